This design comes from an exercise in tuning for small area, a short achievable clock period and few clock cycles on the open sky130 flow, not from production work.
At most, simulation tests tie the RTL to the original design; equivalence was not proved.
The runs stand in the order in which they began. Some may have run side by side, so a run need not build on the results above it, and the first need not be the original design.
Not every run is shown, and edits may drop behaviour that the tests do not exercise.
The RTL of run 3 was laid out without a check of its function.
The clock port is modelled as an ideal driver; clocking choices that lean on that would not hold on a real chip.
Power and IR drop assume default switching activity.

**flow/design.v**
```verilog
module Mips_machine (
	input clk,     
	input rst,     
	output [31:0] imem_addr,    
	input  [31:0] imem_rdata,   
	output [31:0] dmem_addr,    
	output [31:0] dmem_wdata,   
	output        dmem_we,      
	input  [31:0] dmem_rdata    
);
wire [31:0] PC_In,PC_Out,InstMem_Out,Reg1;  
wire RegDst,MemToReg,MemWrite,ALUSrcA,RegWrite,IRWrite,PCWrite,BeQ,BnE;
wire[1:0] ALUop,PCSrc,ALUSrcB;
wire [4:0] mux1_out;
wire [31 : 0]Read_Data_1,Read_Data_2,A,B,mux2_out;
wire [31:0] sign_out;
wire [3:0]ALUci;
wire [31:0] mux3_out,ALU_out,ALU_Result,mux4_out;
wire zero;
  wire [31:0] Ram_Out,Reg2;
PC pc(PC_In,PC_Out,rst,clk,(BeQ&&zero)|(BnE&&~zero)|PCWrite);
assign imem_addr = PC_Out;
assign InstMem_Out = imem_rdata;
RegWe reg1(InstMem_Out,Reg1,rst,clk,IRWrite);
assign dmem_addr = ALU_out;
assign dmem_wdata = B;
assign dmem_we = MemWrite;
assign Ram_Out = dmem_rdata;
SimpleReg reg2(Ram_Out,clk,rst,Reg2);
mux2_1 mux2(mux2_out,MemToReg,Reg2,ALU_out);
mux5b_2to1 mux1(mux1_out,RegDst,Reg1[15:11],Reg1[20:16]);
RegFile RegMem(clk,RegWrite,mux1_out,mux2_out,Reg1[25:21],Read_Data_1,Reg1[20:16],Read_Data_2);
DoubleReg reg3(Read_Data_1,Read_Data_2,clk,rst,A,B);
SignExt sgnext(Reg1[15:0],sign_out);
mux_4to1 mux3(mux3_out,ALUSrcB,B,sign_out,32'b1,sign_out);
mux2_1 mux4(mux4_out,ALUSrcA,A,PC_Out);
ALU ALU1(ALUci,mux4_out,mux3_out,zero,ALU_Result);
SimpleReg reg4(ALU_Result,clk,rst,ALU_out);
mux_4to1 mux5(PC_In,PCSrc,ALU_Result,{PC_Out[31:26],Reg1[25:0]},ALU_out,32'b0);
ALU_control ALUCtrl(Reg1[5:0],ALUop,ALUci);
Control C1(Reg1[31:26],rst,clk,MemWrite,IRWrite,RegDst,MemToReg,RegWrite,ALUSrcA,ALUSrcB,ALUop,BeQ,BnE,PCWrite,PCSrc);
endmodule
module Control(
  input [5:0]op,   
  input rst,  
  input clk,
 output reg MemWrite,IRWrite,RegDst,MemToReg,RegWrite,ALUSrcA,
 output reg [1:0] ALUSrcB,ALUop,
 output reg  BeQ,BnE,PCWrite,
 output reg [1:0] PCSrc
);
reg [3:0] state;
reg [3:0] nextState;
parameter s0= 4'd0;
parameter s1= 4'd1;
parameter s2= 4'd2;
parameter s3= 4'd3;
parameter s4= 4'd4;
parameter s5= 4'd5;
parameter s6= 4'd6;
parameter s7= 4'd7;
parameter s8= 4'd8;
parameter s9= 4'd9;
parameter s10= 4'd10;
parameter s11= 4'd11;
parameter s12= 4'd12;    
always @(posedge clk) begin 
  if(~rst)
    state <= s0;
  else
    state <= nextState;
end
always @(*) begin 
  case (state)
      s0:nextState=s1;
      s1:begin
        if(op==6'b101011 || op==6'b100011)
          nextState=s2;   
        else if(op==6'b000000)
          nextState=s5;   
        else if(op==6'b000101)
          nextState=s7;   
        else if(op==6'b000100)
          nextState=s8;   
        else if(op==6'b001000)
          nextState=s9;   
        else if(op==6'b000010)
          nextState=s11;   
        else
          nextState=s1;   
      end
      s2:begin
        if (op==6'b100011)
          nextState=s12;  
        else
          nextState=s4;  
      end
      s12:nextState=s3;
      s3:nextState=s0;
      s4:nextState=s0;
      s5:nextState=s6;
      s6:nextState=s0;
      s7:nextState=s0;
      s8:nextState=s0;
      s9:nextState=s10;
      s10:nextState=s0;
      s11:nextState=s0;
    default :  nextState=s0; 
  endcase
end
always @(*) begin 
  MemWrite=1'b0;
  IRWrite=1'b0;
  RegDst=1'b0;
  MemToReg=1'b0;
  RegWrite=1'b0;
  ALUSrcA =1'b0;     
  ALUSrcB=2'b00;
  ALUop=2'b00;
  BeQ=1'b0;
  BnE=1'b0;
  PCWrite=1'b0;
  PCSrc=2'b00;
  case (state)
    s0:begin
      IRWrite=1'b1;
      ALUSrcA =1'b0;     
      ALUSrcB=2'b01;
      ALUop=2'b00;
      PCSrc=2'b00;
      PCWrite=1'b1;
    end
    s1:begin
      ALUSrcA =1'b0;     
      ALUSrcB=2'b11;
      ALUop=2'b00;
    end
    s2,s12:begin
      ALUSrcA =1'b1;     
      ALUSrcB=2'b10;
      ALUop=2'b00;
    end
    s3:begin
      ALUSrcA =1'b1;     
      ALUSrcB=2'b10;
      RegDst=1'b0;
      MemToReg=1'b1;
      RegWrite=1'b1;
    end
    s4:begin
      ALUSrcA =1'b1;     
      ALUSrcB=2'b10;
      MemWrite=1'b1;
    end
    s5:begin
      ALUSrcA =1'b1;     
      ALUSrcB=2'b00;
      ALUop=2'b10;
    end
    s6:begin
      ALUSrcA =1'b1;     
      ALUSrcB=2'b00;
      ALUop=2'b10;
      RegDst=1'b1;
      MemToReg=1'b0;
      RegWrite=1'b1;
    end
    s7:begin
      ALUSrcA =1'b1;     
      ALUSrcB=2'b00;
      ALUop=2'b01;
      PCSrc=2'b01;
      BnE=1'b1;
    end
    s8:begin
      ALUSrcA =1'b1;     
      ALUSrcB=2'b00;
      ALUop=2'b01;
      PCSrc=2'b01;
      BeQ=1'b1;
    end
    s9:begin
      ALUSrcA =1'b1;     
      ALUSrcB=2'b10;
      ALUop=2'b00;
    end
    s10:begin
      ALUSrcA =1'b1;     
      ALUSrcB=2'b10;
      ALUop=2'b00;
      RegDst=1'b0;
      MemToReg=1'b0;
      RegWrite=1'b1;
    end
    s11:begin
      PCSrc=2'b10;
      PCWrite=1'b1;
    end
    default : begin
      IRWrite=1'b1;
      ALUSrcA =1'b0;     
      ALUSrcB=2'b01;
      ALUop=2'b00;
      PCSrc=2'b00;
      PCWrite=1'b1;
    end
  endcase
end
endmodule  
module ALU
  (
    input [3:0]ALUOp,
    input [31:0]inA,inB,
    output reg Zero, 
    output reg [31:0]Result
  );
  always @ (ALUOp,inA,inB) begin
	case (ALUOp)
      	4'b0000: Result = inA&inB;
      	4'b0001: Result = inA|inB;
        4'b0010: Result = inA+inB;
      	4'b0110: 
      			 Result = inA-inB;
      	4'b0111: begin
          		if(inA<inB)
                  Result = 32'b1;
          		else
                  Result = 32'b0;	
                end
      	default: Result = 32'b0;
    endcase
    if(Result==0)
        Zero=1;
     else
       Zero=0;
  end
endmodule
module ALU_control(input [5:0]funct,
                   input [1:0]ALUOp,
                   output [3:0]ALUci);
  assign ALUci[3]=1'b0;
  assign ALUci[2]=~ALUOp[1]&ALUOp[0] | ALUOp[1]&~ALUOp[0]&funct[5]&~funct[4]&~funct[3]&~funct[2]&funct[1]&~funct[0] | ALUOp[1]&~ALUOp[0]&funct[5]&~funct[4]&funct[3]&~funct[2]&funct[1]&~funct[0];
  assign ALUci[1]=~ALUOp[1]&~ALUOp[0] | ~ALUOp[1]&ALUOp[0] | ALUOp[1]&~ALUOp[0]&funct[5]&~funct[4]&~funct[3]&~funct[2]&~funct[1]&~funct[0] | ALUOp[1]&~ALUOp[0]&funct[5]&~funct[4]&~funct[3]&~funct[2]&funct[1]&~funct[0] | ALUOp[1]&~ALUOp[0]&funct[5]&~funct[4]&funct[3]&~funct[2]&funct[1]&~funct[0];
  assign ALUci[0]=ALUOp[1]&~ALUOp[0]&funct[5]&~funct[4]&~funct[3]&funct[2]&~funct[1]&funct[0] | ALUOp[1]&~ALUOp[0]&funct[5]&~funct[4]&funct[3]&~funct[2]&funct[1]&~funct[0];
endmodule
module RegFile(  
      input                    clk,                                       
      input                    FR_WE,                   
      input          [4:0]     FR_Waddr,                
  	  input          [31:0]     FR_Wdata,                
      input          [4:0]     FR_RAddr_1,              
  	  output         [31:0]     FR_Rdata_1,             
      input          [4:0]     FR_RAddr_2,  
  	  output         [31:0]     FR_Rdata_2  
 );  
  	  reg     [31:0] reg_File [31:0];           
      always @ (posedge clk ) begin   
                if(FR_WE) begin                         
                     reg_File[FR_Waddr] <= FR_Wdata;    
                end   
      end  
  assign FR_Rdata_1 = reg_File[FR_RAddr_1];
  assign FR_Rdata_2 = reg_File[FR_RAddr_2];
 endmodule
module DoubleReg (     
  input [31:0] DataIn1,DataIn2,
  input clk,reset,     
  output reg [31:0] DataOut1,DataOut2
);
  always @ (posedge clk) begin 
    if(reset == 1'b0) begin
      DataOut1 <= 32'b0;
        DataOut2 <= 32'b0;
    end
    else begin
              DataOut1<=DataIn1;
            DataOut2<=DataIn2;
        end
      end 
endmodule
module SimpleReg (     
	input [31:0] DataIn, 
	input clk,reset,     
	output reg [31:0] DataOut
);
  always @ (posedge clk) begin   
        	if(reset == 1'b0) 
			DataOut <= 32'b0;
		else 
			DataOut<=DataIn;
      end 
endmodule
module RegWe (PCNext, PCResult, reset, clk,PCWrite);
    input               reset;                   
    input               clk;                     
    input               PCWrite;                 
    input       [31:0]  PCNext;                  
    output reg  [31:0]  PCResult;                
    always @(posedge clk)
    begin
      if (!reset)PCResult <= 32'h00000000;            
      else if (PCWrite)PCResult <= PCNext;              
    end
endmodule
module PC (PCNext, PCResult, reset, clk,PCEn);
    input               reset;                   
    input               clk;                     
    input               PCEn;                 
    input       [31:0]  PCNext;                  
    output reg  [31:0]  PCResult;                
    always @(posedge clk)
    begin
      if (!reset)PCResult <= 32'h00000000;            
      else if (PCEn)PCResult <= PCNext;              
    end
endmodule
module SignExt(
  input wire [15:0] DataIn,
  output reg [31:0] DataOut);
  always @*
    begin
      if (DataIn[15]==0)
        DataOut[31:16] = 16'b0000000000000000;
      else
        DataOut[31:16] = 16'b1111111111111111;
		DataOut[15:0] = DataIn;
    end
endmodule
module mux_4to1 (Z,Sel,V,W,X,Y);
  parameter WID = 32;
  input wire [WID-1:0] V,W,X,Y;
  input wire [1:0] Sel;
  output wire [WID-1:0] Z;
  assign Z= Sel[0]? (Sel[1]? Y:X) : (Sel[1]? W:V);
endmodule
module mux2_1 (Z,Sel,X,Y);
  parameter WID = 32;
  input wire [WID-1:0] X, Y;
  input wire Sel;
  output wire [WID-1:0] Z;
  assign Z= Sel ? X:Y;
endmodule
module mux5b_2to1 (Z,Sel,X,Y);    
  parameter WID = 5;
  input wire [WID-1:0] X, Y;
  input wire Sel;
  output wire [WID-1:0] Z;
  assign Z= Sel ? X:Y;
endmodule
```
**flow/run.sh**
```bash
#!/bin/bash
# synth_recipe.tcl (not shown) runs the flow's synth.tcl, then flattens the netlist and writes it again
# the make line also repeats each setting of config.mk as NAME=value (left out here)
make -C /OpenROAD-flow-scripts/flow DESIGN_CONFIG=/design/flow/config.mk WORK_HOME=/design/flow/orfs CLKGATE_MAP_FILE= SYNTH_SCRIPT=/design/flow/synth_recipe.tcl finish
```
**flow/config.mk**
```make
export PLATFORM = sky130hd
export DESIGN_NAME = Mips_machine
export DESIGN_NICKNAME = Mips_machine
export VERILOG_FILES = /design/flow/design.v
export SDC_FILE = /design/flow/constraint.sdc
export NUM_CORES = 4
export LEC_CHECK = 0
export CAP_MARGIN = 20
export CORE_MARGIN = 2
export CORE_UTILIZATION = 40
export SLEW_MARGIN = 20
```
**flow/constraint.sdc**
```tcl
create_clock -name core_clock -period 8.0 [get_ports {clk}]
set_input_delay 1.6000 -clock core_clock [delete_from_list [all_inputs] [get_ports {clk}]]
set_output_delay 1.6000 -clock core_clock [all_outputs]
set_load 0.01 [all_outputs]
```
==> insert_results.sql, run 1 <==
INSERT INTO impl_metrics (metric_group, metric, value, unit) VALUES
('run', 'cap_violations', '0', ''),
('critical_path', 'longest_individual_stage_delay_on_the_worst_path', '780', 'ps'),
('route', 'detail_route.wirelength', '191000', 'um'),
('timing', 'max_clock_freq', '0.140', 'GHz'),
('critical_path', 'r2r_path_start', 'mux3.Sel[1]$_DFF_P_', ''),
('placed_design', 'place.port_buffers', '162', ''),
('timing', 'slew-limit-headroom', '21.9', '%'),
('route', 'routed_via_density', '6.16', ''),
('layout', 'finish.net_count', '3972', ''),
('hold_path', 'min-delay-path-class', 'register to register', ''),
('power', 'p_total', '23000', 'uW'),
('synth', 'ys_types', '101', ''),
('power', 'ir_worst_vdd', '0.189', 'mV'),
('layout', 'fin_util', '45.7', '%'),
('synth', 'avgSynthCellArea', '16.6', 'um^2'),
('clock_tree', 'cts_tree', 'yes', ''),
('clock_tree', 'clock_tree.root_cell', 'clkbuf_16', ''),
('synth', 'number_of_synthesized_flops_with_an_enable_pin', '1024', ''),
('clock_tree', 'cts_htree_levels', '3', ''),
('synth', 'synthTopCellsByArea', 'edfxtp_1, mux4_2, dfxtp_1', ''),
('synth', 'synth_seq_area_share', '57.4', '%'),
('timing', 'grt_setup_unrepaired', 'false', ''),
('clock_tree', 'cts_num_sinks', '1234', ''),
('layout', 'drive_above_1_share', '27.0', '%'),
('route', 'drtPass1Iterations', '6', ''),
('clock_tree', 'clk-insertion-delay-late', '760', 'ps'),
('clock_tree', 'cts_inserted_buffers', '121', ''),
('layout', 'layoutNonFillerInstCount', '5929', ''),
('synth', 'synth-main-ff-cell', 'edfxtp_1', ''),
('critical_path', 'cp_slowest_cell', 'nor2_4', ''),
('critical_path', 'timing.rr.end', 'pc.PCResult[28]$_SDFFE_PN0P_', ''),
('critical_path', 'setup.worst_path.end_class', 'register', ''),
('critical_path', 'timing.critical_path.mode_cell', 'or4b_1', ''),
('placed_design', 'hpwlAfterDp', '119000', 'um'),
('timing', 'final.period_utilization', '89.1', '%'),
('grt', 'initial_antenna_violation_count', '7', ''),
('clock_tree', 'cts.repair_timing.setup_buffer_count', '0', ''),
('critical_path', 'worst_setup_path_start_kind', 'register', ''),
('critical_path', 'r2r.worst_path.cells', '16', ''),
('placed_design', 'place.detailed.instances', '5697', ''),
('clock_tree', 'post_cts_resize_count', '0', ''),
('power', 'reported_leakage_power', '0.0225', 'uW'),
('layout', 'multi_input_area', '0.0248', 'mm^2'),
('timing', 'min_clock_period_post_route', '7130', 'ps'),
('placed_design', 'routabilityCongestion', '0.981', ''),
('timing', 'timing.clock.skew', '33.7', 'ps'),
('route', 'detailroute.via_count', '36544', ''),
('grt', 'grt_max_degree', '113', ''),
('floorplan', 'floorplan.io_pins', '163', ''),
('critical_path', 'setup.worst_path.class', 'register to register', ''),
('synth', 'synth_area_leader', 'edfxtp_1', ''),
('grt', 'grt.overflow.total', '0', ''),
('run_status', 'run_status', 'complete, no violations', ''),
('layout', 'area.sequential', '0.0350', 'mm^2'),
('hold_path', 'hold_depth', '2', ''),
('synth', 'post_synthesis_net_count', '3862', ''),
('timing', 'report.final.slew_viol_count', '0', ''),
('clock_tree', 'cts.reportedPaths.clkPinSlew', '60', 'ps'),
('synth', 'synth.top_cell.area_share', '50.5', '%'),
('synth', 'postSynthCellCount', '3680', ''),
('floorplan', 'floorplan.die_area', '0.155', 'mm^2'),
('route', 'drt-wirelength-per-cell', '32.2', 'um'),
('grt', 'first_global_vias', '36616', ''),
('critical_path', 'timing.critical_path.required', '8640', 'ps'),
('power', 'power.density', '332', 'mW/mm^2'),
('floorplan', 'effective_utilization_at_floorplan', '40.2', '%'),
('route', 'postRouteAntennaNets', '0', ''),
('layout', 'area_growth_syn_to_layout', '13.8', '%'),
('critical_path', 'cp_cell_sequence', 'nor2_4 > a22oi_1 > ha_1 > nor2b_1 > or4_1 > or4b_1 > o21ai_2 > xnor2_1 > o221ai_2 > or3_1 > nor4_1 > nand4_1 > or4b_1 > o31a_1 > or2_2 > o32ai_1', ''),
('floorplan', 'coreArea', '0.152', 'mm^2'),
('critical_path', 'worst-r2r-setup-slack', '870', 'ps');
==> cell usage in the layout (no fill, tap or decap), types with 121 or more instances in the layout <==
cell type,instances
mux4_2,640
inv_1,121
nor2b_1,134
nand2_1,152
mux2i_1,146
dfxtp_1,196
edfxtp_1,1024
clkdlybuf4s50_1,161
clkbuf_16,123
==> state kept, by name, summed over array words and instances (netlist names), 2 cells and up <==
register and flops:
reg4.DataOut 32, pc.PCResult 32, reg1.PCResult 32, reg2.DataOut 32, reg3.DataOut1 32, mux5.Sel 2
RegMem.reg_File 1024, C1.state 4, reg3.DataOut2 32, mux3.Sel 2
==> metal layers <==
metal / share of wire (%) / vias to the layer above / track usage (%)
met4: 3.6 / 0 / 8.50
met5: 0 / - / 0
met2: 50 / 1648 / 41.0
li1: - / 15153 / -
met3: 7.4 / 330 / 3.44
met1: 39 / 19413 / 32.4
==> worst max path at each step <==
stage,slack (ps),depth (start not counted),to,startpoint
after floorplan,2600,19,pc.PCResult[27]$_SDFFE_PN0P_,mux4.Sel$_DFF_P_
after global placement,1060,16,pc.PCResult[30]$_SDFFE_PN0P_,mux3.Sel[1]$_DFF_P_
after detailed placement,970,16,pc.PCResult[28]$_SDFFE_PN0P_,mux3.Sel[1]$_DFF_P_
after CTS,950,16,pc.PCResult[28]$_SDFFE_PN0P_,mux3.Sel[1]$_DFF_P_
after global routing,620,16,pc.PCResult[27]$_SDFFE_PN0P_,mux3.Sel[1]$_DFF_P_
final,870,16,pc.PCResult[28]$_SDFFE_PN0P_,mux3.Sel[1]$_DFF_P_
==> kinds of logic (layout without fill, tap and decap cells) <==
kind of cell,after synthesis,after routing,share of synthesized area [%]
xor gates and xnor gates,29,29,0.429
AOI/OAI and AO/OA,444,444,4.94
adders and majority gates,116,116,2.41
other,0,4,0
DFF,1234,1234,57.4
buffers and inverters,377,592,2.38
and+or+nand+nor,647,647,5.52
muxes,833,833,26.9
==> through the flow <==
stage | setup WS [ps] | hold slack [ps] | instance area, um^2
after floorplan | 2600 | 478 | 60900
final | 870 | 488 | 69300
after global routing | 624 | 505 | 69300
after detailed placement | 968 | 477 | 65100
after global placement | 1060 | 482 | 65100
after CTS | 947 | 488 | 69300
==> synth_stat cells (all sizes together), types with 12 or more instances <==
cell / instances
a21o: 13
a21oi: 118
a22oi: 16
a31oi: 13
and2: 67
buf: 80
clkbuf: 175
dfxtp: 210
edfxtp: 1024
ha: 114
inv: 122
mux2: 46
mux2i: 147
mux4: 640
nand2: 152
nand2b: 19
nand3: 22
nor2: 130
nor2b: 134
nor3: 33
nor4: 16
o211ai: 12
o21a: 17
o21ai: 99
o21bai: 17
o221ai: 14
o31ai: 24
or2: 12
xnor2: 23
==> final cells by class <==
| class | count | area share [%] |
|---|---|---|
| Antenna cell | 4 | 0.0144 |
| Clock buffer | 155 | 4.70 |
| Tap cell | 2030 | 3.66 |
| Clock inverter | 73 | 1.34 |
| Timing Repair Buffer | 242 | 3.37 |
| Multi-Input combinational cell | 2069 | 35.8 |
| Sequential cell | 1234 | 50.5 |
| Inverter | 122 | 0.661 |
==> where the power goes <==
| group | switching (uW) | leakage [uW] | internal [uW] |
|---|---|---|---|
| clock network | 2530 | 0.00204 | 3520 |
| logic | 4910 | 0.00929 | 3360 |
| registers | 708 | 0.0112 | 7940 |
==> critical path: cells and delay by family, from the launching register on <==
| kind | cells | cell delay [ps] |
|---|---|---|
| simple gates | 9 | 4400 |
| compound gates | 5 | 1750 |
| fa+ha+maj | 1 | 350 |
| flops | 1 | 340 |
| xor+xnor | 1 | 180 |
Testbench counts, summed over its fixed seeds: cycles 214,821.
==> run 2: changes to the inputs <==
==> flow/design.v (replaced) <==
module Mips_machine (
	input clk,     
	input rst,     
	output [31:0] imem_addr,    
	input  [31:0] imem_rdata,   
	output [31:0] dmem_addr,    
	output [31:0] dmem_wdata,   
	output        dmem_we,      
	input  [31:0] dmem_rdata    
);
reg [31:0] pc;
reg [31:0] rf [0:31];
reg        e_wen;     
reg        e_lw;
reg        e_sw;
reg        e_imm;     
reg  [2:0] e_fn;      
reg  [4:0] e_rd;
reg [31:0] e_a;
reg [31:0] e_b;       
reg [15:0] e_i;
wire [31:0] opb = e_imm ? {{16{e_i[15]}}, e_i} : e_b;
wire [32:0] diff = {1'b0, e_a} - {1'b0, opb};
reg  [31:0] alu;
always @(*) begin
  case (e_fn)
    3'd1:    alu = diff[31:0];
    3'd2:    alu = e_a & opb;
    3'd3:    alu = e_a | opb;
    3'd4:    alu = {31'd0, diff[32]};
    default: alu = e_a + opb;
  endcase
end
wire [31:0] wb = e_lw ? dmem_rdata : alu;
assign dmem_addr  = alu;
assign dmem_wdata = e_b;
assign dmem_we    = e_sw;
always @(posedge clk)
  if (e_wen) rf[e_rd] <= wb;
wire [31:0] ins = imem_rdata;
wire  [5:0] op  = ins[31:26];
wire  [4:0] rs  = ins[25:21];
wire  [4:0] rt  = ins[20:16];
wire  [4:0] rd  = ins[15:11];
wire  [5:0] fn  = ins[5:0];
wire is_r    = op == 6'h00;
wire is_addi = op == 6'h08;
wire is_lw   = op == 6'h23;
wire is_sw   = op == 6'h2B;
wire is_beq  = op == 6'h04;
wire is_bne  = op == 6'h05;
wire is_j    = op == 6'h02;
wire [31:0] va = (e_wen && e_rd == rs) ? wb : rf[rs];
wire [31:0] vb = (e_wen && e_rd == rt) ? wb : rf[rt];
wire eq    = va == vb;
wire taken = (is_beq & eq) | (is_bne & ~eq);
wire [31:0] pc1  = pc + 32'd1;
wire [31:0] btgt = pc1 + {{16{ins[15]}}, ins[15:0]};
wire [31:0] jtgt = {pc1[31:26], ins[25:0]};
assign imem_addr = pc;
reg [2:0] fsel;
always @(*) begin
  fsel = 3'd0;
  if (is_r) begin
    if (fn[1]) fsel = fn[3] ? 3'd4 : 3'd1;
    else if (fn[2]) fsel = fn[0] ? 3'd3 : 3'd2;
  end
end
always @(posedge clk) begin
  if (!rst) begin
    pc    <= 32'd0;
    e_wen <= 1'b0;
    e_lw  <= 1'b0;
    e_sw  <= 1'b0;
  end else begin
    pc    <= taken ? btgt : is_j ? jtgt : pc1;
    e_wen <= is_r | is_addi | is_lw;
    e_lw  <= is_lw;
    e_sw  <= is_sw;
  end
  e_imm <= ~is_r;
  e_fn  <= fsel;
  e_rd  <= is_r ? rd : rt;
  e_a   <= va;
  e_b   <= vb;
  e_i   <= ins[15:0];
end
endmodule
==> run 2 against run 1 <==
  * Non-clock buffer count increased by 79
  * First-iteration DRC count increased by 39%
  * Sequential cell count decreased by 86
  * Area after synthesis increased by 1.8%
  * Worst setup slack got worse by 520 ps
  * Sequential power decreased by 17%
  * Cell count increased by 11%
  * Clock skew increased by 5.0 ps
  * Total power decreased by 31%
  * Sequential share of layout area decreased by 3.4 points
==> insert_results.sql, run 2 <==
INSERT INTO impl_metrics (metric_group, metric, value, unit) VALUES
('floorplan', 'effective_utilization_at_floorplan', '40.3', '%'),
('floorplan', 'die_x', '398', 'um'),
('power', 'combinationalPowerShare', '18.6', '%'),
('power', 'reported_leakage_power', '0.0242', 'uW'),
('clock_tree', 'clock_tree.root_cell', 'clkbuf_16', ''),
('floorplan', 'number_of_placement_rows', '144', ''),
('placed_design', 'hpwlAfterDp', '137000', 'um'),
('layout', 'finish.net_count', '4629', ''),
('synth', 'number_of_synthesized_flops_with_an_enable_pin', '1024', ''),
('critical_path', 'cp_slowest_cell', 'a2111oi_4', ''),
('grt', 'grt_max_degree', '97', ''),
('layout', 'fillers', '13458', ''),
('critical_path', 'timing.critical_path.mode_cell', 'buf_4', ''),
('floorplan', 'floorplan.die_area', '0.158', 'mm^2'),
('clock_tree', 'cts_num_sinks', '1148', ''),
('floorplan', 'floorplan.io_pins', '163', ''),
('floorplan', 'die_height', '398', 'um'),
('layout', 'mostFrequentLayoutCell', 'edfxtp_1', ''),
('power', 'power.density', '224', 'mW/mm^2'),
('timing', 'final.period_utilization', '95.7', '%'),
('timing', 'setup_viol', '0', ''),
('critical_path', 'critical-path-top-delay-family', 'compound AO/OA/AOI/OAI gates', ''),
('hold_path', 'min-delay-path-class', 'register to register', ''),
('clock_tree', 'cts.repair_timing.setup_buffer_count', '0', ''),
('grt', 'grt_first_pass_wirelength', '302000', 'um'),
('route', 'drt-wirelength-per-cell', '32.6', 'um'),
('synth', 'synthTopCellsByArea', 'edfxtp_1, mux4_2, dfxtp_1', ''),
('timing', 'slew-limit-headroom', '19.9', '%'),
('layout', 'area.sequential', '0.0332', 'mm^2'),
('timing', 'worstMarginPinSlew', '1190', 'ps'),
('power', 'power_frac_clock', '36.1', '%'),
('run', 'cap_violations', '0', ''),
('timing', 'max_clock_freq', '0.131', 'GHz'),
('synth', 'synth_seq_area_share', '53.6', '%'),
('layout', 'area_growth_syn_to_layout', '13.8', '%'),
('synth', 'yosysWarnings', '1', ''),
('synth', 'synth_area_leader', 'edfxtp_1', ''),
('route', 'detail_route.wirelength', '214000', 'um'),
('grt', 'first_global_vias', '40976', ''),
('power', 'switching_share', '28.5', '%'),
('power', 'power_frac_seq', '45.3', '%'),
('clock_tree', 'cts.reportedPaths.clkPinSlew', '70', 'ps'),
('synth', 'syn_area', '0.0620', 'mm^2'),
('critical_path', 'worst_setup_path_start_kind', 'register', ''),
('synth', 'synth-main-ff-cell', 'edfxtp_1', ''),
('clock_tree', 'cts_tree', 'yes', ''),
('clock_tree', 'clk-insertion-delay-late', '760', 'ps'),
('critical_path', 'worstPathBufferInverterCount', '4', ''),
('timing', 'report.final.slew_viol_count', '0', ''),
('route', 'post-route-drc-count', '0', ''),
('synth', 'postSynthCellCount', '4244', ''),
('run_status', 'run_status', 'complete, no violations', ''),
('synth', 'post-synth-top-count-cell', 'edfxtp_1', ''),
('synth', 'fraction_of_synthesis_flops_using_an_asynchronous_set_or_reset_pin', '0', '%'),
('clock_tree', 'cts_htree_levels', '3', ''),
('clock_tree', 'cts_inserted_buffers', '119', ''),
('timing', 'timing.clock.skew', '38.7', 'ps'),
('critical_path', 'critical_path_peak_fanout', '12', ''),
('layout', 'max_ffs_per_register', '1024', ''),
('timing', 'final-hold-violation-count', '0', ''),
('critical_path', 'timing.critical_path.arrival', '6050', 'ps'),
('timing', 'finalSetupTns', '0', 'ps'),
('floorplan', 'coreArea', '0.154', 'mm^2'),
('critical_path', 'timing.critical_path.required', '6400', 'ps'),
('synth', 'post_synthesis_net_count', '4460', ''),
('placed_design', 'place.port_buffers', '162', ''),
('power', 'internal_power', '11300', 'uW'),
('layout', 'drive_above_1_share', '22.6', '%'),
('critical_path', 'setup.worst_path.end_class', 'primary output', ''),
('layout', 'largest_register', 'rf', ''),
('route', 'dr.first_iter.drc_count', '5248', ''),
('synth', 'post_synth_most_frequent_cells', 'edfxtp_1, mux4_2, mux2i_1, nor2_1, nand2_1', ''),
('timing', 'grt_setup_unrepaired', 'false', ''),
('layout', 'multi_input_area', '0.0272', 'mm^2'),
('grt', 'initial_antenna_violation_count', '7', ''),
('power', 'netSwitchingPower', '4500', 'uW'),
('synth', 'avgSynthCellArea', '14.6', 'um^2'),
('grt', 'grt.overflow.total', '0', ''),
('route', 'drtPass1Iterations', '9', ''),
('critical_path', 'longest_individual_stage_delay_on_the_worst_path', '710', 'ps'),
('route', 'routed_via_density', '6.40', ''),
('synth', 'synth.top_cell.area_share', '49.6', '%'),
('timing', 'fin_worst_hold_slack', '660', 'ps'),
('synth', 'ys_types', '101', ''),
('critical_path', 'cp_cell_sequence', 'buf_4 > buf_4 > mux2i_1 > ha_1 > nor2_1 > nand2_1 > a2111oi_4 > o31ai_1 > a21oi_1 > a31oi_1 > xor2_1 > o21ai_0 > o21a_1 > inv_1 > clkdlybuf4s50_1', ''),
('route', 'postRouteAntennaNets', '0', ''),
('placed_design', 'routabilityCongestion', '0.981', ''),
('route', 'detailroute.via_count', '41999', ''),
('grt', 'globalRouteTotalUtil', '26.6', '%'),
('layout', 'most-common-layout-cells', 'edfxtp_1, mux4_2, mux2i_1', ''),
('critical_path', 'setup.worst_path.class', 'register to primary output', ''),
('timing', 'min_clock_period_post_route', '7650', 'ps'),
('clock_tree', 'ctsLongestPathBuffers', '3', ''),
('power', 'ir_worst_vdd', '0.202', 'mV'),
('synth', 'postSynthRegisterBits', '1148', '');
==> run 2: cell types whose count changed after synthesis, sizes merged, moves of 51 or more <==
cell / previous run / this run
a21oi: 118 / 183
a22oi: 16 / 80
buf: 80 / 160
clkbuf: 175 / 113
dfxtp: 210 / 124
mux2i: 147 / 237
mux4: 640 / 521
nand3: 22 / 73
nor2: 130 / 212
nor2b: 134 / 63
==> run 2: layout make-up <==
cell class,count,share of cell area (%)
Multi-Input combinational cell,2669,38.5
Sequential cell,1148,47.1
Timing Repair Buffer,321,4.30
Clock inverter,92,1.32
Inverter,154,0.824
Antenna cell,2,0.00709
Clock buffer,136,4.34
Tap cell,2044,3.62
==> run 2: power groups by stage <==
| stage | sequential (uW) | combinational [uW] | clock (uW) |
|---|---|---|---|
| 6_report | 7170 | 2940 | 5710 |
| 5_1_grt | 7170 | 3130 | 6000 |
| 3_3_place_gp | 7300 | 2840 | 0 |
| 2_1_floorplan | 7280 | 1670 | 0 |
| 4_1_cts | 7170 | 2880 | 5780 |
| 3_5_place_dp | 7300 | 2870 | 0 |
==> run 2: routing by layer <==
metal,global-route usage [%],vias up,wire length [um]
li1,-,17434,-
met1,35.6,21786,82900
met2,43.2,2383,102000
met3,5.01,392,21100
met4,9.66,4,8240
met5,0,-,27
==> run 2: path summary, 6_finish.rpt <==
path / startpoint / end / slack [ps] / depth (start not counted)
worst max-delay path: e_imm$_DFF_P_ / dmem_addr[29] / 350 / 15
worst min-delay path: pc[30]$_SDFF_PN0_ / pc[30]$_SDFF_PN0_ / 660 / 3
worst max register to register: e_imm$_DFF_P_ / pc[29]$_SDFF_PN0_ / 930 / 21
worst min register to register: pc[30]$_SDFF_PN0_ / pc[30]$_SDFF_PN0_ / 660 / 3
==> run 2: kinds of logic after synthesis <==
family / after synthesis / share of synthesized area [%]
multiplexers: 786 / 23.3
XOR/XNOR: 108 / 1.53
AO/OA/AOI/OAI: 765 / 8.35
AND/OR/NAND/NOR: 860 / 7.02
flip-flops: 1148 / 53.6
adder cells (fa/ha/maj): 150 / 3.06
buffers and inverters: 427 / 3.18
==> run 2: metrics by stage <==
step | power [uW] | utilization, % | setup slack [ps] | instance area [um^2] | instances
3_3_place_gp | 10100 | 43.2 | 823 | 66500 | 6332
5_1_grt | 16300 | 45.8 | 152 | 70600 | 6566
4_1_cts | 15800 | 45.8 | 269 | 70500 | 6562
2_1_floorplan | 8950 | - | 1540 | 62000 | 4244
3_5_place_dp | 10200 | 43.2 | 752 | 66500 | 6334
6_report | 15800 | 45.8 | 346 | 70600 | 6566
==> run 2: worst reg2reg max path: stages (launching register included) <==
cell	delay, ps
dfxtp_1	310
buf_4	170
buf_4	280
mux2i_1	510
ha_1	480
nor2_1	260
nand2_1	160
a2111oi_4	710
o31ai_1	290
a21oi_1	400
a31oi_1	200
a311oi_1	350
o32ai_2	130
buf_4	220
xnor2_1	130
o21ai_0	480
o31ai_1	160
buf_4	190
nor4_4	630
mux2i_4	460
buf_12	230
mux2i_1	240
==> run 2: what timing repair did <==
item | in CTS | in global routing
endpoints found under the setup margin | 1 | 1
resized for setup | 1 | 1
hold buffers | 0 | 0
Testbench counts for the RTL of run 2, summed over its fixed seeds: cycles 55,603.
==> run 3: changes to the inputs <==
--- a/flow/design.v
+++ b/flow/design.v
@@ -15,23 +15,8 @@
 reg        e_sw;
-reg        e_imm;     
-reg  [2:0] e_fn;      
 reg  [4:0] e_rd;
-reg [31:0] e_a;
-reg [31:0] e_b;       
-reg [15:0] e_i;
-wire [31:0] opb = e_imm ? {{16{e_i[15]}}, e_i} : e_b;
-wire [32:0] diff = {1'b0, e_a} - {1'b0, opb};
-reg  [31:0] alu;
-always @(*) begin
-  case (e_fn)
-    3'd1:    alu = diff[31:0];
-    3'd2:    alu = e_a & opb;
-    3'd3:    alu = e_a | opb;
-    3'd4:    alu = {31'd0, diff[32]};
-    default: alu = e_a + opb;
-  endcase
-end
-wire [31:0] wb = e_lw ? dmem_rdata : alu;
-assign dmem_addr  = alu;
-assign dmem_wdata = e_b;
+reg [31:0] e_res;     
+reg [31:0] e_sd;      
+wire [31:0] wb = e_lw ? dmem_rdata : e_res;
+assign dmem_addr  = e_res;
+assign dmem_wdata = e_sd;
 assign dmem_we    = e_sw;
@@ -54,2 +39,15 @@
 wire [31:0] vb = (e_wen && e_rd == rt) ? wb : rf[rt];
+wire f_sub = is_r & fn[1];
+wire f_and = is_r & ~fn[1] & fn[2] & ~fn[0];
+wire f_or  = is_r & ~fn[1] & fn[2] & fn[0];
+wire f_slt = is_r & fn[1] & fn[3];
+wire [31:0] opb = is_r ? vb : {{16{ins[15]}}, ins[15:0]};
+wire [32:0] sum = {1'b0, va} + {1'b0, f_sub ? ~opb : opb} + {32'd0, f_sub};
+reg  [31:0] res;
+always @(*) begin
+  if (f_and)      res = va & vb;
+  else if (f_or)  res = va | vb;
+  else if (f_slt) res = {31'd0, ~sum[32]};
+  else            res = sum[31:0];
+end
 wire eq    = va == vb;
@@ -60,10 +58,2 @@
 assign imem_addr = pc;
-reg [2:0] fsel;
-always @(*) begin
-  fsel = 3'd0;
-  if (is_r) begin
-    if (fn[1]) fsel = fn[3] ? 3'd4 : 3'd1;
-    else if (fn[2]) fsel = fn[0] ? 3'd3 : 3'd2;
-  end
-end
 always @(posedge clk) begin
@@ -80,8 +70,5 @@
   end
-  e_imm <= ~is_r;
-  e_fn  <= fsel;
   e_rd  <= is_r ? rd : rt;
-  e_a   <= va;
-  e_b   <= vb;
-  e_i   <= ins[15:0];
+  e_res <= res;
+  e_sd  <= vb;
 end
--- a/flow/config.mk
+++ b/flow/config.mk
@@ -7,2 +7,3 @@
 export LEC_CHECK = 0
+export ABC_CLOCK_PERIOD_IN_PS = 3500
 export CAP_MARGIN = 20
@@ -10,2 +11,3 @@
 export CORE_UTILIZATION = 40
+export SETUP_SLACK_MARGIN = 4.5
 export SLEW_MARGIN = 20
==> run 3 against run 2 <==
  * Count of clock-buffer cells in the layout increased by 2
  * Die area is 8.1% lower
  * Fmax is 34% higher
  * Still clean on timing, DRC and antenna
  * First-iteration DRC count decreased by 12%
  * Worst setup slack better by 2000 ps
  * Clock skew up 1.1 ps
  * Combinational power is 4% lower
  * Sequential share of layout area grew 0.19 points
  * Sequential cell count down 20
  * Critical endpoint is now e_res[0]$_DFF_P_
==> insert_results.sql, run 3 <==
INSERT INTO impl_metrics (metric_group, metric, value, unit) VALUES
('route', 'post-route-drc-count', '0', ''),
('clock_tree', 'cts_htree_levels', '3', ''),
('layout', 'drive_above_1_share', '37.7', '%'),
('critical_path', 'worst-r2r-setup-slack', '2800', 'ps'),
('route', 'dr.first_iter.drc_count', '4636', ''),
('power', 'p_total', '15500', 'uW'),
('clock_tree', 'cts_tree', 'yes', ''),
('placed_design', 'place.port_buffers', '162', ''),
('hold_path', 'min-delay-start', 'pc[30]$_SDFF_PN0_', ''),
('power', 'netSwitchingPower', '4160', 'uW'),
('synth', 'synth.top_cell.area_share', '54.0', '%'),
('timing', 'worstMarginPinSlew', '1170', 'ps'),
('placed_design', 'routabilityCongestion', '0.901', ''),
('layout', 'mostFrequentLayoutCell', 'edfxtp_1', ''),
('timing', 'max_clock_freq', '0.175', 'GHz'),
('timing', 'final-hold-violation-count', '0', ''),
('grt', 'grt_max_degree', '69', ''),
('critical_path', 'r2r_path_start', 'e_lw$_SDFF_PN0_', ''),
('critical_path', 'worstSetupStartpoint', 'imem_rdata[16]', ''),
('floorplan', 'floorplan.die_area', '0.145', 'mm^2'),
('route', 'detail_route.wirelength', '185000', 'um'),
('timing', 'slew-limit-headroom', '21.8', '%'),
('critical_path', 'setup.worst_path.class', 'input pin to register', ''),
('timing', 'final.period_utilization', '71.2', '%'),
('power', 'power_frac_clock', '35.5', '%'),
('run', 'cap_violations', '0', ''),
('floorplan', 'number_of_placement_rows', '138', ''),
('synth', 'fraction_of_synthesis_flops_using_an_asynchronous_set_or_reset_pin', '0', '%'),
('layout', 'finish.net_count', '3856', ''),
('synth', 'synth-main-ff-cell', 'edfxtp_1', ''),
('timing', 'min_clock_period_post_route', '5700', 'ps'),
('layout', 'fillers', '11534', ''),
('synth', 'avgSynthCellArea', '17.3', 'um^2'),
('clock_tree', 'number_of_buffers_inserted_by_hold_repair_at_cts', '0', ''),
('clock_tree', 'cts.reportedPaths.clkPinSlew', '60', 'ps'),
('floorplan', 'die_x', '381', 'um'),
('power', 'reported_leakage_power', '0.0235', 'uW'),
('run_status', 'run_status', 'complete, no violations', ''),
('synth', 'post_synthesis_net_count', '3483', ''),
('grt', 'first_global_vias', '34980', ''),
('synth', 'synth_seq_area_share', '57.7', '%'),
('placed_design', 'place.detailed.instances', '5232', ''),
('synth', 'post-synth-top-count-cell', 'edfxtp_1', ''),
('critical_path', 'critical_path_peak_fanout', '13', ''),
('floorplan', 'effective_utilization_at_floorplan', '40.2', '%'),
('power', 'internal_power', '11400', 'uW'),
('synth', 'yosysWarnings', '1', ''),
('critical_path', 'timing.critical_path.required', '8620', 'ps'),
('critical_path', 'worst_setup_path_start_kind', 'input pin', ''),
('synth', 'postSynthRegisterBits', '1128', ''),
('clock_tree', 'cts_num_sinks', '1128', ''),
('power', 'power.density', '224', 'mW/mm^2'),
('floorplan', 'floorplan.io_pins', '163', ''),
('layout', 'largest_register', 'rf', ''),
('critical_path', 'setup.worst_path.end_class', 'register', ''),
('clock_tree', 'ctsLongestPathBuffers', '3', ''),
('route', 'drtPass1Iterations', '6', ''),
('route', 'detailroute.via_count', '35217', ''),
('power', 'combinationalPowerShare', '18.1', '%'),
('critical_path', 'timing.critical_path.arrival', '6320', 'ps'),
('power', 'power_frac_seq', '46.4', '%'),
('layout', 'area_growth_syn_to_layout', '22.0', '%'),
('synth', 'number_of_synthesized_flops_with_an_enable_pin', '1024', ''),
('synth', 'synthTopCellsByArea', 'edfxtp_1, mux4_2, dfxtp_1', ''),
('clock_tree', 'clock_tree.root_cell', 'clkbuf_16', ''),
('route', 'routed_via_density', '6.25', ''),
('hold_path', 'min-delay-path-class', 'register to register', ''),
('floorplan', 'coreArea', '0.141', 'mm^2'),
('clock_tree', 'clk-insertion-delay-late', '750', 'ps'),
('synth', 'postSynthCellCount', '3280', ''),
('layout', 'layoutNonFillerInstCount', '5638', ''),
('power', 'switching_share', '26.7', '%'),
('timing', 'timing.clock.skew', '39.9', 'ps'),
('layout', 'max_ffs_per_register', '1024', ''),
('clock_tree', 'cts_inserted_buffers', '112', ''),
('placed_design', 'hpwlAfterDp', '108000', 'um'),
('power', 'ir_worst_vdd', '0.202', 'mV'),
('route', 'postRouteAntennaNets', '0', ''),
('layout', 'most-common-layout-cells', 'edfxtp_1, mux4_2, buf_4', ''),
('timing', 'report.final.slew_viol_count', '0', ''),
('grt', 'grt.overflow.total', '0', ''),
('synth', 'synth_area_leader', 'edfxtp_1', ''),
('route', 'drt-wirelength-per-cell', '32.9', 'um'),
('grt', 'globalRouteTotalUtil', '25.3', '%'),
('floorplan', 'die_height', '381', 'um'),
('synth', 'syn_area', '0.0569', 'mm^2'),
('timing', 'finalSetupTns', '0', 'ps'),
('synth', 'ys_types', '71', ''),
('synth', 'post_synth_most_frequent_cells', 'edfxtp_1, mux4_2, nand2_1, clkbuf_1, ha_1', ''),
('timing', 'setup_viol', '0', ''),
('grt', 'grt_first_pass_wirelength', '261000', 'um'),
('grt', 'initial_antenna_violation_count', '3', ''),
('timing', 'grt_setup_unrepaired', 'true', '');
==> run 3: cell types whose count changed after synthesis, sizes merged, moves of 56 or more <==
| cell | delta |
|---|---|
| mux2i | -151 |
| mux4 | +114 |
| nor2 | -88 |
| buf | -81 |
| a22oi | -80 |
| inv | -58 |
| a21oi | -56 |
==> run 3: metrics by stage <==
stage	hold WS [ps]	instance area [um^2]	utilization [%]	worst slack, ps
6_report	700	69400	49.1	2300
5_1_grt	732	69400	49.1	2160
4_1_cts	683	68700	48.6	2460
3_5_place_dp	671	61600	43.6	761
3_3_place_gp	666	61600	43.5	759
2_1_floorplan	698	57300	-	1810
==> run 3: path summary, 6_finish.rpt <==
| check | cells past startpoint | endpoint |
|---|---|---|
| min reg2reg | 3 | pc[30]$_SDFF_PN0_ |
| min | 3 | pc[30]$_SDFF_PN0_ |
| max reg2reg | 19 | e_res[0]$_DFF_P_ |
| max | 20 | e_res[0]$_DFF_P_ |
==> run 3: power by group through the flow <==
stage | combinational, uW | clock (uW) | sequential (uW)
finish | 2810 | 5520 | 7220
global route | 2980 | 5790 | 7220
CTS | 2710 | 5580 | 7220
detailed placement | 2380 | 0 | 7340
global placement | 2350 | 0 | 7340
floorplan | 1400 | 0 | 7300
==> run 3: kinds of logic (layout without fill, tap and decap cells) <==
group           count (synthesis)  in the layout  synth area share, %
simple gates                  441            443                 3.57
flops                        1128           1128                 57.7
compound gates                374            374                 4.17
mux                           767            767                 27.6
fa+ha+maj                     137            137                 3.04
xor+xnor                      120            120                 1.85
other cells                     0              1                    0
buf+inv                       313            778                 2.12
==> run 3: timing repair <==
action,in CTS,in global routing
buffers inserted,124,32
gates resized for setup,293,92
setup endpoints to repair,82,64
pin swaps,97,73
gates cloned,36,5
==> run 3: area by class of cell <==
type,count,area [um^2],area share [%]
Clock buffer,138,3050,4.39
Antenna cell,1,2.50,0.00360
Multi-Input combinational cell,1841,24200,34.9
Tap cell,1890,2360,3.41
Timing Repair Buffer,476,5800,8.36
Sequential cell,1128,32800,47.3
Clock inverter,70,779,1.12
Inverter,94,358,0.515
==> run 3: routing by layer <==
layer | track usage, % | share of wire, % | routed length, um
met5 | 0 | 0.0054 | 10
met4 | 9.16 | 3.6 | 6740
met3 | 4.01 | 9.1 | 16800
met2 | 41.3 | 49 | 89900
met1 | 34.4 | 39 | 71800
==> run 3: worst max-delay path, stage by stage <==
cell	delay, ps
buf_16	130
buf_4	160
buf_16	170
mux4_2	520
mux4_2	530
mux2i_2	300
o21ai_2	180
xnor2_1	160
a21oi_1	280
ha_1	370
a21oi_1	220
nand2_1	70
o31a_1	310
a41oi_2	270
o31ai_2	100
a221o_1	320
buf_4	150
nand4_1	80
nand3_1	120
o41ai_2	270
==> run 4: changes to the inputs <==
==> flow/design.v (replaced) <==
module Mips_machine (
	input clk,     
	input rst,     
	output [31:0] imem_addr,    
	input  [31:0] imem_rdata,   
	output [31:0] dmem_addr,    
	output [31:0] dmem_wdata,   
	output        dmem_we,      
	input  [31:0] dmem_rdata    
);
reg [31:0] rf [0:31];
reg [31:0] pc;
reg        r_valid;
reg [31:0] ir;
reg        r_pred;    
reg [31:0] r_alt;     
reg        x_wen;     
reg        x_lw;
reg        x_sw;
reg        x_br;      
reg        x_bne;
reg        x_pred;
reg [31:0] x_alt;
reg        x_imm;     
reg        x_add;
reg        x_sub;
reg        x_and;
reg        x_or;
reg        x_slt;
reg        x_fa;      
reg        x_fb;      
reg  [4:0] x_rd;
reg [31:0] x_a;
reg [31:0] x_b;
reg [15:0] x_i;
reg        m_wen;
reg        m_lw;
reg        m_sw;
reg        m_slt;     
reg        m_lt;
reg  [4:0] m_rd;
reg [31:0] m_res;     
reg [31:0] m_sd;      
wire [31:0] alu = m_slt ? {31'd0, m_lt} : m_res;
wire [31:0] wb  = m_lw ? dmem_rdata : alu;
assign dmem_addr  = m_res;
assign dmem_wdata = m_sd;
assign dmem_we    = m_sw;
always @(posedge clk)
  if (m_wen) rf[m_rd] <= wb;
wire [31:0] a = x_fa ? alu : x_a;
wire [31:0] b = x_fb ? alu : x_b;
wire [31:0] s_imm = a + {{16{x_i[15]}}, x_i};
wire [31:0] s_add = a + b;
wire [32:0] s_sub = {1'b0, a} - {1'b0, b};
wire [31:0] res = ({32{x_imm}} & s_imm)
                | ({32{x_add}} & s_add)
                | ({32{x_sub}} & s_sub[31:0])
                | ({32{x_and}} & (a & b))
                | ({32{x_or}}  & (a | b));
wire eq      = a == b;
wire mispred = x_br & ((x_bne ^ eq) != x_pred);
wire  [5:0] op  = ir[31:26];
wire  [4:0] rs  = ir[25:21];
wire  [4:0] rt  = ir[20:16];
wire  [4:0] rd  = ir[15:11];
wire  [5:0] fn  = ir[5:0];
wire is_r    = op == 6'h00;
wire is_addi = op == 6'h08;
wire is_lw   = op == 6'h23;
wire is_sw   = op == 6'h2B;
wire is_br   = op[5:1] == 5'b00010;
wire uses_rt = is_r | is_sw | is_br;
wire [31:0] hs = 32'd1 << rs;
wire [31:0] ht = 32'd1 << rt;
reg  [31:0] ra, rb;
integer k;
always @(*) begin
  ra = 32'd0;
  rb = 32'd0;
  for (k = 0; k < 32; k = k + 1) begin
    ra = ra | ({32{hs[k]}} & rf[k]);
    rb = rb | ({32{ht[k]}} & rf[k]);
  end
end
wire [31:0] va = (m_wen && m_rd == rs) ? wb : ra;
wire [31:0] vb = (m_wen && m_rd == rt) ? wb : rb;
wire stall = r_valid & x_lw & ((x_rd == rs) | (uses_rt & (x_rd == rt)));
wire r_go  = r_valid & ~stall & ~mispred;
wire [4:0] r_rd = is_r ? rd : rt;
wire [31:0] ins  = imem_rdata;
wire  [5:0] fop  = ins[31:26];
wire f_j    = fop == 6'h02;
wire f_br   = fop[5:1] == 5'b00010;               
wire f_pred = f_br & (fop[0] ^ (ins[25:21] == ins[20:16]));
wire [31:0] pc1  = pc + 32'd1;
wire [31:0] btgt = pc1 + {{16{ins[15]}}, ins[15:0]};
wire [31:0] jtgt = {pc1[31:26], ins[25:0]};
assign imem_addr = pc;
always @(posedge clk) begin
  if (!rst) begin
    pc      <= 32'd0;
    r_valid <= 1'b0;
    x_wen   <= 1'b0;
    x_lw    <= 1'b0;
    x_sw    <= 1'b0;
    x_br    <= 1'b0;
    m_wen   <= 1'b0;
    m_lw    <= 1'b0;
    m_sw    <= 1'b0;
  end else begin
    pc      <= mispred ? x_alt : stall ? pc : f_pred ? btgt : f_j ? jtgt : pc1;
    r_valid <= mispred ? 1'b0 : stall ? r_valid : 1'b1;
    x_wen   <= r_go & (is_r | is_addi | is_lw);
    x_lw    <= r_go & is_lw;
    x_sw    <= r_go & is_sw;
    x_br    <= r_go & is_br;
    m_wen   <= x_wen;
    m_lw    <= x_lw;
    m_sw    <= x_sw;
  end
  if (!stall) begin
    ir     <= ins;
    r_pred <= f_pred;
    r_alt  <= f_pred ? pc1 : btgt;
  end
  x_bne  <= op[0];
  x_pred <= r_pred;
  x_alt  <= r_alt;
  x_imm  <= ~is_r;
  x_add  <= is_r & ~fn[1] & ~fn[2];
  x_sub  <= is_r & fn[1];
  x_and  <= is_r & ~fn[1] & fn[2] & ~fn[0];
  x_or   <= is_r & ~fn[1] & fn[2] & fn[0];
  x_slt  <= is_r & fn[1] & fn[3];
  x_fa   <= x_wen & (x_rd == rs);
  x_fb   <= x_wen & (x_rd == rt);
  x_rd   <= r_rd;
  x_a    <= va;
  x_b    <= vb;
  x_i    <= ir[15:0];
  m_slt  <= x_slt;
  m_lt   <= s_sub[32];
  m_rd   <= x_rd;
  m_res  <= res;
  m_sd   <= b;
end
endmodule
==> run 4 against run 3 <==
  * First-iteration DRC count rose to 2.6 times the previous value
  * Critical path depth fell by 7
  * Count of clock-buffer cells in the layout rose by 46
  * Die area rose by 8.5%
  * Sequential cell count rose by 199
  * Via count rose by 54%
  * Sequential share of layout area rose by 2.1 points
  * Synthesized cell count rose by 47%
  * Hold slack got worse by 370 ps
  * Non-clock buffer count rose by 63
  * Largest cell class unchanged
==> insert_results.sql, run 4 <==
INSERT INTO impl_metrics (metric_group, metric, value, unit) VALUES
('run_status', 'run_status', 'complete, no violations', ''),
('layout', 'area_growth_syn_to_layout', '22.9', '%'),
('timing', 'slew-limit-headroom', '16.6', '%'),
('grt', 'grt.overflow.total', '0', ''),
('route', 'postRouteAntennaNets', '0', ''),
('grt', 'gr_met1_demand_resource', '46.1', '%'),
('floorplan', 'floorplan.die_area', '0.158', 'mm^2'),
('synth', 'postSynthCellCount', '4828', ''),
('timing', 'timing.clock.skew', '39.3', 'ps'),
('synth', 'synthMuxAreaShare', '2.08', '%'),
('grt', 'grt_max_degree', '72', ''),
('route', 'post-route-drc-count', '0', ''),
('grt', 'grt_most_used_layer', 'met2', ''),
('timing', 'final-hold-violation-count', '0', ''),
('grt', 'initial_antenna_violation_count', '6', ''),
('route', 'routed_via_density', '7.38', ''),
('synth', 'synth.top_cell.area_share', '52.9', '%'),
('timing', 'grt_setup_unrepaired', 'true', ''),
('synth', 'post-synth-top-count-cell', 'edfxtp_1', ''),
('synth', 'synth_xor_area_share', '1.63', '%'),
('power', 'power_frac_clock', '33.5', '%'),
('power', 'reported_leakage_power', '0.0262', 'uW'),
('synth', 'post_synth_fa_ha_maj_area_fraction', '3.35', '%'),
('critical_path', 'cp_slowest_cell', 'nand4_1', ''),
('synth', 'avgSynthCellArea', '12.8', 'um^2'),
('placed_design', 'hpwlAfterDp', '159000', 'um'),
('critical_path', 'r2r.worst_path.cells', '13', ''),
('synth', 'synth_seq_area_share', '60.6', '%'),
('clock_tree', 'cts_num_sinks', '1327', ''),
('clock_tree', 'clk-insertion-delay-late', '820', 'ps'),
('critical_path', 'timing.critical_path.arrival', '4650', 'ps'),
('grt', 'globalRouteTotalUtil', '36.3', '%'),
('run', 'cap_violations', '0', ''),
('layout', 'finish.net_count', '5419', ''),
('power', 'p_total', '18800', 'uW'),
('floorplan', 'die_height', '397', 'um'),
('route', 'detail_route.wirelength', '298000', 'um'),
('synth', 'number_of_synthesized_flops_with_an_enable_pin', '1089', ''),
('critical_path', 'cp_cell_sequence', 'buf_12 > buf_12 > mux2i_4 > ha_4 > nand4b_1 > nor4_4 > nand4_1 > xnor2_2 > and2_4 > nor2_4 > o21ai_1 > o21ba_4 > nor4_4', ''),
('synth', 'postSynthRegisterBits', '1327', ''),
('synth', 'synth-main-ff-cell', 'edfxtp_1', ''),
('synth', 'post_synth_and_or_nand_nor_area_fraction', '7.38', '%'),
('power', 'netSwitchingPower', '5590', 'uW'),
('layout', 'area.sequential', '0.0375', 'mm^2'),
('power', 'power.density', '248', 'mW/mm^2'),
('synth', 'post_synthesis_net_count', '5057', ''),
('synth', 'fraction_of_synthesis_flops_using_an_asynchronous_set_or_reset_pin', '0', '%'),
('clock_tree', 'cts_htree_levels', '4', ''),
('power', 'power_frac_seq', '45.8', '%'),
('clock_tree', 'clock_tree.root_cell', 'clkbuf_16', ''),
('critical_path', 'setup.worst_path.class', 'register to register', ''),
('synth', 'synth_top_family_by_area', 'compound AO/OA/AOI/OAI gates', ''),
('power', 'combinationalPowerShare', '20.7', '%'),
('placed_design', 'place.port_buffers', '162', ''),
('synth', 'yosysWarnings', '1', ''),
('clock_tree', 'cts_inserted_buffers', '138', ''),
('power', 'switching_share', '29.7', '%'),
('critical_path', 'critical_path_peak_fanout', '9', ''),
('layout', 'mostFrequentLayoutCell', 'edfxtp_1', ''),
('clock_tree', 'ctsLongestPathBuffers', '3', ''),
('timing', 'report.final.slew_viol_count', '0', ''),
('critical_path', 'longest_individual_stage_delay_on_the_worst_path', '530', 'ps'),
('power', 'ir_worst_vdd', '0.253', 'mV'),
('grt', 'met2_usage', '49.6', '%'),
('floorplan', 'die_x', '397', 'um'),
('layout', 'drive_above_1_share', '21.3', '%'),
('hold_path', 'min-delay-path-class', 'register to register', ''),
('timing', 'worstMarginPinSlew', '1220', 'ps'),
('timing', 'min_clock_period_post_route', '3950', 'ps'),
('route', 'drt-wirelength-per-cell', '40.5', 'um'),
('synth', 'synthTopCellsByArea', 'edfxtp_1, dfxtp_1, a221oi_1', ''),
('floorplan', 'effective_utilization_at_floorplan', '40.2', '%'),
('grt', 'grt_use_met3', '16.5', '%'),
('hold_path', 'hold_depth', '0', ''),
('timing', 'finalSetupTns', '0', 'ps'),
('critical_path', 'path_depth', '13', ''),
('critical_path', 'setup.worst_path.end_class', 'register', ''),
('clock_tree', 'cts_tree', 'yes', ''),
('floorplan', 'floorplan.io_pins', '163', ''),
('power', 'internal_power', '13200', 'uW'),
('grt', 'first_global_vias', '51174', ''),
('synth', 'syn_area', '0.0618', 'mm^2'),
('route', 'dr.first_iter.drc_count', '11832', ''),
('synth', 'post_synth_most_frequent_cells', 'edfxtp_1, a221oi_1, a22o_1, clkbuf_1, nor2_1', ''),
('critical_path', 'worstPathBufferInverterCount', '2', ''),
('critical_path', 'timing.critical_path.required', '8700', 'ps'),
('timing', 'setup_viol', '0', ''),
('critical_path', 'worst_setup_path_start_kind', 'register', ''),
('floorplan', 'number_of_placement_rows', '144', ''),
('synth', 'ys_types', '99', ''),
('synth', 'synth_area_leader', 'edfxtp_1', ''),
('timing', 'max_clock_freq', '0.253', 'GHz'),
('grt', 'grt_first_pass_wirelength', '401000', 'um'),
('layout', 'fillers', '13188', ''),
('route', 'detailroute.via_count', '54242', ''),
('layout', 'max_ffs_per_register', '1024', ''),
('timing', 'final.period_utilization', '49.4', '%'),
('layout', 'largest_register', 'rf', ''),
('placed_design', 'routabilityCongestion', '0.940', ''),
('clock_tree', 'number_of_buffers_inserted_by_hold_repair_at_cts', '0', ''),
('synth', 'synth-compound-area-share', '21.8', '%'),
('floorplan', 'coreArea', '0.154', 'mm^2'),
('clock_tree', 'cts.reportedPaths.clkPinSlew', '60', 'ps'),
('route', 'drtPass1Iterations', '7', ''),
('layout', 'multi_input_area', '0.0258', 'mm^2'),
('layout', 'most-common-layout-cells', 'edfxtp_1, a221oi_1, a22o_1', ''),
('critical_path', 'critical-path-top-delay-family', 'simple AND/OR/NAND/NOR gates', '');
[run 4: cell count changes after synthesis, moves of 34 or more]
cell	before	now
o21ai_0	78	147
nor2_1	124	251
inv_1	92	166
o211ai_1	4	38
dfxtp_1	104	238
a21oi_1	126	207
a221oi_1	2	522
clkbuf_1	140	265
nor3_1	15	103
edfxtp_1	1024	1089
buf_1	69	23
a22o_1	0	514
mux4_2	634	0
nand4_1	19	140
[run 4: cell families (layout without fill, tap and decap cells)]
kind of cell,count (synthesis),in the layout
AOI/OAI and AO/OA,1702,1702
DFF,1327,1327
and+or+nand+nor,913,913
buffers and inverters,485,954
adders and majority gates,163,163
muxes,123,123
xor gates and xnor gates,115,115
other,0,11
[run 4: worst paths after layout]
path	from	endpoint	slack, ps
setup / recovery	x_fb$_DFF_P_	pc[22]$_SDFFE_PN0P_	4050
hold / removal	x_slt$_DFF_P_	m_slt$_DFF_P_	330
setup reg to reg	x_fb$_DFF_P_	pc[22]$_SDFFE_PN0P_	4050
hold reg to reg	x_slt$_DFF_P_	m_slt$_DFF_P_	330
[run 4: repair_timing]
action	in CTS	in global routing
endpoints found under the setup margin	137	108
pin swaps	94	138
resized for setup	402	219
setup buffers	122	98
cloned	9	1
[run 4: power groups by stage]
stage | clock network (uW) | logic (uW) | registers (uW)
3_3_place_gp | 0 | 3080 | 8740
2_1_floorplan | 0 | 1830 | 8660
3_5_place_dp | 0 | 3110 | 8740
4_1_cts | 6270 | 3510 | 8610
6_report | 6300 | 3900 | 8620
5_1_grt | 6530 | 4070 | 8620
[run 4: area by class of cell]
class                      count  area share (%)
antenna                       11          0.0362
clock buffer                 184            5.08
clock inverter                63           0.553
inverter                     168           0.850
multi-input combinational   3016            33.9
sequential                  1327            49.4
tap                         2044            3.37
timing repair buffer         539            6.78
[run 4: through the flow]
stage / setup slack (ps) / hold slack, ps / util [%] / instance area, um^2 / cells
2_1_floorplan: 4070 / 310 / - / 62100 / 4828
3_3_place_gp: 2180 / 314 / 43.4 / 66700 / 6858
3_5_place_dp: 2350 / 327 / 43.4 / 66700 / 6858
4_1_cts: 4200 / 338 / 48.2 / 74000 / 7236
5_1_grt: 3960 / 342 / 49.4 / 75900 / 7343
6_report: 4050 / 334 / 49.4 / 76000 / 7352
[run 4: worst register-to-register path, cell delays in order, from the launching register on]
cell and delay [ps]:
dfxtp_4 470, buf_12 190, buf_12 120, mux2i_4 300
ha_4 230, nand4b_1 190, nor4_4 520, nand4_1 540
xnor2_2 370, and2_4 360, nor2_4 70, o21ai_1 100
o21ba_4 180, nor4_4 230
[run 4: layer usage]
layer / vias to the layer above / part of all wire [%] / wire length [um]
li1: 20449 / - / -
met1: 26557 / 35 / 105000
met2: 5762 / 40 / 119000
met3: 1466 / 17 / 49200
met4: 8 / 8.3 / 24600
met5: - / 0.058 / 172
Testbench counts for the RTL of run 4, summed over its fixed seeds: cycles 58,559.
==> run 5: changes to the inputs <==
--- a/flow/design.v
+++ b/flow/design.v
@@ -15,3 +15,2 @@
 reg        r_pred;    
-reg [31:0] r_alt;     
 reg        x_wen;     
@@ -29,4 +28,2 @@
 reg        x_slt;
-reg        x_fa;      
-reg        x_fb;      
 reg  [4:0] x_rd;
@@ -34,2 +31,4 @@
 reg [31:0] x_b;
+reg [31:0] x_fa;
+reg [31:0] x_fb;
 reg [15:0] x_i;
@@ -38,4 +37,2 @@
 reg        m_sw;
-reg        m_slt;     
-reg        m_lt;
 reg  [4:0] m_rd;
@@ -43,3 +40,3 @@
 reg [31:0] m_sd;      
-wire [31:0] alu = m_slt ? {31'd0, m_lt} : m_res;
+wire [31:0] alu = m_res;
 wire [31:0] wb  = m_lw ? dmem_rdata : alu;
@@ -50,4 +47,4 @@
   if (m_wen) rf[m_rd] <= wb;
-wire [31:0] a = x_fa ? alu : x_a;
-wire [31:0] b = x_fb ? alu : x_b;
+wire [31:0] a = x_a | x_fa;
+wire [31:0] b = x_b | x_fb;
 wire [31:0] s_imm = a + {{16{x_i[15]}}, x_i};
@@ -59,3 +56,4 @@
                 | ({32{x_and}} & (a & b))
-                | ({32{x_or}}  & (a | b));
+                | ({32{x_or}}  & (a | b))
+                | {31'd0, x_slt & s_sub[32]};
 wire eq      = a == b;
@@ -90,2 +88,6 @@
 wire [4:0] r_rd = is_r ? rd : rt;
+wire r_fa = x_wen & (x_rd == rs);
+wire r_fb = x_wen & (x_rd == rt);
+wire [15:0] boff = r_pred ? ~ir[15:0] : ir[15:0];
+wire [32:0] asum = {pc, 1'b1} + {{16{boff[15]}}, boff, r_pred};
 wire [31:0] ins  = imem_rdata;
@@ -96,3 +98,4 @@
 wire [31:0] pc1  = pc + 32'd1;
-wire [31:0] btgt = pc1 + {{16{ins[15]}}, ins[15:0]};
+wire [32:0] bsum = {pc, 1'b1} + {{16{ins[15]}}, ins[15:0], 1'b1};
+wire [31:0] btgt = bsum[32:1];
 wire [31:0] jtgt = {pc1[31:26], ins[25:0]};
@@ -124,3 +127,2 @@
     r_pred <= f_pred;
-    r_alt  <= f_pred ? pc1 : btgt;
   end
@@ -128,6 +130,6 @@
   x_pred <= r_pred;
-  x_alt  <= r_alt;
+  x_alt  <= asum[32:1];
   x_imm  <= ~is_r;
   x_add  <= is_r & ~fn[1] & ~fn[2];
-  x_sub  <= is_r & fn[1];
+  x_sub  <= is_r & fn[1] & ~fn[3];
   x_and  <= is_r & ~fn[1] & fn[2] & ~fn[0];
@@ -135,10 +137,8 @@
   x_slt  <= is_r & fn[1] & fn[3];
-  x_fa   <= x_wen & (x_rd == rs);
-  x_fb   <= x_wen & (x_rd == rt);
+  x_fa   <= {32{r_fa}} & res;
+  x_fb   <= {32{r_fb}} & res;
   x_rd   <= r_rd;
-  x_a    <= va;
-  x_b    <= vb;
+  x_a    <= {32{~r_fa}} & va;
+  x_b    <= {32{~r_fb}} & vb;
   x_i    <= ir[15:0];
-  m_slt  <= x_slt;
-  m_lt   <= s_sub[32];
   m_rd   <= x_rd;
--- a/flow/config.mk
+++ b/flow/config.mk
@@ -7,6 +7,6 @@
 export LEC_CHECK = 0
-export ABC_CLOCK_PERIOD_IN_PS = 3500
 export CAP_MARGIN = 20
 export CORE_MARGIN = 2
-export CORE_UTILIZATION = 40
+export CORE_UTILIZATION = 35
+export PLACE_DENSITY = 0.5
 export SETUP_SLACK_MARGIN = 4.5
==> run 5 against run 4 <==
  * Still clean
  * First-iteration DRC count fell by 5.2%
  * Non-clock buffer count fell by 83
  * Global-route usage fell by 3.7 points
  * Count of clock-buffer cells in the layout fell by 2
  * Die area rose by 17%
  * Combinational power fell by 4%
  * Hold slack improved by 66 ps
  * Sequential share of layout area rose by 0.064 points
  * Synthesized cell count rose by 7.3%
==> insert_results.sql, run 5 <==
INSERT INTO impl_metrics (metric_group, metric, value, unit) VALUES
('clock_tree', 'cts.reportedPaths.clkPinSlew', '60', 'ps'),
('critical_path', 'timing.rr.end', 'x_a[9]$_DFF_P_', ''),
('timing', 'timing.clock.skew', '36.5', 'ps'),
('layout', 'largest_register', 'rf', ''),
('clock_tree', 'cts_inserted_buffers', '148', ''),
('synth', 'syn_area', '0.0631', 'mm^2'),
('power', 'internal_power', '13700', 'uW'),
('clock_tree', 'number_of_buffers_inserted_by_hold_repair_at_cts', '0', ''),
('route', 'postRouteAntennaNets', '0', ''),
('layout', 'design_area', '0.0763', 'mm^2'),
('critical_path', 'setup.worst_path.end_class', 'register', ''),
('power', 'p_total', '19400', 'uW'),
('timing', 'final-hold-violation-count', '0', ''),
('clock_tree', 'ctsLongestPathBuffers', '3', ''),
('route', 'detail_route.wirelength', '313000', 'um'),
('timing', 'grt_setup_unrepaired', 'true', ''),
('timing', 'report.final.slew_viol_count', '0', ''),
('power', 'ir_worst_vdd', '0.204', 'mV'),
('placed_design', 'place.port_buffers', '162', ''),
('hold_path', 'hold_depth', '0', ''),
('layout', 'mostFrequentLayoutCell', 'edfxtp_1', ''),
('power', 'reported_leakage_power', '0.0259', 'uW'),
('critical_path', 'timing.critical_path.arrival', '4250', 'ps'),
('critical_path', 'worst-r2r-setup-slack', '4410', 'ps'),
('clock_tree', 'cts_htree_levels', '4', ''),
('run_status', 'run_status', 'complete, no violations', ''),
('clock_tree', 'clk-insertion-delay-late', '850', 'ps'),
('timing', 'min_clock_period_post_route', '3590', 'ps'),
('grt', 'grt.overflow.total', '0', ''),
('synth', 'yosysWarnings', '1', ''),
('critical_path', 'worst_setup_path_start_kind', 'register', ''),
('route', 'drtPass1Iterations', '10', ''),
('power', 'combinationalPowerShare', '19.4', '%'),
('synth', 'synth-main-ff-cell', 'edfxtp_1', ''),
('power', 'switching_share', '29.6', '%'),
('synth', 'synth_area_leader', 'edfxtp_1', ''),
('grt', 'grt_max_degree', '65', ''),
('placed_design', 'hpwlAfterDp', '180000', 'um'),
('layout', 'fillers', '16604', ''),
('floorplan', 'coreArea', '0.179', 'mm^2'),
('route', 'detailroute.via_count', '54429', ''),
('grt', 'grt_first_pass_wirelength', '419000', 'um'),
('synth', 'postSynthRegisterBits', '1355', ''),
('layout', 'max_ffs_per_register', '1024', ''),
('timing', 'finalSetupTns', '0', 'ps'),
('critical_path', 'setup.worst_path.class', 'register to register', ''),
('grt', 'globalRouteTotalUtil', '32.6', '%'),
('hold_path', 'min_to', 'm_rd[0]$_DFF_P_', ''),
('layout', 'most-common-layout-cells', 'edfxtp_1, a22oi_1, nor2_1', ''),
('run', 'cap_violations', '0', ''),
('timing', 'max_clock_freq', '0.278', 'GHz'),
('synth', 'post_synthesis_net_count', '5441', ''),
('synth', 'synth.top_cell.area_share', '50.3', '%'),
('clock_tree', 'cts_tree', 'yes', ''),
('hold_path', 'min-delay-start', 'x_rd[0]$_DFF_P_', ''),
('timing', 'setup_viol', '0', ''),
('layout', 'area.sequential', '0.0378', 'mm^2'),
('timing', 'worstMarginPinSlew', '1200', 'ps'),
('route', 'dr.first_iter.drc_count', '11222', ''),
('power', 'power.density', '254', 'mW/mm^2'),
('floorplan', 'floorplan.io_pins', '163', ''),
('timing', 'final.period_utilization', '44.9', '%'),
('clock_tree', 'cts_num_sinks', '1355', ''),
('synth', 'synthTopCellsByArea', 'edfxtp_1, dfxtp_1, a22oi_1', ''),
('layout', 'finish.net_count', '5728', ''),
('critical_path', 'r2r_path_start', 'ir[21]$_DFFE_PN_', ''),
('floorplan', 'floorplan.die_area', '0.184', 'mm^2'),
('synth', 'postSynthCellCount', '5181', ''),
('layout', 'area_growth_syn_to_layout', '20.9', '%'),
('synth', 'post-synth-top-count-cell', 'edfxtp_1', ''),
('synth', 'post_synth_most_frequent_cells', 'edfxtp_1, a22oi_1, nor2_1, dfxtp_1, clkbuf_1', ''),
('floorplan', 'number_of_placement_rows', '155', ''),
('synth', 'synth_seq_area_share', '59.8', '%'),
('critical_path', 'critical_path_peak_fanout', '16', ''),
('grt', 'initial_antenna_violation_count', '11', ''),
('power', 'netSwitchingPower', '5740', 'uW'),
('power', 'power_frac_clock', '36.4', '%'),
('critical_path', 'r2r.worst_path.cells', '8', ''),
('synth', 'number_of_synthesized_flops_with_an_enable_pin', '1057', ''),
('layout', 'drive_above_1_share', '17.6', '%'),
('route', 'drt-wirelength-per-cell', '39.4', 'um'),
('route', 'routed_via_density', '6.85', ''),
('grt', 'first_global_vias', '51304', ''),
('layout', 'multi_input_area', '0.0258', 'mm^2'),
('floorplan', 'die_x', '429', 'um'),
('hold_path', 'min-delay-path-class', 'register to register', ''),
('floorplan', 'die_height', '429', 'um'),
('synth', 'fraction_of_synthesis_flops_using_an_asynchronous_set_or_reset_pin', '0', '%'),
('critical_path', 'timing.critical_path.required', '8660', 'ps'),
('power', 'power_frac_seq', '44.2', '%'),
('synth', 'avgSynthCellArea', '12.2', 'um^2'),
('placed_design', 'routabilityCongestion', '0.938', ''),
('timing', 'slew-limit-headroom', '20.3', '%'),
('layout', 'fin_util', '42.7', '%'),
('placed_design', 'detailed_place.area', '0.0688', 'mm^2'),
('synth', 'ys_types', '86', ''),
('clock_tree', 'clock_tree.root_cell', 'clkbuf_16', ''),
('floorplan', 'effective_utilization_at_floorplan', '35.3', '%'),
('route', 'post-route-drc-count', '0', '');
## run 5: area by class of cell
class | count | area share, %
Clock inverter | 85 | 1.23
Sequential cell | 1355 | 49.5
Tap cell | 2355 | 3.86
Antenna cell | 4 | 0.0131
Multi-Input combinational cell | 3355 | 33.9
Timing Repair Buffer | 456 | 5.53
Clock buffer | 182 | 5.21
Inverter | 152 | 0.789
## run 5: what timing repair did
item,in CTS,in global routing
buffers inserted,57,49
resized for setup,203,172
pin swaps,50,60
cloned,3,2
setup endpoints to repair,188,120
## run 5: per-layer routing
metal	part of all wire, %	up-vias	track usage [%]	wire [um]
met2	41	4841	46.8	130000
met1	38	26982	43.0	118000
li1	-	21369	-	-
met5	0.056	-	0.703	174
met3	14	1217	10.5	43400
met4	7.1	20	18.8	22300
## run 5: worst max path at each step
| stage | slack [ps] | startpoint | to | cells past startpoint |
|---|---|---|---|---|
| after floorplan | 4130 | imem_rdata[0] | pc[30]$_SDFFE_PN0P_ | 13 |
| after global placement | 3070 | imem_rdata[0] | pc[30]$_SDFFE_PN0P_ | 14 |
| after detailed placement | 3050 | imem_rdata[0] | pc[30]$_SDFFE_PN0P_ | 14 |
| after CTS | 4500 | ir[24]$_DFFE_PN_ | x_a[21]$_DFF_P_ | 9 |
| after global routing | 4420 | x_fa[28]$_DFF_P_ | pc[28]$_SDFFE_PN0P_ | 13 |
| final | 4410 | ir[21]$_DFFE_PN_ | x_a[9]$_DFF_P_ | 8 |
## run 5: per-stage QoR
stage          cells  setup slack, ps  hold WS, ps
2_1_floorplan   5181             4130          364
3_3_place_gp    7560             3070          389
3_5_place_dp    7562             3050          389
4_1_cts         7889             4500          400
5_1_grt         7941             4420          403
6_report        7944             4410          400
## run 5: cell families after synthesis
group,share of synthesized area (%)
compound gates,20.8
xor+xnor,2.43
fa+ha+maj,3.89
buf+inv,2.86
flops,59.8
mux,0.783
simple gates,9.47
## run 5: power by group through the flow
stage               registers [uW]  logic [uW]  clock network (uW)
floorplan                     8690        1860                   0
global placement              8730        3310                   0
detailed placement            8730        3320                   0
CTS                           8580        3480                7100
global route                  8590        3930                7370
finish                        8580        3760                7070
## run 5: worst max-delay path, cell delays in order (launching register included)
cell and delay (ps):
edfxtp_1 650, nand2b_2 510, nor2_4 90, buf_4 280
a22o_1 290, a221oi_1 300, nand4_1 160, nor3_1 940
a211oi_1 180
Testbench counts for the RTL of run 5, summed over its fixed seeds: cycles 58,559.
==> run 6: changes to the inputs <==
--- a/flow/config.mk
+++ b/flow/config.mk
@@ -10,2 +10,4 @@
 export CORE_UTILIZATION = 35
+export CTS_CLUSTER_DIAMETER = 80
+export CTS_CLUSTER_SIZE = 30
 export PLACE_DENSITY = 0.5
==> run 6 against run 5 <==
  * Register-to-register slack got worse by 60 ps
  * Via count fell by 0.51%
  * Sequential cell count stayed put
  * Non-clock buffer count is 3 higher
  * Design area is 2.5% lower
  * First-iteration DRC count shrank 1.1%
  * Hold slack gained 6.6 ps
==> insert_results.sql, run 6 <==
INSERT INTO impl_metrics (metric_group, metric, value, unit) VALUES
('run_status', 'run_status', 'complete, no violations', ''),
('floorplan', 'die_x', '429', 'um'),
('synth', 'fraction_of_synthesis_flops_using_an_asynchronous_set_or_reset_pin', '0', '%'),
('timing', 'grt_setup_unrepaired', 'true', ''),
('grt', 'grt.overflow.total', '0', ''),
('layout', 'layoutNonFillerInstCount', '7832', ''),
('critical_path', 'cp_cell_sequence', 'nand2b_2 > nor2_4 > buf_4 > a22o_1 > a221oi_1 > nand4_1 > nor3_1 > a211oi_1', ''),
('timing', 'worstMarginPinSlew', '1210', 'ps'),
('layout', 'largest_register', 'rf', ''),
('floorplan', 'effective_utilization_at_floorplan', '35.3', '%'),
('clock_tree', 'cts_inserted_buffers', '81', ''),
('floorplan', 'coreArea', '0.179', 'mm^2'),
('synth', 'synth_area_leader', 'edfxtp_1', ''),
('clock_tree', 'cts_tree', 'yes', ''),
('timing', 'timing.clock.skew', '62.5', 'ps'),
('critical_path', 'setup.worst_path.end_class', 'register', ''),
('layout', 'max_ffs_per_register', '1024', ''),
('synth', 'post_synthesis_net_count', '5441', ''),
('timing', 'min_clock_period_post_route', '3650', 'ps'),
('clock_tree', 'cts_num_sinks', '1355', ''),
('critical_path', 'worstPathBufferInverterCount', '1', ''),
('floorplan', 'floorplan.io_pins', '163', ''),
('hold_path', 'min-delay-path-class', 'register to register', ''),
('critical_path', 'setup.worst_path.class', 'register to register', ''),
('layout', 'design_area', '0.0744', 'mm^2'),
('critical_path', 'cp_slowest_cell', 'nor2_4', ''),
('critical_path', 'timing.critical_path.arrival', '4240', 'ps'),
('placed_design', 'place.detailed.instances', '7562', ''),
('layout', 'area_growth_syn_to_layout', '17.9', '%'),
('layout', 'most-common-layout-cells', 'edfxtp_1, a22oi_1, nor2_1', ''),
('grt', 'first_global_vias', '50541', ''),
('timing', 'finalSetupTns', '0', 'ps'),
('placed_design', 'hpwlAfterDp', '180000', 'um'),
('synth', 'avgSynthCellArea', '12.2', 'um^2'),
('timing', 'final.period_utilization', '45.7', '%'),
('timing', 'report.final.slew_viol_count', '0', ''),
('clock_tree', 'cts.reportedPaths.clkPinSlew', '90', 'ps'),
('floorplan', 'floorplan.die_area', '0.184', 'mm^2'),
('route', 'detailroute.via_count', '54151', ''),
('placed_design', 'place.port_buffers', '162', ''),
('critical_path', 'critical_path_peak_fanout', '13', ''),
('route', 'drt-wirelength-per-cell', '39.8', 'um'),
('route', 'drtPass1Iterations', '8', ''),
('synth', 'post-synth-top-count-cell', 'edfxtp_1', ''),
('placed_design', 'detailed_place.area', '0.0688', 'mm^2'),
('layout', 'mostFrequentLayoutCell', 'edfxtp_1', ''),
('synth', 'synth-main-ff-cell', 'edfxtp_1', ''),
('synth', 'number_of_synthesized_flops_with_an_enable_pin', '1057', ''),
('clock_tree', 'clock_tree.root_cell', 'clkbuf_16', ''),
('grt', 'initial_antenna_violation_count', '8', ''),
('timing', 'fin_worst_hold_slack', '407', 'ps'),
('floorplan', 'number_of_placement_rows', '155', ''),
('critical_path', 'critical-path-top-delay-family', 'simple AND/OR/NAND/NOR gates', ''),
('layout', 'fillers', '16721', ''),
('synth', 'synth.top_cell.area_share', '50.3', '%'),
('placed_design', 'place_ws', '3050', 'ps'),
('route', 'dr.first_iter.drc_count', '11103', ''),
('run', 'cap_violations', '0', ''),
('route', 'postRouteAntennaNets', '0', ''),
('layout', 'finish.net_count', '5664', ''),
('critical_path', 'timing.critical_path.required', '8580', 'ps'),
('synth', 'syn_area', '0.0631', 'mm^2'),
('layout', 'area.sequential', '0.0377', 'mm^2'),
('grt', 'grt_max_degree', '65', ''),
('timing', 'slew-limit-headroom', '19.3', '%'),
('grt', 'globalRouteTotalUtil', '32.4', '%'),
('layout', 'drive_above_1_share', '16.7', '%'),
('synth', 'postSynthCellCount', '5181', ''),
('timing', 'setup_viol', '0', ''),
('route', 'post-route-drc-count', '0', ''),
('timing', 'postLayoutSetupSlackWorst', '4350', 'ps'),
('clock_tree', 'number_of_buffers_inserted_by_hold_repair_at_cts', '0', ''),
('critical_path', 'longest_individual_stage_delay_on_the_worst_path', '670', 'ps'),
('power', 'reported_leakage_power', '0.0250', 'uW'),
('route', 'detail_route.wirelength', '311000', 'um'),
('synth', 'synth_seq_area_share', '59.8', '%'),
('layout', 'multi_input_area', '0.0259', 'mm^2'),
('route', 'routed_via_density', '6.91', ''),
('power', 'ir_worst_vdd', '0.226', 'mV'),
('clock_tree', 'cts_htree_levels', '3', ''),
('critical_path', 'worst_setup_path_start_kind', 'register', ''),
('synth', 'post_synth_most_frequent_cells', 'edfxtp_1, a22oi_1, nor2_1, dfxtp_1, clkbuf_1', ''),
('placed_design', 'routabilityCongestion', '0.938', ''),
('clock_tree', 'clk-insertion-delay-late', '780', 'ps'),
('grt', 'grt_first_pass_wirelength', '417000', 'um'),
('floorplan', 'die_height', '429', 'um'),
('synth', 'yosysWarnings', '1', ''),
('synth', 'ys_types', '86', ''),
('synth', 'synthTopCellsByArea', 'edfxtp_1, dfxtp_1, a22oi_1', ''),
('timing', 'final-hold-violation-count', '0', ''),
('power', 'power.density', '233', 'mW/mm^2'),
('timing', 'max_clock_freq', '0.274', 'GHz'),
('synth', 'postSynthRegisterBits', '1355', ''),
('clock_tree', 'ctsLongestPathBuffers', '3', '');
## run 6: cell count changes in the layout (fill, tap and decap cells not counted), sizes merged, moves of 3 or more
cell	previous run	this run
bufinv	13	2
clkbuf	187	94
clkinv	51	27
clkinvlp	14	4
diode	4	7
inv	159	181
## run 6: cell families (layout without fill, tap and decap cells)
family,after synthesis,count (layout),share of synthesized area [%]
AOI/OAI and AO/OA,1739,1740,20.8
xor gates and xnor gates,175,175,2.43
adders and majority gates,194,194,3.89
buffers and inverters,472,760,2.86
DFF,1355,1355,59.8
muxes,45,45,0.783
other,0,7,0
and+or+nand+nor,1201,1201,9.47
## run 6: power breakdown
| part | total (uW) | internal, uW | switching [uW] |
|---|---|---|---|
| registers | 8570 | 8440 | 131 |
| clock network | 5040 | 2160 | 2880 |
| logic | 3760 | 1220 | 2540 |
## run 6: layout make-up
type	count	area share [%]
Antenna cell	7	0.0235
Clock buffer	87	2.78
Clock inverter	62	1.21
Inverter	152	0.805
Multi-Input combinational cell	3355	34.8
Sequential cell	1355	50.7
Tap cell	2355	3.96
Timing Repair Buffer	459	5.67
## run 6: final timing paths
check | from | end | slack [ps] | cells after the start
worst max register to register | ir[21]$_DFFE_PN_ | x_a[18]$_DFF_P_ | 4350 | 8
worst min register to register | x_rd[0]$_DFF_P_ | m_rd[0]$_DFF_P_ | 410 | 0
worst max-delay path | ir[21]$_DFFE_PN_ | x_a[18]$_DFF_P_ | 4350 | 8
worst min-delay path | x_rd[0]$_DFF_P_ | m_rd[0]$_DFF_P_ | 410 | 0
## run 6: layer usage
metal	track usage (%)	vias up	share of wire, %
met1	43.3	27045	38
met4	17.6	6	6.8
li1	-	21177	-
met5	0	-	0.015
met3	9.62	1091	13
met2	47.2	4832	42
## run 6: what timing repair did
action                                  in CTS  in global routing
cloned                                       4                  2
endpoints found under the setup margin     184                111
pin swaps                                   55                 75
setup buffers                               59                 49
gates resized for setup                    213                176
## run 6: through the flow
| stage | util (%) | total power (uW) |
|---|---|---|
| 6_report | 41.6 | 17400 |
| 5_1_grt | 41.6 | 17800 |
| 4_1_cts | 40.9 | 17100 |
| 3_5_place_dp | 38.4 | 12000 |
| 3_3_place_gp | 38.4 | 12000 |
| 2_1_floorplan | - | 10600 |
==> run 7: changes to the inputs <==
--- a/flow/design.v
+++ b/flow/design.v
@@ -15,2 +15,4 @@
 reg        r_pred;    
+reg [31:0] r_hs;      
+reg [31:0] r_ht;      
 reg        x_wen;     
@@ -71,4 +73,4 @@
 wire uses_rt = is_r | is_sw | is_br;
-wire [31:0] hs = 32'd1 << rs;
-wire [31:0] ht = 32'd1 << rt;
+wire [31:0] hs = r_hs;
+wire [31:0] ht = r_ht;
 reg  [31:0] ra, rb;
@@ -124,2 +126,4 @@
   end
+  r_hs   <= 32'd1 << (stall ? rs : ins[25:21]);
+  r_ht   <= 32'd1 << (stall ? rt : ins[20:16]);
   if (!stall) begin
--- a/flow/config.mk
+++ b/flow/config.mk
@@ -10,4 +10,2 @@
 export CORE_UTILIZATION = 35
-export CTS_CLUSTER_DIAMETER = 80
-export CTS_CLUSTER_SIZE = 30
 export PLACE_DENSITY = 0.5
==> run 7 against run 6 <==
  * Utilization rose by 0.11 points
  * Non-clock buffer count fell by 110
  * Register-to-register slack improved by 240 ps
  * Hold slack got worse by 11 ps
  * Die area rose by 1.9%
  * Area after synthesis rose by 1.9%
  * Clock power rose by 46%
  * Sequential power rose by 4.2%
  * Clock skew fell by 5.0 ps
  * Fmax rose by 6.0%
  * Sequential share of layout area rose by 0.56 points
  * Count of clock-buffer cells in the layout rose by 99
  * Critical path type is now register to primary output
  * Critical endpoint is now imem_addr[13]
  * Largest power group unchanged
  * Highest routed layer unchanged
==> insert_results.sql, run 7 <==
INSERT INTO impl_metrics (metric_group, metric, value, unit) VALUES
('synth', 'post_synth_most_frequent_cells', 'edfxtp_1, a22oi_1, nor2_1, dfxtp_1, clkbuf_1', ''),
('synth', 'synthTopCellsByArea', 'edfxtp_1, dfxtp_1, a22oi_1', ''),
('timing', 'worstMarginPinSlew', '1340', 'ps'),
('critical_path', 'setup.worst_path.class', 'register to primary output', ''),
('clock_tree', 'ctsLongestPathBuffers', '3', ''),
('synth', 'yosysWarnings', '1', ''),
('layout', 'mostFrequentLayoutCell', 'edfxtp_1', ''),
('placed_design', 'place.port_buffers', '162', ''),
('floorplan', 'die_height', '433', 'um'),
('route', 'routed_via_density', '6.63', ''),
('layout', 'multi_input_area', '0.0252', 'mm^2'),
('hold_path', 'min_to', 'm_rd[3]$_DFF_P_', ''),
('timing', 'setup_viol', '0', ''),
('layout', 'finish.net_count', '5703', ''),
('route', 'detailroute.via_count', '53261', ''),
('placed_design', 'place_ws', '2690', 'ps'),
('timing', 'postLayoutSetupSlackWorst', '4550', 'ps'),
('synth', 'post-synth-top-count-cell', 'edfxtp_1', ''),
('grt', 'grt.overflow.total', '0', ''),
('synth', 'synth_top_family_by_area', 'compound AO/OA/AOI/OAI gates', ''),
('timing', 'max_clock_freq', '0.290', 'GHz'),
('critical_path', 'cp_cell_sequence', 'clkdlybuf4s50_1', ''),
('timing', 'slew-limit-headroom', '10.0', '%'),
('clock_tree', 'clock_tree.root_cell', 'clkbuf_16', ''),
('power', 'ir_worst_vdd', '0.249', 'mV'),
('route', 'dr.first_iter.drc_count', '11009', ''),
('placed_design', 'detailed_place.area', '0.0695', 'mm^2'),
('grt', 'grt_first_pass_wirelength', '414000', 'um'),
('layout', 'drive_above_1_share', '16.0', '%'),
('floorplan', 'number_of_placement_rows', '157', ''),
('critical_path', 'r2r_path_start', 'm_wen$_SDFF_PN0_', ''),
('clock_tree', 'cts_num_sinks', '1419', ''),
('critical_path', 'timing.critical_path.arrival', '1850', 'ps'),
('critical_path', 'worst_setup_path_start_kind', 'register', ''),
('route', 'detail_route.wirelength', '309000', 'um'),
('timing', 'timing.clock.skew', '57.5', 'ps'),
('hold_path', 'min-delay-start', 'x_rd[3]$_DFF_P_', ''),
('synth', 'postSynthRegisterBits', '1419', ''),
('layout', 'max_ffs_per_register', '1024', ''),
('layout', 'area_growth_syn_to_layout', '18.6', '%'),
('timing', 'report.final.slew_viol_count', '0', ''),
('layout', 'most-common-layout-cells', 'edfxtp_1, a22oi_1, nor2_1', ''),
('synth', 'post_synth_and_or_nand_nor_area_fraction', '9.36', '%'),
('route', 'drtPass1Iterations', '14', ''),
('timing', 'grt_setup_unrepaired', 'true', ''),
('placed_design', 'routabilityCongestion', '0.956', ''),
('layout', 'layoutNonFillerInstCount', '8039', ''),
('route', 'drt-wirelength-per-cell', '38.4', 'um'),
('synth', 'synth.top_cell.area_share', '49.3', '%'),
('floorplan', 'floorplan.io_pins', '163', ''),
('clock_tree', 'cts_tree', 'yes', ''),
('critical_path', 'worst-r2r-setup-slack', '4590', 'ps'),
('timing', 'min_clock_period_post_route', '3450', 'ps'),
('synth', 'number_of_synthesized_flops_with_an_enable_pin', '1057', ''),
('synth', 'post_synthesis_net_count', '5501', ''),
('synth', 'ys_types', '95', ''),
('critical_path', 'longest_individual_stage_delay_on_the_worst_path', '580', 'ps'),
('run_status', 'run_status', 'complete, no violations', ''),
('critical_path', 'setup.worst_path.end_class', 'primary output', ''),
('clock_tree', 'cts_inserted_buffers', '155', ''),
('power', 'reported_leakage_power', '0.0261', 'uW'),
('critical_path', 'worstPathBufferInverterCount', '1', ''),
('synth', 'synth-main-ff-cell', 'edfxtp_1', ''),
('clock_tree', 'clk-insertion-delay-late', '850', 'ps'),
('critical_path', 'cp_slowest_cell', 'clkdlybuf4s50_1', ''),
('synth', 'synthMuxAreaShare', '0.834', '%'),
('clock_tree', 'cts.reportedPaths.clkPinSlew', '60', 'ps'),
('placed_design', 'hpwlAfterDp', '176000', 'um'),
('hold_path', 'hold_depth', '0', ''),
('placed_design', 'place.detailed.instances', '7703', ''),
('timing', 'final-hold-violation-count', '0', ''),
('critical_path', 'r2r.worst_path.cells', '3', ''),
('layout', 'fillers', '17102', ''),
('clock_tree', 'number_of_buffers_inserted_by_hold_repair_at_cts', '0', ''),
('synth', 'avgSynthCellArea', '12.3', 'um^2'),
('grt', 'initial_antenna_violation_count', '9', ''),
('synth', 'synth_xor_area_share', '2.52', '%'),
('grt', 'first_global_vias', '51112', ''),
('floorplan', 'floorplan.die_area', '0.187', 'mm^2'),
('timing', 'finalSetupTns', '0', 'ps'),
('grt', 'globalRouteTotalUtil', '32.0', '%'),
('route', 'post-route-drc-count', '0', ''),
('timing', 'final.period_utilization', '43.1', '%'),
('synth', 'synth-compound-area-share', '20.1', '%'),
('synth', 'fraction_of_synthesis_flops_using_an_asynchronous_set_or_reset_pin', '0', '%'),
('floorplan', 'effective_utilization_at_floorplan', '35.2', '%'),
('synth', 'postSynthCellCount', '5241', ''),
('grt', 'grt_max_degree', '78', ''),
('layout', 'area.sequential', '0.0391', 'mm^2'),
('hold_path', 'min-delay-path-class', 'register to register', ''),
('synth', 'syn_area', '0.0643', 'mm^2'),
('critical_path', 'timing.critical_path.required', '6400', 'ps'),
('clock_tree', 'cts_htree_levels', '4', ''),
('critical_path', 'critical-path-top-delay-family', 'buffers and inverters', ''),
('synth', 'synth_seq_area_share', '60.6', '%'),
('critical_path', 'timing.rr.end', 'rf[11][0]$_DFFE_PP_', ''),
('run', 'cap_violations', '0', ''),
('floorplan', 'coreArea', '0.183', 'mm^2'),
('power', 'power.density', '261', 'mW/mm^2'),
('floorplan', 'die_x', '433', 'um'),
('layout', 'largest_register', 'rf', ''),
('synth', 'post_synth_fa_ha_maj_area_fraction', '3.82', '%'),
('route', 'postRouteAntennaNets', '0', ''),
('synth', 'synth_area_leader', 'edfxtp_1', ''),
('critical_path', 'critical_path_peak_fanout', '8', ''),
('layout', 'design_area', '0.0763', 'mm^2');
-- run 7: cells by family after synthesis --
| family | after synthesis |
|---|---|
| buffers and inverters | 465 |
| XOR/XNOR | 185 |
| AO/OA/AOI/OAI | 1728 |
| AND/OR/NAND/NOR | 1201 |
| multiplexers | 49 |
| flip-flops | 1419 |
| adder cells (fa/ha/maj) | 194 |
-- run 7: worst register-to-register path: cells and delay by family (launching register included) --
kind	cells	cell delay (ps)
AND/OR/NAND/NOR	2	1740
buffers and inverters	1	720
flip-flops	1	550
-- run 7: metrics by stage --
step	power, uW	utilization (%)	hold slack, ps
5_1_grt	20500	41.7	410
6_report	20000	41.7	396
3_3_place_gp	12400	38.0	397
2_1_floorplan	10900	-	367
4_1_cts	19700	41.2	404
3_5_place_dp	12400	38.0	396
-- run 7: where the power goes --
| group | leakage, uW | switching, uW | internal [uW] |
|---|---|---|---|
| Combinational | 0.0110 | 2460 | 1200 |
| Sequential | 0.0126 | 164 | 8770 |
| Clock | 0.00250 | 3230 | 4130 |
| Total | 0.0261 | 5850 | 14100 |
-- run 7: timing repair --
item,CTS,global route
buffers inserted,18,24
gates cloned,0,3
resized for setup,153,150
pin swaps,31,48
endpoints found under the setup margin,133,121
-- run 7: layer usage --
| layer | vias up | share of wire, % | global-route usage, % |
|---|---|---|---|
| met3 | 1090 | 14 | 10.6 |
| met1 | 26362 | 37 | 40.9 |
| li1 | 21265 | - | - |
| met5 | - | 0.024 | 0 |
| met2 | 4534 | 43 | 47.3 |
| met4 | 10 | 6.7 | 17.9 |
-- run 7: worst max path at each step --
stage	startpoint	end	slack (ps)	cells past startpoint
final	pc[13]$_SDFFE_PN0P_	imem_addr[13]	4550	1
after global routing	r_pred$_DFFE_PN_	x_alt[30]$_DFF_P_	4440	13
after CTS	x_fb[1]$_DFF_P_	x_fb[23]$_DFF_P_	4450	13
after detailed placement	imem_rdata[15]	pc[31]$_SDFFE_PN0P_	2690	12
after global placement	imem_rdata[15]	pc[31]$_SDFFE_PN0P_	2650	12
after floorplan	imem_rdata[15]	pc[31]$_SDFFE_PN0P_	4250	11
-- run 7: cell type report --
type	instances	share of cell area (%)
flip-flops and latches	1419	51.3
well taps	2464	4.04
clock inverters	96	1.28
repair buffers	349	4.05
clock buffers	186	5.45
inverters	160	0.838
repair inverters	1	0.0115
multi-input cells	3357	33.0
diodes	7	0.0230
Testbench counts for the RTL of run 7, summed over its fixed seeds: cycles 58,559.
==> run 8: changes to the inputs <==
==> flow/flow/run.sh (new file) <==
#!/bin/bash
# The standard layout, with every input and output port buffered by a
# sky130_fd_sc_hd__buf_2 instead of the buffer the resizer picks by default.
set -euo pipefail
export BUFFER_PORTS_ARGS="-buffer_cell sky130_fd_sc_hd__buf_2"
bash standard.sh finish > standard.log 2>&1
==> flow/standard.sh (new file) <==
#!/bin/bash
# synth_recipe.tcl (not shown) runs the flow's synth.tcl, then flattens the netlist and writes it again
# the make line also repeats each setting of config.mk as NAME=value (left out here)
make -C /OpenROAD-flow-scripts/flow DESIGN_CONFIG=/design/flow/config.mk WORK_HOME=/design/flow/orfs CLKGATE_MAP_FILE= SYNTH_SCRIPT=/design/flow/synth_recipe.tcl "${@:-finish}"
--- a/flow/config.mk
+++ b/flow/config.mk
@@ -10,2 +10,4 @@
 export CORE_UTILIZATION = 35
+export CTS_CLUSTER_DIAMETER = 80
+export CTS_CLUSTER_SIZE = 25
 export PLACE_DENSITY = 0.5
removed: flow/run.sh
==> run 8 against run 7 <==
  * Still clean
  * Sequential share of layout area grew 2.3 points
  * Total power shrank 12%
  * Register-to-register slack lost 90 ps
  * Count of clock-buffer cells in the layout shrank 89
  * Hold slack gained 14 ps
  * Cell count shrank 1.8%
  * Critical path type is now register to register
==> insert_results.sql, run 8 <==
INSERT INTO impl_metrics (metric_group, metric, value, unit) VALUES
('grt', 'grt.overflow.total', '0', ''),
('synth', 'post_synthesis_net_count', '5501', ''),
('synth', 'postSynthRegisterBits', '1419', ''),
('clock_tree', 'clock_tree.root_cell', 'clkbuf_16', ''),
('grt', 'initial_antenna_violation_count', '16', ''),
('clock_tree', 'ctsLongestPathBuffers', '3', ''),
('critical_path', 'worst_setup_path_start_kind', 'register', ''),
('floorplan', 'coreArea', '0.183', 'mm^2'),
('critical_path', 'worstPathBufferInverterCount', '1', ''),
('power', 'switching_share', '31.4', '%'),
('synth', 'synth.top_cell.area_share', '49.3', '%'),
('power', 'power.density', '239', 'mW/mm^2'),
('timing', 'fin_worst_hold_slack', '410', 'ps'),
('synth', 'post_synth_most_frequent_cells', 'edfxtp_1, a22oi_1, nor2_1, dfxtp_1, clkbuf_1', ''),
('timing', 'finalSetupTns', '0', 'ps'),
('timing', 'min_clock_period_post_route', '3500', 'ps'),
('critical_path', 'worst-r2r-setup-slack', '4500', 'ps'),
('power', 'reported_leakage_power', '0.0249', 'uW'),
('critical_path', 'timing.critical_path.arrival', '3890', 'ps'),
('timing', 'slew-limit-headroom', '13.0', '%'),
('hold_path', 'min-delay-path-class', 'register to register', ''),
('synth', 'synth_seq_area_share', '60.6', '%'),
('floorplan', 'die_height', '433', 'um'),
('route', 'drt-wirelength-per-cell', '38.6', 'um'),
('clock_tree', 'cts_num_sinks', '1419', ''),
('critical_path', 'timing.critical_path.required', '8380', 'ps'),
('layout', 'mostFrequentLayoutCell', 'edfxtp_1', ''),
('timing', 'worstMarginPinSlew', '1310', 'ps'),
('clock_tree', 'cts_tree', 'yes', ''),
('route', 'detailroute.via_count', '53277', ''),
('run_status', 'run_status', 'complete, no violations', ''),
('run', 'cap_violations', '0', ''),
('route', 'drtPass1Iterations', '9', ''),
('layout', 'max_ffs_per_register', '1024', ''),
('layout', 'drive_above_1_share', '16.8', '%'),
('timing', 'final.period_utilization', '43.8', '%'),
('clock_tree', 'cts_inserted_buffers', '83', ''),
('floorplan', 'die_x', '433', 'um'),
('timing', 'final-hold-violation-count', '0', ''),
('synth', 'ys_types', '95', ''),
('timing', 'report.final.slew_viol_count', '0', ''),
('synth', 'avgSynthCellArea', '12.3', 'um^2'),
('critical_path', 'setup.worst_path.end_class', 'register', ''),
('timing', 'setup_viol', '0', ''),
('route', 'routed_via_density', '6.75', ''),
('grt', 'globalRouteTotalUtil', '31.5', '%'),
('clock_tree', 'clk-insertion-delay-late', '800', 'ps'),
('layout', 'fillers', '17270', ''),
('critical_path', 'longest_individual_stage_delay_on_the_worst_path', '1190', 'ps'),
('route', 'post-route-drc-count', '0', ''),
('floorplan', 'number_of_placement_rows', '157', ''),
('critical_path', 'setup.worst_path.class', 'register to register', ''),
('critical_path', 'critical_path_peak_fanout', '17', ''),
('critical_path', 'critical-path-top-delay-family', 'simple AND/OR/NAND/NOR gates', ''),
('clock_tree', 'cts.reportedPaths.clkPinSlew', '100', 'ps'),
('timing', 'max_clock_freq', '0.285', 'GHz'),
('placed_design', 'hpwlAfterDp', '171000', 'um'),
('synth', 'synth-main-ff-cell', 'edfxtp_1', ''),
('synth', 'syn_area', '0.0643', 'mm^2'),
('placed_design', 'place.port_buffers', '162', ''),
('synth', 'postSynthCellCount', '5241', ''),
('power', 'ir_worst_vdd', '0.263', 'mV'),
('route', 'detail_route.wirelength', '305000', 'um'),
('floorplan', 'floorplan.die_area', '0.187', 'mm^2'),
('power', 'power_frac_clock', '28.7', '%'),
('floorplan', 'effective_utilization_at_floorplan', '35.2', '%'),
('layout', 'largest_register', 'rf', ''),
('timing', 'grt_setup_unrepaired', 'true', ''),
('critical_path', 'cp_cell_sequence', 'nand3_1 > nor2_4 > buf_4', ''),
('layout', 'most-common-layout-cells', 'edfxtp_1, a22oi_1, nor2_1', ''),
('route', 'postRouteAntennaNets', '0', ''),
('grt', 'grt_first_pass_wirelength', '410000', 'um'),
('route', 'dr.first_iter.drc_count', '11163', ''),
('layout', 'multi_input_area', '0.0251', 'mm^2'),
('power', 'netSwitchingPower', '5490', 'uW'),
('grt', 'first_global_vias', '50489', ''),
('synth', 'fraction_of_synthesis_flops_using_an_asynchronous_set_or_reset_pin', '0', '%'),
('timing', 'timing.clock.skew', '67.8', 'ps'),
('synth', 'yosysWarnings', '1', ''),
('power', 'internal_power', '12000', 'uW'),
('synth', 'number_of_synthesized_flops_with_an_enable_pin', '1057', ''),
('power', 'power_frac_seq', '51.1', '%'),
('critical_path', 'cp_slowest_cell', 'nor2_4', ''),
('placed_design', 'routabilityCongestion', '0.939', ''),
('layout', 'area.sequential', '0.0391', 'mm^2'),
('clock_tree', 'cts_htree_levels', '3', ''),
('power', 'p_total', '17500', 'uW'),
('synth', 'synthTopCellsByArea', 'edfxtp_1, dfxtp_1, a22oi_1', ''),
('power', 'combinationalPowerShare', '20.2', '%'),
('layout', 'finish.net_count', '5618', ''),
('layout', 'area_growth_syn_to_layout', '13.3', '%'),
('grt', 'grt_max_degree', '58', ''),
('floorplan', 'floorplan.io_pins', '163', ''),
('synth', 'synth_area_leader', 'edfxtp_1', ''),
('synth', 'post-synth-top-count-cell', 'edfxtp_1', '');
[run 8: cell count changes in the layout (fill, tap and decap cells not counted), moves of 7 or more]
| cell | before | now |
|---|---|---|
| dfxtp_2 | 85 | 66 |
| clkdlybuf4s50_1 | 138 | 0 |
| dlygate4sd2_1 | 10 | 0 |
| dfxtp_4 | 11 | 0 |
| buf_2 | 1 | 161 |
| clkinv_1 | 38 | 3 |
| clkbuf_1 | 19 | 12 |
| clkbuf_16 | 161 | 84 |
| buf_4 | 178 | 169 |
| clkinv_2 | 24 | 6 |
| dfxtp_1 | 266 | 296 |
| dlymetal6s2s_1 | 7 | 0 |
| inv_6 | 4 | 12 |
| bufinv_16 | 13 | 1 |
[run 8: cell families (layout without fill, tap and decap cells)]
logic type | after synthesis | in the layout | synth area share (%)
mux | 49 | 49 | 0.834
other cells | 0 | 5 | 0
compound gates | 1728 | 1728 | 20.1
buf+inv | 465 | 647 | 2.78
flops | 1419 | 1419 | 60.6
simple gates | 1201 | 1201 | 9.36
fa+ha+maj | 194 | 194 | 3.82
xor+xnor | 185 | 185 | 2.52
[run 8: routing by layer]
layer | GRT usage, % | vias up | part of all wire (%)
li1 | - | 20989 | -
met1 | 41.8 | 26537 | 38
met2 | 45.9 | 4733 | 42
met3 | 10.2 | 1002 | 14
met4 | 15.9 | 16 | 6.3
met5 | 0.182 | - | 0.041
[run 8: what timing repair did]
item / CTS / global route
hold buffers: 0 / 0
pin swaps: 26 / 48
buffers inserted: 14 / 22
endpoints found under the setup margin: 149 / 125
gates cloned: 0 / 0
gates resized for setup: 83 / 124
[run 8: stage by stage]
step	instances	setup slack [ps]	util, %	instance area (um^2)
after detailed placement	7700	3570	37.6	68700
after floorplan	5241	4250	-	64500
after global placement	7700	3460	37.6	68700
final	7892	4500	39.9	72900
after CTS	7864	4480	39.4	72000
after global routing	7889	4420	39.9	72900
[run 8: path summary, 6_finish.rpt]
path	start	endpoint	cells after the start
max	m_wen$_SDFF_PN0_	rf[15][6]$_DFFE_PP_	3
min	x_rd[2]$_DFF_P_	m_rd[2]$_DFF_P_	0
max reg2reg	m_wen$_SDFF_PN0_	rf[15][6]$_DFFE_PP_	3
min reg2reg	x_rd[2]$_DFF_P_	m_rd[2]$_DFF_P_	0
[run 8: layout make-up]
class	count	area share (%)
inverters	160	0.846
repair buffers	337	2.97
diodes	5	0.0172
clock buffers	97	2.96
flip-flops and latches	1419	53.6
clock inverters	53	0.930
multi-input cells	3357	34.4
well taps	2464	4.23
[run 8: power groups by stage]
stage	Sequential (uW)	Clock, uW	Combinational, uW
after floorplan	9030	0	1890
after global placement	9080	0	3130
after detailed placement	9080	0	3150
after CTS	8920	5030	3270
after global routing	8930	5280	3720
final	8920	5010	3530
==> run 9: changes to the inputs <==
==> flow/run.sh (new file) <==
#!/bin/bash
# synth_recipe.tcl (not shown) runs the flow's synth.tcl, then flattens the netlist and writes it again
# the make line also repeats each setting of config.mk as NAME=value (left out here)
make -C /OpenROAD-flow-scripts/flow DESIGN_CONFIG=/design/flow/config.mk WORK_HOME=/design/flow/orfs CLKGATE_MAP_FILE= SYNTH_SCRIPT=/design/flow/synth_recipe.tcl finish
removed: flow/flow/run.sh
removed: flow/standard.sh
==> run 9 against run 8 <==
  * Global-route usage grew 0.27 points
  * Highest routed layer unchanged
  * Via count shrank 0.51%
  * Cell count grew 0.41%
  * Clock skew shrank 19 ps
  * Hold slack lost 2.2 ps
  * Non-clock buffer count grew 18
  * Combinational power grew 5%
  * First-iteration DRC count shrank 3.1%
  * Critical endpoint is now rf[11][10]$_DFFE_PP_
  * Utilization grew 0.84 points
==> insert_results.sql, run 9 <==
INSERT INTO impl_metrics (metric_group, metric, value, unit) VALUES
('run_status', 'run_status', 'complete, no violations', ''),
('synth', 'synth_area_leader', 'edfxtp_1', ''),
('floorplan', 'die_height', '433', 'um'),
('layout', 'max_ffs_per_register', '1024', ''),
('layout', 'mostFrequentLayoutCell', 'edfxtp_1', ''),
('synth', 'number_of_synthesized_flops_with_an_enable_pin', '1057', ''),
('timing', 'final-hold-violation-count', '0', ''),
('route', 'detailroute.via_count', '53006', ''),
('layout', 'most-common-layout-cells', 'edfxtp_1, a22oi_1, nor2_1', ''),
('run', 'cap_violations', '0', ''),
('synth', 'synth.top_cell.area_share', '49.3', '%'),
('critical_path', 'timing.rr.end', 'rf[11][10]$_DFFE_PP_', ''),
('route', 'postRouteAntennaNets', '0', ''),
('route', 'post-route-drc-count', '0', ''),
('route', 'drtPass1Iterations', '8', ''),
('grt', 'grt_max_degree', '78', ''),
('placed_design', 'routabilityCongestion', '0.956', ''),
('timing', 'slew-limit-headroom', '11.7', '%'),
('critical_path', 'setup.worst_path.class', 'register to register', ''),
('clock_tree', 'clock_tree.root_cell', 'clkbuf_16', ''),
('synth', 'postSynthCellCount', '5241', ''),
('grt', 'grt.overflow.total', '0', ''),
('timing', 'worstMarginPinSlew', '1310', 'ps'),
('hold_path', 'min-delay-path-class', 'register to register', ''),
('layout', 'design_area', '0.0744', 'mm^2'),
('layout', 'largest_register', 'rf', ''),
('layout', 'fin_util', '40.7', '%'),
('critical_path', 'timing.critical_path.arrival', '3880', 'ps'),
('route', 'drt-wirelength-per-cell', '38.8', 'um'),
('layout', 'finish.net_count', '5641', ''),
('synth', 'post_synthesis_net_count', '5501', ''),
('clock_tree', 'cts_num_sinks', '1419', ''),
('timing', 'min_clock_period_post_route', '3490', 'ps'),
('floorplan', 'floorplan.io_pins', '163', ''),
('clock_tree', 'cts_tree', 'yes', ''),
('placed_design', 'hpwlAfterDp', '176000', 'um'),
('critical_path', 'timing.critical_path.required', '8390', 'ps'),
('clock_tree', 'ctsLongestPathBuffers', '3', ''),
('timing', 'final.period_utilization', '43.6', '%'),
('power', 'power.density', '241', 'mW/mm^2'),
('timing', 'finalSetupTns', '0', 'ps'),
('grt', 'globalRouteTotalUtil', '31.8', '%'),
('floorplan', 'die_x', '433', 'um'),
('floorplan', 'coreArea', '0.183', 'mm^2'),
('floorplan', 'effective_utilization_at_floorplan', '35.2', '%'),
('route', 'detail_route.wirelength', '307000', 'um'),
('grt', 'first_global_vias', '50452', ''),
('timing', 'grt_setup_unrepaired', 'true', ''),
('synth', 'ys_types', '95', ''),
('power', 'ir_worst_vdd', '0.234', 'mV'),
('critical_path', 'setup.worst_path.end_class', 'register', ''),
('critical_path', 'longest_individual_stage_delay_on_the_worst_path', '1030', 'ps'),
('floorplan', 'number_of_placement_rows', '157', ''),
('critical_path', 'worst-r2r-setup-slack', '4510', 'ps'),
('synth', 'synth_seq_area_share', '60.6', '%'),
('critical_path', 'critical_path_peak_fanout', '22', ''),
('floorplan', 'floorplan.die_area', '0.187', 'mm^2'),
('layout', 'drive_above_1_share', '15.1', '%'),
('critical_path', 'cp_slowest_cell', 'nor2_4', ''),
('clock_tree', 'cts_htree_levels', '3', ''),
('timing', 'timing.clock.skew', '48.6', 'ps'),
('critical_path', 'worstSetupStartpoint', 'm_wen$_SDFF_PN0_', ''),
('synth', 'avgSynthCellArea', '12.3', 'um^2'),
('grt', 'grt_first_pass_wirelength', '412000', 'um'),
('route', 'dr.first_iter.drc_count', '10822', ''),
('layout', 'area_growth_syn_to_layout', '15.7', '%'),
('synth', 'postSynthRegisterBits', '1419', ''),
('critical_path', 'r2r.worst_path.cells', '3', ''),
('placed_design', 'detailed_place.area', '0.0695', 'mm^2'),
('clock_tree', 'cts.reportedPaths.clkPinSlew', '100', 'ps'),
('synth', 'post-synth-top-count-cell', 'edfxtp_1', ''),
('critical_path', 'worst_setup_path_start_kind', 'register', ''),
('layout', 'area.sequential', '0.0391', 'mm^2'),
('clock_tree', 'cts_inserted_buffers', '88', ''),
('power', 'p_total', '18000', 'uW'),
('critical_path', 'r2r_path_start', 'm_wen$_SDFF_PN0_', ''),
('synth', 'post_synth_most_frequent_cells', 'edfxtp_1, a22oi_1, nor2_1, dfxtp_1, clkbuf_1', ''),
('synth', 'yosysWarnings', '1', ''),
('timing', 'report.final.slew_viol_count', '0', ''),
('synth', 'synth-main-ff-cell', 'edfxtp_1', ''),
('placed_design', 'place.port_buffers', '162', ''),
('critical_path', 'endpoint', 'rf[11][10]$_DFFE_PP_', ''),
('synth', 'syn_area', '0.0643', 'mm^2'),
('clock_tree', 'clk-insertion-delay-late', '780', 'ps'),
('critical_path', 'cp_cell_sequence', 'nand3_1 > nor2_4 > buf_4', ''),
('synth', 'fraction_of_synthesis_flops_using_an_asynchronous_set_or_reset_pin', '0', '%'),
('synth', 'synthTopCellsByArea', 'edfxtp_1, dfxtp_1, a22oi_1', ''),
('timing', 'max_clock_freq', '0.286', 'GHz'),
('layout', 'fillers', '17247', ''),
('timing', 'setup_viol', '0', ''),
('layout', 'multi_input_area', '0.0253', 'mm^2'),
('power', 'reported_leakage_power', '0.0252', 'uW'),
('grt', 'initial_antenna_violation_count', '7', ''),
('route', 'routed_via_density', '6.69', '');
==> run 9: cell count changes in the layout (fill, tap and decap cells not counted), sizes merged, moves of 3 or more <==
| cell | delta |
|---|---|
| dlygate4sd2 | +7 |
| bufinv | +3 |
| clkdlybuf4s50 | +137 |
| clkbuf | +14 |
| buf | -142 |
| diode | +4 |
| dlymetal6s2s | +8 |
==> run 9: power breakdown <==
| part | internal [uW] | switching, uW |
|---|---|---|
| sequential | 8750 | 163 |
| combinational | 1220 | 2470 |
| clock | 2360 | 2980 |
| total | 12300 | 5620 |
==> run 9: critical path: cells and delay by family (launching register included) <==
family / cells / cell delay [ps]
flops: 1 / 570
buf+inv: 1 / 740
simple gates: 2 / 1730
==> run 9: through the flow <==
step                worst slack, ps  hold slack [ps]  std cells
finish                         4510              408       7924
global route                   4460              416       7916
CTS                            4420              409       7883
detailed placement             2690              396       7703
global placement               2650              397       7703
floorplan                      4250              367       5241
==> run 9: final cells by class <==
cell class	instances	share of cell area [%]
multi-input cells	3357	34.0
well taps	2464	4.14
clock buffers	103	3.13
repair buffers	355	4.19
clock inverters	57	1.11
flip-flops and latches	1419	52.6
diodes	9	0.0303
inverters	160	0.859
==> run 9: cell families (layout without fill, tap and decap cells) <==
family                   count (synthesis)  in the layout  synth area share (%)
AO/OA/AOI/OAI                         1728           1728                  20.1
flip-flops                            1419           1419                  60.6
AND/OR/NAND/NOR                       1201           1201                  9.36
buffers and inverters                  465            675                  2.78
adder cells (fa/ha/maj)                194            194                  3.82
XOR/XNOR                               185            185                  2.52
multiplexers                            49             49                 0.834
other                                    0              9                     0
==> run 9: timing repair <==
item | 4_1_cts | 5_1_grt
setup buffers | 20 | 29
hold buffers | 0 | 0
pin swaps | 36 | 53
gates cloned | 0 | 2
setup endpoints to repair | 132 | 136
resized for setup | 156 | 162
==> run 9: worst min path at each step <==
| stage | startpoint | to | slack (ps) | cells after the start |
|---|---|---|---|---|
| CTS | x_rd[4]$_DFF_P_ | m_rd[4]$_DFF_P_ | 410 | 0 |
| global placement | x_rd[4]$_DFF_P_ | m_rd[4]$_DFF_P_ | 400 | 0 |
| floorplan | ir[10]$_DFFE_PN_ | x_i[10]$_DFF_P_ | 370 | 0 |
| finish | x_rd[4]$_DFF_P_ | m_rd[4]$_DFF_P_ | 410 | 0 |
| global route | x_rd[2]$_DFF_P_ | m_rd[2]$_DFF_P_ | 420 | 0 |
| detailed placement | x_rd[4]$_DFF_P_ | m_rd[4]$_DFF_P_ | 400 | 0 |
==> run 9: metal layers <==
layer  global-route usage (%)  routed length, um  up-vias
met5                        0                150        -
met4                     17.6              21300       16
met3                     10.1              40800     1091
met2                     47.2             130000     4499
met1                     40.9             115000    26317
li1                         -                  -    21083
==> run 10: changes to the inputs <==
==> flow/flow/run.sh (new file) <==
#!/bin/bash
# The standard layout, with two changes:
# - every input and output port is buffered by a sky130_fd_sc_hd__buf_2
#   instead of the buffer the resizer picks by default;
# - after clock tree synthesis and its timing repair, a second timing repair
#   pass runs (flow/post_cts.tcl).
set -euo pipefail
export BUFFER_PORTS_ARGS="-buffer_cell sky130_fd_sc_hd__buf_2"
export POST_CTS_TCL="$(pwd)/flow/post_cts.tcl"
bash standard.sh finish > standard.log 2>&1
==> flow/flow/post_cts.tcl (new file) <==
# A second setup/hold repair pass after the one cts.tcl runs, then
# legalize again.
log_cmd estimate_parasitics -placement
repair_timing_helper
set result [catch { detailed_placement } msg]
if { $result != 0 } {
  error "Detailed placement failed after the second repair: $msg"
}
check_placement -verbose
==> flow/standard.sh (new file) <==
#!/bin/bash
# synth_recipe.tcl (not shown) runs the flow's synth.tcl, then flattens the netlist and writes it again
# the make line also repeats each setting of config.mk as NAME=value (left out here)
make -C /OpenROAD-flow-scripts/flow DESIGN_CONFIG=/design/flow/config.mk WORK_HOME=/design/flow/orfs CLKGATE_MAP_FILE= SYNTH_SCRIPT=/design/flow/synth_recipe.tcl "${@:-finish}"
removed: flow/run.sh
==> run 10 against run 9 <==
  * Still clean
  * Utilization decreased by 0.85 points
  * Register-to-register slack got worse by 20 ps
  * Hold slack improved by 3.2 ps
  * Via count increased by 0.33%
  * Total power decreased by 2.8%
  * Critical path depth unchanged
  * Wire length decreased by 0.65%
  * Cell count decreased by 0.40%
  * Die area unchanged
  * Largest cell class unchanged
==> insert_results.sql, run 10 <==
INSERT INTO impl_metrics (metric_group, metric, value, unit) VALUES
('run_status', 'run_status', 'complete, no violations', ''),
('grt', 'grt_max_degree', '58', ''),
('critical_path', 'setup.worst_path.end_class', 'register', ''),
('route', 'top_layer_used_by_detailed_routing', 'met5', ''),
('floorplan', 'number_of_placement_rows', '157', ''),
('clock_tree', 'clk-insertion-delay-late', '800', 'ps'),
('hold_path', 'min-delay-path-class', 'register to register', ''),
('grt', 'initial_antenna_violation_count', '16', ''),
('timing', 'final-hold-violation-count', '0', ''),
('timing', 'timing.clock.skew', '63.8', 'ps'),
('timing', 'grt_setup_unrepaired', 'true', ''),
('run', 'cap_violations', '0', ''),
('synth', 'ys_types', '95', ''),
('synth', 'avgSynthCellArea', '12.3', 'um^2'),
('critical_path', 'timing.critical_path.arrival', '3900', 'ps'),
('placed_design', 'hpwlAfterDp', '171000', 'um'),
('floorplan', 'floorplan.die_area', '0.187', 'mm^2'),
('layout', 'most-common-layout-cells', 'edfxtp_1, a22oi_1, nor2_1', ''),
('timing', 'postLayoutSetupSlackWorst', '4490', 'ps'),
('layout', 'fillers', '17275', ''),
('route', 'detailroute.via_count', '53181', ''),
('synth', 'postSynthCellCount', '5241', ''),
('synth', 'synth-main-ff-cell', 'edfxtp_1', ''),
('grt', 'globalRouteTotalUtil', '31.5', '%'),
('power', 'ir_worst_vdd', '0.261', 'mV'),
('floorplan', 'floorplan.io_pins', '163', ''),
('synth', 'post-synth-top-count-cell', 'edfxtp_1', ''),
('timing', 'slew-limit-headroom', '14.9', '%'),
('grt', 'grt_first_pass_wirelength', '410000', 'um'),
('floorplan', 'die_x', '433', 'um'),
('synth', 'synth_xor_area_share', '2.52', '%'),
('synth', 'synth_area_leader', 'edfxtp_1', ''),
('placed_design', 'routabilityCongestion', '0.939', ''),
('clock_tree', 'cts_tree', 'yes', ''),
('power', 'power.density', '240', 'mW/mm^2'),
('placed_design', 'place_ws', '3570', 'ps'),
('layout', 'area_growth_syn_to_layout', '13.3', '%'),
('layout', 'mostFrequentLayoutCell', 'edfxtp_1', ''),
('synth', 'synthTopCellsByArea', 'edfxtp_1, dfxtp_1, a22oi_1', ''),
('clock_tree', 'cts_num_sinks', '1419', ''),
('route', 'detail_route.wirelength', '305000', 'um'),
('synth', 'post_synth_fa_ha_maj_area_fraction', '3.82', '%'),
('route', 'drt-wirelength-per-cell', '38.7', 'um'),
('critical_path', 'critical_path_peak_fanout', '17', ''),
('grt', 'grt.overflow.total', '0', ''),
('hold_path', 'min_to', 'm_rd[1]$_DFF_P_', ''),
('critical_path', 'worst-r2r-setup-slack', '4490', 'ps'),
('layout', 'largest_register', 'rf', ''),
('timing', 'max_clock_freq', '0.285', 'GHz'),
('timing', 'final.period_utilization', '43.9', '%'),
('critical_path', 'worst_setup_path_start_kind', 'register', ''),
('synth', 'synth-compound-area-share', '20.1', '%'),
('layout', 'max_ffs_per_register', '1024', ''),
('floorplan', 'coreArea', '0.183', 'mm^2'),
('synth', 'fraction_of_synthesis_flops_using_an_asynchronous_set_or_reset_pin', '0', '%'),
('hold_path', 'hold_depth', '0', ''),
('grt', 'first_global_vias', '50477', ''),
('layout', 'area.sequential', '0.0391', 'mm^2'),
('route', 'met2_length', '127000', 'um'),
('synth', 'synth_seq_area_share', '60.6', '%'),
('synth', 'syn_area', '0.0643', 'mm^2'),
('synth', 'synthMuxAreaShare', '0.834', '%'),
('layout', 'finish.net_count', '5618', ''),
('synth', 'postSynthRegisterBits', '1419', ''),
('route', 'postRouteAntennaNets', '0', ''),
('critical_path', 'timing.rr.end', 'rf[15][6]$_DFFE_PP_', ''),
('floorplan', 'die_height', '433', 'um'),
('synth', 'yosysWarnings', '1', ''),
('synth', 'post_synth_and_or_nand_nor_area_fraction', '9.36', '%'),
('timing', 'report.final.slew_viol_count', '0', ''),
('route', 'dr.first_iter.drc_count', '10692', ''),
('power', 'reported_leakage_power', '0.0249', 'uW'),
('critical_path', 'r2r_path_start', 'm_wen$_SDFF_PN0_', ''),
('route', 'routed_via_density', '6.74', ''),
('layout', 'drive_above_1_share', '16.9', '%'),
('route', 'post-route-drc-count', '0', ''),
('route', 'drtPass1Iterations', '10', ''),
('synth', 'post_synth_most_frequent_cells', 'edfxtp_1, a22oi_1, nor2_1, dfxtp_1, clkbuf_1', ''),
('synth', 'number_of_synthesized_flops_with_an_enable_pin', '1057', ''),
('placed_design', 'place.port_buffers', '162', ''),
('timing', 'setup_viol', '0', ''),
('layout', 'multi_input_area', '0.0251', 'mm^2'),
('critical_path', 'setup.worst_path.class', 'register to register', ''),
('timing', 'finalSetupTns', '0', 'ps'),
('synth', 'synth_top_family_by_area', 'compound AO/OA/AOI/OAI gates', ''),
('timing', 'worstMarginPinSlew', '1280', 'ps'),
('synth', 'post_synthesis_net_count', '5501', ''),
('floorplan', 'effective_utilization_at_floorplan', '35.2', '%'),
('route', 'wl_met1', '115000', 'um'),
('timing', 'min_clock_period_post_route', '3510', 'ps'),
('critical_path', 'r2r.worst_path.cells', '3', ''),
('synth', 'synth.top_cell.area_share', '49.3', '%'),
('hold_path', 'min-delay-start', 'x_rd[1]$_DFF_P_', ''),
('route', 'detailed_routed_wire_length_on_met3', '43700', 'um'),
('clock_tree', 'cts.reportedPaths.clkPinSlew', '100', 'ps'),
('critical_path', 'timing.critical_path.required', '8390', 'ps');
## run 10: how the worst max path moves through the flow
stage,from,to,cells past startpoint
3_5_place_dp,imem_rdata[15],pc[31]$_SDFFE_PN0P_,12
5_1_grt,x_fb[11]$_DFF_P_,x_fb[0]$_DFF_P_,13
6_report,m_wen$_SDFF_PN0_,rf[15][6]$_DFFE_PP_,3
3_3_place_gp,imem_rdata[15],pc[31]$_SDFFE_PN0P_,12
2_1_floorplan,imem_rdata[15],pc[31]$_SDFFE_PN0P_,11
## run 10: cell type report
| class | instances | share of cell area, % |
|---|---|---|
| antenna | 5 | 0.0172 |
| clock buffer | 97 | 2.96 |
| clock inverter | 53 | 0.930 |
| inverter | 160 | 0.848 |
| multi-input combinational | 3357 | 34.4 |
| sequential | 1419 | 53.6 |
| tap | 2464 | 4.23 |
| timing repair buffer | 337 | 2.97 |
## run 10: cell families (layout without fill, tap and decap cells)
group | after synthesis | in the layout
XOR/XNOR | 185 | 185
adder cells (fa/ha/maj) | 194 | 194
AND/OR/NAND/NOR | 1201 | 1201
buffers and inverters | 465 | 647
AO/OA/AOI/OAI | 1728 | 1728
other | 0 | 5
multiplexers | 49 | 49
flip-flops | 1419 | 1419
## run 10: metrics by stage
step | utilization (%) | hold WS (ps) | power [uW] | instances | area (um^2)
3_3_place_gp | 37.6 | 403 | 12200 | 7700 | 68700
5_1_grt | 39.8 | 416 | 17900 | 7889 | 72900
3_5_place_dp | 37.6 | 400 | 12200 | 7700 | 68700
6_report | 39.9 | 411 | 17500 | 7892 | 72900
2_1_floorplan | - | 367 | 10900 | 5241 | 64500
## run 10: routing by layer
metal	track usage [%]	vias up
li1	-	21015
met1	41.8	26552
met2	45.9	4610
met3	10.2	992
met4	15.8	12
met5	0.182	-
## run 10: worst max-delay path: stages, from the launching register on
cell and delay [ps]:
dfxtp_1 550, nand3_1 690, nor2_4 1190, buf_4 650
## run 10: power breakdown
part | switching [uW] | total (uW) | leakage [uW] | internal (uW)
Combinational | 2450 | 3530 | 0.0109 | 1080
Sequential | 165 | 8920 | 0.0126 | 8750
Clock | 2880 | 5010 | 0.00137 | 2130
Total | 5490 | 17500 | 0.0249 | 12000
==> run 11: changes to the inputs <==
==> flow/flow/run.sh (replaced) <==
#!/bin/bash
# The standard layout, with every input and output port buffered by a
# sky130_fd_sc_hd__buf_2 instead of the buffer the resizer picks by default.
set -euo pipefail
export BUFFER_PORTS_ARGS="-buffer_cell sky130_fd_sc_hd__buf_2"
bash standard.sh finish > standard.log 2>&1
--- a/flow/config.mk
+++ b/flow/config.mk
@@ -9,6 +9,6 @@
 export CORE_MARGIN = 2
-export CORE_UTILIZATION = 35
+export CORE_UTILIZATION = 45
 export CTS_CLUSTER_DIAMETER = 80
 export CTS_CLUSTER_SIZE = 25
-export PLACE_DENSITY = 0.5
+export PLACE_DENSITY = 0.65
 export SETUP_SLACK_MARGIN = 4.5
removed: flow/flow/post_cts.tcl
==> run 11 against run 10 <==
  * First-iteration DRC count rose by 8.3%
  * Design area is 1.9% lower
  * Cell count shrank 7.5%
  * Non-clock buffer count fell by 2
  * Fmax grew 1.2%
  * Area after synthesis stayed put
  * Sequential power about the same
  * Worst setup slack better by 43 ps
  * Sequential cell count is the same
  * Highest routed layer unchanged
==> insert_results.sql, run 11 <==
INSERT INTO impl_metrics (metric_group, metric, value, unit) VALUES
('run_status', 'run_status', 'complete, no violations', ''),
('synth', 'number_of_synthesized_flops_with_an_enable_pin', '1057', ''),
('hold_path', 'min-delay-path-class', 'register to register', ''),
('critical_path', 'cp_slowest_cell', 'nor2_4', ''),
('grt', 'grt_max_degree', '72', ''),
('layout', 'largest_register', 'rf', ''),
('clock_tree', 'ctsLongestPathBuffers', '3', ''),
('synth', 'synth_area_leader', 'edfxtp_1', ''),
('layout', 'fillers', '12233', ''),
('power', 'ir_worst_vdd', '0.252', 'mV'),
('clock_tree', 'cts_inserted_buffers', '74', ''),
('clock_tree', 'cts_num_sinks', '1419', ''),
('grt', 'first_global_vias', '50165', ''),
('grt', 'grt_most_used_layer', 'met2', ''),
('critical_path', 'worstPathBufferInverterCount', '1', ''),
('timing', 'final-hold-violation-count', '0', ''),
('layout', 'drive_above_1_share', '15.8', '%'),
('grt', 'gr_met1_demand_resource', '46.5', '%'),
('placed_design', 'place.port_buffers', '162', ''),
('layout', 'mostFrequentLayoutCell', 'edfxtp_1', ''),
('grt', 'initial_antenna_violation_count', '10', ''),
('timing', 'fin_worst_hold_slack', '401', 'ps'),
('clock_tree', 'cts_tree', 'yes', ''),
('placed_design', 'routabilityCongestion', '0.998', ''),
('layout', 'multi_input_area', '0.0249', 'mm^2'),
('layout', 'most-common-layout-cells', 'edfxtp_1, a22oi_1, nor2_1', ''),
('floorplan', 'floorplan.io_pins', '163', ''),
('route', 'drt-wirelength-per-cell', '38.1', 'um'),
('route', 'detailroute.via_count', '53924', ''),
('synth', 'synth-main-ff-cell', 'edfxtp_1', ''),
('clock_tree', 'cts_htree_levels', '3', ''),
('synth', 'avgSynthCellArea', '12.3', 'um^2'),
('hold_path', 'min_to', 'm_rd[2]$_DFF_P_', ''),
('critical_path', 'critical-path-top-delay-family', 'simple AND/OR/NAND/NOR gates', ''),
('placed_design', 'hpwlAfterDp', '157000', 'um'),
('clock_tree', 'clock_tree.root_cell', 'clkbuf_16', ''),
('timing', 'final.period_utilization', '43.4', '%'),
('floorplan', 'die_x', '382', 'um'),
('synth', 'fraction_of_synthesis_flops_using_an_asynchronous_set_or_reset_pin', '0', '%'),
('power', 'power.density', '235', 'mW/mm^2'),
('timing', 'min_clock_period_post_route', '3470', 'ps'),
('timing', 'grt_setup_unrepaired', 'true', ''),
('timing', 'finalSetupTns', '0', 'ps'),
('timing', 'slew-limit-headroom', '16.3', '%'),
('synth', 'post-synth-top-count-cell', 'edfxtp_1', ''),
('synth', 'post_synthesis_net_count', '5501', ''),
('synth', 'post_synth_most_frequent_cells', 'edfxtp_1, a22oi_1, nor2_1, dfxtp_1, clkbuf_1', ''),
('synth', 'postSynthRegisterBits', '1419', ''),
('floorplan', 'coreArea', '0.142', 'mm^2'),
('critical_path', 'worst_setup_path_start_kind', 'register', ''),
('floorplan', 'die_height', '382', 'um'),
('timing', 'max_clock_freq', '0.288', 'GHz'),
('floorplan', 'number_of_placement_rows', '138', ''),
('critical_path', 'timing.critical_path.required', '8330', 'ps'),
('grt', 'grt.overflow.total', '0', ''),
('run', 'cap_violations', '0', ''),
('hold_path', 'min-delay-start', 'x_rd[2]$_DFF_P_', ''),
('route', 'postRouteAntennaNets', '0', ''),
('critical_path', 'timing.critical_path.arrival', '3800', 'ps'),
('timing', 'setup_viol', '0', ''),
('timing', 'report.final.slew_viol_count', '0', ''),
('critical_path', 'r2r_path_start', 'm_wen$_SDFF_PN0_', ''),
('power', 'reported_leakage_power', '0.0246', 'uW'),
('critical_path', 'worst-r2r-setup-slack', '4530', 'ps'),
('critical_path', 'cp_cell_sequence', 'nand3b_1 > nor2_4 > buf_4', ''),
('synth', 'syn_area', '0.0643', 'mm^2'),
('route', 'routed_via_density', '7.38', ''),
('floorplan', 'floorplan.die_area', '0.146', 'mm^2'),
('timing', 'worstMarginPinSlew', '1250', 'ps'),
('critical_path', 'longest_individual_stage_delay_on_the_worst_path', '1100', 'ps'),
('layout', 'max_ffs_per_register', '1024', ''),
('clock_tree', 'cts.reportedPaths.clkPinSlew', '100', 'ps'),
('grt', 'met2_usage', '51.7', '%'),
('grt', 'globalRouteTotalUtil', '36.6', '%'),
('synth', 'synth.top_cell.area_share', '49.3', '%'),
('timing', 'timing.clock.skew', '35.7', 'ps'),
('route', 'detail_route.wirelength', '278000', 'um'),
('synth', 'yosysWarnings', '1', ''),
('critical_path', 'critical_path_peak_fanout', '21', ''),
('layout', 'finish.net_count', '5607', ''),
('critical_path', 'r2r.worst_path.cells', '3', ''),
('synth', 'synth_seq_area_share', '60.6', '%'),
('synth', 'synthTopCellsByArea', 'edfxtp_1, dfxtp_1, a22oi_1', ''),
('grt', 'grt_use_met3', '15.5', '%'),
('synth', 'postSynthCellCount', '5241', ''),
('synth', 'ys_types', '95', ''),
('layout', 'area.sequential', '0.0391', 'mm^2'),
('route', 'drtPass1Iterations', '13', ''),
('critical_path', 'setup.worst_path.class', 'register to register', ''),
('critical_path', 'timing.rr.end', 'rf[26][4]$_DFFE_PP_', ''),
('floorplan', 'effective_utilization_at_floorplan', '45.4', '%'),
('grt', 'grt_first_pass_wirelength', '379000', 'um'),
('critical_path', 'setup.worst_path.end_class', 'register', ''),
('clock_tree', 'clk-insertion-delay-late', '740', 'ps'),
('route', 'dr.first_iter.drc_count', '11576', ''),
('layout', 'area_growth_syn_to_layout', '11.2', '%'),
('route', 'post-route-drc-count', '0', ''),
('hold_path', 'hold_depth', '0', '');
[run 11: changes by cell type in the layout (fill, tap and decap cells not counted), moves of 6 or more]
cell,before,now
clkbuf_16,84,78
clkbuf_1,12,24
or2_2,70,62
diode_2,5,14
clkinv_8,10,4
buf_4,169,163
or2_4,2,10
inv_6,13,3
[run 11: worst max-delay path by stage]
| stage | from | to | cells past startpoint |
|---|---|---|---|
| finish | m_wen$_SDFF_PN0_ | rf[26][4]$_DFFE_PP_ | 3 |
| global route | x_fa[13]$_DFF_P_ | x_lw$_SDFF_PN0_ | 12 |
| CTS | x_fa[30]$_DFF_P_ | x_lw$_SDFF_PN0_ | 13 |
| detailed placement | imem_rdata[15] | pc[31]$_SDFFE_PN0P_ | 12 |
| global placement | imem_rdata[15] | pc[31]$_SDFFE_PN0P_ | 12 |
| floorplan | imem_rdata[15] | pc[31]$_SDFFE_PN0P_ | 11 |
[run 11: metal layers]
metal	part of all wire, %	up-vias
li1	-	20997
met1	35	25873
met2	40	5530
met3	17	1515
met4	8.2	9
met5	0.10	-
[run 11: power by group]
part	switching, uW	internal, uW	total (uW)
Clock	2550	1890	4440
Combinational	2390	1090	3480
Sequential	168	8750	8920
Total	5100	11700	16800
[run 11: cell families after synthesis]
kind of cell | after synthesis | share of synthesized area (%)
adders and majority gates | 194 | 3.82
buffers and inverters | 465 | 2.78
DFF | 1419 | 60.6
and+or+nand+nor | 1201 | 9.36
xor gates and xnor gates | 185 | 2.52
muxes | 49 | 0.834
AOI/OAI and AO/OA | 1728 | 20.1
[run 11: stage by stage]
step                cells  total power (uW)  cell area [um^2]  util [%]  setup WS (ps)
finish               7302             16800             71500      50.5           4530
global route         7292             17200             71500      50.4           4440
CTS                  7258             16500             70700      49.8           4360
detailed placement   7116             12100             67900      47.9           3580
global placement     7116             12100             67900      47.9           3500
floorplan            5241             10900             64500         -           4250
[run 11: area by class of cell]
cell class                 count  area share [%]
antenna                       14          0.0490
clock buffer                 103            2.87
clock inverter                24           0.422
inverter                     160           0.857
multi-input combinational   3357            34.8
sequential                  1419            54.6
tap                         1890            3.31
timing repair buffer         335            3.03
[run 11: timing repair]
action | 4_1_cts | 5_1_grt
setup buffers | 15 | 26
hold buffers | 0 | 0
pin swaps | 25 | 35
endpoints found under the setup margin | 119 | 156
gates resized for setup | 61 | 113
==> run 12: changes to the inputs <==
--- a/flow/config.mk
+++ b/flow/config.mk
@@ -9,6 +9,6 @@
 export CORE_MARGIN = 2
-export CORE_UTILIZATION = 45
+export CORE_UTILIZATION = 55
 export CTS_CLUSTER_DIAMETER = 80
 export CTS_CLUSTER_SIZE = 25
-export PLACE_DENSITY = 0.65
+export PLACE_DENSITY = 0.75
 export SETUP_SLACK_MARGIN = 4.5
==> run 12 against run 11 <==
  * Count of clock-buffer cells in the layout fell by 4
  * First-iteration DRC count rose by 12%
  * Global-route usage rose by 6.3 points
  * Register-to-register slack barely moved
  * Wire length fell by 3.7%
  * Via count rose by 1.4%
  * Non-clock buffer count fell by 2
  * Total power fell by 1.4%
  * Critical endpoint is now pc[31]$_SDFFE_PN0P_
  * Still clean on timing, DRC and antenna
  * Combinational power barely moved
  * Sequential power barely moved
==> insert_results.sql, run 12 <==
INSERT INTO impl_metrics (metric_group, metric, value, unit) VALUES
('critical_path', 'worstPathBufferInverterCount', '1', ''),
('layout', 'area_growth_syn_to_layout', '10.1', '%'),
('synth', 'post_synth_most_frequent_cells', 'edfxtp_1, a22oi_1, nor2_1, dfxtp_1, clkbuf_1', ''),
('critical_path', 'r2r_path_start', 'x_b[4]$_DFF_P_', ''),
('synth', 'synth.top_cell.area_share', '49.3', '%'),
('floorplan', 'floorplan.io_pins', '163', ''),
('placed_design', 'detailed_place.area', '0.0674', 'mm^2'),
('layout', 'finish.net_count', '5602', ''),
('clock_tree', 'cts_inserted_buffers', '71', ''),
('route', 'dr.first_iter.drc_count', '12970', ''),
('floorplan', 'effective_utilization_at_floorplan', '55.4', '%'),
('synth', 'yosysWarnings', '1', ''),
('hold_path', 'min-delay-path-class', 'register to register', ''),
('floorplan', 'number_of_placement_rows', '125', ''),
('clock_tree', 'number_of_buffers_inserted_by_hold_repair_at_cts', '0', ''),
('critical_path', 'critical-path-top-delay-family', 'compound AO/OA/AOI/OAI gates', ''),
('critical_path', 'path_depth', '12', ''),
('grt', 'first_global_vias', '50971', ''),
('layout', 'mostFrequentLayoutCell', 'edfxtp_1', ''),
('clock_tree', 'clk-insertion-delay-late', '720', 'ps'),
('synth', 'avgSynthCellArea', '12.3', 'um^2'),
('grt', 'grt.overflow.total', '0', ''),
('placed_design', 'place_ws', '3510', 'ps'),
('layout', 'design_area', '0.0708', 'mm^2'),
('power', 'power.density', '234', 'mW/mm^2'),
('synth', 'postSynthRegisterBits', '1419', ''),
('route', 'postRouteAntennaNets', '0', ''),
('layout', 'drive_above_1_share', '15.4', '%'),
('timing', 'finalSetupTns', '0', 'ps'),
('critical_path', 'endpoint', 'pc[31]$_SDFFE_PN0P_', ''),
('route', 'routed_via_density', '7.89', ''),
('timing', 'fin_worst_hold_slack', '396', 'ps'),
('clock_tree', 'ctsLongestPathBuffers', '3', ''),
('route', 'drt-wirelength-per-cell', '38.6', 'um'),
('timing', 'grt_setup_unrepaired', 'true', ''),
('timing', 'report.final.slew_viol_count', '0', ''),
('critical_path', 'r2r.worst_path.cells', '12', ''),
('synth', 'fraction_of_synthesis_flops_using_an_asynchronous_set_or_reset_pin', '0', '%'),
('timing', 'min_clock_period_post_route', '3480', 'ps'),
('critical_path', 'worst_setup_path_start_kind', 'input pin', ''),
('floorplan', 'coreArea', '0.116', 'mm^2'),
('clock_tree', 'cts_tree', 'yes', ''),
('layout', 'max_ffs_per_register', '1024', ''),
('synth', 'synth_seq_area_share', '60.6', '%'),
('clock_tree', 'clock_tree.root_cell', 'clkbuf_16', ''),
('timing', 'postLayoutSetupSlackWorst', '4520', 'ps'),
('power', 'reported_leakage_power', '0.0245', 'uW'),
('critical_path', 'longest_individual_stage_delay_on_the_worst_path', '480', 'ps'),
('power', 'internal_power', '11600', 'uW'),
('route', 'detail_route.wirelength', '268000', 'um'),
('power', 'switching_share', '29.9', '%'),
('timing', 'slew-limit-headroom', '3.04', '%'),
('power', 'ir_worst_vdd', '0.244', 'mV'),
('power', 'power_frac_seq', '53.6', '%'),
('synth', 'syn_area', '0.0643', 'mm^2'),
('grt', 'grt_max_degree', '65', ''),
('hold_path', 'min-delay-start', 'x_rd[3]$_DFF_P_', ''),
('power', 'netSwitchingPower', '4970', 'uW'),
('synth', 'ys_types', '95', ''),
('timing', 'final.period_utilization', '43.5', '%'),
('run', 'cap_violations', '0', ''),
('power', 'p_total', '16600', 'uW'),
('critical_path', 'timing.rr.end', 'x_fb[23]$_DFF_P_', ''),
('critical_path', 'worst-r2r-setup-slack', '4520', 'ps'),
('critical_path', 'timing.critical_path.arrival', '4060', 'ps'),
('floorplan', 'die_height', '346', 'um'),
('synth', 'synth_area_leader', 'edfxtp_1', ''),
('critical_path', 'timing.critical_path.required', '8580', 'ps'),
('synth', 'post-synth-top-count-cell', 'edfxtp_1', ''),
('floorplan', 'floorplan.die_area', '0.120', 'mm^2'),
('layout', 'largest_register', 'rf', ''),
('timing', 'final-hold-violation-count', '0', ''),
('placed_design', 'routabilityCongestion', '0.990', ''),
('layout', 'most-common-layout-cells', 'edfxtp_1, a22oi_1, nor2_1', ''),
('grt', 'globalRouteTotalUtil', '43.0', '%'),
('critical_path', 'setup.worst_path.end_class', 'register', ''),
('clock_tree', 'cts.reportedPaths.clkPinSlew', '90', 'ps'),
('clock_tree', 'cts_htree_levels', '3', ''),
('placed_design', 'hpwlAfterDp', '148000', 'um'),
('timing', 'setup_viol', '0', ''),
('synth', 'synthTopCellsByArea', 'edfxtp_1, dfxtp_1, a22oi_1', ''),
('critical_path', 'worstSetupStartpoint', 'imem_rdata[15]', ''),
('timing', 'timing.clock.skew', '43.4', 'ps'),
('critical_path', 'critical_path_peak_fanout', '21', ''),
('power', 'combinationalPowerShare', '20.8', '%'),
('grt', 'grt_first_pass_wirelength', '367000', 'um'),
('critical_path', 'cp_slowest_cell', 'or4_4', ''),
('clock_tree', 'cts_num_sinks', '1419', ''),
('synth', 'synth-main-ff-cell', 'edfxtp_1', ''),
('placed_design', 'place.port_buffers', '162', ''),
('route', 'drtPass1Iterations', '17', ''),
('route', 'post-route-drc-count', '0', ''),
('synth', 'post_synthesis_net_count', '5501', ''),
('power', 'power_frac_clock', '25.6', '%'),
('critical_path', 'setup.worst_path.class', 'input pin to register', ''),
('floorplan', 'die_x', '346', 'um'),
('critical_path', 'timing.critical_path.mode_cell', 'a21o_1', ''),
('grt', 'initial_antenna_violation_count', '12', ''),
('timing', 'max_clock_freq', '0.288', 'GHz'),
('route', 'detailroute.via_count', '54692', ''),
('timing', 'worstMarginPinSlew', '1440', 'ps'),
('synth', 'number_of_synthesized_flops_with_an_enable_pin', '1057', ''),
('synth', 'postSynthCellCount', '5241', ''),
('critical_path', 'cp_cell_sequence', 'buf_8 > ha_4 > a21o_1 > a21o_1 > a21oi_4 > o221ai_1 > or4_4 > o2111ai_4 > a2111oi_2 > nor3b_2 > xor2_1 > a21oi_1', ''),
('run_status', 'run_status', 'complete, no violations', '');
run 12: power groups by stage:
stage	Sequential [uW]	Combinational, uW	Clock [uW]
6_report	8900	3460	4240
3_3_place_gp	9050	2990	0
5_1_grt	8910	3610	4430
4_1_cts	8890	3120	4200
3_5_place_dp	9050	3030	0
2_1_floorplan	9030	1890	0
run 12: repair_timing:
item	4_1_cts	5_1_grt
gates cloned	0	0
setup buffers	18	20
gates resized for setup	48	119
endpoints found under the setup margin	129	134
pin swaps	20	46
run 12: cell families after synthesis:
kind of cell,Yosys count,share of synthesized area [%]
flops,1419,60.6
buf+inv,465,2.78
compound gates,1728,20.1
xor+xnor,185,2.52
simple gates,1201,9.36
mux,49,0.834
fa+ha+maj,194,3.82
run 12: worst register-to-register path, stage by stage, from the launching register on:
cell and delay, ps:
dfxtp_1 330, or2_2 340, ha_4 360, o21ai_2 120, a21oi_4 190, a41oi_4 200, nor3b_4 360, o21ai_1 170
a311oi_1 380, xor2_1 130, a221oi_1 360, o221ai_2 210, and2_1 210
run 12: layout make-up:
cell class                 instances  area [um^2]
fill                            8996        45200
sequential                      1419        39100
multi-input combinational       3357        24900
timing repair buffer             333         2140
clock buffer                      99         1950
tap                             1524         1910
inverter                         160          614
clock inverter                    18          220
antenna                           20         50.0
run 12: worst min-delay path by stage:
stage	to	cells after the start
after global routing	m_rd[3]$_DFF_P_	0
after detailed placement	m_rd[3]$_DFF_P_	0
after floorplan	x_i[10]$_DFF_P_	0
after global placement	m_rd[3]$_DFF_P_	0
final	m_rd[3]$_DFF_P_	0
after CTS	m_rd[3]$_DFF_P_	0
run 12: metal layers:
layer / vias to the layer above / routed length (um) / part of all wire, % / GRT usage [%]
met2: 5978 / 106000 / 40 / 59.7
met1: 25837 / 86900 / 32 / 52.6
met3: 1873 / 47900 / 18 / 20.4
met4: 16 / 26600 / 9.9 / 29.7
li1: 20988 / - / - / -
met5: - / 302 / 0.11 / 1.52
run 12: through the flow:
step                instances  util [%]
CTS                      6890      60.3
global placement         6755      58.1
global route             6913      61.0
detailed placement       6755      58.1
finish                   6930      61.0
floorplan                5241         -
==> run 13: changes to the inputs <==
--- a/flow/config.mk
+++ b/flow/config.mk
@@ -9,6 +9,6 @@
 export CORE_MARGIN = 2
-export CORE_UTILIZATION = 55
+export CORE_UTILIZATION = 50
 export CTS_CLUSTER_DIAMETER = 80
 export CTS_CLUSTER_SIZE = 25
-export PLACE_DENSITY = 0.75
+export PLACE_DENSITY = 0.7
 export SETUP_SLACK_MARGIN = 4.5
==> run 13 against run 12 <==
  * Still clean
  * Fmax is 1.3% higher
  * Hold slack better by 1.3 ps
  * Wire length grew 1.9%
  * Via count is 0.52% lower
  * Critical endpoint is now x_fa[0]$_DFF_P_
==> insert_results.sql, run 13 <==
INSERT INTO impl_metrics (metric_group, metric, value, unit) VALUES
('layout', 'area_growth_syn_to_layout', '10.6', '%'),
('synth', 'avgSynthCellArea', '12.3', 'um^2'),
('synth', 'synth-main-ff-cell', 'edfxtp_1', ''),
('timing', 'final.period_utilization', '42.9', '%'),
('layout', 'most-common-layout-cells', 'edfxtp_1, a22oi_1, nor2_1', ''),
('synth', 'fraction_of_synthesis_flops_using_an_asynchronous_set_or_reset_pin', '0', '%'),
('timing', 'setup_viol', '0', ''),
('grt', 'initial_antenna_violation_count', '18', ''),
('route', 'detailroute.via_count', '54407', ''),
('grt', 'grt.overflow.total', '0', ''),
('grt', 'globalRouteTotalUtil', '40.1', '%'),
('grt', 'grt_first_pass_wirelength', '372000', 'um'),
('power', 'ir_worst_vdd', '0.214', 'mV'),
('synth', 'post-synth-top-count-cell', 'edfxtp_1', ''),
('layout', 'mostFrequentLayoutCell', 'edfxtp_1', ''),
('clock_tree', 'clk-insertion-delay-late', '750', 'ps'),
('timing', 'slew-limit-headroom', '9.22', '%'),
('critical_path', 'worst_setup_path_start_kind', 'register', ''),
('run', 'cap_violations', '0', ''),
('critical_path', 'timing.critical_path.arrival', '4060', 'ps'),
('layout', 'design_area', '0.0711', 'mm^2'),
('critical_path', 'setup.worst_path.class', 'register to register', ''),
('floorplan', 'number_of_placement_rows', '131', ''),
('synth', 'synthTopCellsByArea', 'edfxtp_1, dfxtp_1, a22oi_1', ''),
('critical_path', 'worst-r2r-setup-slack', '4570', 'ps'),
('route', 'detail_route.wirelength', '273000', 'um'),
('synth', 'post_synth_most_frequent_cells', 'edfxtp_1, a22oi_1, nor2_1, dfxtp_1, clkbuf_1', ''),
('critical_path', 'timing.critical_path.required', '8620', 'ps'),
('grt', 'first_global_vias', '50194', ''),
('timing', 'min_clock_period_post_route', '3430', 'ps'),
('floorplan', 'coreArea', '0.128', 'mm^2'),
('route', 'postRouteAntennaNets', '0', ''),
('power', 'power.density', '236', 'mW/mm^2'),
('layout', 'max_ffs_per_register', '1024', ''),
('synth', 'synth_area_leader', 'edfxtp_1', ''),
('synth', 'synth.top_cell.area_share', '49.3', '%'),
('route', 'drt-wirelength-per-cell', '38.6', 'um'),
('clock_tree', 'ctsLongestPathBuffers', '3', ''),
('timing', 'finalSetupTns', '0', 'ps'),
('placed_design', 'hpwlAfterDp', '148000', 'um'),
('clock_tree', 'clock_tree.root_cell', 'clkbuf_16', ''),
('placed_design', 'detailed_place.area', '0.0676', 'mm^2'),
('synth', 'ys_types', '95', ''),
('power', 'reported_leakage_power', '0.0245', 'uW'),
('floorplan', 'floorplan.io_pins', '163', ''),
('placed_design', 'place.port_buffers', '162', ''),
('synth', 'number_of_synthesized_flops_with_an_enable_pin', '1057', ''),
('synth', 'yosysWarnings', '1', ''),
('timing', 'report.final.slew_viol_count', '0', ''),
('grt', 'grt_max_degree', '65', ''),
('floorplan', 'floorplan.die_area', '0.132', 'mm^2'),
('run_status', 'run_status', 'complete, no violations', ''),
('synth', 'post_synthesis_net_count', '5501', ''),
('timing', 'grt_setup_unrepaired', 'true', ''),
('synth', 'synth_seq_area_share', '60.6', '%'),
('critical_path', 'critical_path_peak_fanout', '6', ''),
('route', 'post-route-drc-count', '0', ''),
('synth', 'postSynthCellCount', '5241', ''),
('timing', 'final-hold-violation-count', '0', ''),
('timing', 'worstMarginPinSlew', '1350', 'ps'),
('route', 'drtPass1Iterations', '13', ''),
('clock_tree', 'cts_htree_levels', '3', ''),
('hold_path', 'min-delay-path-class', 'register to register', ''),
('clock_tree', 'cts_tree', 'yes', ''),
('floorplan', 'effective_utilization_at_floorplan', '50.4', '%'),
('layout', 'fillers', '10423', ''),
('timing', 'timing.clock.skew', '45.3', 'ps'),
('layout', 'finish.net_count', '5601', ''),
('layout', 'largest_register', 'rf', ''),
('clock_tree', 'cts.reportedPaths.clkPinSlew', '100', 'ps'),
('route', 'routed_via_density', '7.70', ''),
('timing', 'max_clock_freq', '0.291', 'GHz'),
('synth', 'postSynthRegisterBits', '1419', ''),
('floorplan', 'die_height', '363', 'um'),
('clock_tree', 'cts_inserted_buffers', '73', ''),
('clock_tree', 'cts_num_sinks', '1419', ''),
('placed_design', 'routabilityCongestion', '0.957', ''),
('layout', 'drive_above_1_share', '15.8', '%'),
('critical_path', 'setup.worst_path.end_class', 'register', ''),
('synth', 'syn_area', '0.0643', 'mm^2'),
('floorplan', 'die_x', '363', 'um'),
('route', 'dr.first_iter.drc_count', '12497', '');
[run 13: timing repair]
| action | 4_1_cts | 5_1_grt |
|---|---|---|
| pin swaps | 23 | 41 |
| endpoints found under the setup margin | 124 | 115 |
| buffers inserted | 24 | 14 |
| gates resized for setup | 55 | 117 |
| hold buffers | 0 | 0 |
[run 13: worst paths after layout]
check | start | endpoint | depth (start not counted)
setup reg to reg | x_a[9]$_DFF_P_ | x_fa[0]$_DFF_P_ | 12
setup / recovery | x_a[9]$_DFF_P_ | x_fa[0]$_DFF_P_ | 12
hold / removal | x_rd[4]$_DFF_P_ | m_rd[4]$_DFF_P_ | 0
hold reg to reg | x_rd[4]$_DFF_P_ | m_rd[4]$_DFF_P_ | 0
[run 13: kinds of logic (layout without fill, tap and decap cells)]
group / Yosys count / after routing / share of synthesized area [%]
buffers and inverters: 465 / 612 / 2.78
other: 0 / 14 / 0
and+or+nand+nor: 1201 / 1201 / 9.36
xor gates and xnor gates: 185 / 185 / 2.52
AOI/OAI and AO/OA: 1728 / 1728 / 20.1
muxes: 49 / 49 / 0.834
adders and majority gates: 194 / 194 / 3.82
DFF: 1419 / 1419 / 60.6
[run 13: layout make-up]
| class | count | area (um^2) | share of cell area [%] |
|---|---|---|---|
| inverter | 160 | 613 | 0.862 |
| clock inverter | 27 | 354 | 0.498 |
| timing repair buffer | 330 | 2140 | 3.01 |
| clock buffer | 95 | 1910 | 2.68 |
| sequential | 1419 | 39100 | 54.9 |
| tap | 1662 | 2080 | 2.92 |
| antenna | 14 | 35.0 | 0.0493 |
| multi-input combinational | 3357 | 24900 | 35.0 |
[run 13: critical path: stages, from the launching register on]
cell and delay (ps):
dfxtp_1 330, or2_2 330, ha_1 420, nor2b_1 160
o211ai_1 110, a211oi_2 330, nor4_2 80, a22oi_2 310
a311oi_2 190, o31ai_2 260, a211o_1 340, nand4_1 230
and2_1 230
[run 13: stage by stage]
step                total power, uW  utilization [%]  setup WS [ps]  hold WS [ps]  instances
floorplan                     10900                -           4250           367       5241
global placement              12100             52.9           3550           379       6888
detailed placement            12100             52.9           3590           384       6888
CTS                           16400             55.1           4470           396       7034
global route                  17100             55.7           4430           404       7053
finish                        16800             55.7           4570           397       7064
[run 13: metal layers]
layer / vias to the layer above / GRT usage (%) / routed length [um]
li1: 20986 / - / -
met2: 5961 / 56.4 / 110000
met1: 25701 / 49.8 / 90100
met5: - / 0.777 / 238
met3: 1741 / 17.6 / 47600
met4: 18 / 26.8 / 25400
[run 13: power breakdown]
group / internal [uW] / total [uW] / leakage [uW] / switching (uW)
Sequential: 8750 / 8900 / 0.0126 / 142
Combinational: 1080 / 3500 / 0.0109 / 2420
Clock: 1780 / 4360 / 0.00109 / 2580
Total: 11600 / 16800 / 0.0245 / 5140

==> afterwards: timing with drivers on the ports <==
How much do the figures lean on ideal ports? The routed layouts below were timed once more, with nothing changed but the port constraints.
Step 1 assumes that a clkbuf_16 drives the clock port and a buf_2 every other input.
Step 2 adds t to the input delays and takes it off the output delays; t is the mean of the earliest and latest rising clock arrival at the registers after step 1. Input paths then give back, and output paths get back, about the clock's delay inside the block.
Slacks: no drivers / after step 1 / after step 2; pairs: no drivers / after step 1.
run	t, ns	setup WS [ns]	worst setup path at the end
run 1	0.828	0.870 / 0.870 / 0.870	register to register
run 2	0.821	0.346 / 0.263 / 0.663	input to register
run 3	0.818	2.301 / 2.002 / 1.184	input to register
run 4	0.880	4.046 / 4.046 / 3.432	input to register
run 5	0.908	4.408 / 4.408 / 3.700	input to register
run 6	0.842	4.346 / 4.346 / 3.602	input to register
run 7	0.914	4.552 / 4.453 / 3.767	input to register
run 8	0.861	4.497 / 4.497 / 3.831	input to register
run 9	0.860	4.509 / 4.480 / 3.808	input to register
run 10	0.859	4.488 / 4.488 / 3.839	input to register
run 11	0.802	4.531 / 4.531 / 3.828	input to register
run 12	0.766	4.523 / 4.519 / 3.753	input to register
run 13	0.814	4.568 / 4.568 / 3.832	input to register
After both steps setup and hold are still met in every run listed. The setup slack of run 3, which loses most, moves by -0.299 ns with the drivers and by -1.117 ns with both steps.
